What follows belongs to an exercise in optimizing a design on an open flow for small area and a short achievable clock period; a production flow would make more cautious choices.
Where RTL was checked, it was by simulation tests only, not by an equivalence proof against the original.
The runs stand in the order in which they began. Some may have run side by side, so a run need not build on the results above it, and the first need not be the original design.
The series may have gaps, and a smaller design here may also do less where the tests do not look.
Only the layout flow was run in runs 4 and 5; the RTL was not checked for function there.
Power is estimated from default activity; no workload was simulated.

### flow/constraint.sdc
create_clock -name core_clock -period 6.5 [get_ports {i_clock}]
set_input_delay 1.3000 -clock core_clock [delete_from_list [all_inputs] [get_ports {i_clock}]]
set_output_delay 1.3000 -clock core_clock [all_outputs]
set_load 0.01 [all_outputs]
### flow/design.v
module SatTruncFP
  #(
    parameter	NB_XI  	= 20,
    parameter	NBF_XI	= 12,
    parameter	NB_XO	= 8,
    parameter	NBF_XO	= 6
    )
   (
    input [(NB_XI)-1:0]  i_data,
    output [(NB_XO)-1:0] o_data
    );
   localparam	NBI_XI	=	NB_XI	-	NBF_XI;
   localparam	NBI_XO	=	NB_XO	-	NBF_XO;
   wire [NB_XO-1:0] 	 aux_Sat;
   wire [NBF_XO-1:0] 	 aux_trunc;
   wire 		 condicion;
   wire [NB_XO-1:0] 	 resultado1;
   wire [NB_XO-1:0] 	 resultado2;
	generate
	   if (NBF_XI >= NBF_XO)
	     begin
		assign	aux_trunc = i_data[(NBF_XI-1):(NBF_XI - NBF_XO)];
	     end
	   else
	     begin
		assign	aux_trunc = {i_data[NBF_XI-1:0],{(NBF_XO - NBF_XI){1'b0}}};
	     end
	   if (NBI_XI > NBI_XO)
	     begin
		assign	condicion		=	(i_data[(NB_XI-2)-:(NBI_XI-NBI_XO)] == {(NBI_XI-NBI_XO){i_data[NB_XI-1]}});
		assign	resultado1		=	{i_data[(NB_XI-1)],{(NB_XO-1){~i_data[(NB_XI-1)]}}};
		assign	resultado2		=	{i_data[(NB_XI-1)],i_data[NBF_XI +:NBI_XO-1],aux_trunc};
		assign	aux_Sat			=	condicion	?	resultado2	:	resultado1;
	     end
	   else
	     begin
		if (NBI_XO == NBI_XI)
                  assign  aux_Sat = {i_data[(NB_XI-1)-:NBI_XI],aux_trunc};
		else
		  assign  aux_Sat	= {{(NBI_XO - NBI_XI){i_data[NB_XI-1]}},i_data[(NB_XI-1)-:NBI_XI],aux_trunc};
	     end
	endgenerate
   assign	o_data=aux_Sat;
endmodule
module adder_mult(
        i_clock,
        i_reset,
        i_enable,
        i_data0,
        i_data1,
        o_data
    );
parameter NB_DATA0      = 8;     
parameter NBF_DATA0     = 6;     
parameter NB_DATA1      = 8;     
parameter NBF_DATA1     = 6;     
parameter NB_DATA_OUT   = 16;    
localparam NBI_DATA0    = NB_DATA0 - NBF_DATA0;  
localparam NBI_DATA1    = NB_DATA1 - NBF_DATA1;  
input                                   i_clock;     
input                                   i_reset;     
input                                   i_enable;    
input       signed  [NB_DATA0-1 : 0]    i_data0;     
input       signed  [NB_DATA1-1 : 0]    i_data1;     
output  reg signed  [NB_DATA_OUT-1 : 0] o_data;      
wire signed [(  (NBI_DATA1 <= NBI_DATA0 && NBF_DATA1 <= NBF_DATA0) ? NB_DATA0-1 :
                (NBI_DATA1 <= NBI_DATA0 && NBF_DATA0 <= NBF_DATA1) ? NBI_DATA0+NBF_DATA1-1 :
                (NBI_DATA0 <= NBI_DATA1 && NBF_DATA1 <= NBF_DATA0) ? NBI_DATA1+NBF_DATA0-1 :
                NB_DATA1-1 ) 
            : 0] w_data0;
wire signed [(  (NBI_DATA1 <= NBI_DATA0 && NBF_DATA1 <= NBF_DATA0) ? NB_DATA0-1 :
                (NBI_DATA1 <= NBI_DATA0 && NBF_DATA0 <= NBF_DATA1) ? NBI_DATA0+NBF_DATA1-1 :
                (NBI_DATA0 <= NBI_DATA1 && NBF_DATA1 <= NBF_DATA0) ? NBI_DATA1+NBF_DATA0-1 :
                NB_DATA1-1 ) : 0] w_data1;
assign w_data0 =    (NBI_DATA1 <= NBI_DATA0 && NBF_DATA1 <= NBF_DATA0) ? i_data0 :
                    (NBI_DATA1 <= NBI_DATA0 && NBF_DATA0 <= NBF_DATA1) ? {i_data0, {NBF_DATA1-NBF_DATA0{1'b0}}} :
                    (NBI_DATA0 <= NBI_DATA1 && NBF_DATA1 <= NBF_DATA0) ? {{NBI_DATA1-NBI_DATA0{i_data0[NB_DATA0-1]}}, i_data0} :
                    {{NBI_DATA1-NBI_DATA0{i_data0[NB_DATA0-1]}}, i_data0, {NBF_DATA1-NBF_DATA0{1'b0}}}; 
assign w_data1 =    (NBI_DATA1 <= NBI_DATA0 && NBF_DATA1 <= NBF_DATA0) ? {{NBI_DATA0-NBI_DATA1{i_data1[NB_DATA1-1]}},i_data1,{NBF_DATA0-NBF_DATA1{1'b0}}} :
                    (NBI_DATA1 <= NBI_DATA0 && NBF_DATA0 <= NBF_DATA1) ? {{NBI_DATA0-NBI_DATA1{i_data1[NB_DATA1-1]}}, i_data1} :
                    (NBI_DATA0 <= NBI_DATA1 && NBF_DATA1 <= NBF_DATA0) ? {i_data1, {NBF_DATA0-NBF_DATA1{1'b0}}} :
                    i_data1; 
always @(posedge i_clock or posedge i_reset) begin
    if (i_reset == 1'b1) begin
        o_data <= {NB_DATA_OUT{1'b0}};     
    end
    else begin
        if (i_enable == 1'b0) begin
            o_data <= w_data0 + w_data1;
        end
        else begin
            o_data <= i_data0 * i_data1;
        end
    end
end
endmodule
module fir_filter(
        i_clock,
        i_en,
        i_reset,
        i_signal,
        o_signal
    );
parameter WW_INPUT   = 8;
parameter WW_OUTPUT  = 8;
input                               i_clock;
input                               i_en;
input                               i_reset;
input   signed [WW_INPUT-1 : 0]     i_signal;
output  signed [WW_OUTPUT-1 : 0]    o_signal;
localparam WW_COEFF = 8;
integer i;       
genvar  igen;    
reg     signed [WW_INPUT-1 : 0]             register    [14:1];
wire    signed [WW_COEFF-1 : 0]             coeff       [14:0];
wire    signed [WW_INPUT+WW_COEFF-1 : 0]    prod        [14:0];
wire    signed [WW_INPUT+WW_COEFF+1-1 : 0]  sum         [8:1]; 
wire    signed [WW_INPUT+WW_COEFF+2-1 : 0]  sum1        [4:1]; 
wire    signed [WW_INPUT+WW_COEFF+3-1 : 0]  sum2        [2:1]; 
wire    signed [WW_INPUT+WW_COEFF+4-1 : 0]  sum3; 
reg     signed [WW_INPUT+WW_COEFF-1 : 0]    prod_d      [14:0];
reg     signed [WW_INPUT+WW_COEFF+4-1 : 0]  sum3_d;
reg     signed [WW_INPUT+WW_COEFF+1-1 : 0]  sum_d       [8:1];
assign coeff[ 0] = 8'hFF;
assign coeff[ 1] = 8'hFF;
assign coeff[ 2] = 8'hFF;
assign coeff[ 3] = 8'h00;
assign coeff[ 4] = 8'h03;
assign coeff[ 5] = 8'h08;
assign coeff[ 6] = 8'h0D;
assign coeff[ 7] = 8'h10;
assign coeff[ 8] = 8'h0D;
assign coeff[ 9] = 8'h08;
assign coeff[10] = 8'h03;
assign coeff[11] = 8'h00;
assign coeff[12] = 8'hFF;
assign coeff[13] = 8'hFF;
assign coeff[14] = 8'hFF;
always @(posedge i_clock) begin
    if (i_reset == 1'b1) begin
        for (i=1; i<=14; i=i+1) begin
            register[i] <= {WW_INPUT{1'b0}};  
        end
    end 
    else begin
        if (i_en == 1'b1) begin
            register[ 1] <= i_signal;
            for (i=2; i<=14; i=i+1) begin
                register[i] <= register[i-1];
            end
        end
    end
end
generate
    assign prod[ 0] = coeff[ 0] * i_signal;
    for (igen=1; igen<=14; igen=igen+1) begin
        assign prod[igen] = coeff[igen] * register[igen];
    end
endgenerate
always @(posedge i_clock) begin
    for (i=0; i<=14; i=i+1) begin
        prod_d[i] <= prod[i];
    end
end
assign sum[ 1] = prod_d[ 0] + prod_d[ 1];    
assign sum[ 2] = prod_d[ 2] + prod_d[ 3];
assign sum[ 3] = prod_d[ 4] + prod_d[ 5];
assign sum[ 4] = prod_d[ 6] + prod_d[ 7];
assign sum[ 5] = prod_d[08] + prod_d[ 9];
assign sum[ 6] = prod_d[10] + prod_d[11];
assign sum[ 7] = prod_d[12] + prod_d[13];
assign sum[ 8] = {prod_d[14][WW_INPUT+WW_COEFF-1],prod_d[14]};
always @(posedge i_clock) begin
    for (i=1; i<=8; i=i+1) begin
        sum_d[i] <= sum[i];
    end
end
assign sum1[ 1] = sum_d[ 1] + sum_d[ 2];     
assign sum1[ 2] = sum_d[ 3] + sum_d[ 4];
assign sum1[ 3] = sum_d[ 5] + sum_d[ 6];
assign sum1[ 4] = sum_d[ 7] + sum_d[ 8];
assign sum2[ 1] = sum1[ 1] + sum1[ 2];       
assign sum2[ 2] = sum1[ 3] + sum1[ 4];
assign sum3 = sum2[ 1] + sum2[ 2];           
always @(posedge i_clock)
    sum3_d <= sum3;
SatTruncFP #
    (
    .NB_XI(WW_INPUT+WW_COEFF+4),
    .NBF_XI((WW_INPUT-2)*2),
    .NB_XO(WW_OUTPUT),
    .NBF_XO(WW_OUTPUT-2)
    )
inst_SatTruncFP_dataB
    (
    .i_data(sum3_d),
    .o_data(o_signal)
    );
endmodule
module fir_dual_arith(
    i_clock,
    i_reset,
    i_enable,
    i_op,
    i_sample0,
    i_sample1,
    o_data0,
    o_data1
    );
parameter   NB_DATA     = 8;
parameter   NBF_DATA    = 6;
parameter   NB_LOG_DATA = 16;
input                       i_clock;     
input                       i_reset;     
input                       i_enable;    
input                       i_op;        
input   [NB_DATA-1 : 0]     i_sample0;   
input   [NB_DATA-1 : 0]     i_sample1;   
output  [NB_LOG_DATA-1 : 0] o_data0;     
output  [NB_LOG_DATA-1 : 0] o_data1;     
wire    [NB_DATA-1 : 0]     w_filtered_signal0;
wire    [NB_DATA-1 : 0]     w_filtered_signal1;
fir_filter #
    (
    .WW_INPUT(NB_DATA),
    .WW_OUTPUT(NB_DATA)
    )
u_fir_filter0
    (
    .i_clock(i_clock),
    .i_en(i_enable),
    .i_reset(~i_reset),
    .i_signal(i_sample0),
    .o_signal(w_filtered_signal0)
    );
fir_filter #
    (
    .WW_INPUT(NB_DATA),
    .WW_OUTPUT(NB_DATA)
    )
u_fir_filter1
    (
    .i_clock(i_clock),
    .i_en(i_enable),
    .i_reset(~i_reset),
    .i_signal(i_sample1),
    .o_signal(w_filtered_signal1)
    );
adder_mult #
    (
    .NB_DATA0(NB_DATA),
    .NBF_DATA0(NBF_DATA),
    .NB_DATA1(NB_DATA),
    .NBF_DATA1(NBF_DATA),
    .NB_DATA_OUT(NB_LOG_DATA)
    )
u_adder_mult
    (
    .i_clock(i_clock),
    .i_reset(~i_reset),
    .i_enable(i_op),
    .i_data0(w_filtered_signal0),
    .i_data1(w_filtered_signal1),
    .o_data(o_data1)
    );
assign o_data0[NB_LOG_DATA/2-1:0]           = w_filtered_signal0;
assign o_data0[NB_LOG_DATA-1:NB_LOG_DATA/2] = w_filtered_signal1;
endmodule
### flow/config.mk
export PLATFORM = sky130hd
export DESIGN_NAME = fir_dual_arith
export DESIGN_NICKNAME = fir_dual_arith
export VERILOG_FILES = /design/flow/design.v
export SDC_FILE = /design/flow/constraint.sdc
export NUM_CORES = 4
export LEC_CHECK = 0
export CAP_MARGIN = 20
export CORE_MARGIN = 2
export CORE_UTILIZATION = 40
export SLEW_MARGIN = 20
### flow/run.sh
#!/bin/bash
# synth_recipe.tcl (not shown) runs the flow's synth.tcl, then flattens the netlist and writes it again
# the make line also repeats each setting of config.mk as NAME=value (left out here)
make -C /OpenROAD-flow-scripts/flow DESIGN_CONFIG=/design/flow/config.mk WORK_HOME=/design/flow/orfs CLKGATE_MAP_FILE= SYNTH_SCRIPT=/design/flow/synth_recipe.tcl finish
==> impl_metrics.tcl, run 1 <==
set metrics [dict create \
    power.total_mw 23.82 \
    synth_edf_count 0 \
    ant_nets 0 \
    grt_pass1_wl_um 133600 \
    die-area_um2 105700 \
    max_slew.worst_pin.slew_ps 987.0 \
    synth_fp_nets 4483 \
    crit_type "flop to flop" \
    ios 52 \
    drive_above_1_share_pct 5.081 \
    cellLeakagePower_nw 22.19 \
    synth_warnings 5 \
    wl_um 81380 \
    async_reset_ff_share_pct 1.860 \
    post-route-util_pct 45.64 \
    clkTransAtPathRegs_ps 60 \
    viasPerCell 4.561 \
    slew_headroom_pct 34.20 \
    rsz0062_at_grt "no" \
    critPathMaxFanout 14 \
    cts-root-buf "clkbuf_16" \
    fin_tns_setup_ps 0 \
    synth_seq_area_share_pct 41.95 \
    layout.nets 4565 \
    htree_levels 3 \
    setup_viol 0 \
    grt_max_degree 102 \
    antenna_found_initial 2 \
    hold_buffers 0 \
    drc 0 \
    first_iter_violations 968 \
    clock_sinks 860 \
    synthToLayoutAreaGrowth_pct 12.94 \
    timing.final.ws_setup_ps 536.4 \
    core_area_um2 102000 \
    track_usage_pct 15.75 \
    start_util_pct 40.41 \
    syn_inst 3797 \
    status "finished clean" \
    synth_cell_types 64 \
    hold_class "flop to flop" \
    holdWs_ps 307.5 \
    dpl_worst_slack_ps 432.2 \
    syn_avg_cell_area_um2 10.86 \
    firstDrtPassIters 5 \
    fin_crit_ps 5964 \
    io_buffers 51 \
    ir_drop_v 0.001508 \
    crit_required_ps 7050 \
    post_drt_wl_per_cell_um 15.28 \
    yosys_register_bits 860 \
    maxSlewViolCount 0 \
    cts_buffer_depth 3 \
    grt_pass1_vias 25010 \
    fin_skew_ps 31.01 \
    synthFlopType "dfxtp_1" \
    die_w_um 325.1 \
    place_congestion 0.8330 \
    min_period_over_period_pct 91.75 \
    cp-end-kind "flop" \
    num_vias 24290 \
    hold_viol 0 \
    power_density_nw_per_um2 511.4 \
    cap_violations 0 \
    rows 117 \
    cts_tree "yes" \
    grt.overflow.total 0 \
    worstPathArrival_ps 6510 \
    clock.fmax_mhz 167.7 \
    postCtsSetupRepairBufs 0 \
    startpoint_type "flop" \
    die_h_um 325.1 \
    netlist_area_um2 41230 \
    fillCellCount 9505 \
    insertion_delay_ps 670 \
    cts_buffers 93 \
    dp_hpwl_um 62610 \
]
==> report_power, final <==
group	internal, mW	switching (mW)	leakage [nW]	total (mW)
sequential	5.74	0.140	7.06	5.88
clock	3.28	2.18	1.62	5.46
combinational	5.78	6.69	13.5	12.5
==> placed cells by master (no fill, tap or decap), drive strengths merged, types with 13 or more instances in the layout <==
cell type and instances:
xnor2 191, nor2b 255, nand2 95, buf 19, nor3 46, or3 13, clkinv 27, nand2b 31
clkbuf 133, clkdlybuf4s50 49, a21o 42, dfrtp 16, o21bai 36, dfxtp 844, and2 13, xor2 63
inv 569, fa 304, nand3 25, mux2i 224, nor2 175, a21oi 213, o21ai 72, ha 362
==> worst max-delay path, cell delays in order (launching register included) <==
cell and delay (ps):
dfxtp_1 320, buf_4 220, nor3_1 80, nand2_1 70, o21ai_2 110, nor2_1 370, a21oi_1 80, buf_4 180
inv_1 160, ha_1 230, inv_1 80, fa_1 540, inv_1 50, fa_1 460, fa_1 540, inv_1 50
fa_1 520, inv_1 40, ha_1 330, a21boi_0 160, o21ai_0 250, a21oi_1 130, o21ai_0 230, a211oi_1 120
or3_1 310, a31o_2 230
==> cell usage after synthesis, types with 40 or more instances <==
master / number / area [µm²]
xor2_1: 63 / 551.8
nor2b_1: 255 / 1595
dfxtp_1: 844 / 16900
mux2i_1: 224 / 2242
a21o_1: 40 / 300.3
nor3_1: 44 / 220.2
o21ai_0: 67 / 335.3
a21oi_1: 211 / 1056
clkbuf_1: 55 / 206.5
ha_1: 362 / 4529
nand2_1: 95 / 356.6
nor2_1: 175 / 656.9
inv_1: 564 / 2117
fa_1: 304 / 6086
xnor2_1: 191 / 1673
==> cells by family after synthesis <==
group	after synthesis	synth area share, %
muxes	225	5.465
buffers and inverters	647	5.908
adders and majority gates	666	25.74
xor gates and xnor gates	254	5.395
DFF	860	41.95
AOI/OAI and AO/OA	450	6.754
and+or+nand+nor	695	8.788
==> path summary, 6_finish.rpt <==
path                                              start                    endpoint  slack (ps)  depth (start not counted)
min in group asynchronous                       i_reset      u_adder_mult.o_data[4]         530                          1
min                        u_fir_filter1.prod_d[10][10]  u_fir_filter1.sum_d[6][10]         310                          0
max                            u_fir_filter1.sum3_d[19]     u_adder_mult.o_data[14]         540                         25
max reg2reg                    u_fir_filter1.sum3_d[19]     u_adder_mult.o_data[14]         540                         25
max in group asynchronous                       i_reset      u_adder_mult.o_data[0]        5610                          1
min reg2reg                u_fir_filter1.prod_d[10][10]  u_fir_filter1.sum_d[6][10]         310                          0
==> area by class of cell <==
type	count	area (µm²)	area share, %
Multi-Input combinational cell	2290	21510	46.18
Sequential cell	860	17300	37.14
Clock buffer	133	2790	5.991
Inverter	566	2125	4.562
Tap cell	1368	1712	3.675
Timing Repair Buffer	68	669.4	1.437
Clock inverter	39	469.2	1.008
Antenna cell	1	2.502	0.005373
==> registers in the layout, summed over array words and instances (netlist names), 16 cells and up <==
name / cells
u_fir_filter0.prod_d: 168
u_fir_filter1.prod_d: 168
u_fir_filter0.sum_d: 128
u_fir_filter1.sum_d: 128
u_fir_filter0.register: 112
u_fir_filter1.register: 112
u_adder_mult.o_data: 16
==> repair_timing <==
item / 4_1_cts / 5_1_grt
setup endpoints to repair: 0 / 2
resized for setup: 0 / 1
hold endpoints to repair: 0 / 0
==> per-layer routing <==
layer	share of wire [%]	up-vias	global-route usage, %
met1	50	11560	22.22
met2	45	255	25.22
li1	-	12390	-
met3	3.4	86	2.604
met5	0.025	-	0
met4	1.5	2	3.684
==> per-stage QoR <==
stage | instance area (µm²) | cells
finish | 46570 | 5325
global route | 46570 | 5324
CTS | 46560 | 5324
detailed placement | 43300 | 5152
global placement | 43300 | 5152
floorplan | 41230 | 3797
==> run 2: changes to the inputs <==
==> flow/design.v (replaced) <==
module SatTruncFP(i_z, o_f);
    input [9:0] i_z;
    output [7:0] o_f;
    assign o_f = i_z[9] ? 8'h80 : i_z[8] ? 8'h7f : {~i_z[7], i_z[6:0]};
endmodule
module adder_mult(i_clock, i_reset, i_op, i_f0, i_f1, i_d0, i_d1, o_data);
    input i_clock;
    input i_reset;       
    input i_op;          
    input [7:0] i_f0, i_f1;    
    input [7:0] i_d0, i_d1;    
    output reg [15:0] o_data;
    wire [7:0] a = i_f0;
    wire [7:0] b = i_f1;
    reg [22:0] mcs;
    wire m0 = a[0] & b[0];
    wire m1 = a[0] & b[1];
    wire m2 = a[0] & b[2];
    wire m3 = a[0] & b[3];
    wire m4 = a[0] & b[4];
    wire m5 = a[0] & b[5];
    wire m6 = a[0] & b[6];
    wire m7 = ~(a[0] & b[7]);
    wire m8 = a[1] & b[0];
    wire m9 = a[1] & b[1];
    wire m10 = a[1] & b[2];
    wire m11 = a[1] & b[3];
    wire m12 = a[1] & b[4];
    wire m13 = a[1] & b[5];
    wire m14 = a[1] & b[6];
    wire m15 = ~(a[1] & b[7]);
    wire m16 = a[2] & b[0];
    wire m17 = a[2] & b[1];
    wire m18 = a[2] & b[2];
    wire m19 = a[2] & b[3];
    wire m20 = a[2] & b[4];
    wire m21 = a[2] & b[5];
    wire m22 = a[2] & b[6];
    wire m23 = ~(a[2] & b[7]);
    wire m24 = a[3] & b[0];
    wire m25 = a[3] & b[1];
    wire m26 = a[3] & b[2];
    wire m27 = a[3] & b[3];
    wire m28 = a[3] & b[4];
    wire m29 = a[3] & b[5];
    wire m30 = a[3] & b[6];
    wire m31 = ~(a[3] & b[7]);
    wire m32 = a[4] & b[0];
    wire m33 = a[4] & b[1];
    wire m34 = a[4] & b[2];
    wire m35 = a[4] & b[3];
    wire m36 = a[4] & b[4];
    wire m37 = a[4] & b[5];
    wire m38 = a[4] & b[6];
    wire m39 = ~(a[4] & b[7]);
    wire m40 = a[5] & b[0];
    wire m41 = a[5] & b[1];
    wire m42 = a[5] & b[2];
    wire m43 = a[5] & b[3];
    wire m44 = a[5] & b[4];
    wire m45 = a[5] & b[5];
    wire m46 = a[5] & b[6];
    wire m47 = ~(a[5] & b[7]);
    wire m48 = a[6] & b[0];
    wire m49 = a[6] & b[1];
    wire m50 = a[6] & b[2];
    wire m51 = a[6] & b[3];
    wire m52 = a[6] & b[4];
    wire m53 = a[6] & b[5];
    wire m54 = a[6] & b[6];
    wire m55 = ~(a[6] & b[7]);
    wire m56 = ~(a[7] & b[0]);
    wire m57 = ~(a[7] & b[1]);
    wire m58 = ~(a[7] & b[2]);
    wire m59 = ~(a[7] & b[3]);
    wire m60 = ~(a[7] & b[4]);
    wire m61 = ~(a[7] & b[5]);
    wire m62 = ~(a[7] & b[6]);
    wire m63 = a[7] & b[7];
    wire m64 = m2 ^ m9 ^ m16;
    wire m65 = (m2 & m9) | (m2 & m16) | (m9 & m16);
    wire m66 = m3 ^ m10 ^ m17;
    wire m67 = (m3 & m10) | (m3 & m17) | (m10 & m17);
    wire m68 = m24 ^ m65 ^ m66;
    wire m69 = (m24 & m65) | (m24 & m66) | (m65 & m66);
    wire m70 = m4 ^ m11 ^ m18;
    wire m71 = (m4 & m11) | (m4 & m18) | (m11 & m18);
    wire m72 = m25 ^ m32 ^ m67;
    wire m73 = (m25 & m32) | (m25 & m67) | (m32 & m67);
    wire m74 = m70 ^ m69 ^ m72;
    wire m75 = (m70 & m69) | (m70 & m72) | (m69 & m72);
    wire m76 = m5 ^ m12 ^ m19;
    wire m77 = (m5 & m12) | (m5 & m19) | (m12 & m19);
    wire m78 = m26 ^ m33 ^ m40;
    wire m79 = (m26 & m33) | (m26 & m40) | (m33 & m40);
    wire m80 = m71 ^ m76 ^ m78;
    wire m81 = (m71 & m76) | (m71 & m78) | (m76 & m78);
    wire m82 = m73 ^ m80 ^ m75;
    wire m83 = (m73 & m80) | (m73 & m75) | (m80 & m75);
    wire m84 = m6 ^ m13 ^ m20;
    wire m85 = (m6 & m13) | (m6 & m20) | (m13 & m20);
    wire m86 = m27 ^ m34 ^ m41;
    wire m87 = (m27 & m34) | (m27 & m41) | (m34 & m41);
    wire m88 = m48 ^ m77 ^ m79;
    wire m89 = (m48 & m77) | (m48 & m79) | (m77 & m79);
    wire m90 = m84 ^ m86 ^ m81;
    wire m91 = (m84 & m86) | (m84 & m81) | (m86 & m81);
    wire m92 = m88 ^ m90 ^ m83;
    wire m93 = (m88 & m90) | (m88 & m83) | (m90 & m83);
    wire m94 = m7 ^ m14 ^ m21;
    wire m95 = (m7 & m14) | (m7 & m21) | (m14 & m21);
    wire m96 = m28 ^ m35 ^ m42;
    wire m97 = (m28 & m35) | (m28 & m42) | (m35 & m42);
    wire m98 = m49 ^ m56 ^ m85;
    wire m99 = (m49 & m56) | (m49 & m85) | (m56 & m85);
    wire m100 = m87 ^ m94 ^ m96;
    wire m101 = (m87 & m94) | (m87 & m96) | (m94 & m96);
    wire m102 = m89 ^ m98 ^ m100;
    wire m103 = (m89 & m98) | (m89 & m100) | (m98 & m100);
    wire m104 = m91 ^ m102 ^ m93;
    wire m105 = (m91 & m102) | (m91 & m93) | (m102 & m93);
    wire m106 = ~(m15 ^ m22);
    wire m107 = m15 | m22;
    wire m108 = m29 ^ m36 ^ m43;
    wire m109 = (m29 & m36) | (m29 & m43) | (m36 & m43);
    wire m110 = m50 ^ m57 ^ m95;
    wire m111 = (m50 & m57) | (m50 & m95) | (m57 & m95);
    wire m112 = m97 ^ m106 ^ m108;
    wire m113 = (m97 & m106) | (m97 & m108) | (m106 & m108);
    wire m114 = m99 ^ m101 ^ m110;
    wire m115 = (m99 & m101) | (m99 & m110) | (m101 & m110);
    wire m116 = m112 ^ m103 ^ m114;
    wire m117 = (m112 & m103) | (m112 & m114) | (m103 & m114);
    wire m118 = m23 ^ m30 ^ m37;
    wire m119 = (m23 & m30) | (m23 & m37) | (m30 & m37);
    wire m120 = m44 ^ m51 ^ m58;
    wire m121 = (m44 & m51) | (m44 & m58) | (m51 & m58);
    wire m122 = m107 ^ m109 ^ m118;
    wire m123 = (m107 & m109) | (m107 & m118) | (m109 & m118);
    wire m124 = m120 ^ m111 ^ m113;
    wire m125 = (m120 & m111) | (m120 & m113) | (m111 & m113);
    wire m126 = m122 ^ m115 ^ m124;
    wire m127 = (m122 & m115) | (m122 & m124) | (m115 & m124);
    wire m128 = m31 ^ m38 ^ m45;
    wire m129 = (m31 & m38) | (m31 & m45) | (m38 & m45);
    wire m130 = m52 ^ m59 ^ m119;
    wire m131 = (m52 & m59) | (m52 & m119) | (m59 & m119);
    wire m132 = m121 ^ m128 ^ m123;
    wire m133 = (m121 & m128) | (m121 & m123) | (m128 & m123);
    wire m134 = m130 ^ m125 ^ m132;
    wire m135 = (m130 & m125) | (m130 & m132) | (m125 & m132);
    wire m136 = m39 ^ m46 ^ m53;
    wire m137 = (m39 & m46) | (m39 & m53) | (m46 & m53);
    wire m138 = m60 ^ m129 ^ m136;
    wire m139 = (m60 & m129) | (m60 & m136) | (m129 & m136);
    wire m140 = m131 ^ m138 ^ m133;
    wire m141 = (m131 & m138) | (m131 & m133) | (m138 & m133);
    wire m142 = m47 ^ m54 ^ m61;
    wire m143 = (m47 & m54) | (m47 & m61) | (m54 & m61);
    wire m144 = m137 ^ m142 ^ m139;
    wire m145 = (m137 & m142) | (m137 & m139) | (m142 & m139);
    wire m146 = m55 ^ m62 ^ m143;
    wire m147 = (m55 & m62) | (m55 & m143) | (m62 & m143);
    always @(posedge i_clock) begin
        mcs[0] <= m0;
        mcs[1] <= m1;
        mcs[2] <= m8;
        mcs[3] <= m64;
        mcs[4] <= m68;
        mcs[5] <= m74;
        mcs[6] <= m82;
        mcs[7] <= m92;
        mcs[8] <= m104;
        mcs[9] <= m105;
        mcs[10] <= m116;
        mcs[11] <= m117;
        mcs[12] <= m126;
        mcs[13] <= m127;
        mcs[14] <= m134;
        mcs[15] <= m135;
        mcs[16] <= m140;
        mcs[17] <= m141;
        mcs[18] <= m144;
        mcs[19] <= m145;
        mcs[20] <= m146;
        mcs[21] <= m63;
        mcs[22] <= m147;
    end
    wire [15:0] prod = {1'b1, mcs[21], mcs[19], mcs[17], mcs[15], mcs[13], mcs[11], mcs[9], mcs[8], mcs[7], mcs[6], mcs[5], mcs[4], mcs[3], mcs[1], mcs[0]} + {1'b0, mcs[22], mcs[20], mcs[18], mcs[16], mcs[14], mcs[12], mcs[10], 1'b0, 1'b0, 1'b0, 1'b0, 1'b0, 1'b0, mcs[2], 1'b0};
    wire [15:0] sum = {{8{i_d0[7]}}, i_d0} + {{8{i_d1[7]}}, i_d1};
    always @(posedge i_clock or negedge i_reset) begin
        if (!i_reset) o_data <= 16'd0;
        else o_data <= i_op ? prod : sum;
    end
endmodule
module fir_filter(i_clock, i_reset, i_en, i_signal, o_signal);
    input i_clock;
    input i_reset;       
    input i_en;
    input [7:0] i_signal;
    output reg [7:0] o_signal;
    reg [7:0] dl1;
    reg [7:0] dl2;
    reg [7:0] dl3;
    reg [7:0] dl4;
    reg [7:0] dl5;
    reg [7:0] dl6;
    reg [7:0] dl7;
    reg [7:0] dl8;
    reg [7:0] dl9;
    reg [7:0] dl10;
    reg [7:0] dl11;
    reg [7:0] dl12;
    reg [7:0] dl13;
    reg [7:0] dl14;
    wire [7:0] xe0 = i_signal ^ 8'h7f;
    always @(posedge i_clock) begin
        if (!i_reset) begin
            dl1 <= 8'h7f;
            dl2 <= 8'h7f;
            dl3 <= 8'h80;
            dl4 <= 8'h80;
            dl5 <= 8'h80;
            dl6 <= 8'h80;
            dl7 <= 8'h80;
            dl8 <= 8'h80;
            dl9 <= 8'h80;
            dl10 <= 8'h80;
            dl11 <= 8'h80;
            dl12 <= 8'h7f;
            dl13 <= 8'h7f;
            dl14 <= 8'h7f;
        end else if (i_en) begin
            dl1 <= xe0;
            dl2 <= dl1;
            dl3 <= dl2 ^ 8'hff;
            dl4 <= dl3;
            dl5 <= dl4;
            dl6 <= dl5;
            dl7 <= dl6;
            dl8 <= dl7;
            dl9 <= dl8;
            dl10 <= dl9;
            dl11 <= dl10;
            dl12 <= dl11 ^ 8'hff;
            dl13 <= dl12;
            dl14 <= dl13;
        end
    end
    reg [44:0] cs;
    wire p0 = dl1[0] ^ dl2[0] ^ dl4[0];
    wire p1 = (dl1[0] & dl2[0]) | (dl1[0] & dl4[0]) | (dl2[0] & dl4[0]);
    wire p2 = dl6[0] ^ dl8[0] ^ dl10[0];
    wire p3 = (dl6[0] & dl8[0]) | (dl6[0] & dl10[0]) | (dl8[0] & dl10[0]);
    wire p4 = dl12[0] ^ dl13[0] ^ dl14[0];
    wire p5 = (dl12[0] & dl13[0]) | (dl12[0] & dl14[0]) | (dl13[0] & dl14[0]);
    wire p6 = p0 ^ p2 ^ p4;
    wire p7 = (p0 & p2) | (p0 & p4) | (p2 & p4);
    wire p8 = ~(dl1[1] ^ dl2[1]);
    wire p9 = dl1[1] | dl2[1];
    wire p10 = dl4[1] ^ dl4[0] ^ dl6[1];
    wire p11 = (dl4[1] & dl4[0]) | (dl4[1] & dl6[1]) | (dl4[0] & dl6[1]);
    wire p12 = dl8[1] ^ dl10[1] ^ dl10[0];
    wire p13 = (dl8[1] & dl10[1]) | (dl8[1] & dl10[0]) | (dl10[1] & dl10[0]);
    wire p14 = dl12[1] ^ dl13[1] ^ dl14[1];
    wire p15 = (dl12[1] & dl13[1]) | (dl12[1] & dl14[1]) | (dl13[1] & dl14[1]);
    wire p16 = p1 ^ p3 ^ p5;
    wire p17 = (p1 & p3) | (p1 & p5) | (p3 & p5);
    wire p18 = p8 ^ p10 ^ p12;
    wire p19 = (p8 & p10) | (p8 & p12) | (p10 & p12);
    wire p20 = p14 ^ p7 ^ p16;
    wire p21 = (p14 & p7) | (p14 & p16) | (p7 & p16);
    wire p22 = p18 ^ xe0[1] ^ p20;
    wire p23 = (p18 & xe0[1]) | (p18 & p20) | (xe0[1] & p20);
    wire p24 = ~(dl1[2] ^ dl2[2]);
    wire p25 = dl1[2] | dl2[2];
    wire p26 = dl4[2] ^ dl4[1] ^ dl6[2];
    wire p27 = (dl4[2] & dl4[1]) | (dl4[2] & dl6[2]) | (dl4[1] & dl6[2]);
    wire p28 = dl6[0] ^ dl8[2] ^ dl8[0];
    wire p29 = (dl6[0] & dl8[2]) | (dl6[0] & dl8[0]) | (dl8[2] & dl8[0]);
    wire p30 = dl10[2] ^ dl10[1] ^ dl12[2];
    wire p31 = (dl10[2] & dl10[1]) | (dl10[2] & dl12[2]) | (dl10[1] & dl12[2]);
    wire p32 = dl13[2] ^ dl14[2] ^ p9;
    wire p33 = (dl13[2] & dl14[2]) | (dl13[2] & p9) | (dl14[2] & p9);
    wire p34 = p11 ^ p13 ^ p15;
    wire p35 = (p11 & p13) | (p11 & p15) | (p13 & p15);
    wire p36 = p24 ^ p26 ^ p28;
    wire p37 = (p24 & p26) | (p24 & p28) | (p26 & p28);
    wire p38 = p30 ^ p17 ^ p19;
    wire p39 = (p30 & p17) | (p30 & p19) | (p17 & p19);
    wire p40 = p32 ^ p34 ^ p36;
    wire p41 = (p32 & p34) | (p32 & p36) | (p34 & p36);
    wire p42 = xe0[2] ^ p21 ^ p38;
    wire p43 = (xe0[2] & p21) | (xe0[2] & p38) | (p21 & p38);
    wire p44 = dl1[3] ^ dl2[3] ^ dl4[3];
    wire p45 = (dl1[3] & dl2[3]) | (dl1[3] & dl4[3]) | (dl2[3] & dl4[3]);
    wire p46 = dl4[2] ^ dl5[0] ^ dl6[3];
    wire p47 = (dl4[2] & dl5[0]) | (dl4[2] & dl6[3]) | (dl5[0] & dl6[3]);
    wire p48 = dl6[1] ^ dl6[0] ^ dl8[3];
    wire p49 = (dl6[1] & dl6[0]) | (dl6[1] & dl8[3]) | (dl6[0] & dl8[3]);
    wire p50 = dl8[1] ^ dl8[0] ^ dl9[0];
    wire p51 = (dl8[1] & dl8[0]) | (dl8[1] & dl9[0]) | (dl8[0] & dl9[0]);
    wire p52 = dl10[3] ^ dl10[2] ^ dl12[3];
    wire p53 = (dl10[3] & dl10[2]) | (dl10[3] & dl12[3]) | (dl10[2] & dl12[3]);
    wire p54 = dl13[3] ^ dl14[3] ^ p25;
    wire p55 = (dl13[3] & dl14[3]) | (dl13[3] & p25) | (dl14[3] & p25);
    wire p56 = p27 ^ p29 ^ p31;
    wire p57 = (p27 & p29) | (p27 & p31) | (p29 & p31);
    wire p58 = p44 ^ p46 ^ p48;
    wire p59 = (p44 & p46) | (p44 & p48) | (p46 & p48);
    wire p60 = p50 ^ p52 ^ p33;
    wire p61 = (p50 & p52) | (p50 & p33) | (p52 & p33);
    wire p62 = p35 ^ p37 ^ p54;
    wire p63 = (p35 & p37) | (p35 & p54) | (p37 & p54);
    wire p64 = p56 ^ p58 ^ xe0[3];
    wire p65 = (p56 & p58) | (p56 & xe0[3]) | (p58 & xe0[3]);
    wire p66 = p39 ^ p41 ^ p60;
    wire p67 = (p39 & p41) | (p39 & p60) | (p41 & p60);
    wire p68 = dl1[4] ^ dl2[4] ^ dl4[4];
    wire p69 = (dl1[4] & dl2[4]) | (dl1[4] & dl4[4]) | (dl2[4] & dl4[4]);
    wire p70 = dl4[3] ^ dl5[1] ^ dl6[4];
    wire p71 = (dl4[3] & dl5[1]) | (dl4[3] & dl6[4]) | (dl5[1] & dl6[4]);
    wire p72 = dl6[2] ^ dl6[1] ^ dl7[0];
    wire p73 = (dl6[2] & dl6[1]) | (dl6[2] & dl7[0]) | (dl6[1] & dl7[0]);
    wire p74 = dl8[4] ^ dl8[2] ^ dl8[1];
    wire p75 = (dl8[4] & dl8[2]) | (dl8[4] & dl8[1]) | (dl8[2] & dl8[1]);
    wire p76 = dl9[1] ^ dl10[4] ^ dl10[3];
    wire p77 = (dl9[1] & dl10[4]) | (dl9[1] & dl10[3]) | (dl10[4] & dl10[3]);
    wire p78 = dl12[4] ^ dl13[4] ^ dl14[4];
    wire p79 = (dl12[4] & dl13[4]) | (dl12[4] & dl14[4]) | (dl13[4] & dl14[4]);
    wire p80 = p45 ^ p47 ^ p49;
    wire p81 = (p45 & p47) | (p45 & p49) | (p47 & p49);
    wire p82 = p51 ^ p53 ^ p68;
    wire p83 = (p51 & p53) | (p51 & p68) | (p53 & p68);
    wire p84 = p70 ^ p72 ^ p74;
    wire p85 = (p70 & p72) | (p70 & p74) | (p72 & p74);
    wire p86 = p76 ^ p78 ^ p55;
    wire p87 = (p76 & p78) | (p76 & p55) | (p78 & p55);
    wire p88 = p57 ^ p59 ^ p80;
    wire p89 = (p57 & p59) | (p57 & p80) | (p59 & p80);
    wire p90 = p82 ^ p84 ^ xe0[4];
    wire p91 = (p82 & p84) | (p82 & xe0[4]) | (p84 & xe0[4]);
    wire p92 = p61 ^ p63 ^ p86;
    wire p93 = (p61 & p63) | (p61 & p86) | (p63 & p86);
    wire p94 = dl1[5] ^ dl2[5] ^ dl4[5];
    wire p95 = (dl1[5] & dl2[5]) | (dl1[5] & dl4[5]) | (dl2[5] & dl4[5]);
    wire p96 = dl4[4] ^ dl5[2] ^ dl6[5];
    wire p97 = (dl4[4] & dl5[2]) | (dl4[4] & dl6[5]) | (dl5[2] & dl6[5]);
    wire p98 = dl6[3] ^ dl6[2] ^ dl7[1];
    wire p99 = (dl6[3] & dl6[2]) | (dl6[3] & dl7[1]) | (dl6[2] & dl7[1]);
    wire p100 = dl8[5] ^ dl8[3] ^ dl8[2];
    wire p101 = (dl8[5] & dl8[3]) | (dl8[5] & dl8[2]) | (dl8[3] & dl8[2]);
    wire p102 = dl9[2] ^ dl10[5] ^ dl10[4];
    wire p103 = (dl9[2] & dl10[5]) | (dl9[2] & dl10[4]) | (dl10[5] & dl10[4]);
    wire p104 = dl12[5] ^ dl13[5] ^ dl14[5];
    wire p105 = (dl12[5] & dl13[5]) | (dl12[5] & dl14[5]) | (dl13[5] & dl14[5]);
    wire p106 = p69 ^ p71 ^ p73;
    wire p107 = (p69 & p71) | (p69 & p73) | (p71 & p73);
    wire p108 = p75 ^ p77 ^ p79;
    wire p109 = (p75 & p77) | (p75 & p79) | (p77 & p79);
    wire p110 = p94 ^ p96 ^ p98;
    wire p111 = (p94 & p96) | (p94 & p98) | (p96 & p98);
    wire p112 = p100 ^ p102 ^ p104;
    wire p113 = (p100 & p102) | (p100 & p104) | (p102 & p104);
    wire p114 = p81 ^ p83 ^ p85;
    wire p115 = (p81 & p83) | (p81 & p85) | (p83 & p85);
    wire p116 = p106 ^ p108 ^ p110;
    wire p117 = (p106 & p108) | (p106 & p110) | (p108 & p110);
    wire p118 = p112 ^ xe0[5] ^ p87;
    wire p119 = (p112 & xe0[5]) | (p112 & p87) | (xe0[5] & p87);
    wire p120 = p89 ^ p114 ^ p116;
    wire p121 = (p89 & p114) | (p89 & p116) | (p114 & p116);
    wire p122 = dl1[6] ^ dl2[6] ^ dl4[6];
    wire p123 = (dl1[6] & dl2[6]) | (dl1[6] & dl4[6]) | (dl2[6] & dl4[6]);
    wire p124 = dl4[5] ^ dl5[3] ^ dl6[6];
    wire p125 = (dl4[5] & dl5[3]) | (dl4[5] & dl6[6]) | (dl5[3] & dl6[6]);
    wire p126 = dl6[4] ^ dl6[3] ^ dl7[2];
    wire p127 = (dl6[4] & dl6[3]) | (dl6[4] & dl7[2]) | (dl6[3] & dl7[2]);
    wire p128 = dl8[6] ^ dl8[4] ^ dl8[3];
    wire p129 = (dl8[6] & dl8[4]) | (dl8[6] & dl8[3]) | (dl8[4] & dl8[3]);
    wire p130 = dl9[3] ^ dl10[6] ^ dl10[5];
    wire p131 = (dl9[3] & dl10[6]) | (dl9[3] & dl10[5]) | (dl10[6] & dl10[5]);
    wire p132 = dl12[6] ^ dl13[6] ^ dl14[6];
    wire p133 = (dl12[6] & dl13[6]) | (dl12[6] & dl14[6]) | (dl13[6] & dl14[6]);
    wire p134 = p95 ^ p97 ^ p99;
    wire p135 = (p95 & p97) | (p95 & p99) | (p97 & p99);
    wire p136 = p101 ^ p103 ^ p105;
    wire p137 = (p101 & p103) | (p101 & p105) | (p103 & p105);
    wire p138 = p122 ^ p124 ^ p126;
    wire p139 = (p122 & p124) | (p122 & p126) | (p124 & p126);
    wire p140 = p128 ^ p130 ^ p132;
    wire p141 = (p128 & p130) | (p128 & p132) | (p130 & p132);
    wire p142 = p107 ^ p109 ^ p111;
    wire p143 = (p107 & p109) | (p107 & p111) | (p109 & p111);
    wire p144 = p113 ^ p134 ^ p136;
    wire p145 = (p113 & p134) | (p113 & p136) | (p134 & p136);
    wire p146 = p138 ^ p140 ^ xe0[6];
    wire p147 = (p138 & p140) | (p138 & xe0[6]) | (p140 & xe0[6]);
    wire p148 = p115 ^ p117 ^ p142;
    wire p149 = (p115 & p117) | (p115 & p142) | (p117 & p142);
    wire p150 = dl1[7] ^ dl2[7] ^ dl4[7];
    wire p151 = (dl1[7] & dl2[7]) | (dl1[7] & dl4[7]) | (dl2[7] & dl4[7]);
    wire p152 = dl4[6] ^ dl5[4] ^ dl6[7];
    wire p153 = (dl4[6] & dl5[4]) | (dl4[6] & dl6[7]) | (dl5[4] & dl6[7]);
    wire p154 = dl6[5] ^ dl6[4] ^ dl7[3];
    wire p155 = (dl6[5] & dl6[4]) | (dl6[5] & dl7[3]) | (dl6[4] & dl7[3]);
    wire p156 = dl8[7] ^ dl8[5] ^ dl8[4];
    wire p157 = (dl8[7] & dl8[5]) | (dl8[7] & dl8[4]) | (dl8[5] & dl8[4]);
    wire p158 = dl9[4] ^ dl10[7] ^ dl10[6];
    wire p159 = (dl9[4] & dl10[7]) | (dl9[4] & dl10[6]) | (dl10[7] & dl10[6]);
    wire p160 = dl12[7] ^ dl13[7] ^ dl14[7];
    wire p161 = (dl12[7] & dl13[7]) | (dl12[7] & dl14[7]) | (dl13[7] & dl14[7]);
    wire p162 = p123 ^ p125 ^ p127;
    wire p163 = (p123 & p125) | (p123 & p127) | (p125 & p127);
    wire p164 = p129 ^ p131 ^ p133;
    wire p165 = (p129 & p131) | (p129 & p133) | (p131 & p133);
    wire p166 = p150 ^ p152 ^ p154;
    wire p167 = (p150 & p152) | (p150 & p154) | (p152 & p154);
    wire p168 = p156 ^ p158 ^ p160;
    wire p169 = (p156 & p158) | (p156 & p160) | (p158 & p160);
    wire p170 = p135 ^ p137 ^ p139;
    wire p171 = (p135 & p137) | (p135 & p139) | (p137 & p139);
    wire p172 = p141 ^ p162 ^ p164;
    wire p173 = (p141 & p162) | (p141 & p164) | (p162 & p164);
    wire p174 = p166 ^ p168 ^ xe0[7];
    wire p175 = (p166 & p168) | (p166 & xe0[7]) | (p168 & xe0[7]);
    wire p176 = p143 ^ p145 ^ p170;
    wire p177 = (p143 & p145) | (p143 & p170) | (p145 & p170);
    wire p178 = ~(dl4[7] ^ dl5[5]);
    wire p179 = dl4[7] | dl5[5];
    wire p180 = dl6[6] ^ dl6[5] ^ dl7[4];
    wire p181 = (dl6[6] & dl6[5]) | (dl6[6] & dl7[4]) | (dl6[5] & dl7[4]);
    wire p182 = dl8[6] ^ dl8[5] ^ dl9[5];
    wire p183 = (dl8[6] & dl8[5]) | (dl8[6] & dl9[5]) | (dl8[5] & dl9[5]);
    wire p184 = dl10[7] ^ p151 ^ p153;
    wire p185 = (dl10[7] & p151) | (dl10[7] & p153) | (p151 & p153);
    wire p186 = p155 ^ p157 ^ p159;
    wire p187 = (p155 & p157) | (p155 & p159) | (p157 & p159);
    wire p188 = p161 ^ p178 ^ p180;
    wire p189 = (p161 & p178) | (p161 & p180) | (p178 & p180);
    wire p190 = p182 ^ p163 ^ p165;
    wire p191 = (p182 & p163) | (p182 & p165) | (p163 & p165);
    wire p192 = p167 ^ p169 ^ p184;
    wire p193 = (p167 & p169) | (p167 & p184) | (p169 & p184);
    wire p194 = p186 ^ p188 ^ p171;
    wire p195 = (p186 & p188) | (p186 & p171) | (p188 & p171);
    wire p196 = p173 ^ p190 ^ p192;
    wire p197 = (p173 & p190) | (p173 & p192) | (p190 & p192);
    wire p198 = dl5[6] ^ dl6[7] ^ dl6[6];
    wire p199 = (dl5[6] & dl6[7]) | (dl5[6] & dl6[6]) | (dl6[7] & dl6[6]);
    wire p200 = dl7[5] ^ dl8[7] ^ dl8[6];
    wire p201 = (dl7[5] & dl8[7]) | (dl7[5] & dl8[6]) | (dl8[7] & dl8[6]);
    wire p202 = dl9[6] ^ p179 ^ p181;
    wire p203 = (dl9[6] & p179) | (dl9[6] & p181) | (p179 & p181);
    wire p204 = p183 ^ p198 ^ p200;
    wire p205 = (p183 & p198) | (p183 & p200) | (p198 & p200);
    wire p206 = p185 ^ p187 ^ p189;
    wire p207 = (p185 & p187) | (p185 & p189) | (p187 & p189);
    wire p208 = p202 ^ p204 ^ p191;
    wire p209 = (p202 & p204) | (p202 & p191) | (p204 & p191);
    wire p210 = ~(dl5[7] ^ dl6[7]);
    wire p211 = dl5[7] | dl6[7];
    wire p212 = dl7[6] ^ dl8[7] ^ dl9[7];
    wire p213 = (dl7[6] & dl8[7]) | (dl7[6] & dl9[7]) | (dl8[7] & dl9[7]);
    wire p214 = p199 ^ p201 ^ p210;
    wire p215 = (p199 & p201) | (p199 & p210) | (p201 & p210);
    wire p216 = p212 ^ p203 ^ p205;
    wire p217 = (p212 & p203) | (p212 & p205) | (p203 & p205);
    wire p218 = p214 ^ p207 ^ p216;
    wire p219 = (p214 & p207) | (p214 & p216) | (p207 & p216);
    wire p220 = ~(dl7[7] ^ p211);
    wire p221 = dl7[7] | p211;
    wire p222 = p213 ^ p215 ^ p220;
    wire p223 = (p213 & p215) | (p213 & p220) | (p215 & p220);
    wire p224 = ~(p221 ^ p223);
    wire p225 = p221 | p223;
    always @(posedge i_clock) begin
        cs[0] <= xe0[0];
        cs[1] <= p6;
        cs[2] <= p22;
        cs[3] <= p40;
        cs[4] <= p23;
        cs[5] <= p42;
        cs[6] <= p62;
        cs[7] <= p64;
        cs[8] <= p43;
        cs[9] <= p66;
        cs[10] <= p88;
        cs[11] <= p65;
        cs[12] <= p90;
        cs[13] <= p67;
        cs[14] <= p92;
        cs[15] <= p91;
        cs[16] <= p93;
        cs[17] <= p118;
        cs[18] <= p120;
        cs[19] <= p144;
        cs[20] <= p146;
        cs[21] <= p119;
        cs[22] <= p121;
        cs[23] <= p148;
        cs[24] <= p172;
        cs[25] <= p147;
        cs[26] <= p174;
        cs[27] <= p149;
        cs[28] <= p176;
        cs[29] <= p175;
        cs[30] <= p177;
        cs[31] <= p194;
        cs[32] <= p196;
        cs[33] <= p193;
        cs[34] <= p206;
        cs[35] <= p195;
        cs[36] <= p197;
        cs[37] <= p208;
        cs[38] <= p209;
        cs[39] <= p218;
        cs[40] <= p217;
        cs[41] <= p222;
        cs[42] <= p219;
        cs[43] <= p224;
        cs[44] <= p225;
    end
    wire q226 = cs[3] ^ cs[4] ^ cs[5];
    wire q227 = (cs[3] & cs[4]) | (cs[3] & cs[5]) | (cs[4] & cs[5]);
    wire q228 = cs[6] ^ cs[7] ^ cs[8];
    wire q229 = (cs[6] & cs[7]) | (cs[6] & cs[8]) | (cs[7] & cs[8]);
    wire q230 = cs[9] ^ q227 ^ q228;
    wire q231 = (cs[9] & q227) | (cs[9] & q228) | (q227 & q228);
    wire q232 = cs[10] ^ cs[11] ^ cs[12];
    wire q233 = (cs[10] & cs[11]) | (cs[10] & cs[12]) | (cs[11] & cs[12]);
    wire q234 = cs[13] ^ cs[14] ^ q229;
    wire q235 = (cs[13] & cs[14]) | (cs[13] & q229) | (cs[14] & q229);
    wire q236 = q232 ^ q231 ^ q234;
    wire q237 = (q232 & q231) | (q232 & q234) | (q231 & q234);
    wire q238 = cs[15] ^ cs[16] ^ cs[17];
    wire q239 = (cs[15] & cs[16]) | (cs[15] & cs[17]) | (cs[16] & cs[17]);
    wire q240 = cs[18] ^ q233 ^ q238;
    wire q241 = (cs[18] & q233) | (cs[18] & q238) | (q233 & q238);
    wire q242 = q235 ^ q240 ^ q237;
    wire q243 = (q235 & q240) | (q235 & q237) | (q240 & q237);
    wire q244 = cs[19] ^ cs[20] ^ cs[21];
    wire q245 = (cs[19] & cs[20]) | (cs[19] & cs[21]) | (cs[20] & cs[21]);
    wire q246 = cs[22] ^ cs[23] ^ q239;
    wire q247 = (cs[22] & cs[23]) | (cs[22] & q239) | (cs[23] & q239);
    wire q248 = q244 ^ q241 ^ q246;
    wire q249 = (q244 & q241) | (q244 & q246) | (q241 & q246);
    wire q250 = cs[24] ^ cs[25] ^ cs[26];
    wire q251 = (cs[24] & cs[25]) | (cs[24] & cs[26]) | (cs[25] & cs[26]);
    wire q252 = cs[27] ^ cs[28] ^ q245;
    wire q253 = (cs[27] & cs[28]) | (cs[27] & q245) | (cs[28] & q245);
    wire q254 = q250 ^ q247 ^ q252;
    wire q255 = (q250 & q247) | (q250 & q252) | (q247 & q252);
    wire q256 = cs[29] ^ cs[30] ^ cs[31];
    wire q257 = (cs[29] & cs[30]) | (cs[29] & cs[31]) | (cs[30] & cs[31]);
    wire q258 = cs[32] ^ q251 ^ q256;
    wire q259 = (cs[32] & q251) | (cs[32] & q256) | (q251 & q256);
    wire q260 = q253 ^ q258 ^ q255;
    wire q261 = (q253 & q258) | (q253 & q255) | (q258 & q255);
    wire q262 = cs[33] ^ cs[34] ^ cs[35];
    wire q263 = (cs[33] & cs[34]) | (cs[33] & cs[35]) | (cs[34] & cs[35]);
    wire q264 = cs[36] ^ cs[37] ^ q257;
    wire q265 = (cs[36] & cs[37]) | (cs[36] & q257) | (cs[37] & q257);
    wire q266 = q262 ^ q259 ^ q264;
    wire q267 = (q262 & q259) | (q262 & q264) | (q259 & q264);
    wire q268 = cs[38] ^ cs[39] ^ q263;
    wire q269 = (cs[38] & cs[39]) | (cs[38] & q263) | (cs[39] & q263);
    wire q270 = q265 ^ q268 ^ q267;
    wire q271 = (q265 & q268) | (q265 & q267) | (q268 & q267);
    wire q272 = cs[40] ^ cs[41] ^ cs[42];
    wire q273 = (cs[40] & cs[41]) | (cs[40] & cs[42]) | (cs[41] & cs[42]);
    wire q274 = q272 ^ q269 ^ q271;
    wire q275 = (q272 & q269) | (q272 & q271) | (q269 & q271);
    wire q276 = cs[43] ^ q273 ^ q275;
    wire q277 = (cs[43] & q273) | (cs[43] & q275) | (q273 & q275);
    wire q278 = ~(cs[44] ^ q277);
    wire q279 = cs[44] | q277;
    wire [15:0] z = {1'b1, 1'b1, q278, q276, q274, q270, q261, q260, q249, q243, q242, q236, q230, q226, cs[2], cs[0]} + {1'b0, q279, 1'b0, 1'b0, 1'b0, 1'b0, q266, 1'b0, q254, q248, 1'b0, 1'b0, 1'b0, 1'b0, 1'b0, cs[1]};
    wire [7:0] f;
    SatTruncFP u_sat(.i_z(z[15:6]), .o_f(f));
    always @(posedge i_clock) o_signal <= f;
endmodule
module fir_dual_arith(i_clock, i_reset, i_enable, i_op, i_sample0, i_sample1, o_data0, o_data1);
    input i_clock;
    input i_reset;       
    input i_enable;
    input i_op;
    input [7:0] i_sample0;
    input [7:0] i_sample1;
    output [15:0] o_data0;
    output [15:0] o_data1;
    wire [7:0] w_f0, w_f1;
    fir_filter u_fir_filter0(.i_clock(i_clock), .i_reset(i_reset), .i_en(i_enable), .i_signal(i_sample0), .o_signal(w_f0));
    fir_filter u_fir_filter1(.i_clock(i_clock), .i_reset(i_reset), .i_en(i_enable), .i_signal(i_sample1), .o_signal(w_f1));
    wire [7:0] w_s0 = w_f0;
    wire [7:0] w_s1 = w_f1;
    reg [15:0] r_data0;
    always @(posedge i_clock) r_data0 <= {w_s1, w_s0};
    assign o_data0 = r_data0;
    adder_mult u_adder_mult(.i_clock(i_clock), .i_reset(i_reset), .i_op(i_op), .i_f0(w_s0), .i_f1(w_s1),
        .i_d0(r_data0[7:0]), .i_d1(r_data0[15:8]), .o_data(o_data1));
endmodule
==> run 2 against run 1 <==
Net effect:
- combinational power down 68%
- sequential cell count is 475 lower
- first-iteration DRC count fell by 40%
- wire length shrank 53%
- via count shrank 49%
- final cell count fell by 48%
- utilization about the same
- non-clock buffer count shrank 14
- global-route usage fell by 1.1 points
- setup slack gained 2100 ps
- area after synthesis is 48% lower
- worst hold slack improved by 160 ps
- critical path type unchanged
- highest routed layer is now met4
==> impl_metrics.tcl, run 2 <==
set metrics [dict create \
    layout.nets 2406 \
    antenna_found_initial 0 \
    synth_seq_area_share_pct 36.37 \
    dp_hpwl_um 28570 \
    slew_headroom_pct 32.04 \
    first_iter_violations 580 \
    drc 0 \
    mostFrequentLayoutCell "inv_1" \
    final_cell_mix "inv_1, dfxtp_1, fa_1, nand2_1, mux2i_1" \
    antennaDiodeCount 0 \
    yosys_register_bits 385 \
    htree_levels 2 \
    synth_top_cell_by_area "dfxtp_1" \
    rows 84 \
    cts_tree "yes" \
    core_area_um2 52760 \
    crit_required_ps 7000 \
    place_congestion 0.8146 \
    ir_drop_v 0.0002405 \
    cap_violations 0 \
    yosys-top-cells-count "inv_1, dfxtp_1, fa_1" \
    synthToLayoutAreaGrowth_pct 12.49 \
    status "finished clean" \
    clkTransAtPathRegs_ps 60 \
    die_w_um 235.4 \
    top_regs "u_fir_filter0.cs: 45 flops, u_fir_filter1.cs: 45 flops, u_adder_mult.mcs: 23 flops" \
    cts_buffer_depth 3 \
    rsz0062_at_grt "no" \
    post-route-util_pct 45.66 \
    cts_buffers 44 \
    hold_viol 0 \
    track_usage_pct 14.62 \
    cts_resized 0 \
    synth_cell_types 52 \
    timing.final.ws_setup_ps 2636 \
    fin_tns_setup_ps 0 \
    dpl_worst_slack_ps 2658 \
    num_vias 12440 \
    grt_pass1_wl_um 66660 \
    startpoint_type "flop" \
    ios 52 \
    r2r_slack_ps 2640 \
    die-area_um2 55400 \
    max_slew.worst_pin.slew_ps 1019 \
    cp-end-kind "flop" \
    fin_skew_ps 15.67 \
    crit_type "flop to flop" \
    min_period_over_period_pct 59.45 \
    synth_warnings 3 \
    start_util_pct 40.59 \
    wl_um 38420 \
    synthFlopType "dfxtp_1" \
    grt.overflow.total 0 \
    syn_avg_cell_area_um2 10.70 \
    ant_nets 0 \
    syn_inst 2001 \
    cellLeakagePower_nw 11.02 \
    yosysMostFrequentCell "inv_1" \
    grt_pass1_vias 13370 \
    maxSlewViolCount 0 \
    regArea_um2 7787 \
    io_buffers 51 \
    netlist_area_um2 21410 \
    postCtsSetupRepairBufs 0 \
    placed_cell_area_um2 22560 \
    drive_above_1_share_pct 4.635 \
    hold_class "flop to flop" \
    clock_sinks 385 \
    post_drt_wl_per_cell_um 13.92 \
    cts-root-buf "clkbuf_16" \
    synth_top_cells_by_area "dfxtp_1, fa_1, inv_1, mux2i_1, nor2b_1" \
    clock.fmax_mhz 258.8 \
    viasPerCell 4.508 \
    firstDrtPassIters 5 \
    yosysTopAreaCellShare_pct 34.50 \
    critPathMaxFanout 12 \
    fin_crit_ps 3864 \
    async_reset_ff_share_pct 4.156 \
    synth_edf_count 0 \
    power_density_nw_per_um2 400.6 \
    synth_fp_nets 2369 \
    die_h_um 235.4 \
    grt_max_degree 143 \
    multi_input_area_um2 11580 \
    fillCellCount 4919 \
    setup_viol 0 \
    hold_buffers 0 \
    insertion_delay_ps 570 \
    design_area_um2 24090 \
    worstPathArrival_ps 4370 \
]
[run 2: cell types whose count changed in the layout (fill, tap and decap cells not counted), sizes merged, moves of 39 or more]
| cell | delta |
|---|---|
| a21oi | -188 |
| clkbuf | -75 |
| dfxtp | -475 |
| ha | -322 |
| inv | -97 |
| mux2i | -56 |
| nand2 | +76 |
| nor2 | -158 |
| nor2b | -123 |
| nor3 | -39 |
| xnor2 | -178 |
| xor2 | -52 |
[run 2: final timing paths]
check	endpoint	cells past startpoint	start
setup / recovery	u_fir_filter0.o_signal[6]	12	u_fir_filter0.cs[29]
hold / removal	u_adder_mult.o_data[0]	1	u_adder_mult.mcs[0]
setup reg to reg	u_fir_filter0.o_signal[6]	12	u_fir_filter0.cs[29]
hold reg to reg	u_adder_mult.o_data[0]	1	u_adder_mult.mcs[0]
max in group asynchronous	u_adder_mult.o_data[11]	1	i_reset
min in group asynchronous	u_adder_mult.o_data[0]	1	i_reset
[run 2: layout make-up]
cell class	count	area share [%]
Inverter	470	7.324
Timing Repair Buffer	54	2.343
Clock inverter	21	1.127
Tap cell	688	3.574
Multi-Input combinational cell	1083	48.09
Sequential cell	385	32.33
Clock buffer	58	5.210
[run 2: cells by family (layout without fill, tap and decap cells)]
group                      count (synthesis)  count (layout)  share of synthesized area [%]
DFF                                      385             385                          36.37
adders and majority gates                348             348                          31.13
xor gates and xnor gates                  24              24                         0.9816
muxes                                    169             169                          7.906
AOI/OAI and AO/OA                        144             144                          4.488
and+or+nand+nor                          398             398                          9.595
buffers and inverters                    533             603                          9.530
[run 2: where the power goes]
part           total (mW)  internal, mW  switching, mW  leakage [nW]
clock                2.59          1.60          0.992         0.755
combinational        3.98          1.85           2.13          7.04
sequential           3.08          2.79          0.293          3.22
total                9.65          6.24           3.41          11.0
[run 2: routing by layer]
metal / routed length [µm] / global-route usage (%)
met5: 0 / 0
met4: 719 / 4.073
met3: 1329 / 2.228
met2: 18390 / 24.86
met1: 17980 / 19.40
[run 2: metrics by stage]
step	std cells	hold slack (ps)	total power [mW]
floorplan	2001	393.5	6.089
global placement	2680	444.9	7.064
detailed placement	2680	448.4	7.162
CTS	2759	467.3	9.821
global route	2759	468.4	10.59
finish	2759	463.1	9.650
[run 2: critical path, cell delays in order, from the launching register on]
cell and delay (ps):
dfxtp_1 320, fa_1 440, fa_1 500, fa_1 400, fa_1 400, fa_1 380, inv_1 80, fa_1 210
ha_1 390, and2_1 270, nand2_1 80, mux2i_1 150, a31o_1 180
==> run 3: changes to the inputs <==
--- a/flow/config.mk
+++ b/flow/config.mk
@@ -10,2 +10,3 @@
 export CORE_UTILIZATION = 40
+export SETUP_SLACK_MARGIN = 4.0
 export SLEW_MARGIN = 20
==> run 3 against run 2 <==
Net effect:
- clock skew up 3.4 ps
- critical path depth unchanged
- power up 6.4%
- final cell count up 2.1%
- sequential power about the same
- via count up 1.3%
- critical endpoint is now u_fir_filter1.o_signal[2]
- utilization up 1.9 points
- still clean on timing, DRC and antenna
- synthesized cell count unchanged
==> impl_metrics.tcl, run 3 <==
set metrics [dict create \
    status "finished clean" \
    multi_input_area_um2 11990 \
    rsz0062_at_grt "yes" \
    syn_inst 2001 \
    r2r_slack_ps 3130 \
    comb_power_share_pct 45.5 \
    max_slew.worst_pin.slew_ps 826.8 \
    synthFlopType "dfxtp_1" \
    grt_max_degree 127 \
    fin_crit_ps 3368 \
    antennaDiodeCount 0 \
    cp-end-kind "flop" \
    yosysTopAreaCellShare_pct 34.50 \
    wl_met3_um 1254 \
    cap_violations 0 \
    die-area_um2 55400 \
    regArea_um2 7979 \
    track_usage_pct 14.99 \
    critical_path.top_delay_family "adder cells" \
    top_regs "u_fir_filter0.cs: 45 flops, u_fir_filter1.cs: 45 flops, u_adder_mult.mcs: 23 flops" \
    crit_type "flop to flop" \
    netlist_area_um2 21410 \
    yosys-top-cells-count "inv_1, dfxtp_1, fa_1" \
    die_w_um 235.4 \
    start_util_pct 40.59 \
    fillCellCount 4791 \
    rows 84 \
    async_reset_ff_share_pct 4.156 \
    slew_headroom_pct 44.88 \
    cp_slowest_cell "fa_1" \
    final_cell_mix "inv_1, dfxtp_1, fa_1, mux2i_1, nand2_1" \
    min_period_over_period_pct 51.82 \
    first_iter_violations 475 \
    startpoint_type "flop" \
    synth_cell_types 52 \
    cpMostUsedCell "fa_2" \
    dp_hpwl_um 28520 \
    switching_share_pct 35.81 \
    syn_avg_cell_area_um2 10.70 \
    place_congestion 0.7891 \
    mostFrequentLayoutCell "inv_1" \
    intPower_mw 6.592 \
    synth_top_cells_by_area "dfxtp_1, fa_1, inv_1, mux2i_1, nor2b_1" \
    wl_met2_um 19100 \
    cts_tree "yes" \
    synth_top_cell_by_area "dfxtp_1" \
    clkTransAtPathRegs_ps 60 \
    top_layer_used "met4" \
    setup_viol 0 \
    cts-root-buf "clkbuf_16" \
    fin_tns_setup_ps 0 \
    io_buffers 51 \
    drive_above_1_share_pct 17.75 \
    cp_slowest_stage_delay_ps 450 \
    hold_viol 0 \
    p_sw_mw 3.677 \
    grt_pass1_vias 13670 \
    layout.nets 2464 \
    firstDrtPassIters 4 \
    path_cells "fa_2 > fa_1 > fa_2 > fa_2 > fa_2 > inv_2 > fa_2 > nand2b_4 > nor2_4 > nand2_4 > a21boi_1 > a21oi_1" \
    yosysMostFrequentCell "inv_1" \
    die_h_um 235.4 \
    grt_pass1_wl_um 67790 \
    num_vias 12600 \
    power_density_nw_per_um2 409.0 \
    grt.overflow.total 0 \
    ir_drop_v 0.0002504 \
    cellLeakagePower_nw 11.36 \
    antenna_found_initial 0 \
    p_clk_share_pct 24.5 \
    crit_required_ps 6990 \
    htree_levels 2 \
    synth_seq_area_share_pct 36.37 \
    hold_class "flop to flop" \
    synth_edf_count 0 \
    post_drt_wl_per_cell_um 14.02 \
    power_frac_seq_pct 30.0 \
    cts_buffer_depth 3 \
    clock.fmax_mhz 296.9 \
    worstPathArrival_ps 3860 \
    wl_met1_um 18340 \
    ant_nets 0 \
    cts_buffers 44 \
    wl_um 39510 \
    synth_fp_nets 2369 \
    drc 0 \
    maxSlewViolCount 0 \
    insertion_delay_ps 580 \
    path_buf_inv 1 \
    post-route-util_pct 47.59 \
    viasPerCell 4.470 \
    synthToLayoutAreaGrowth_pct 17.26 \
    ios 52 \
    clock_sinks 385 \
    yosys_register_bits 385 \
    core_area_um2 52760 \
    fin_skew_ps 19.08 \
    critPathMaxFanout 4 \
    synth_warnings 3 \
    holdWs_ps 415.5 \
]
## run 3: what timing repair did
item,in CTS,in global routing
pin swaps,32,45
hold buffers,0,0
buffers inserted,29,28
resized for setup,201,109
endpoints found under the setup margin,138,82
## run 3: worst paths after layout
path	cells after the start	end	from
hold reg to reg	0	r_data0[10]	u_fir_filter1.o_signal[2]
min in group asynchronous	1	u_adder_mult.o_data[2]	i_reset
setup / recovery	12	u_fir_filter1.o_signal[2]	u_fir_filter1.cs[29]
hold / removal	0	r_data0[10]	u_fir_filter1.o_signal[2]
max in group asynchronous	1	u_adder_mult.o_data[8]	i_reset
setup reg to reg	12	u_fir_filter1.o_signal[2]	u_fir_filter1.cs[29]
## run 3: power groups by stage
stage	clock network, mW	logic [mW]	registers (mW)
global route	2.70	5.41	3.13
CTS	2.61	4.37	3.10
finish	2.52	4.67	3.08
global placement	0	4.06	3.14
detailed placement	0	4.16	3.15
floorplan	0	3.17	3.07
## run 3: cell families after synthesis
group                    after synthesis  share of synthesized area (%)
multiplexers                         169                          7.906
AO/OA/AOI/OAI                        144                          4.488
adder cells (fa/ha/maj)              348                          31.13
XOR/XNOR                              24                         0.9816
flip-flops                           385                          36.37
buffers and inverters                533                          9.530
AND/OR/NAND/NOR                      398                          9.595
## run 3: metal layers
| metal | GRT usage (%) | vias to the layer above |
|---|---|---|
| met4 | 3.937 | 0 |
| met1 | 19.28 | 6197 |
| li1 | - | 6212 |
| met2 | 25.95 | 131 |
| met5 | 0 | - |
| met3 | 2.767 | 57 |
## run 3: worst register-to-register path, stage by stage (launching register included)
cell and delay, ps:
dfxtp_2 320, fa_2 380, fa_1 450, fa_2 350, fa_2 350, fa_2 340, inv_2 60, fa_2 430
nand2b_4 170, nor2_4 120, nand2_4 70, a21boi_1 130, a21oi_1 110
## run 3: layout make-up
type	instances	share of cell area [%]
sequential	385	31.78
clock inverter	16	0.8172
multi-input combinational	1083	47.74
timing repair buffer	112	4.096
clock buffer	64	5.088
tap	688	3.428
inverter	470	7.051
## run 3: per-stage QoR
step	cell area, µm²	power, mW	setup slack [ps]	instances
finish	25110	10.27	3132	2818
CTS	24660	10.07	3111	2790
global placement	22700	7.202	3118	2681
detailed placement	22700	7.308	3060	2681
global route	25110	11.24	2989	2818
floorplan	21560	6.244	3175	2001
==> run 4: changes to the inputs <==
==> flow/design.v (replaced) <==
module SatTruncFP(i_z, o_f);
    input [9:0] i_z;
    output [7:0] o_f;
    assign o_f = i_z[9] ? 8'h80 : i_z[8] ? 8'h7f : {~i_z[7], i_z[6:0]};
endmodule
module adder_mult(i_clock, i_reset, i_op, i_f0, i_f1, i_d0, i_d1, o_data);
    input i_clock;
    input i_reset;       
    input i_op;          
    input [7:0] i_f0, i_f1;    
    input [7:0] i_d0, i_d1;    
    output reg [15:0] o_data;
    wire [7:0] a = i_f0;
    wire [7:0] b = i_f1;
    reg [29:0] mcs;
    wire m0 = a[0] & b[0];
    wire m1 = a[0] & b[1];
    wire m2 = a[0] & b[2];
    wire m3 = a[0] & b[3];
    wire m4 = a[0] & b[4];
    wire m5 = a[0] & b[5];
    wire m6 = a[0] & b[6];
    wire m7 = ~(a[0] & b[7]);
    wire m8 = a[1] & b[0];
    wire m9 = a[1] & b[1];
    wire m10 = a[1] & b[2];
    wire m11 = a[1] & b[3];
    wire m12 = a[1] & b[4];
    wire m13 = a[1] & b[5];
    wire m14 = a[1] & b[6];
    wire m15 = ~(a[1] & b[7]);
    wire m16 = a[2] & b[0];
    wire m17 = a[2] & b[1];
    wire m18 = a[2] & b[2];
    wire m19 = a[2] & b[3];
    wire m20 = a[2] & b[4];
    wire m21 = a[2] & b[5];
    wire m22 = a[2] & b[6];
    wire m23 = ~(a[2] & b[7]);
    wire m24 = a[3] & b[0];
    wire m25 = a[3] & b[1];
    wire m26 = a[3] & b[2];
    wire m27 = a[3] & b[3];
    wire m28 = a[3] & b[4];
    wire m29 = a[3] & b[5];
    wire m30 = a[3] & b[6];
    wire m31 = ~(a[3] & b[7]);
    wire m32 = a[4] & b[0];
    wire m33 = a[4] & b[1];
    wire m34 = a[4] & b[2];
    wire m35 = a[4] & b[3];
    wire m36 = a[4] & b[4];
    wire m37 = a[4] & b[5];
    wire m38 = a[4] & b[6];
    wire m39 = ~(a[4] & b[7]);
    wire m40 = a[5] & b[0];
    wire m41 = a[5] & b[1];
    wire m42 = a[5] & b[2];
    wire m43 = a[5] & b[3];
    wire m44 = a[5] & b[4];
    wire m45 = a[5] & b[5];
    wire m46 = a[5] & b[6];
    wire m47 = ~(a[5] & b[7]);
    wire m48 = a[6] & b[0];
    wire m49 = a[6] & b[1];
    wire m50 = a[6] & b[2];
    wire m51 = a[6] & b[3];
    wire m52 = a[6] & b[4];
    wire m53 = a[6] & b[5];
    wire m54 = a[6] & b[6];
    wire m55 = ~(a[6] & b[7]);
    wire m56 = ~(a[7] & b[0]);
    wire m57 = ~(a[7] & b[1]);
    wire m58 = ~(a[7] & b[2]);
    wire m59 = ~(a[7] & b[3]);
    wire m60 = ~(a[7] & b[4]);
    wire m61 = ~(a[7] & b[5]);
    wire m62 = ~(a[7] & b[6]);
    wire m63 = a[7] & b[7];
    wire m64 = m2 ^ m9 ^ m16;
    wire m65 = (m2 & m9) | (m2 & m16) | (m9 & m16);
    wire m66 = m3 ^ m10 ^ m17;
    wire m67 = (m3 & m10) | (m3 & m17) | (m10 & m17);
    wire m68 = m24 ^ m65 ^ m66;
    wire m69 = (m24 & m65) | (m24 & m66) | (m65 & m66);
    wire m70 = m4 ^ m11 ^ m18;
    wire m71 = (m4 & m11) | (m4 & m18) | (m11 & m18);
    wire m72 = m25 ^ m32 ^ m67;
    wire m73 = (m25 & m32) | (m25 & m67) | (m32 & m67);
    wire m74 = m70 ^ m69 ^ m72;
    wire m75 = (m70 & m69) | (m70 & m72) | (m69 & m72);
    wire m76 = m5 ^ m12 ^ m19;
    wire m77 = (m5 & m12) | (m5 & m19) | (m12 & m19);
    wire m78 = m26 ^ m33 ^ m40;
    wire m79 = (m26 & m33) | (m26 & m40) | (m33 & m40);
    wire m80 = m71 ^ m76 ^ m78;
    wire m81 = (m71 & m76) | (m71 & m78) | (m76 & m78);
    wire m82 = m6 ^ m13 ^ m20;
    wire m83 = (m6 & m13) | (m6 & m20) | (m13 & m20);
    wire m84 = m27 ^ m34 ^ m41;
    wire m85 = (m27 & m34) | (m27 & m41) | (m34 & m41);
    wire m86 = m48 ^ m77 ^ m79;
    wire m87 = (m48 & m77) | (m48 & m79) | (m77 & m79);
    wire m88 = m82 ^ m84 ^ m81;
    wire m89 = (m82 & m84) | (m82 & m81) | (m84 & m81);
    wire m90 = m7 ^ m14 ^ m21;
    wire m91 = (m7 & m14) | (m7 & m21) | (m14 & m21);
    wire m92 = m28 ^ m35 ^ m42;
    wire m93 = (m28 & m35) | (m28 & m42) | (m35 & m42);
    wire m94 = m49 ^ m56 ^ m83;
    wire m95 = (m49 & m56) | (m49 & m83) | (m56 & m83);
    wire m96 = m85 ^ m90 ^ m92;
    wire m97 = (m85 & m90) | (m85 & m92) | (m90 & m92);
    wire m98 = m87 ^ m94 ^ m96;
    wire m99 = (m87 & m94) | (m87 & m96) | (m94 & m96);
    wire m100 = m15 ^ m22 ^ m29;
    wire m101 = (m15 & m22) | (m15 & m29) | (m22 & m29);
    wire m102 = m36 ^ m43 ^ m50;
    wire m103 = (m36 & m43) | (m36 & m50) | (m43 & m50);
    wire m104 = m57 ^ m91 ^ m93;
    wire m105 = (m57 & m91) | (m57 & m93) | (m91 & m93);
    wire m106 = m100 ^ m102 ^ m95;
    wire m107 = (m100 & m102) | (m100 & m95) | (m102 & m95);
    wire m108 = m23 ^ m30 ^ m37;
    wire m109 = (m23 & m30) | (m23 & m37) | (m30 & m37);
    wire m110 = m44 ^ m51 ^ m58;
    wire m111 = (m44 & m51) | (m44 & m58) | (m51 & m58);
    wire m112 = m101 ^ m103 ^ m108;
    wire m113 = (m101 & m103) | (m101 & m108) | (m103 & m108);
    wire m114 = m110 ^ m105 ^ m112;
    wire m115 = (m110 & m105) | (m110 & m112) | (m105 & m112);
    wire m116 = m31 ^ m38 ^ m45;
    wire m117 = (m31 & m38) | (m31 & m45) | (m38 & m45);
    wire m118 = m52 ^ m59 ^ m109;
    wire m119 = (m52 & m59) | (m52 & m109) | (m59 & m109);
    wire m120 = m111 ^ m116 ^ m113;
    wire m121 = (m111 & m116) | (m111 & m113) | (m116 & m113);
    wire m122 = m39 ^ m46 ^ m53;
    wire m123 = (m39 & m46) | (m39 & m53) | (m46 & m53);
    wire m124 = m60 ^ m117 ^ m122;
    wire m125 = (m60 & m117) | (m60 & m122) | (m117 & m122);
    wire m126 = m47 ^ m54 ^ m61;
    wire m127 = (m47 & m54) | (m47 & m61) | (m54 & m61);
    wire m128 = m123 ^ m126 ^ m125;
    wire m129 = (m123 & m126) | (m123 & m125) | (m126 & m125);
    wire m130 = m55 ^ m62 ^ m127;
    wire m131 = (m55 & m62) | (m55 & m127) | (m62 & m127);
    always @(posedge i_clock) begin
        mcs[0] <= m0;
        mcs[1] <= m1;
        mcs[2] <= m8;
        mcs[3] <= m64;
        mcs[4] <= m68;
        mcs[5] <= m74;
        mcs[6] <= m73;
        mcs[7] <= m80;
        mcs[8] <= m75;
        mcs[9] <= m86;
        mcs[10] <= m88;
        mcs[11] <= m89;
        mcs[12] <= m98;
        mcs[13] <= m97;
        mcs[14] <= m104;
        mcs[15] <= m99;
        mcs[16] <= m106;
        mcs[17] <= m107;
        mcs[18] <= m114;
        mcs[19] <= m118;
        mcs[20] <= m115;
        mcs[21] <= m120;
        mcs[22] <= m119;
        mcs[23] <= m124;
        mcs[24] <= m121;
        mcs[25] <= m128;
        mcs[26] <= m129;
        mcs[27] <= m130;
        mcs[28] <= m63;
        mcs[29] <= m131;
    end
    wire n132 = mcs[6] ^ mcs[7];
    wire n133 = mcs[6] & mcs[7];
    wire n134 = mcs[9] ^ mcs[10];
    wire n135 = mcs[9] & mcs[10];
    wire n136 = mcs[11] ^ mcs[12];
    wire n137 = mcs[11] & mcs[12];
    wire n138 = mcs[13] ^ mcs[14] ^ mcs[15];
    wire n139 = (mcs[13] & mcs[14]) | (mcs[13] & mcs[15]) | (mcs[14] & mcs[15]);
    wire n140 = mcs[16] ^ n137 ^ n138;
    wire n141 = (mcs[16] & n137) | (mcs[16] & n138) | (n137 & n138);
    wire n142 = mcs[17] ^ mcs[18] ^ n139;
    wire n143 = (mcs[17] & mcs[18]) | (mcs[17] & n139) | (mcs[18] & n139);
    wire n144 = mcs[19] ^ mcs[20] ^ mcs[21];
    wire n145 = (mcs[19] & mcs[20]) | (mcs[19] & mcs[21]) | (mcs[20] & mcs[21]);
    wire n146 = mcs[22] ^ mcs[23] ^ mcs[24];
    wire n147 = (mcs[22] & mcs[23]) | (mcs[22] & mcs[24]) | (mcs[23] & mcs[24]);
    wire [15:0] prod = {1'b1, mcs[28], mcs[26], mcs[25], n145, n143, n141, n140, n135, n133, mcs[8], mcs[5], mcs[4], mcs[3], mcs[1], mcs[0]} + {1'b0, mcs[29], mcs[27], n147, n146, n144, n142, 1'b1, n136, n134, n132, 1'b0, 1'b0, 1'b0, mcs[2], 1'b0};
    wire [15:0] sum = {{8{i_d0[7]}}, i_d0} + {{8{i_d1[7]}}, i_d1};
    always @(posedge i_clock or negedge i_reset) begin
        if (!i_reset) o_data <= 16'd0;
        else o_data <= i_op ? prod : sum;
    end
endmodule
module fir_filter(i_clock, i_reset, i_en, i_signal, o_signal);
    input i_clock;
    input i_reset;       
    input i_en;
    input [7:0] i_signal;
    output reg [7:0] o_signal;
    reg [7:0] dl1;
    reg [7:0] dl2;
    reg [7:0] dl3;
    reg [7:0] dl4;
    reg [7:0] dl5;
    reg [7:0] dl6;
    reg [7:0] dl7;
    reg [7:0] dl8;
    reg [7:0] dl9;
    reg [7:0] dl10;
    reg [7:0] dl11;
    reg [7:0] dl12;
    reg [7:0] dl13;
    reg [7:0] dl14;
    wire [7:0] xe0 = i_signal ^ 8'h7f;
    always @(posedge i_clock) begin
        if (!i_reset) begin
            dl1 <= 8'h7f;
            dl2 <= 8'h7f;
            dl3 <= 8'h80;
            dl4 <= 8'h80;
            dl5 <= 8'h80;
            dl6 <= 8'h80;
            dl7 <= 8'h80;
            dl8 <= 8'h80;
            dl9 <= 8'h80;
            dl10 <= 8'h80;
            dl11 <= 8'h80;
            dl12 <= 8'h7f;
            dl13 <= 8'h7f;
            dl14 <= 8'h7f;
        end else if (i_en) begin
            dl1 <= xe0;
            dl2 <= dl1;
            dl3 <= dl2 ^ 8'hff;
            dl4 <= dl3;
            dl5 <= dl4;
            dl6 <= dl5;
            dl7 <= dl6;
            dl8 <= dl7;
            dl9 <= dl8;
            dl10 <= dl9;
            dl11 <= dl10;
            dl12 <= dl11 ^ 8'hff;
            dl13 <= dl12;
            dl14 <= dl13;
        end
    end
    reg [42:0] cs;
    wire p0 = dl1[0] ^ dl2[0] ^ dl4[0];
    wire p1 = (dl1[0] & dl2[0]) | (dl1[0] & dl4[0]) | (dl2[0] & dl4[0]);
    wire p2 = dl6[0] ^ dl8[0] ^ dl10[0];
    wire p3 = (dl6[0] & dl8[0]) | (dl6[0] & dl10[0]) | (dl8[0] & dl10[0]);
    wire p4 = dl12[0] ^ dl13[0] ^ dl14[0];
    wire p5 = (dl12[0] & dl13[0]) | (dl12[0] & dl14[0]) | (dl13[0] & dl14[0]);
    wire p6 = p0 ^ p2 ^ p4;
    wire p7 = (p0 & p2) | (p0 & p4) | (p2 & p4);
    wire p8 = dl1[1] ^ dl2[1] ^ dl4[1];
    wire p9 = (dl1[1] & dl2[1]) | (dl1[1] & dl4[1]) | (dl2[1] & dl4[1]);
    wire p10 = dl4[0] ^ dl6[1] ^ dl8[1];
    wire p11 = (dl4[0] & dl6[1]) | (dl4[0] & dl8[1]) | (dl6[1] & dl8[1]);
    wire p12 = dl10[1] ^ dl10[0] ^ dl12[1];
    wire p13 = (dl10[1] & dl10[0]) | (dl10[1] & dl12[1]) | (dl10[0] & dl12[1]);
    wire p14 = dl13[1] ^ dl14[1] ^ p1;
    wire p15 = (dl13[1] & dl14[1]) | (dl13[1] & p1) | (dl14[1] & p1);
    wire p16 = p3 ^ p5 ^ p8;
    wire p17 = (p3 & p5) | (p3 & p8) | (p5 & p8);
    wire p18 = p10 ^ p12 ^ xe0[1];
    wire p19 = (p10 & p12) | (p10 & xe0[1]) | (p12 & xe0[1]);
    wire p20 = p7 ^ p14 ^ p16;
    wire p21 = (p7 & p14) | (p7 & p16) | (p14 & p16);
    wire p22 = dl1[2] ^ dl2[2] ^ dl4[2];
    wire p23 = (dl1[2] & dl2[2]) | (dl1[2] & dl4[2]) | (dl2[2] & dl4[2]);
    wire p24 = dl4[1] ^ dl6[2] ^ dl6[0];
    wire p25 = (dl4[1] & dl6[2]) | (dl4[1] & dl6[0]) | (dl6[2] & dl6[0]);
    wire p26 = dl8[2] ^ dl8[0] ^ dl10[2];
    wire p27 = (dl8[2] & dl8[0]) | (dl8[2] & dl10[2]) | (dl8[0] & dl10[2]);
    wire p28 = dl10[1] ^ dl12[2] ^ dl13[2];
    wire p29 = (dl10[1] & dl12[2]) | (dl10[1] & dl13[2]) | (dl12[2] & dl13[2]);
    wire p30 = dl14[2] ^ p9 ^ p11;
    wire p31 = (dl14[2] & p9) | (dl14[2] & p11) | (p9 & p11);
    wire p32 = p13 ^ p22 ^ p24;
    wire p33 = (p13 & p22) | (p13 & p24) | (p22 & p24);
    wire p34 = p26 ^ p28 ^ xe0[2];
    wire p35 = (p26 & p28) | (p26 & xe0[2]) | (p28 & xe0[2]);
    wire p36 = p15 ^ p17 ^ p30;
    wire p37 = (p15 & p17) | (p15 & p30) | (p17 & p30);
    wire p38 = p32 ^ p19 ^ p34;
    wire p39 = (p32 & p19) | (p32 & p34) | (p19 & p34);
    wire p40 = dl1[3] ^ dl2[3] ^ dl4[3];
    wire p41 = (dl1[3] & dl2[3]) | (dl1[3] & dl4[3]) | (dl2[3] & dl4[3]);
    wire p42 = dl4[2] ^ dl5[0] ^ dl6[3];
    wire p43 = (dl4[2] & dl5[0]) | (dl4[2] & dl6[3]) | (dl5[0] & dl6[3]);
    wire p44 = dl6[1] ^ dl6[0] ^ dl8[3];
    wire p45 = (dl6[1] & dl6[0]) | (dl6[1] & dl8[3]) | (dl6[0] & dl8[3]);
    wire p46 = dl8[1] ^ dl8[0] ^ dl9[0];
    wire p47 = (dl8[1] & dl8[0]) | (dl8[1] & dl9[0]) | (dl8[0] & dl9[0]);
    wire p48 = dl10[3] ^ dl10[2] ^ dl12[3];
    wire p49 = (dl10[3] & dl10[2]) | (dl10[3] & dl12[3]) | (dl10[2] & dl12[3]);
    wire p50 = dl13[3] ^ dl14[3] ^ p23;
    wire p51 = (dl13[3] & dl14[3]) | (dl13[3] & p23) | (dl14[3] & p23);
    wire p52 = p25 ^ p27 ^ p29;
    wire p53 = (p25 & p27) | (p25 & p29) | (p27 & p29);
    wire p54 = p40 ^ p42 ^ p44;
    wire p55 = (p40 & p42) | (p40 & p44) | (p42 & p44);
    wire p56 = p46 ^ p48 ^ xe0[3];
    wire p57 = (p46 & p48) | (p46 & xe0[3]) | (p48 & xe0[3]);
    wire p58 = p31 ^ p33 ^ p50;
    wire p59 = (p31 & p33) | (p31 & p50) | (p33 & p50);
    wire p60 = p52 ^ p54 ^ p35;
    wire p61 = (p52 & p54) | (p52 & p35) | (p54 & p35);
    wire p62 = p56 ^ p37 ^ p58;
    wire p63 = (p56 & p37) | (p56 & p58) | (p37 & p58);
    wire p64 = dl1[4] ^ dl2[4] ^ dl4[4];
    wire p65 = (dl1[4] & dl2[4]) | (dl1[4] & dl4[4]) | (dl2[4] & dl4[4]);
    wire p66 = dl4[3] ^ dl5[1] ^ dl6[4];
    wire p67 = (dl4[3] & dl5[1]) | (dl4[3] & dl6[4]) | (dl5[1] & dl6[4]);
    wire p68 = dl6[2] ^ dl6[1] ^ dl7[0];
    wire p69 = (dl6[2] & dl6[1]) | (dl6[2] & dl7[0]) | (dl6[1] & dl7[0]);
    wire p70 = dl8[4] ^ dl8[2] ^ dl8[1];
    wire p71 = (dl8[4] & dl8[2]) | (dl8[4] & dl8[1]) | (dl8[2] & dl8[1]);
    wire p72 = dl9[1] ^ dl10[4] ^ dl10[3];
    wire p73 = (dl9[1] & dl10[4]) | (dl9[1] & dl10[3]) | (dl10[4] & dl10[3]);
    wire p74 = dl12[4] ^ dl13[4] ^ dl14[4];
    wire p75 = (dl12[4] & dl13[4]) | (dl12[4] & dl14[4]) | (dl13[4] & dl14[4]);
    wire p76 = p41 ^ p43 ^ p45;
    wire p77 = (p41 & p43) | (p41 & p45) | (p43 & p45);
    wire p78 = p47 ^ p49 ^ p64;
    wire p79 = (p47 & p49) | (p47 & p64) | (p49 & p64);
    wire p80 = p66 ^ p68 ^ p70;
    wire p81 = (p66 & p68) | (p66 & p70) | (p68 & p70);
    wire p82 = p72 ^ p74 ^ xe0[4];
    wire p83 = (p72 & p74) | (p72 & xe0[4]) | (p74 & xe0[4]);
    wire p84 = p51 ^ p53 ^ p55;
    wire p85 = (p51 & p53) | (p51 & p55) | (p53 & p55);
    wire p86 = p76 ^ p78 ^ p80;
    wire p87 = (p76 & p78) | (p76 & p80) | (p78 & p80);
    wire p88 = p57 ^ p82 ^ p59;
    wire p89 = (p57 & p82) | (p57 & p59) | (p82 & p59);
    wire p90 = dl1[5] ^ dl2[5] ^ dl4[5];
    wire p91 = (dl1[5] & dl2[5]) | (dl1[5] & dl4[5]) | (dl2[5] & dl4[5]);
    wire p92 = dl4[4] ^ dl5[2] ^ dl6[5];
    wire p93 = (dl4[4] & dl5[2]) | (dl4[4] & dl6[5]) | (dl5[2] & dl6[5]);
    wire p94 = dl6[3] ^ dl6[2] ^ dl7[1];
    wire p95 = (dl6[3] & dl6[2]) | (dl6[3] & dl7[1]) | (dl6[2] & dl7[1]);
    wire p96 = dl8[5] ^ dl8[3] ^ dl8[2];
    wire p97 = (dl8[5] & dl8[3]) | (dl8[5] & dl8[2]) | (dl8[3] & dl8[2]);
    wire p98 = dl9[2] ^ dl10[5] ^ dl10[4];
    wire p99 = (dl9[2] & dl10[5]) | (dl9[2] & dl10[4]) | (dl10[5] & dl10[4]);
    wire p100 = dl12[5] ^ dl13[5] ^ dl14[5];
    wire p101 = (dl12[5] & dl13[5]) | (dl12[5] & dl14[5]) | (dl13[5] & dl14[5]);
    wire p102 = p65 ^ p67 ^ p69;
    wire p103 = (p65 & p67) | (p65 & p69) | (p67 & p69);
    wire p104 = p71 ^ p73 ^ p75;
    wire p105 = (p71 & p73) | (p71 & p75) | (p73 & p75);
    wire p106 = p90 ^ p92 ^ p94;
    wire p107 = (p90 & p92) | (p90 & p94) | (p92 & p94);
    wire p108 = p96 ^ p98 ^ p100;
    wire p109 = (p96 & p98) | (p96 & p100) | (p98 & p100);
    wire p110 = xe0[5] ^ p77 ^ p79;
    wire p111 = (xe0[5] & p77) | (xe0[5] & p79) | (p77 & p79);
    wire p112 = p81 ^ p102 ^ p104;
    wire p113 = (p81 & p102) | (p81 & p104) | (p102 & p104);
    wire p114 = p106 ^ p108 ^ p83;
    wire p115 = (p106 & p108) | (p106 & p83) | (p108 & p83);
    wire p116 = p85 ^ p87 ^ p110;
    wire p117 = (p85 & p87) | (p85 & p110) | (p87 & p110);
    wire p118 = dl1[6] ^ dl2[6] ^ dl4[6];
    wire p119 = (dl1[6] & dl2[6]) | (dl1[6] & dl4[6]) | (dl2[6] & dl4[6]);
    wire p120 = dl4[5] ^ dl5[3] ^ dl6[6];
    wire p121 = (dl4[5] & dl5[3]) | (dl4[5] & dl6[6]) | (dl5[3] & dl6[6]);
    wire p122 = dl6[4] ^ dl6[3] ^ dl7[2];
    wire p123 = (dl6[4] & dl6[3]) | (dl6[4] & dl7[2]) | (dl6[3] & dl7[2]);
    wire p124 = dl8[6] ^ dl8[4] ^ dl8[3];
    wire p125 = (dl8[6] & dl8[4]) | (dl8[6] & dl8[3]) | (dl8[4] & dl8[3]);
    wire p126 = dl9[3] ^ dl10[6] ^ dl10[5];
    wire p127 = (dl9[3] & dl10[6]) | (dl9[3] & dl10[5]) | (dl10[6] & dl10[5]);
    wire p128 = dl12[6] ^ dl13[6] ^ dl14[6];
    wire p129 = (dl12[6] & dl13[6]) | (dl12[6] & dl14[6]) | (dl13[6] & dl14[6]);
    wire p130 = p91 ^ p93 ^ p95;
    wire p131 = (p91 & p93) | (p91 & p95) | (p93 & p95);
    wire p132 = p97 ^ p99 ^ p101;
    wire p133 = (p97 & p99) | (p97 & p101) | (p99 & p101);
    wire p134 = p118 ^ p120 ^ p122;
    wire p135 = (p118 & p120) | (p118 & p122) | (p120 & p122);
    wire p136 = p124 ^ p126 ^ p128;
    wire p137 = (p124 & p126) | (p124 & p128) | (p126 & p128);
    wire p138 = xe0[6] ^ p103 ^ p105;
    wire p139 = (xe0[6] & p103) | (xe0[6] & p105) | (p103 & p105);
    wire p140 = p107 ^ p109 ^ p130;
    wire p141 = (p107 & p109) | (p107 & p130) | (p109 & p130);
    wire p142 = p132 ^ p134 ^ p136;
    wire p143 = (p132 & p134) | (p132 & p136) | (p134 & p136);
    wire p144 = p111 ^ p113 ^ p138;
    wire p145 = (p111 & p113) | (p111 & p138) | (p113 & p138);
    wire p146 = dl1[7] ^ dl2[7] ^ dl4[7];
    wire p147 = (dl1[7] & dl2[7]) | (dl1[7] & dl4[7]) | (dl2[7] & dl4[7]);
    wire p148 = dl4[6] ^ dl5[4] ^ dl6[7];
    wire p149 = (dl4[6] & dl5[4]) | (dl4[6] & dl6[7]) | (dl5[4] & dl6[7]);
    wire p150 = dl6[5] ^ dl6[4] ^ dl7[3];
    wire p151 = (dl6[5] & dl6[4]) | (dl6[5] & dl7[3]) | (dl6[4] & dl7[3]);
    wire p152 = dl8[7] ^ dl8[5] ^ dl8[4];
    wire p153 = (dl8[7] & dl8[5]) | (dl8[7] & dl8[4]) | (dl8[5] & dl8[4]);
    wire p154 = dl9[4] ^ dl10[7] ^ dl10[6];
    wire p155 = (dl9[4] & dl10[7]) | (dl9[4] & dl10[6]) | (dl10[7] & dl10[6]);
    wire p156 = dl12[7] ^ dl13[7] ^ dl14[7];
    wire p157 = (dl12[7] & dl13[7]) | (dl12[7] & dl14[7]) | (dl13[7] & dl14[7]);
    wire p158 = p119 ^ p121 ^ p123;
    wire p159 = (p119 & p121) | (p119 & p123) | (p121 & p123);
    wire p160 = p125 ^ p127 ^ p129;
    wire p161 = (p125 & p127) | (p125 & p129) | (p127 & p129);
    wire p162 = p146 ^ p148 ^ p150;
    wire p163 = (p146 & p148) | (p146 & p150) | (p148 & p150);
    wire p164 = p152 ^ p154 ^ p156;
    wire p165 = (p152 & p154) | (p152 & p156) | (p154 & p156);
    wire p166 = xe0[7] ^ p131 ^ p133;
    wire p167 = (xe0[7] & p131) | (xe0[7] & p133) | (p131 & p133);
    wire p168 = p135 ^ p137 ^ p158;
    wire p169 = (p135 & p137) | (p135 & p158) | (p137 & p158);
    wire p170 = p160 ^ p162 ^ p164;
    wire p171 = (p160 & p162) | (p160 & p164) | (p162 & p164);
    wire p172 = p139 ^ p141 ^ p143;
    wire p173 = (p139 & p141) | (p139 & p143) | (p141 & p143);
    wire p174 = p166 ^ p168 ^ p170;
    wire p175 = (p166 & p168) | (p166 & p170) | (p168 & p170);
    wire p176 = dl4[7] ^ dl5[5] ^ dl6[6];
    wire p177 = (dl4[7] & dl5[5]) | (dl4[7] & dl6[6]) | (dl5[5] & dl6[6]);
    wire p178 = dl6[5] ^ dl7[4] ^ dl8[6];
    wire p179 = (dl6[5] & dl7[4]) | (dl6[5] & dl8[6]) | (dl7[4] & dl8[6]);
    wire p180 = dl8[5] ^ dl9[5] ^ dl10[7];
    wire p181 = (dl8[5] & dl9[5]) | (dl8[5] & dl10[7]) | (dl9[5] & dl10[7]);
    wire p182 = p147 ^ p149 ^ p151;
    wire p183 = (p147 & p149) | (p147 & p151) | (p149 & p151);
    wire p184 = p153 ^ p155 ^ p157;
    wire p185 = (p153 & p155) | (p153 & p157) | (p155 & p157);
    wire p186 = p176 ^ p178 ^ p180;
    wire p187 = (p176 & p178) | (p176 & p180) | (p178 & p180);
    wire p188 = p159 ^ p161 ^ p163;
    wire p189 = (p159 & p161) | (p159 & p163) | (p161 & p163);
    wire p190 = p165 ^ p182 ^ p184;
    wire p191 = (p165 & p182) | (p165 & p184) | (p182 & p184);
    wire p192 = p186 ^ p167 ^ p169;
    wire p193 = (p186 & p167) | (p186 & p169) | (p167 & p169);
    wire p194 = p171 ^ p188 ^ p190;
    wire p195 = (p171 & p188) | (p171 & p190) | (p188 & p190);
    wire p196 = dl5[6] ^ dl6[7] ^ dl6[6];
    wire p197 = (dl5[6] & dl6[7]) | (dl5[6] & dl6[6]) | (dl6[7] & dl6[6]);
    wire p198 = dl7[5] ^ dl8[7] ^ dl8[6];
    wire p199 = (dl7[5] & dl8[7]) | (dl7[5] & dl8[6]) | (dl8[7] & dl8[6]);
    wire p200 = dl9[6] ^ p177 ^ p179;
    wire p201 = (dl9[6] & p177) | (dl9[6] & p179) | (p177 & p179);
    wire p202 = p181 ^ p196 ^ p198;
    wire p203 = (p181 & p196) | (p181 & p198) | (p196 & p198);
    wire p204 = p183 ^ p185 ^ p187;
    wire p205 = (p183 & p185) | (p183 & p187) | (p185 & p187);
    wire p206 = p200 ^ p202 ^ p189;
    wire p207 = (p200 & p202) | (p200 & p189) | (p202 & p189);
    wire p208 = dl5[7] ^ dl6[7] ^ dl7[6];
    wire p209 = (dl5[7] & dl6[7]) | (dl5[7] & dl7[6]) | (dl6[7] & dl7[6]);
    wire p210 = dl8[7] ^ dl9[7] ^ p197;
    wire p211 = (dl8[7] & dl9[7]) | (dl8[7] & p197) | (dl9[7] & p197);
    wire p212 = p199 ^ p208 ^ p201;
    wire p213 = (p199 & p208) | (p199 & p201) | (p208 & p201);
    wire p214 = p203 ^ p210 ^ p205;
    wire p215 = (p203 & p210) | (p203 & p205) | (p210 & p205);
    wire p216 = dl7[7] ^ p209 ^ p211;
    wire p217 = (dl7[7] & p209) | (dl7[7] & p211) | (p209 & p211);
    always @(posedge i_clock) begin
        cs[0] <= xe0[0];
        cs[1] <= p6;
        cs[2] <= p18;
        cs[3] <= p20;
        cs[4] <= p21;
        cs[5] <= p36;
        cs[6] <= p38;
        cs[7] <= p39;
        cs[8] <= p60;
        cs[9] <= p62;
        cs[10] <= p84;
        cs[11] <= p86;
        cs[12] <= p61;
        cs[13] <= p63;
        cs[14] <= p88;
        cs[15] <= p112;
        cs[16] <= p114;
        cs[17] <= p89;
        cs[18] <= p116;
        cs[19] <= p140;
        cs[20] <= p142;
        cs[21] <= p115;
        cs[22] <= p117;
        cs[23] <= p144;
        cs[24] <= p145;
        cs[25] <= p172;
        cs[26] <= p174;
        cs[27] <= p173;
        cs[28] <= p175;
        cs[29] <= p192;
        cs[30] <= p194;
        cs[31] <= p191;
        cs[32] <= p204;
        cs[33] <= p193;
        cs[34] <= p195;
        cs[35] <= p206;
        cs[36] <= p212;
        cs[37] <= p207;
        cs[38] <= p214;
        cs[39] <= p213;
        cs[40] <= p216;
        cs[41] <= p215;
        cs[42] <= p217;
    end
    wire q218 = cs[2] ^ cs[3];
    wire q219 = cs[2] & cs[3];
    wire q220 = cs[4] ^ cs[5] ^ cs[6];
    wire q221 = (cs[4] & cs[5]) | (cs[4] & cs[6]) | (cs[5] & cs[6]);
    wire q222 = q219 ^ q220;
    wire q223 = q219 & q220;
    wire q224 = cs[7] ^ cs[8] ^ cs[9];
    wire q225 = (cs[7] & cs[8]) | (cs[7] & cs[9]) | (cs[8] & cs[9]);
    wire q226 = q221 ^ q224;
    wire q227 = q221 & q224;
    wire q228 = cs[10] ^ cs[11] ^ cs[12];
    wire q229 = (cs[10] & cs[11]) | (cs[10] & cs[12]) | (cs[11] & cs[12]);
    wire q230 = cs[13] ^ cs[14] ^ q225;
    wire q231 = (cs[13] & cs[14]) | (cs[13] & q225) | (cs[14] & q225);
    wire q232 = q228 ^ q227;
    wire q233 = q228 & q227;
    wire q234 = cs[15] ^ cs[16] ^ cs[17];
    wire q235 = (cs[15] & cs[16]) | (cs[15] & cs[17]) | (cs[16] & cs[17]);
    wire q236 = cs[18] ^ q229 ^ q234;
    wire q237 = (cs[18] & q229) | (cs[18] & q234) | (q229 & q234);
    wire q238 = q231 ^ q236;
    wire q239 = q231 & q236;
    wire q240 = cs[19] ^ cs[20] ^ cs[21];
    wire q241 = (cs[19] & cs[20]) | (cs[19] & cs[21]) | (cs[20] & cs[21]);
    wire q242 = cs[22] ^ cs[23] ^ q235;
    wire q243 = (cs[22] & cs[23]) | (cs[22] & q235) | (cs[23] & q235);
    wire q244 = q240 ^ q237 ^ q242;
    wire q245 = (q240 & q237) | (q240 & q242) | (q237 & q242);
    wire q246 = cs[24] ^ cs[25] ^ cs[26];
    wire q247 = (cs[24] & cs[25]) | (cs[24] & cs[26]) | (cs[25] & cs[26]);
    wire q248 = q241 ^ q246 ^ q243;
    wire q249 = (q241 & q246) | (q241 & q243) | (q246 & q243);
    wire q250 = cs[27] ^ cs[28] ^ cs[29];
    wire q251 = (cs[27] & cs[28]) | (cs[27] & cs[29]) | (cs[28] & cs[29]);
    wire q252 = cs[30] ^ q247 ^ q250;
    wire q253 = (cs[30] & q247) | (cs[30] & q250) | (q247 & q250);
    wire q254 = q252 ^ q249;
    wire q255 = q252 & q249;
    wire q256 = cs[31] ^ cs[32] ^ cs[33];
    wire q257 = (cs[31] & cs[32]) | (cs[31] & cs[33]) | (cs[32] & cs[33]);
    wire q258 = cs[34] ^ cs[35] ^ q251;
    wire q259 = (cs[34] & cs[35]) | (cs[34] & q251) | (cs[35] & q251);
    wire q260 = q256 ^ q253 ^ q258;
    wire q261 = (q256 & q253) | (q256 & q258) | (q253 & q258);
    wire q262 = cs[36] ^ cs[37] ^ cs[38];
    wire q263 = (cs[36] & cs[37]) | (cs[36] & cs[38]) | (cs[37] & cs[38]);
    wire q264 = q257 ^ q262 ^ q259;
    wire q265 = (q257 & q262) | (q257 & q259) | (q262 & q259);
    wire q266 = q261 ^ q264;
    wire q267 = q261 & q264;
    wire q268 = cs[39] ^ cs[40] ^ cs[41];
    wire q269 = (cs[39] & cs[40]) | (cs[39] & cs[41]) | (cs[40] & cs[41]);
    wire q270 = q263 ^ q268 ^ q265;
    wire q271 = (q263 & q268) | (q263 & q265) | (q268 & q265);
    wire q272 = q267 ^ q270;
    wire q273 = q267 & q270;
    wire q274 = cs[42] ^ q269 ^ q271;
    wire q275 = (cs[42] & q269) | (cs[42] & q271) | (q269 & q271);
    wire q276 = q273 ^ q274;
    wire q277 = q273 & q274;
    wire q278 = q275 ^ q277;
    wire q279 = q275 & q277;
    wire [15:0] z = {1'b1, q279, q278, q276, q272, q266, q255, q254, q245, q239, q233, q230, q223, q222, q218, cs[0]} + {1'b0, 1'b1, 1'b1, 1'b1, 1'b1, 1'b1, q260, 1'b1, q248, q244, q238, q232, q226, 1'b1, 1'b1, cs[1]};
    wire [7:0] f;
    SatTruncFP u_sat(.i_z(z[15:6]), .o_f(f));
    always @(posedge i_clock) o_signal <= f;
endmodule
module fir_dual_arith(i_clock, i_reset, i_enable, i_op, i_sample0, i_sample1, o_data0, o_data1);
    input i_clock;
    input i_reset;       
    input i_enable;
    input i_op;
    input [7:0] i_sample0;
    input [7:0] i_sample1;
    output [15:0] o_data0;
    output [15:0] o_data1;
    wire [7:0] w_f0, w_f1;
    fir_filter u_fir_filter0(.i_clock(i_clock), .i_reset(i_reset), .i_en(i_enable), .i_signal(i_sample0), .o_signal(w_f0));
    fir_filter u_fir_filter1(.i_clock(i_clock), .i_reset(i_reset), .i_en(i_enable), .i_signal(i_sample1), .o_signal(w_f1));
    wire [7:0] w_s0 = w_f0;
    wire [7:0] w_s1 = w_f1;
    reg [15:0] r_data0;
    always @(posedge i_clock) r_data0 <= {w_s1, w_s0};
    assign o_data0 = r_data0;
    adder_mult u_adder_mult(.i_clock(i_clock), .i_reset(i_reset), .i_op(i_op), .i_f0(w_s0), .i_f1(w_s1),
        .i_d0(r_data0[7:0]), .i_d1(r_data0[15:8]), .o_data(o_data1));
endmodule
==> run 4 against run 3 <==
Net effect:
- sequential power hardly changed
- via count fell by 1.8%
- largest power group unchanged
- maximum frequency fell by 3.2%
- first-iteration DRC count grew 10%
- sequential share of layout area rose by 0.71 points
- final cell count fell by 3.3%
- largest cell class unchanged
- synthesized cell count shrank 4.1%
- area after synthesis down 1.4%
- non-clock buffer count is 4 lower
- power down 2.3%
- critical endpoint is now u_fir_filter1.o_signal[1]
- still clean
- critical path depth increased by 3
- combinational power about the same
- critical path type unchanged
==> impl_metrics.tcl, run 4 <==
set metrics [dict create \
    p_clk_share_pct 23.0 \
    drive_above_1_share_pct 15.80 \
    met2_usage_pct 24.56 \
    setup_viol 0 \
    post-route-util_pct 47.17 \
    grtUsageMet3_pct 2.310 \
    clock.fmax_mhz 287.3 \
    critPathMaxFanout 4 \
    ir_drop_v 0.0002519 \
    ant_nets 0 \
    synth_top_cells_by_area "dfxtp_1, fa_1, mux2i_1, inv_1, nor2b_1" \
    cap_violations 0 \
    place_inst 2604 \
    antenna_found_initial 0 \
    top_usage_layer "met2" \
    fin_skew_ps 12.14 \
    hold_class "flop to flop" \
    core_area_um2 52340 \
    cp-end-kind "flop" \
    top_regs "u_fir_filter0.cs: 43 flops, u_fir_filter1.cs: 43 flops, u_adder_mult.mcs: 30 flops" \
    r2r_slack_ps 3020 \
    holdWs_ps 473.0 \
    post_drt_wl_per_cell_um 14.30 \
    grt_max_degree 155 \
    syn_avg_cell_area_um2 11.00 \
    synth_cell_types 55 \
    ios 52 \
    cp_slowest_cell "fa_1" \
    max_slew.worst_pin.slew_ps 894.5 \
    num_vias 12370 \
    layout.nets 2390 \
    cts_buffers 41 \
    critical_path.top_delay_family "adder cells" \
    synthToLayoutAreaGrowth_pct 16.92 \
    die-area_um2 54650 \
    grt.overflow.total 0 \
    fin_crit_ps 3480 \
    crit_required_ps 6930 \
    clock_sinks 388 \
    netlist_area_um2 21120 \
    hold_path_depth 2 \
    synth_seq_area_share_pct 37.16 \
    synth_edf_count 0 \
    dpl_worst_slack_ps 2757 \
    cellLeakagePower_nw 11.11 \
    rows 84 \
    power_frac_seq_pct 30.8 \
    power_density_nw_per_um2 406.4 \
    synth_top_cell_by_area "dfxtp_1" \
    regToRegStartpoint "u_fir_filter1.cs[29]" \
    yosysTopAreaCellShare_pct 35.26 \
    die_h_um 233.8 \
    p_sw_mw 3.603 \
    antennaDiodeCount 0 \
    hold_path_end "u_fir_filter1.dl4[7]" \
    maxSlewViolCount 0 \
    syn_inst 1919 \
    final_cell_mix "inv_1, dfxtp_1, fa_1, mux2i_1, nand2_1" \
    io_buffers 51 \
    viasPerCell 4.539 \
    path_buf_inv 4 \
    min_from "u_fir_filter1.dl3[7]" \
    grt_use_met1_pct 20.15 \
    dp_hpwl_um 28090 \
    cp_slowest_stage_delay_ps 470 \
    timing.final.ws_setup_ps 3020 \
    intPower_mw 6.430 \
    start_util_pct 40.35 \
    insertion_delay_ps 550 \
    min_period_over_period_pct 53.54 \
    fillCellCount 4708 \
    multi_input_area_um2 11980 \
    hold_viol 0 \
    fin_tns_setup_ps 0 \
    synthFlopType "dfxtp_1" \
    r2r_end "u_fir_filter1.o_signal[1]" \
    slew_headroom_pct 40.37 \
    placed_cell_area_um2 22470 \
    mostFrequentLayoutCell "inv_1" \
    worstPathArrival_ps 3910 \
    status "finished clean" \
    track_usage_pct 14.83 \
    regArea_um2 8021 \
    path_cells "fa_2 > inv_2 > fa_2 > inv_2 > fa_2 > inv_2 > fa_2 > inv_2 > fa_1 > ha_4 > ha_4 > or4_4 > a211oi_4 > xnor2_2 > a21oi_1" \
    crit_type "flop to flop" \
    cts_buffer_depth 3 \
    firstDrtPassIters 5 \
    final_cells 2726 \
    clkTransAtPathRegs_ps 60 \
    switching_share_pct 35.91 \
    rsz0062_at_grt "yes" \
    yosysMostFrequentCell "inv_1" \
    comb_power_share_pct 46.2 \
    design_area_um2 24690 \
    first_iter_violations 523 \
    drc 0 \
    yosys_register_bits 388 \
    die_w_um 233.8 \
    htree_levels 2 \
    power.total_mw 10.03 \
    cts-root-buf "clkbuf_16" \
    place_congestion 0.7911 \
    grt_pass1_wl_um 65120 \
    ff2ff_path_depth 15 \
    wl_um 38980 \
    grt_pass1_vias 12990 \
    worstSetupStartpoint "u_fir_filter1.cs[29]" \
    startpoint_type "flop" \
    cts_tree "yes" \
    synth_warnings 3 \
    async_reset_ff_share_pct 4.124 \
    yosys-top-cells-count "inv_1, dfxtp_1, fa_1" \
    synth_fp_nets 2297 \
]
-- run 4: cells by family (layout without fill, tap and decap cells) --
kind of cell               count (synthesis)  after routing  share of synthesized area [%]
buffers and inverters                    455            574                          8.093
DFF                                      388            388                          37.16
and+or+nand+nor                          377            377                          9.041
adders and majority gates                358            358                          31.88
muxes                                    174            174                          8.253
AOI/OAI and AO/OA                        141            141                          4.497
xor gates and xnor gates                  26             26                          1.078
-- run 4: timing repair --
item / 4_1_cts / 5_1_grt
pin swaps: 44 / 46
endpoints found under the hold margin: 0 / 0
buffers inserted: 30 / 22
gates cloned: 0 / 1
setup endpoints to repair: 134 / 141
resized for setup: 189 / 92
hold buffers: 0 / 0
-- run 4: cell type report --
type                       instances  area share (%)
clock buffer                      59           4.753
clock inverter                    10          0.5270
inverter                         397           6.071
multi-input combinational       1076           48.54
sequential                       388           32.49
tap                              688           3.486
timing repair buffer             108           4.140
-- run 4: worst min-delay path: stages, from the launching register on --
cell      delay, ps
dfxtp_1         320
nand2_1          50
o211ai_1         60
-- run 4: how the worst max path moves through the flow --
stage	endpoint	slack (ps)	cells past startpoint
floorplan	u_fir_filter1.o_signal[0]	3050	15
global placement	u_adder_mult.o_data[15]	2910	5
detailed placement	u_adder_mult.o_data[15]	2760	5
CTS	u_fir_filter1.o_signal[1]	2950	15
global route	u_fir_filter1.o_signal[1]	2910	15
finish	u_fir_filter1.o_signal[1]	3020	15
-- run 4: routing by layer --
layer  vias to the layer above  wire length [µm]
met1                      6152             18650
met5                         -                 0
met3                        46              1275
met4                         0               774
met2                       142             18290
li1                       6034                 -
-- run 4: power groups by stage --
stage	clock network, mW	registers, mW	logic [mW]
floorplan	0	3.07	3.10
global placement	0	3.15	3.94
detailed placement	0	3.15	4.04
CTS	2.38	3.10	4.51
global route	2.47	3.13	5.27
finish	2.31	3.09	4.64
==> run 5: changes to the inputs <==
==> flow/design.v (replaced) <==
module SatTruncFP(i_z, o_f);
    input [9:0] i_z;
    output [7:0] o_f;
    assign o_f = i_z[9] ? 8'h80 : i_z[8] ? 8'h7f : {~i_z[7], i_z[6:0]};
endmodule
module adder_mult(i_clock, i_reset, i_op, i_f0, i_f1, i_d0, i_d1, o_data);
    input i_clock;
    input i_reset;       
    input i_op;          
    input [7:0] i_f0, i_f1;    
    input [7:0] i_d0, i_d1;    
    output reg [15:0] o_data;
    wire [7:0] a = i_f0;
    wire [7:0] b = i_f1;
    reg [39:0] mcs;
    wire m0 = a[0] & b[0];
    wire m1 = a[0] & b[1];
    wire m2 = a[0] & b[2];
    wire m3 = a[0] & b[3];
    wire m4 = a[0] & b[4];
    wire m5 = a[0] & b[5];
    wire m6 = a[0] & b[6];
    wire m7 = ~(a[0] & b[7]);
    wire m8 = a[1] & b[0];
    wire m9 = a[1] & b[1];
    wire m10 = a[1] & b[2];
    wire m11 = a[1] & b[3];
    wire m12 = a[1] & b[4];
    wire m13 = a[1] & b[5];
    wire m14 = a[1] & b[6];
    wire m15 = ~(a[1] & b[7]);
    wire m16 = a[2] & b[0];
    wire m17 = a[2] & b[1];
    wire m18 = a[2] & b[2];
    wire m19 = a[2] & b[3];
    wire m20 = a[2] & b[4];
    wire m21 = a[2] & b[5];
    wire m22 = a[2] & b[6];
    wire m23 = ~(a[2] & b[7]);
    wire m24 = a[3] & b[0];
    wire m25 = a[3] & b[1];
    wire m26 = a[3] & b[2];
    wire m27 = a[3] & b[3];
    wire m28 = a[3] & b[4];
    wire m29 = a[3] & b[5];
    wire m30 = a[3] & b[6];
    wire m31 = ~(a[3] & b[7]);
    wire m32 = a[4] & b[0];
    wire m33 = a[4] & b[1];
    wire m34 = a[4] & b[2];
    wire m35 = a[4] & b[3];
    wire m36 = a[4] & b[4];
    wire m37 = a[4] & b[5];
    wire m38 = a[4] & b[6];
    wire m39 = ~(a[4] & b[7]);
    wire m40 = a[5] & b[0];
    wire m41 = a[5] & b[1];
    wire m42 = a[5] & b[2];
    wire m43 = a[5] & b[3];
    wire m44 = a[5] & b[4];
    wire m45 = a[5] & b[5];
    wire m46 = a[5] & b[6];
    wire m47 = ~(a[5] & b[7]);
    wire m48 = a[6] & b[0];
    wire m49 = a[6] & b[1];
    wire m50 = a[6] & b[2];
    wire m51 = a[6] & b[3];
    wire m52 = a[6] & b[4];
    wire m53 = a[6] & b[5];
    wire m54 = a[6] & b[6];
    wire m55 = ~(a[6] & b[7]);
    wire m56 = ~(a[7] & b[0]);
    wire m57 = ~(a[7] & b[1]);
    wire m58 = ~(a[7] & b[2]);
    wire m59 = ~(a[7] & b[3]);
    wire m60 = ~(a[7] & b[4]);
    wire m61 = ~(a[7] & b[5]);
    wire m62 = ~(a[7] & b[6]);
    wire m63 = a[7] & b[7];
    wire m64 = m6 ^ m13;
    wire m65 = m6 & m13;
    wire m66 = m7 ^ m14 ^ m21;
    wire m67 = (m7 & m14) | (m7 & m21) | (m14 & m21);
    wire m68 = m28 ^ m35;
    wire m69 = m28 & m35;
    wire m70 = ~(m15 ^ m22);
    wire m71 = m15 | m22;
    wire m72 = m29 ^ m36 ^ m43;
    wire m73 = (m29 & m36) | (m29 & m43) | (m36 & m43);
    wire m74 = m23 ^ m30 ^ m37;
    wire m75 = (m23 & m30) | (m23 & m37) | (m30 & m37);
    wire m76 = m4 ^ m11;
    wire m77 = m4 & m11;
    wire m78 = m5 ^ m12 ^ m19;
    wire m79 = (m5 & m12) | (m5 & m19) | (m12 & m19);
    wire m80 = m26 ^ m33;
    wire m81 = m26 & m33;
    wire m82 = m20 ^ m27 ^ m34;
    wire m83 = (m20 & m27) | (m20 & m34) | (m27 & m34);
    wire m84 = m41 ^ m48 ^ m64;
    wire m85 = (m41 & m48) | (m41 & m64) | (m48 & m64);
    wire m86 = m42 ^ m49 ^ m56;
    wire m87 = (m42 & m49) | (m42 & m56) | (m49 & m56);
    wire m88 = m65 ^ m68 ^ m66;
    wire m89 = (m65 & m68) | (m65 & m66) | (m68 & m66);
    wire m90 = m50 ^ m57 ^ m69;
    wire m91 = (m50 & m57) | (m50 & m69) | (m57 & m69);
    wire m92 = m67 ^ m70 ^ m72;
    wire m93 = (m67 & m70) | (m67 & m72) | (m70 & m72);
    wire m94 = m44 ^ m51 ^ m58;
    wire m95 = (m44 & m51) | (m44 & m58) | (m51 & m58);
    wire m96 = m71 ^ m73 ^ m74;
    wire m97 = (m71 & m73) | (m71 & m74) | (m73 & m74);
    wire m98 = m31 ^ m38 ^ m45;
    wire m99 = (m31 & m38) | (m31 & m45) | (m38 & m45);
    wire m100 = m52 ^ m59 ^ m75;
    wire m101 = (m52 & m59) | (m52 & m75) | (m59 & m75);
    wire m102 = m39 ^ m46 ^ m53;
    wire m103 = (m39 & m46) | (m39 & m53) | (m46 & m53);
    wire m104 = m3 ^ m10;
    wire m105 = m3 & m10;
    wire m106 = m18 ^ m25 ^ m32;
    wire m107 = (m18 & m25) | (m18 & m32) | (m25 & m32);
    wire m108 = m40 ^ m77 ^ m80;
    wire m109 = (m40 & m77) | (m40 & m80) | (m77 & m80);
    wire m110 = m81 ^ m79 ^ m82;
    wire m111 = (m81 & m79) | (m81 & m82) | (m79 & m82);
    wire m112 = m83 ^ m86 ^ m85;
    wire m113 = (m83 & m86) | (m83 & m85) | (m86 & m85);
    wire m114 = m87 ^ m90 ^ m89;
    wire m115 = (m87 & m90) | (m87 & m89) | (m90 & m89);
    wire m116 = m94 ^ m91 ^ m93;
    wire m117 = (m94 & m91) | (m94 & m93) | (m91 & m93);
    wire m118 = m95 ^ m98 ^ m97;
    wire m119 = (m95 & m98) | (m95 & m97) | (m98 & m97);
    wire m120 = m60 ^ m99 ^ m102;
    wire m121 = (m60 & m99) | (m60 & m102) | (m99 & m102);
    wire m122 = m47 ^ m54 ^ m61;
    wire m123 = (m47 & m54) | (m47 & m61) | (m54 & m61);
    always @(posedge i_clock) begin
        mcs[0] <= m0;
        mcs[1] <= m1;
        mcs[2] <= m8;
        mcs[3] <= m2;
        mcs[4] <= m9;
        mcs[5] <= m16;
        mcs[6] <= m104;
        mcs[7] <= m17;
        mcs[8] <= m24;
        mcs[9] <= m105;
        mcs[10] <= m106;
        mcs[11] <= m76;
        mcs[12] <= m107;
        mcs[13] <= m108;
        mcs[14] <= m78;
        mcs[15] <= m109;
        mcs[16] <= m110;
        mcs[17] <= m84;
        mcs[18] <= m111;
        mcs[19] <= m112;
        mcs[20] <= m88;
        mcs[21] <= m113;
        mcs[22] <= m114;
        mcs[23] <= m92;
        mcs[24] <= m115;
        mcs[25] <= m116;
        mcs[26] <= m96;
        mcs[27] <= m117;
        mcs[28] <= m118;
        mcs[29] <= m100;
        mcs[30] <= m119;
        mcs[31] <= m120;
        mcs[32] <= m101;
        mcs[33] <= m121;
        mcs[34] <= m122;
        mcs[35] <= m103;
        mcs[36] <= m123;
        mcs[37] <= m55;
        mcs[38] <= m62;
        mcs[39] <= m63;
    end
    wire n124 = mcs[3] ^ mcs[4];
    wire n125 = mcs[3] & mcs[4];
    wire n126 = mcs[6] ^ mcs[7] ^ mcs[8];
    wire n127 = (mcs[6] & mcs[7]) | (mcs[6] & mcs[8]) | (mcs[7] & mcs[8]);
    wire n128 = mcs[9] ^ mcs[10] ^ mcs[11];
    wire n129 = (mcs[9] & mcs[10]) | (mcs[9] & mcs[11]) | (mcs[10] & mcs[11]);
    wire n130 = mcs[12] ^ mcs[13] ^ mcs[14];
    wire n131 = (mcs[12] & mcs[13]) | (mcs[12] & mcs[14]) | (mcs[13] & mcs[14]);
    wire n132 = mcs[15] ^ mcs[16] ^ mcs[17];
    wire n133 = (mcs[15] & mcs[16]) | (mcs[15] & mcs[17]) | (mcs[16] & mcs[17]);
    wire n134 = mcs[18] ^ mcs[19] ^ mcs[20];
    wire n135 = (mcs[18] & mcs[19]) | (mcs[18] & mcs[20]) | (mcs[19] & mcs[20]);
    wire n136 = mcs[21] ^ mcs[22] ^ mcs[23];
    wire n137 = (mcs[21] & mcs[22]) | (mcs[21] & mcs[23]) | (mcs[22] & mcs[23]);
    wire n138 = mcs[24] ^ mcs[25] ^ mcs[26];
    wire n139 = (mcs[24] & mcs[25]) | (mcs[24] & mcs[26]) | (mcs[25] & mcs[26]);
    wire n140 = mcs[27] ^ mcs[28] ^ mcs[29];
    wire n141 = (mcs[27] & mcs[28]) | (mcs[27] & mcs[29]) | (mcs[28] & mcs[29]);
    wire n142 = mcs[30] ^ mcs[31] ^ mcs[32];
    wire n143 = (mcs[30] & mcs[31]) | (mcs[30] & mcs[32]) | (mcs[31] & mcs[32]);
    wire n144 = mcs[33] ^ mcs[34] ^ mcs[35];
    wire n145 = (mcs[33] & mcs[34]) | (mcs[33] & mcs[35]) | (mcs[34] & mcs[35]);
    wire n146 = mcs[36] ^ mcs[37] ^ mcs[38];
    wire n147 = (mcs[36] & mcs[37]) | (mcs[36] & mcs[38]) | (mcs[37] & mcs[38]);
    wire [15:0] prod = {1'b1, n147, n145, n143, n141, n139, n137, n135, n133, n131, n129, n127, n125, n124, mcs[1], mcs[0]} + {1'b0, mcs[39], n146, n144, n142, n140, n138, n136, n134, n132, n130, n128, n126, mcs[5], mcs[2], 1'b0};
    wire [15:0] sum = {{8{i_d0[7]}}, i_d0} + {{8{i_d1[7]}}, i_d1};
    always @(posedge i_clock or negedge i_reset) begin
        if (!i_reset) o_data <= 16'd0;
        else o_data <= i_op ? prod : sum;
    end
endmodule
module fir_filter(i_clock, i_reset, i_en, i_signal, o_signal);
    input i_clock;
    input i_reset;       
    input i_en;
    input [7:0] i_signal;
    output reg [9:0] o_signal;
    reg [7:0] dl1;
    reg [7:0] dl2;
    reg [7:0] dl3;
    reg [7:0] dl4;
    reg [7:0] dl5;
    reg [7:0] dl6;
    reg [7:0] dl7;
    reg [7:0] dl8;
    reg [7:0] dl9;
    reg [7:0] dl10;
    reg [7:0] dl11;
    reg [7:0] dl12;
    reg [7:0] dl13;
    reg [7:0] dl14;
    wire [7:0] xe0 = i_signal ^ 8'h7f;
    always @(posedge i_clock) begin
        if (!i_reset) begin
            dl1 <= 8'h7f;
            dl2 <= 8'h7f;
            dl3 <= 8'h80;
            dl4 <= 8'h80;
            dl5 <= 8'h80;
            dl6 <= 8'h80;
            dl7 <= 8'h80;
            dl8 <= 8'h80;
            dl9 <= 8'h80;
            dl10 <= 8'h80;
            dl11 <= 8'h80;
            dl12 <= 8'h7f;
            dl13 <= 8'h7f;
            dl14 <= 8'h7f;
        end else if (i_en) begin
            dl1 <= xe0;
            dl2 <= dl1;
            dl3 <= dl2 ^ 8'hff;
            dl4 <= dl3;
            dl5 <= dl4;
            dl6 <= dl5;
            dl7 <= dl6;
            dl8 <= dl7;
            dl9 <= dl8;
            dl10 <= dl9;
            dl11 <= dl10;
            dl12 <= dl11 ^ 8'hff;
            dl13 <= dl12;
            dl14 <= dl13;
        end
    end
    reg [49:0] cs;
    wire p0 = 1'b1 ^ dl1[1];
    wire p1 = 1'b1 & dl1[1];
    wire p2 = ~(dl1[2] ^ dl2[2]);
    wire p3 = dl1[2] | dl2[2];
    wire p4 = dl4[2] ^ dl4[1] ^ dl6[2];
    wire p5 = (dl4[2] & dl4[1]) | (dl4[2] & dl6[2]) | (dl4[1] & dl6[2]);
    wire p6 = dl1[3] ^ dl2[3] ^ dl4[3];
    wire p7 = (dl1[3] & dl2[3]) | (dl1[3] & dl4[3]) | (dl2[3] & dl4[3]);
    wire p8 = dl4[2] ^ dl5[0] ^ dl6[3];
    wire p9 = (dl4[2] & dl5[0]) | (dl4[2] & dl6[3]) | (dl5[0] & dl6[3]);
    wire p10 = dl6[1] ^ dl6[0] ^ dl8[3];
    wire p11 = (dl6[1] & dl6[0]) | (dl6[1] & dl8[3]) | (dl6[0] & dl8[3]);
    wire p12 = dl8[1] ^ dl8[0] ^ dl9[0];
    wire p13 = (dl8[1] & dl8[0]) | (dl8[1] & dl9[0]) | (dl8[0] & dl9[0]);
    wire p14 = dl1[4] ^ dl2[4] ^ dl4[4];
    wire p15 = (dl1[4] & dl2[4]) | (dl1[4] & dl4[4]) | (dl2[4] & dl4[4]);
    wire p16 = dl4[3] ^ dl5[1] ^ dl6[4];
    wire p17 = (dl4[3] & dl5[1]) | (dl4[3] & dl6[4]) | (dl5[1] & dl6[4]);
    wire p18 = dl6[2] ^ dl6[1] ^ dl7[0];
    wire p19 = (dl6[2] & dl6[1]) | (dl6[2] & dl7[0]) | (dl6[1] & dl7[0]);
    wire p20 = dl8[4] ^ dl8[2] ^ dl8[1];
    wire p21 = (dl8[4] & dl8[2]) | (dl8[4] & dl8[1]) | (dl8[2] & dl8[1]);
    wire p22 = dl9[1] ^ dl10[4] ^ dl10[3];
    wire p23 = (dl9[1] & dl10[4]) | (dl9[1] & dl10[3]) | (dl10[4] & dl10[3]);
    wire p24 = dl12[4] ^ dl13[4];
    wire p25 = dl12[4] & dl13[4];
    wire p26 = dl1[5] ^ dl2[5] ^ dl4[5];
    wire p27 = (dl1[5] & dl2[5]) | (dl1[5] & dl4[5]) | (dl2[5] & dl4[5]);
    wire p28 = dl4[4] ^ dl5[2] ^ dl6[5];
    wire p29 = (dl4[4] & dl5[2]) | (dl4[4] & dl6[5]) | (dl5[2] & dl6[5]);
    wire p30 = dl6[3] ^ dl6[2] ^ dl7[1];
    wire p31 = (dl6[3] & dl6[2]) | (dl6[3] & dl7[1]) | (dl6[2] & dl7[1]);
    wire p32 = dl8[5] ^ dl8[3] ^ dl8[2];
    wire p33 = (dl8[5] & dl8[3]) | (dl8[5] & dl8[2]) | (dl8[3] & dl8[2]);
    wire p34 = dl9[2] ^ dl10[5] ^ dl10[4];
    wire p35 = (dl9[2] & dl10[5]) | (dl9[2] & dl10[4]) | (dl10[5] & dl10[4]);
    wire p36 = dl12[5] ^ dl13[5] ^ dl14[5];
    wire p37 = (dl12[5] & dl13[5]) | (dl12[5] & dl14[5]) | (dl13[5] & dl14[5]);
    wire p38 = dl1[6] ^ dl2[6] ^ dl4[6];
    wire p39 = (dl1[6] & dl2[6]) | (dl1[6] & dl4[6]) | (dl2[6] & dl4[6]);
    wire p40 = dl4[5] ^ dl5[3] ^ dl6[6];
    wire p41 = (dl4[5] & dl5[3]) | (dl4[5] & dl6[6]) | (dl5[3] & dl6[6]);
    wire p42 = dl6[4] ^ dl6[3] ^ dl7[2];
    wire p43 = (dl6[4] & dl6[3]) | (dl6[4] & dl7[2]) | (dl6[3] & dl7[2]);
    wire p44 = dl8[6] ^ dl8[4] ^ dl8[3];
    wire p45 = (dl8[6] & dl8[4]) | (dl8[6] & dl8[3]) | (dl8[4] & dl8[3]);
    wire p46 = dl9[3] ^ dl10[6] ^ dl10[5];
    wire p47 = (dl9[3] & dl10[6]) | (dl9[3] & dl10[5]) | (dl10[6] & dl10[5]);
    wire p48 = dl12[6] ^ dl13[6] ^ dl14[6];
    wire p49 = (dl12[6] & dl13[6]) | (dl12[6] & dl14[6]) | (dl13[6] & dl14[6]);
    wire p50 = dl1[7] ^ dl2[7] ^ dl4[7];
    wire p51 = (dl1[7] & dl2[7]) | (dl1[7] & dl4[7]) | (dl2[7] & dl4[7]);
    wire p52 = dl4[6] ^ dl5[4] ^ dl6[7];
    wire p53 = (dl4[6] & dl5[4]) | (dl4[6] & dl6[7]) | (dl5[4] & dl6[7]);
    wire p54 = dl6[5] ^ dl6[4] ^ dl7[3];
    wire p55 = (dl6[5] & dl6[4]) | (dl6[5] & dl7[3]) | (dl6[4] & dl7[3]);
    wire p56 = dl8[7] ^ dl8[5] ^ dl8[4];
    wire p57 = (dl8[7] & dl8[5]) | (dl8[7] & dl8[4]) | (dl8[5] & dl8[4]);
    wire p58 = dl9[4] ^ dl10[7] ^ dl10[6];
    wire p59 = (dl9[4] & dl10[7]) | (dl9[4] & dl10[6]) | (dl10[7] & dl10[6]);
    wire p60 = dl12[7] ^ dl13[7] ^ dl14[7];
    wire p61 = (dl12[7] & dl13[7]) | (dl12[7] & dl14[7]) | (dl13[7] & dl14[7]);
    wire p62 = ~(dl4[7] ^ dl5[5]);
    wire p63 = dl4[7] | dl5[5];
    wire p64 = dl6[6] ^ dl6[5] ^ dl7[4];
    wire p65 = (dl6[6] & dl6[5]) | (dl6[6] & dl7[4]) | (dl6[5] & dl7[4]);
    wire p66 = dl1[0] ^ dl2[0] ^ dl4[0];
    wire p67 = (dl1[0] & dl2[0]) | (dl1[0] & dl4[0]) | (dl2[0] & dl4[0]);
    wire p68 = dl2[1] ^ dl4[1] ^ dl4[0];
    wire p69 = (dl2[1] & dl4[1]) | (dl2[1] & dl4[0]) | (dl4[1] & dl4[0]);
    wire p70 = dl6[1] ^ dl8[1] ^ dl10[1];
    wire p71 = (dl6[1] & dl8[1]) | (dl6[1] & dl10[1]) | (dl8[1] & dl10[1]);
    wire p72 = dl10[0] ^ dl12[1];
    wire p73 = dl10[0] & dl12[1];
    wire p74 = dl6[0] ^ dl8[2] ^ dl8[0];
    wire p75 = (dl6[0] & dl8[2]) | (dl6[0] & dl8[0]) | (dl8[2] & dl8[0]);
    wire p76 = dl10[2] ^ dl10[1] ^ dl12[2];
    wire p77 = (dl10[2] & dl10[1]) | (dl10[2] & dl12[2]) | (dl10[1] & dl12[2]);
    wire p78 = dl13[2] ^ dl14[2] ^ p1;
    wire p79 = (dl13[2] & dl14[2]) | (dl13[2] & p1) | (dl14[2] & p1);
    wire p80 = p2 ^ p4;
    wire p81 = p2 & p4;
    wire p82 = dl10[3] ^ dl10[2] ^ dl12[3];
    wire p83 = (dl10[3] & dl10[2]) | (dl10[3] & dl12[3]) | (dl10[2] & dl12[3]);
    wire p84 = dl13[3] ^ dl14[3] ^ p3;
    wire p85 = (dl13[3] & dl14[3]) | (dl13[3] & p3) | (dl14[3] & p3);
    wire p86 = p5 ^ p6 ^ p8;
    wire p87 = (p5 & p6) | (p5 & p8) | (p6 & p8);
    wire p88 = p10 ^ p12 ^ xe0[3];
    wire p89 = (p10 & p12) | (p10 & xe0[3]) | (p12 & xe0[3]);
    wire p90 = dl14[4] ^ p24 ^ p7;
    wire p91 = (dl14[4] & p24) | (dl14[4] & p7) | (p24 & p7);
    wire p92 = p9 ^ p11 ^ p13;
    wire p93 = (p9 & p11) | (p9 & p13) | (p11 & p13);
    wire p94 = p14 ^ p16 ^ p18;
    wire p95 = (p14 & p16) | (p14 & p18) | (p16 & p18);
    wire p96 = p20 ^ p22 ^ xe0[4];
    wire p97 = (p20 & p22) | (p20 & xe0[4]) | (p22 & xe0[4]);
    wire p98 = p25 ^ p15 ^ p17;
    wire p99 = (p25 & p15) | (p25 & p17) | (p15 & p17);
    wire p100 = p19 ^ p21 ^ p23;
    wire p101 = (p19 & p21) | (p19 & p23) | (p21 & p23);
    wire p102 = p26 ^ p28 ^ p30;
    wire p103 = (p26 & p28) | (p26 & p30) | (p28 & p30);
    wire p104 = p32 ^ p34 ^ p36;
    wire p105 = (p32 & p34) | (p32 & p36) | (p34 & p36);
    wire p106 = p27 ^ p29 ^ p31;
    wire p107 = (p27 & p29) | (p27 & p31) | (p29 & p31);
    wire p108 = p33 ^ p35 ^ p37;
    wire p109 = (p33 & p35) | (p33 & p37) | (p35 & p37);
    wire p110 = p38 ^ p40 ^ p42;
    wire p111 = (p38 & p40) | (p38 & p42) | (p40 & p42);
    wire p112 = p44 ^ p46 ^ p48;
    wire p113 = (p44 & p46) | (p44 & p48) | (p46 & p48);
    wire p114 = p39 ^ p41 ^ p43;
    wire p115 = (p39 & p41) | (p39 & p43) | (p41 & p43);
    wire p116 = p45 ^ p47 ^ p49;
    wire p117 = (p45 & p47) | (p45 & p49) | (p47 & p49);
    wire p118 = p50 ^ p52 ^ p54;
    wire p119 = (p50 & p52) | (p50 & p54) | (p52 & p54);
    wire p120 = p56 ^ p58 ^ p60;
    wire p121 = (p56 & p58) | (p56 & p60) | (p58 & p60);
    wire p122 = dl8[6] ^ dl8[5] ^ dl9[5];
    wire p123 = (dl8[6] & dl8[5]) | (dl8[6] & dl9[5]) | (dl8[5] & dl9[5]);
    wire p124 = dl10[7] ^ p51 ^ p53;
    wire p125 = (dl10[7] & p51) | (dl10[7] & p53) | (p51 & p53);
    wire p126 = p55 ^ p57 ^ p59;
    wire p127 = (p55 & p57) | (p55 & p59) | (p57 & p59);
    wire p128 = p61 ^ p62 ^ p64;
    wire p129 = (p61 & p62) | (p61 & p64) | (p62 & p64);
    wire p130 = dl5[6] ^ dl6[7] ^ dl6[6];
    wire p131 = (dl5[6] & dl6[7]) | (dl5[6] & dl6[6]) | (dl6[7] & dl6[6]);
    wire p132 = dl7[5] ^ dl8[7] ^ dl8[6];
    wire p133 = (dl7[5] & dl8[7]) | (dl7[5] & dl8[6]) | (dl8[7] & dl8[6]);
    wire p134 = dl9[6] ^ p63;
    wire p135 = dl9[6] & p63;
    wire p136 = 1'b1 ^ dl5[7];
    wire p137 = 1'b1 & dl5[7];
    wire p138 = dl6[0] ^ dl8[0] ^ dl10[0];
    wire p139 = (dl6[0] & dl8[0]) | (dl6[0] & dl10[0]) | (dl8[0] & dl10[0]);
    wire p140 = dl13[1] ^ dl14[1] ^ p72;
    wire p141 = (dl13[1] & dl14[1]) | (dl13[1] & p72) | (dl14[1] & p72);
    wire p142 = p0 ^ p67;
    wire p143 = p0 & p67;
    wire p144 = p73 ^ p69 ^ p71;
    wire p145 = (p73 & p69) | (p73 & p71) | (p69 & p71);
    wire p146 = p74 ^ p76 ^ xe0[2];
    wire p147 = (p74 & p76) | (p74 & xe0[2]) | (p76 & xe0[2]);
    wire p148 = p75 ^ p77 ^ p82;
    wire p149 = (p75 & p77) | (p75 & p82) | (p77 & p82);
    wire p150 = p79 ^ p81 ^ p84;
    wire p151 = (p79 & p81) | (p79 & p84) | (p81 & p84);
    wire p152 = p83 ^ p85 ^ p87;
    wire p153 = (p83 & p85) | (p83 & p87) | (p85 & p87);
    wire p154 = p90 ^ p92 ^ p94;
    wire p155 = (p90 & p92) | (p90 & p94) | (p92 & p94);
    wire p156 = xe0[5] ^ p91 ^ p93;
    wire p157 = (xe0[5] & p91) | (xe0[5] & p93) | (p91 & p93);
    wire p158 = p95 ^ p98 ^ p100;
    wire p159 = (p95 & p98) | (p95 & p100) | (p98 & p100);
    wire p160 = p102 ^ p104;
    wire p161 = p102 & p104;
    wire p162 = xe0[6] ^ p99 ^ p101;
    wire p163 = (xe0[6] & p99) | (xe0[6] & p101) | (p99 & p101);
    wire p164 = p103 ^ p105 ^ p106;
    wire p165 = (p103 & p105) | (p103 & p106) | (p105 & p106);
    wire p166 = p108 ^ p110 ^ p112;
    wire p167 = (p108 & p110) | (p108 & p112) | (p110 & p112);
    wire p168 = xe0[7] ^ p107 ^ p109;
    wire p169 = (xe0[7] & p107) | (xe0[7] & p109) | (p107 & p109);
    wire p170 = p111 ^ p113 ^ p114;
    wire p171 = (p111 & p113) | (p111 & p114) | (p113 & p114);
    wire p172 = p116 ^ p118 ^ p120;
    wire p173 = (p116 & p118) | (p116 & p120) | (p118 & p120);
    wire p174 = p122 ^ p115 ^ p117;
    wire p175 = (p122 & p115) | (p122 & p117) | (p115 & p117);
    wire p176 = p119 ^ p121 ^ p124;
    wire p177 = (p119 & p121) | (p119 & p124) | (p121 & p124);
    wire p178 = p126 ^ p128;
    wire p179 = p126 & p128;
    wire p180 = p123 ^ p130 ^ p132;
    wire p181 = (p123 & p130) | (p123 & p132) | (p130 & p132);
    wire p182 = p65 ^ p134 ^ p125;
    wire p183 = (p65 & p134) | (p65 & p125) | (p134 & p125);
    wire p184 = p127 ^ p129;
    wire p185 = p127 & p129;
    wire p186 = dl6[7] ^ dl7[6] ^ dl8[7];
    wire p187 = (dl6[7] & dl7[6]) | (dl6[7] & dl8[7]) | (dl7[6] & dl8[7]);
    wire p188 = dl9[7] ^ p136 ^ p131;
    wire p189 = (dl9[7] & p136) | (dl9[7] & p131) | (p136 & p131);
    wire p190 = p133 ^ p135;
    wire p191 = p133 & p135;
    wire p192 = dl12[0] ^ dl13[0] ^ dl14[0];
    wire p193 = (dl12[0] & dl13[0]) | (dl12[0] & dl14[0]) | (dl13[0] & dl14[0]);
    wire p194 = p139 ^ p68 ^ p70;
    wire p195 = (p139 & p68) | (p139 & p70) | (p68 & p70);
    wire p196 = xe0[1] ^ p140;
    wire p197 = xe0[1] & p140;
    wire p198 = p141 ^ p143 ^ p78;
    wire p199 = (p141 & p143) | (p141 & p78) | (p143 & p78);
    wire p200 = p80 ^ p144 ^ p146;
    wire p201 = (p80 & p144) | (p80 & p146) | (p144 & p146);
    wire p202 = p145 ^ p148 ^ p86;
    wire p203 = (p145 & p148) | (p145 & p86) | (p148 & p86);
    wire p204 = p147 ^ p88 ^ p150;
    wire p205 = (p147 & p88) | (p147 & p150) | (p88 & p150);
    wire p206 = p149 ^ p89 ^ p96;
    wire p207 = (p149 & p89) | (p149 & p96) | (p89 & p96);
    wire p208 = p151 ^ p152 ^ p154;
    wire p209 = (p151 & p152) | (p151 & p154) | (p152 & p154);
    wire p210 = p97 ^ p160 ^ p153;
    wire p211 = (p97 & p160) | (p97 & p153) | (p160 & p153);
    wire p212 = p155 ^ p156 ^ p158;
    wire p213 = (p155 & p156) | (p155 & p158) | (p156 & p158);
    wire p214 = p161 ^ p157 ^ p159;
    wire p215 = (p161 & p157) | (p161 & p159) | (p157 & p159);
    wire p216 = p162 ^ p164 ^ p166;
    wire p217 = (p162 & p164) | (p162 & p166) | (p164 & p166);
    wire p218 = p163 ^ p165 ^ p167;
    wire p219 = (p163 & p165) | (p163 & p167) | (p165 & p167);
    wire p220 = p168 ^ p170 ^ p172;
    wire p221 = (p168 & p170) | (p168 & p172) | (p170 & p172);
    wire p222 = p178 ^ p169 ^ p171;
    wire p223 = (p178 & p169) | (p178 & p171) | (p169 & p171);
    wire p224 = p173 ^ p174 ^ p176;
    wire p225 = (p173 & p174) | (p173 & p176) | (p174 & p176);
    wire p226 = p180 ^ p179 ^ p184;
    wire p227 = (p180 & p179) | (p180 & p184) | (p179 & p184);
    wire p228 = p175 ^ p177 ^ p182;
    wire p229 = (p175 & p177) | (p175 & p182) | (p177 & p182);
    wire p230 = p186 ^ p181 ^ p188;
    wire p231 = (p186 & p181) | (p186 & p188) | (p181 & p188);
    wire p232 = p190 ^ p185 ^ p183;
    wire p233 = (p190 & p185) | (p190 & p183) | (p185 & p183);
    wire p234 = ~(dl7[7] ^ p137);
    wire p235 = dl7[7] | p137;
    wire p236 = p187 ^ p189 ^ p191;
    wire p237 = (p187 & p189) | (p187 & p191) | (p189 & p191);
    always @(posedge i_clock) begin
        cs[0] <= p192;
        cs[1] <= p138;
        cs[2] <= p66;
        cs[3] <= xe0[0];
        cs[4] <= p193;
        cs[5] <= p194;
        cs[6] <= p196;
        cs[7] <= p142;
        cs[8] <= p195;
        cs[9] <= p197;
        cs[10] <= p198;
        cs[11] <= p200;
        cs[12] <= p199;
        cs[13] <= p201;
        cs[14] <= p202;
        cs[15] <= p204;
        cs[16] <= p203;
        cs[17] <= p205;
        cs[18] <= p206;
        cs[19] <= p208;
        cs[20] <= p207;
        cs[21] <= p209;
        cs[22] <= p210;
        cs[23] <= p212;
        cs[24] <= p211;
        cs[25] <= p213;
        cs[26] <= p214;
        cs[27] <= p216;
        cs[28] <= p215;
        cs[29] <= p217;
        cs[30] <= p218;
        cs[31] <= p220;
        cs[32] <= p219;
        cs[33] <= p221;
        cs[34] <= p222;
        cs[35] <= p224;
        cs[36] <= p223;
        cs[37] <= p225;
        cs[38] <= p226;
        cs[39] <= p228;
        cs[40] <= p227;
        cs[41] <= p229;
        cs[42] <= p230;
        cs[43] <= p232;
        cs[44] <= p231;
        cs[45] <= p233;
        cs[46] <= p234;
        cs[47] <= p236;
        cs[48] <= p235;
        cs[49] <= p237;
    end
    wire q238 = cs[0] ^ cs[1];
    wire q239 = cs[0] & cs[1];
    wire q240 = cs[4] ^ cs[5] ^ cs[6];
    wire q241 = (cs[4] & cs[5]) | (cs[4] & cs[6]) | (cs[5] & cs[6]);
    wire q242 = cs[8] ^ cs[9] ^ cs[10];
    wire q243 = (cs[8] & cs[9]) | (cs[8] & cs[10]) | (cs[9] & cs[10]);
    wire q244 = cs[12] ^ cs[13] ^ cs[14];
    wire q245 = (cs[12] & cs[13]) | (cs[12] & cs[14]) | (cs[13] & cs[14]);
    wire q246 = cs[16] ^ cs[17] ^ cs[18];
    wire q247 = (cs[16] & cs[17]) | (cs[16] & cs[18]) | (cs[17] & cs[18]);
    wire q248 = cs[20] ^ cs[21] ^ cs[22];
    wire q249 = (cs[20] & cs[21]) | (cs[20] & cs[22]) | (cs[21] & cs[22]);
    wire q250 = cs[24] ^ cs[25] ^ cs[26];
    wire q251 = (cs[24] & cs[25]) | (cs[24] & cs[26]) | (cs[25] & cs[26]);
    wire q252 = cs[28] ^ cs[29] ^ cs[30];
    wire q253 = (cs[28] & cs[29]) | (cs[28] & cs[30]) | (cs[29] & cs[30]);
    wire q254 = cs[32] ^ cs[33] ^ cs[34];
    wire q255 = (cs[32] & cs[33]) | (cs[32] & cs[34]) | (cs[33] & cs[34]);
    wire q256 = cs[36] ^ cs[37] ^ cs[38];
    wire q257 = (cs[36] & cs[37]) | (cs[36] & cs[38]) | (cs[37] & cs[38]);
    wire q258 = cs[40] ^ cs[41] ^ cs[42];
    wire q259 = (cs[40] & cs[41]) | (cs[40] & cs[42]) | (cs[41] & cs[42]);
    wire q260 = cs[44] ^ cs[45] ^ cs[46];
    wire q261 = (cs[44] & cs[45]) | (cs[44] & cs[46]) | (cs[45] & cs[46]);
    wire q262 = 1'b1 ^ cs[48];
    wire q263 = 1'b1 & cs[48];
    wire q264 = cs[2] ^ cs[3];
    wire q265 = cs[2] & cs[3];
    wire q266 = cs[7] ^ q239 ^ q240;
    wire q267 = (cs[7] & q239) | (cs[7] & q240) | (q239 & q240);
    wire q268 = cs[11] ^ q241 ^ q242;
    wire q269 = (cs[11] & q241) | (cs[11] & q242) | (q241 & q242);
    wire q270 = cs[15] ^ q243 ^ q244;
    wire q271 = (cs[15] & q243) | (cs[15] & q244) | (q243 & q244);
    wire q272 = cs[19] ^ q245 ^ q246;
    wire q273 = (cs[19] & q245) | (cs[19] & q246) | (q245 & q246);
    wire q274 = cs[23] ^ q247 ^ q248;
    wire q275 = (cs[23] & q247) | (cs[23] & q248) | (q247 & q248);
    wire q276 = cs[27] ^ q249 ^ q250;
    wire q277 = (cs[27] & q249) | (cs[27] & q250) | (q249 & q250);
    wire q278 = cs[31] ^ q251 ^ q252;
    wire q279 = (cs[31] & q251) | (cs[31] & q252) | (q251 & q252);
    wire q280 = cs[35] ^ q253 ^ q254;
    wire q281 = (cs[35] & q253) | (cs[35] & q254) | (q253 & q254);
    wire q282 = cs[39] ^ q255 ^ q256;
    wire q283 = (cs[39] & q255) | (cs[39] & q256) | (q255 & q256);
    wire q284 = cs[43] ^ q257 ^ q258;
    wire q285 = (cs[43] & q257) | (cs[43] & q258) | (q257 & q258);
    wire q286 = cs[47] ^ q259 ^ q260;
    wire q287 = (cs[47] & q259) | (cs[47] & q260) | (q259 & q260);
    wire q288 = cs[49] ^ q262 ^ q261;
    wire q289 = (cs[49] & q262) | (cs[49] & q261) | (q262 & q261);
    wire q290 = 1'b1 ^ q263;
    wire q291 = 1'b1 & q263;
    wire [15:0] z = {1'b1, q291, q289, q287, q285, q283, q281, q279, q277, q275, q273, q271, q269, q267, q265, q264} + {1'b0, 1'b1, q290, q288, q286, q284, q282, q280, q278, q276, q274, q272, q270, q268, q266, q238};
    always @(posedge i_clock) o_signal <= z[15:6];
endmodule
module fir_dual_arith(i_clock, i_reset, i_enable, i_op, i_sample0, i_sample1, o_data0, o_data1);
    input i_clock;
    input i_reset;       
    input i_enable;
    input i_op;
    input [7:0] i_sample0;
    input [7:0] i_sample1;
    output [15:0] o_data0;
    output [15:0] o_data1;
    wire [9:0] w_f0, w_f1;
    fir_filter u_fir_filter0(.i_clock(i_clock), .i_reset(i_reset), .i_en(i_enable), .i_signal(i_sample0), .o_signal(w_f0));
    fir_filter u_fir_filter1(.i_clock(i_clock), .i_reset(i_reset), .i_en(i_enable), .i_signal(i_sample1), .o_signal(w_f1));
    wire [7:0] w_s0, w_s1;
    SatTruncFP u_sat0(.i_z(w_f0), .o_f(w_s0));
    SatTruncFP u_sat1(.i_z(w_f1), .o_f(w_s1));
    reg [15:0] r_data0;
    always @(posedge i_clock) r_data0 <= {w_s1, w_s0};
    assign o_data0 = r_data0;
    adder_mult u_adder_mult(.i_clock(i_clock), .i_reset(i_reset), .i_op(i_op), .i_f0(w_s0), .i_f1(w_s1),
        .i_d0(r_data0[7:0]), .i_d1(r_data0[15:8]), .o_data(o_data1));
endmodule
==> run 5 against run 4 <==
Net effect:
- combinational power increased by 9.5%
- die area is 5.9% higher
- via count is 6.9% higher
- final cell count rose by 8.4%
- synthesized cell count up 9.3%
- still clean
- setup slack better by 530 ps
- wire length increased by 7.7%
- clock-buffer cell count grew 9
- sequential share of layout area increased by 0.11 points
==> impl_metrics.tcl, run 5 <==
set metrics [dict create \
    yosysMostFrequentCell "inv_1" \
    die_w_um 240.5 \
    cp-end-kind "flop" \
    synth_warnings 3 \
    intPower_mw 6.959 \
    firstDrtPassIters 5 \
    grt_pass1_vias 14310 \
    track_usage_pct 15.46 \
    cts_buffer_depth 3 \
    htree_levels 2 \
    start_util_pct 40.54 \
    ant_nets 0 \
    fin_crit_ps 2953 \
    hold_viol 0 \
    fin_skew_ps 8.862 \
    crit_required_ps 6950 \
    p_clk_share_pct 24.1 \
    synthToLayoutAreaGrowth_pct 17.20 \
    syn_inst 2097 \
    slew_headroom_pct 47.14 \
    first_iter_violations 456 \
    synth_cell_types 59 \
    synth_seq_area_share_pct 37.57 \
    rows 86 \
    dp_hpwl_um 30800 \
    yosysTopAreaCellShare_pct 35.78 \
    yosys_register_bits 416 \
    synthFlopType "dfxtp_1" \
    die_h_um 240.5 \
    p_sw_mw 3.952 \
    synth_fp_nets 2495 \
    setup_viol 0 \
    hold_class "flop to flop" \
    startpoint_type "flop" \
    clock_sinks 416 \
    status "finished clean" \
    cap_violations 0 \
    grt_max_degree 132 \
    maxSlewViolCount 0 \
    drc 0 \
    core_area_um2 55200 \
    cts-root-buf "clkbuf_16" \
    viasPerCell 4.478 \
    post_drt_wl_per_cell_um 14.21 \
    antenna_found_initial 0 \
    worstPathArrival_ps 3400 \
    wl_um 41970 \
    max_slew.worst_pin.slew_ps 792.9 \
    ir_drop_v 0.0002695 \
    grt.overflow.total 0 \
    io_buffers 51 \
    top_regs "u_fir_filter0.cs: 50 flops, u_fir_filter1.cs: 50 flops, u_adder_mult.mcs: 40 flops" \
    insertion_delay_ps 570 \
    drive_above_1_share_pct 16.14 \
    synth_top_cells_by_area "dfxtp_1, fa_1, inv_1, mux2i_1, ha_1" \
    hold_buffers 0 \
    num_vias 13230 \
    clock.fmax_mhz 338.6 \
    power_frac_seq_pct 29.3 \
    crit_type "flop to flop" \
    mostFrequentLayoutCell "inv_1" \
    cts_tree "yes" \
    cts_buffers 47 \
    clkTransAtPathRegs_ps 60 \
    comb_power_share_pct 46.5 \
    place_congestion 0.8309 \
    die-area_um2 57850 \
    power.total_mw 10.91 \
    netlist_area_um2 22380 \
    layout.nets 2570 \
    switching_share_pct 36.22 \
    yosys-top-cells-count "inv_1, dfxtp_1, fa_1" \
    syn_avg_cell_area_um2 10.67 \
    fin_tns_setup_ps 0 \
    grt_pass1_wl_um 71750 \
    synth_top_cell_by_area "dfxtp_1" \
    min_period_over_period_pct 45.43 \
    cellLeakagePower_nw 12.00 \
    antennaDiodeCount 0 \
    rsz0062_at_grt "yes" \
    critPathMaxFanout 4 \
    ios 52 \
    final_cell_mix "inv_1, dfxtp_1, fa_1, mux2i_1, nand2_1" \
    synth_edf_count 0 \
    async_reset_ff_share_pct 3.846 \
    power_density_nw_per_um2 416.0 \
]
==> run 5: final timing paths <==
path,cells after the start,from,slack [ps],end
min in group asynchronous,1,i_reset,780,u_adder_mult.o_data[0]
max,12,u_fir_filter1.cs[8],3550,u_fir_filter1.o_signal[8]
max reg2reg,12,u_fir_filter1.cs[8],3550,u_fir_filter1.o_signal[8]
max in group asynchronous,1,i_reset,5240,u_adder_mult.o_data[14]
min,1,u_adder_mult.mcs[0],470,u_adder_mult.o_data[0]
min reg2reg,1,u_adder_mult.mcs[0],470,u_adder_mult.o_data[0]
==> run 5: metal layers <==
layer / track usage [%] / wire length [µm] / vias up
li1: - / - / 6526
met3: 2.299 / 1269 / 65
met1: 19.74 / 18890 / 6477
met5: 0 / 0 / -
met4: 4.555 / 915 / 0
met2: 27.15 / 20890 / 160
==> run 5: layout make-up <==
class	count	area, µm²
Multi-Input combinational cell	1154	12520
Inverter	460	1727
Clock inverter	15	152.6
Clock buffer	68	1388
Sequential cell	416	8551
Timing Repair Buffer	93	957.2
Fill cell	4989	28970
Tap cell	748	935.9
==> run 5: power by group through the flow <==
stage                     sequential [mW]  combinational (mW)  clock (mW)
after detailed placement             3.26                4.53           0
after floorplan                      3.26                3.31           0
final                                3.20                5.08        2.63
after global routing                 3.25                5.77        2.82
after CTS                            3.21                4.82        2.71
after global placement               3.26                4.44           0
==> run 5: logic make-up (layout without fill, tap and decap cells) <==
kind of cell    Yosys count  in the layout  synth area share, %
flops                   416            416                37.57
xor+xnor                 28             28                1.096
mux                     168            168                7.520
fa+ha+maj               378            378                30.90
simple gates            418            418                9.052
buf+inv                 527            636                8.940
compound gates          162            162                4.926
==> run 5: through the flow <==
step,hold slack (ps),std cells,util (%),setup slack (ps),area [µm²]
floorplan,438.9,2097,-,3736,22540
global placement,450.8,2833,43.05,3051,23760
detailed placement,453.0,2833,43.05,3056,23760
CTS,468.3,2945,46.96,3542,25920
global route,487.9,2954,47.52,3404,26230
finish,466.6,2954,47.52,3547,26230
==> run 5: critical path, cell delays in order, from the launching register on <==
cell and delay (ps):
dfxtp_2 320, inv_2 30, fa_1 520, inv_1 50
fa_1 480, ha_4 310, nand4_1 140, a21oi_4 240
a2111oi_4 100, buf_6 150, o311ai_4 270, a21oi_2 90
xnor2_1 130
==> run 5: timing repair <==
action | 4_1_cts | 5_1_grt
setup buffers | 29 | 8
endpoints found under the setup margin | 191 | 119
pin swaps | 49 | 58
gates resized for setup | 227 | 71
endpoints found under the hold margin | 0 | 0
gates cloned | 0 | 1

[static timing again, ports no longer ideal]
Ports are ideal in the flow. The routed layouts listed here were re-timed in OpenROAD.
Step 1, drivers: a clkbuf_16 drives i_clock and a buf_2 each remaining input, both assumed.
Step 2 times the ports against the registers' clock, not the clock port: input delays grow and output delays shrink by t, the midpoint of the rising clock arrivals with the driver on.
Three values: ideal ports, drivers, drivers and shift; two values: the first two.
run	t, ns	setup WS [ns]	hold slack, ns	latest minus earliest clock arrival (ns)	slew at the worst register clock pin (ns)
run 1	0.716	0.536 / 0.536 / 0.536	0.307 / 0.307 / 0.307	0.033 / 0.032	0.06 / 0.06
run 2	0.612	2.636 / 2.636 / 2.636	0.463 / 0.463 / 0.463	0.016 / 0.016	0.06 / 0.06
run 3	0.619	3.132 / 3.132 / 3.132	0.415 / 0.415 / 0.415	0.023 / 0.023	0.06 / 0.06
run 4	0.603	3.020 / 3.020 / 3.020	0.473 / 0.473 / 0.473	0.017 / 0.017	0.07 / 0.07
run 5	0.617	3.547 / 3.547 / 3.414	0.467 / 0.467 / 0.467	0.010 / 0.011	0.06 / 0.06
After both steps every run listed still meets setup and hold. The setup slack of run 5, which loses most, moves by 0.000 ns with the drivers and by -0.133 ns with both steps.
